This design comes from an exercise in tuning for small area, a short achievable clock period and few clock cycles per item on the open sky130 flow, not from production work. At most, simulation tests tie the RTL to the original design; equivalence was not proved. The runs stand in the order in which they began. Some may have run side by side, so a run need not build on the results above it, and the first need not be the original design. Not every run is shown, and edits may drop behaviour that the tests do not exercise. Function not checked in runs 2 to 5 and 7 to 10: the RTL went through the layout flow alone.

**flow/weights.mem**
```
00000000111111000000000011111011111110110000000000000000111111100000001011111111000000111111111111111101000000010000000100000000
00000001111111101111111111111111111111100000000011111101000000000000000011111111000000000000000011111101000000011111111000000001
11111110111110011111101111111111111111111111100111110101000000000001001000000101000010000000100011111010000000001111111000000000
11111101111111000000000000000010000000011111110011111100111111011111111111110110111111111111111111111000111111101111101011111010
00000001111111011111111011111100111111101111111000000000000000000000001000000000000000001111111011111101111111100000000000000000
00000000000000101111111100000000000000111111110011111110000000000000000100000010000000000000000000000011111111101111111000000000
00000001000000000000000000000000000000001111110111111101111111100000001011111011111101111111101011111110111111011111100100000000
11111111000000000000011000000100111110010000000000001001111111111111101100000111000011100000001011111101000001010000011100000000
00000001000000001101011010111111110100101110101111100110111111011111110000000100000110000001010100000011111101001111000011101100
00000000111111001111111000000000000000000000000111111110111111110000001011111110111111110000001000000000000000011111111100000001
00000001000000011110100111110111000010000000011011111100000000001111101111111111111110111110000111000110111000111110110100000000
11111100111111100000000100000011000000001111110100000001000001001111111000000100000000001111011111111010111111001111111111111100
11111101111111011111100111111111000000001111110111111001111011111111110100000001000001100000110100001000000001011111110111111100
11111111111101001110110111110010111101011110111111111001000000001111001011101110000101110010100000010010000100001111101100000000
11111101000000000000001100000100000000100000000000000011000000000000000000000100000000001111110011111010000000010000000000000000
11111110111111010000011011111100000000001111110011111111000000001111111100000011111111011101100110111101111000000000000000000010
00000000111010011100110011011011111110010000000000000111000000010000010000001010000011110001010000000110111010101110001011110111
00000110111100111101000110110000110110011011110111111000000010100000100000001011001100000011000000101100000100110000001000000011
00001000000001111100001011001111000000110010000000001001111111111111011011110000111011001100111010101110110010111111001011111111
11111011000001100001000000001101000000010000000000000001000001010000011100001010111110101110101111101010000000000000001111111111
00000010110001011101000000000000000000010000001000000000000010000000111000011000000010100000111000000110111100111101111011011110
00000101111111011110011011011111000001001110101011010100000000001111000011101010000100010001001100001111000000101111010100000001
11111110111111110001001000010101000011011111110011111111000000110000100000001000000010010000100111111000000010010000000000000101
11111111111100110000100011101011111101010000101011111111111111110000000011111010111011111011001010101110101110111111110011111111
11101101111001001101110111110100111111110000100000001111111101000000011000010000000100000000110111110001111001011101101111111111
00011110000101010000110000001111000011111110111000000110000101110000011100001010000101110001101100010101000100111111001011110011
00000001111111101110110011100110000010110001000011111100000000011111110011111001111101001011011111100010111101001111111000000001
11111101000101110011001100101111001000000001100100000110000001110000110100001011111011111101110111101001111111010000101000000110
11100101111001111111111000010000000001010000000100000100000000000000111000010101000011010000110100000101111100011110101011111000
00011000000010101111110000000001111111101110010011001010000000101101011011110111000000110000011100001011000001001111100100000010
00001011000000110001111100110001000110100000111000000101000001011111101011111011000001000000001100000100000101000000011000000110
00000001111110001111111111111000111111110001011111111101111110110000001111111111111010001010111010110110111100010000000011111011
11101101111101011111101011110010111111100000011011110110111011000000101100001010111110101110111100001000000010010000011100010110
00100100000100100000100100010001000011010001010000101010000011000000001000000100000010010000101000001001111110001110100011101111
00000100000000001111100100000000000011001111111011100111111111100000000000000000111111001101010011111010111101100000001011111110
11111110001001110100010100110110001010010000110000000010111101110000100000010100111110110000011000011000000111100000011100000110
11110010000000010000100100001000000001010000010100000110111100110000100000010000000010100000001111111010000000000000100100001110
00100100000001101111101111111110111111111111110000001000111110011101010011110011000001010000101100000011111101111110010111111010
11111000111101000000000000011100000101011111001000001011111111110000001100000010000010000001100100101001001100100000010000000100
00000000000000001110111011110100111100111111101011111000000000010000001011111001110100101101011111100101111111001111111000000001
00010101000101000000010111101101111010001110011111001100111101101111010011101000111001110000000000001001000001010001001000010100
00001111000010100000011000001101000011100000111000010011111101001110100011101101000000000000110100001000000001001111111111111100
00001000000001111111110111110110111110111111000011101011000000000000000011111110111011111111101011111100111100111110100000000001
11111001000000110010111100110010001001010000110011110101111101100000010000010011111001111100011011011011000001010000011100001101
00010010000101110000110100000110000001100000100011111100110111011110101111111000111101001111110000000110000100100000111000011111
11111000111110101111110000000011000000000000100100010111111110111111100000000010000010000000111000000011111010101100010111111101
11101011111001101110100100010010000000000000100011111000111101010000100100000111000100000001011011110001111101001111010100000010
00000001000100101110101011011011110100001101011011111011000000000000000011111010111011011111000111110101111110001111100111111111
00010001000011011111001011100110110111101101010011001000111110101110111111100101111110110000111000000011000100010001010000000001
11111101111111011111110000001000000001110000101011111111111100011111100011111011000000000000011100000011000001001111111111111001
00010001000100111111110011010101111000001111000100000110111111111111100111111010111111000000100111101000111001111101000000000000
11111100111110100000100100000101000000000000000011110110111110110000001100000000111110111110100111111110111111010000010100001010
00010000000011000000000100000110000001001111110111011110111001011110001111110010111101011111111100000101000011100001011000000110
11101000111101000000000000000000000010110001100000011111111110111111110000000110000010010000011000000000111010001100100011111101
11101011111011101111100100000011111111010000001111110011111111001111110000000011000010100000001011110011111000001111010100000010
11111101001001110000001111101001110010101110011000000000111111101111110111110101111110111110010011111000111100001111101111111101
00001000000101010000011011111011111100101110001111111000111101111111011111110011111111110000101000011011000110000000100000000010
11110000000000101111111100000011000010010000100000000001111111101111011111111001000001000000011000001001000011000000001011111010
00011000000111000000010011011110111011110000010000000101000000001111101111111010000011100000011011100000111000101111011000000000
11111011111110100000000111111110111111011111111111111101000000001111111000000011000000011111100011111010111111000000000111111111
00000010000011100000000100010100000010101111110100010001000010101111100011101111111101000000011100010100000101110000100100001011
11111110000000100000001011110111000000000001100100010000000000000000010100000101000100000001100011111000110000011110010000000000
00000000111110111111011111111011111110111111110111111100111111111111011111111100000001010000000011110100111011100000000000000000
00000000000101110000100011111111111001101111110000000000111111000000000011111111111101101101111111110110111001010000000011111011
```
**flow/config.mk**
```make
export PLATFORM = sky130hd
export DESIGN_NAME = Full_Connect
export DESIGN_NICKNAME = Full_Connect
export VERILOG_FILES = /design/flow/design.v
export SDC_FILE = /design/flow/constraint.sdc
export NUM_CORES = 4
export LEC_CHECK = 0
export CAP_MARGIN = 20
export CORE_MARGIN = 2
export CORE_UTILIZATION = 40
export SLEW_MARGIN = 20
export SYNTH_MEMORY_MAX_BITS = 16384
```
**flow/run.sh**
```bash
#!/bin/bash
# synth_recipe.tcl (not shown) runs the flow's synth.tcl, then flattens the netlist and writes it again
# the make line also repeats each setting of config.mk as NAME=value (left out here)
make -C /OpenROAD-flow-scripts/flow DESIGN_CONFIG=/design/flow/config.mk WORK_HOME=/design/flow/orfs CLKGATE_MAP_FILE= SYNTH_SCRIPT=/design/flow/synth_recipe.tcl finish
```
**flow/constraint.sdc**
```tcl
create_clock -name core_clock -period 8.0 [get_ports {aclk}]
set_input_delay 1.6000 -clock core_clock [delete_from_list [all_inputs] [get_ports {aclk}]]
set_output_delay 1.6000 -clock core_clock [all_outputs]
set_load 0.01 [all_outputs]
```
**flow/design.v**
```verilog
module Delay_2(
	input  aclk,
	input  aresetn,
	input  iStart,
	output oStart
);
reg [1:0] Start_Delay;  
always @(posedge aclk or negedge aresetn) begin
    if(!aresetn) begin
        Start_Delay <= 0;
    end
    else begin
        Start_Delay[0] <= iStart;
        Start_Delay[1] <= Start_Delay[0];
    end
end
assign oStart = Start_Delay[1];
endmodule
module Delay_2_Data(
	input  aclk,
	input  aresetn,
	input  [31:0] iStart,
	output [31:0] oStart
);
reg [31:0] Start_Delay [1:0];  
always @(posedge aclk or negedge aresetn) begin
    if(!aresetn) begin
        Start_Delay[0] <= 0;
        Start_Delay[1] <= 0;
    end
    else begin
        Start_Delay[0] <= iStart;
        Start_Delay[1] <= Start_Delay[0];
    end
end
assign oStart = Start_Delay[1];
endmodule
module FSM(
S_AXIS_ACLK,S_AXIS_ARESETN,Din_Valid,Ti1,Ti2,To1,To2,Cal_Valid,Dout_Valid
    );
    input S_AXIS_ACLK;
    input S_AXIS_ARESETN;
    input Din_Valid,Ti1,Ti2;  
    output reg Cal_Valid,Dout_Valid,To1,To2;  
    parameter   S0=2'b00,  
                S1=2'b01,  
                S2=2'b11;  
    reg [2:0] cs;  
    reg [2:0] ns;  
    always @(posedge S_AXIS_ACLK or negedge S_AXIS_ARESETN) begin
        if(!S_AXIS_ARESETN)
            cs <= S0;
        else
            cs <= ns;
    end
    always @(cs or Din_Valid or Ti1 or Ti2) begin
        ns = S0;
        case(cs)
            S0: ns = Din_Valid? S1:S0;
            S1: ns = Ti1? S2:S1;
            S2: ns = Ti2? S0:S2;
       default: ns = S0;
        endcase
     end
     always @(cs) begin
        case(cs)
            S0: begin To1=0;To2=0;Cal_Valid=0;Dout_Valid=0; end
            S1: begin To1=1;To2=0;Cal_Valid=1;Dout_Valid=0; end
            S2: begin To1=0;To2=1;Cal_Valid=0;Dout_Valid=1; end
       default: begin To1=0;To2=0;Cal_Valid=0;Dout_Valid=0; end
        endcase
     end
endmodule
module Timer(
S_AXIS_ACLK,S_AXIS_ARESETN,Ti1,Ti2,To1,To2,Addr
);
    input  S_AXIS_ACLK;
    input  S_AXIS_ARESETN;
    input  Ti1,Ti2;
    output To1,To2;
    output [5:0] Addr;
    reg [7:0]  cnt1;
    reg [7:0]  cnt2;
    always @(posedge S_AXIS_ACLK or negedge S_AXIS_ARESETN) begin
        if(!S_AXIS_ARESETN)
            cnt1 <= 0;
        else begin
            if(Ti1)
                cnt1 <= cnt1 + 1'b1;
            else 
                cnt1 <= 0;
        end
    end
    always @(posedge S_AXIS_ACLK or negedge S_AXIS_ARESETN) begin
        if(!S_AXIS_ARESETN)
            cnt2 <= 0;
        else begin
            if(Ti2)
                cnt2 <= cnt2 + 1'b1;
            else 
                cnt2 <= 0;
        end
    end
    assign To1 = (cnt1 < 8'd63)? 0:1;
    assign To2 = 1;
    assign Addr = cnt1[5:0];
endmodule
module FSM_Timer(
S_AXIS_ACLK,S_AXIS_ARESETN,Din_Valid,Cal_Valid,Dout_Valid,Addr
    );
    input  S_AXIS_ACLK;
    input  S_AXIS_ARESETN;
    input  Din_Valid;
    output Cal_Valid;
    output Dout_Valid;
    output [5:0] Addr;
    wire Ti1,Ti2,To1,To2;
    FSM FSM(
    .S_AXIS_ACLK(S_AXIS_ACLK),
    .S_AXIS_ARESETN(S_AXIS_ARESETN),
    .Din_Valid(Din_Valid),
    .Ti1(Ti1),.Ti2(Ti2),.To1(To1),.To2(To2),
    .Cal_Valid(Cal_Valid),
    .Dout_Valid(Dout_Valid)
    );
    Timer Timer(
    .S_AXIS_ACLK(S_AXIS_ACLK),
    .S_AXIS_ARESETN(S_AXIS_ARESETN),
   .Ti1(To1),.Ti2(To2),.To1(Ti1),.To2(Ti2),
   .Addr(Addr)
   );
endmodule
module Mul_Accumulate(
    input clk,
    input rst_n,
    input Cal_Valid,
    input signed [7:0]  weight,
    input signed [31:0] data,
    output reg signed [31:0] Dout
);
    reg  [31:0] buffer ;
    always @(posedge clk or negedge rst_n) begin
        if(!rst_n) begin
            Dout <= 0;
            buffer <= 0;
        end
        else begin
            if(Cal_Valid)begin
                buffer <= weight * data;
                Dout   <= buffer + Dout;
            end
            else begin
                Dout   <= 0;
                buffer <= 0;
            end
        end
    end
endmodule
module Weight_ROM #(
    parameter N = 16
)(
    input              aclk,
    input              aresetn,
    input  [5:0]       addr,
    output reg [8*N-1:0] dout
);
    reg [8*N-1:0] rom [0:63];
    reg [5:0]     addr_r;
    initial $readmemb("weights.mem", rom);
    always @(posedge aclk or negedge aresetn) begin
        if (!aresetn) begin
            addr_r <= 0;
            dout   <= 0;
        end
        else begin
            addr_r <= addr;
            dout   <= rom[addr_r];
        end
    end
endmodule
module Full_Connect (
    input              aclk,
    input              aresetn,
    input              s_valid,
    input  [31:0]      s_data,
    output             s_ready,
    output             m_valid,
    output [16*32-1:0] m_data
);
    localparam N = 16;
    wire        Cal_Valid, Dout_Valid;
    wire [5:0]  Addr;
    wire [8*N-1:0] weights;
    wire [31:0] data_d2;
    wire        cal_d2;
    reg  [31:0] data_r;
    reg         cal_d3, cal_d4;
    assign s_ready = !Cal_Valid && !Dout_Valid;
    FSM_Timer FSM_Timer (
        .S_AXIS_ACLK(aclk),
        .S_AXIS_ARESETN(aresetn),
        .Din_Valid(s_valid),
        .Cal_Valid(Cal_Valid),
        .Dout_Valid(Dout_Valid),
        .Addr(Addr)
    );
    always @(posedge aclk or negedge aresetn) begin
        if (!aresetn) begin
            data_r <= 0;
            cal_d3 <= 0;
            cal_d4 <= 0;
        end
        else begin
            data_r <= s_data;
            cal_d3 <= cal_d2;
            cal_d4 <= cal_d3;
        end
    end
    Weight_ROM #(.N(N)) Weight_ROM (
        .aclk(aclk),
        .aresetn(aresetn),
        .addr(Addr),
        .dout(weights)
    );
    Delay_2 Delay_Valid (
        .aclk(aclk),
        .aresetn(aresetn),
        .iStart(Cal_Valid),
        .oStart(cal_d2)
    );
    Delay_2_Data Delay_Data (
        .aclk(aclk),
        .aresetn(aresetn),
        .iStart(data_r),
        .oStart(data_d2)
    );
    wire        mac_valid = cal_d2 | cal_d3;
    wire [31:0] mac_data  = cal_d2 ? data_d2 : 32'd0;
    genvar i;
    generate
        for (i = 0; i < N; i = i + 1) begin : neuron
            Mul_Accumulate Mul_Accumulate (
                .clk(aclk),
                .rst_n(aresetn),
                .Cal_Valid(mac_valid),
                .weight(weights[8*i+7:8*i]),
                .data(mac_data),
                .Dout(m_data[32*i+31:32*i])
            );
        end
    endgenerate
    assign m_valid = cal_d4 & !cal_d3;
endmodule
```
==> results_dict.tcl, run 1 <==
set metrics [dict create \
    pin_count 549 \
    drv_slew 0 \
    numCtsBuffers 163 \
    synth-compound-area-share_pct 10.91 \
    required_ns 8.77 \
    gr-usage-met1_pct 37.45 \
    drc 0 \
    hp-class "reg -> reg" \
    syn_area_um2 181800 \
    muxShareOfSynthArea_pct 0.1569 \
    clkSinkCount 1257 \
    busiest_layer "met2" \
    fin_crit_sh_pct 94.76 \
    slew_headroom_pct 12.90 \
    rsz0062_at_grt "false" \
    antenna_found_initial 45 \
    cp_max_fo 53 \
    gp_congestion 1.046 \
    utilization_pct 44.20 \
    grtUsageMet3_pct 4.916 \
    clkLatencyLatePin_ns 0.93 \
    layout_commonest_cell "inv_1" \
    grt_max_degree 252 \
    ant_nets 0 \
    nFillCells 44670 \
    startpoint "Delay_Valid.Start_Delay[1]$_DFF_PN0_" \
    cts_resized 0 \
    port_buffers 548 \
    hold_violations 0 \
    cts_hold_repair.buffers 0 \
    area_delta_synth_final_pct 10.01 \
    status "finished clean" \
    cp_data_arrival_time_ns 8.35 \
    synthCells 20880 \
    synth_xor_area_share_pct 4.562 \
    startpoint_type "flip-flop" \
    grt_pass1_vias 153200 \
    grt.met2_usage_pct 44.93 \
    ctsHtreeMaxLevel 4 \
    synth_top_family_by_area "adder cells" \
    setup_tns_ns 0 \
    drive_gt1_share_pct 4.310 \
    die_x_um 678.2 \
    cap_viol_max_count 0 \
    firstDrtPassIters 6 \
    end_kind "flip-flop" \
    die-area_um2 459900 \
    setup_viol 0 \
    dr_total_vias 149100 \
    synthFlopType "dfrtp_1" \
    drt_wl_total_um 649200 \
    synth-seq-cells 1257 \
    synth_nets 25020 \
    synth_cell_type_count 91 \
    worst_pin_slew_ns 1.293 \
    min-delay-start "Delay_Data.Start_Delay[0][15]$_DFF_PN0_" \
    core.rowCount 247 \
    grt_overflow 0 \
    grt_pass1_wl_um 978300 \
    clkSlewWorstSetupHoldPaths_ns 0.06 \
    min_period_ns 7.580 \
    synth-async-reset-ratio_pct 100.0 \
    ys_warn_count 8 \
    crit_type "reg -> reg" \
    post_cts_buffers 0 \
    cts_tree "built" \
    die_h_um 678.2 \
    routedWlPerCell_um 24.15 \
    fmaxAchievable_mhz 131.9 \
    synthAdderAreaFrac_pct 38.63 \
    first_iter_violations 12500 \
    r2r_start "Delay_Valid.Start_Delay[1]$_DFF_PN0_" \
    final_cell_mix "inv_1, and3_1, fa_1, nor2_1, ha_1" \
    clockBufferDepth 4 \
    synth_edf_count 0 \
    fp.coreArea_um2 452400 \
    place_hpwl_um 482500 \
    viasPerCell 5.546 \
    skew_ns 0.06051 \
    seq_area_frac_synth_pct 17.30 \
    nets 24890 \
    grt_usage_pct 27.98 \
    start_util_pct 40.18 \
    root_buffer "clkbuf_16" \
    yosys.area_share.simple_pct 18.18 \
    avgSynthCellArea_um2 8.706 \
]
## worst paths after layout
| kind | slack [ns] | cells past startpoint | endpoint |
|---|---|---|---|
| setup / recovery | 0.42 | 17 | neuron[1].Mul_Accumulate.buffer[25]$_DFF_PN0_ |
| hold / removal | 0.33 | 0 | Delay_Data.Start_Delay[1][15]$_DFF_PN0_ |
| setup reg to reg | 0.42 | 17 | neuron[1].Mul_Accumulate.buffer[25]$_DFF_PN0_ |
| hold reg to reg | 0.33 | 0 | Delay_Data.Start_Delay[1][15]$_DFF_PN0_ |
| max in group asynchronous | 5.49 | 3 | neuron[1].Mul_Accumulate.Dout[9]$_DFF_PN0_ |
| min in group asynchronous | 0.66 | 1 | Delay_Data.Start_Delay[1][0]$_DFF_PN0_ |
## per-layer routing
layer / up-vias / share of wire, % / wire length [um]
met2: 5368 / 46 / 295500
met3: 1120 / 7.7 / 49730
met4: 16 / 4.7 / 30830
met5: - / 0.016 / 101
met1: 75310 / 42 / 273000
li1: 67270 / - / -
## synth_stat cells (23+ instances only)
cell type	count	area share, %
a311oi_1	31	0.15
a31o_2	26	0.13
fa_1	2522	28
nor2_1	1613	3.3
nand2_1	1232	2.5
and3_1	2557	8.8
o221ai_1	24	0.12
o21bai_1	109	0.45
ha_1	1576	11
o22ai_1	31	0.11
o31ai_1	54	0.22
xor2_1	382	1.8
o311ai_0	26	0.13
a211oi_1	101	0.42
o21a_1	91	0.38
nor4_1	26	0.089
nand4_1	56	0.19
nor3_1	208	0.57
a21o_1	471	1.9
a31oi_1	114	0.39
or3_1	53	0.18
and2_1	170	0.59
a2111oi_0	34	0.16
o211ai_1	78	0.32
nor2b_1	81	0.28
buf_1	54	0.11
inv_1	3661	7.6
a211o_1	23	0.11
or2_2	40	0.14
a221oi_1	25	0.12
mux2i_1	24	0.13
clkbuf_1	1253	2.6
nor3b_1	24	0.099
a21oi_1	1001	2.8
o21ai_0	625	1.7
dfrtp_1	1257	17
nand3_1	207	0.57
xnor2_1	565	2.7
and4_1	23	0.11
nand2b_1	125	0.43
## registers in the layout, summed over array words and instances (netlist names)
signal,flops
Weight_ROM.addr_r,6
data_r,32
Weight_ROM.dout,117
FSM_Timer.Timer.cnt1,8
FSM_Timer.FSM.cs,2
Delay_Valid.Start_Delay,2
neuron.Mul_Accumulate.buffer,512
cal_d4,1
cal_d3,1
Delay_Data.Start_Delay,64
neuron.Mul_Accumulate.Dout,512
## cell type report
cell class,instances,area (um^2),area share [%]
multi-input combinational,14650,131800,65.89
sequential,1257,31580,15.79
inverter,3662,13750,6.877
timing repair buffer,1015,9734,4.867
tap,5976,7477,3.739
clock buffer,213,4487,2.244
clock inverter,79,1136,0.5681
antenna,25,62.56,0.03128
## worst max-delay path, cell delays in order, from the launching register on
cell	delay [ns]
dfrtp_4	1.01
nand2_1	0.80
buf_4	0.42
nor2_1	0.43
fa_1	0.58
fa_1	0.50
fa_1	0.50
inv_1	0.05
fa_1	0.48
inv_1	0.05
ha_1	0.23
a2111oi_0	0.64
o21ai_0	0.32
a21oi_1	0.36
a21oi_1	0.18
a21o_1	0.23
a2111oi_0	0.38
a2111oi_0	0.12
## kinds of logic after synthesis
kind of cell             Yosys count
adder cells (fa/ha/maj)         4099
flip-flops                      1257
multiplexers                      26
XOR/XNOR                         947
AO/OA/AOI/OAI                   3109
AND/OR/NAND/NOR                 6473
buffers and inverters           4971
## stage by stage
stage | cells | area, um^2 | setup WS [ns] | hold WS (ns)
final | 26880 | 200000 | 0.4195 | 0.3256
after global routing | 26860 | 199900 | 0.09344 | 0.3363
after floorplan | 20880 | 181800 | 1.659 | 0.3312
after global placement | 26560 | 194300 | 0.7535 | 0.3323
after CTS | 26860 | 199900 | 0.6189 | 0.3145
after detailed placement | 26560 | 194300 | 0.6522 | 0.3347
Testbench counts, summed over its fixed seeds: cycles 25,368, items 384.
Power of run 1 is left out: the tool's default activity adds up to more than one toggle a clock period on the data nets, which glitch-free logic cannot reach.
==> inputs of run 2 (changes only) <==
==> flow/design.v (replaced) <==
module Mul_Accumulate(
    input             clk,
    input             first,
    input      [11:0] sel,
    input      [31:0] data,
    output reg [31:0] Dout
);
    wire [31:0] d2 = {data[30:0], 1'b0};
    wire [31:0] pp [0:3];
    wire [31:0] negs;
    genvar d;
    generate
        for (d = 0; d < 4; d = d + 1) begin : digit
            wire one = sel[3*d+0];
            wire two = sel[3*d+1];
            wire neg = sel[3*d+2];
            wire [31:0] m = ({32{one}} & data) | ({32{two}} & d2);
            assign pp[d] = (m ^ {32{neg}}) << (2*d);
        end
    endgenerate
    assign negs = {25'd0, sel[11], 1'b0, sel[8], 1'b0, sel[5], 1'b0, sel[2]};
    wire [31:0] acc = first ? 32'd0 : Dout;
    always @(posedge clk)
        Dout <= acc + pp[0] + pp[1] + pp[2] + pp[3] + negs;
endmodule
module Weight_ROM #(
    parameter N = 16
)(
    input  [5:0]        addr,
    output [12*N-1:0]   sel
);
    reg [8*N-1:0] rom [0:63];
    initial $readmemb("weights.mem", rom);
    wire [8*N-1:0] w = rom[addr];
    genvar n, d;
    generate
        for (n = 0; n < N; n = n + 1) begin : neuron
            wire [8:0] wb = {w[8*n+7:8*n], 1'b0};
            for (d = 0; d < 4; d = d + 1) begin : digit
                wire b0 = wb[2*d];
                wire b1 = wb[2*d+1];
                wire b2 = wb[2*d+2];
                assign sel[12*n+3*d+0] = b1 ^ b0;
                assign sel[12*n+3*d+1] = (b2 & ~b1 & ~b0) | (~b2 & b1 & b0);
                assign sel[12*n+3*d+2] = b2 & ~(b1 & b0);
            end
        end
    endgenerate
endmodule
module Full_Connect (
    input              aclk,
    input              aresetn,
    input              s_valid,
    input  [31:0]      s_data,
    output             s_ready,
    output             m_valid,
    output [16*32-1:0] m_data
);
    localparam N = 16;
    reg         busy;        
    reg  [5:0]  cnt;         
    reg         v1, l1;      
    reg         f1;          
    reg         l2;          
    reg  [31:0] x1;
    reg  [12*N-1:0] sel1;
    wire [12*N-1:0] sel;
    wire take = busy | s_valid;
    assign s_ready = !busy;
    always @(posedge aclk or negedge aresetn) begin
        if (!aresetn) begin
            busy <= 1'b0;
            cnt  <= 6'd0;
            v1   <= 1'b0;
            l1   <= 1'b0;
            l2   <= 1'b0;
        end
        else begin
            if (take) begin
                cnt  <= cnt + 6'd1;
                busy <= (cnt != 6'd63);
            end
            v1 <= take;
            l1 <= take & (cnt == 6'd63);
            l2 <= v1 & l1;
        end
    end
    Weight_ROM #(.N(N)) Weight_ROM (
        .addr(cnt),
        .sel(sel)
    );
    always @(posedge aclk) begin
        x1   <= s_data;
        sel1 <= sel;
        f1   <= (cnt == 6'd0);
    end
    genvar i;
    generate
        for (i = 0; i < N; i = i + 1) begin : neuron
            Mul_Accumulate Mul_Accumulate (
                .clk(aclk),
                .first(f1),
                .sel(sel1[12*i+11:12*i]),
                .data(x1),
                .Dout(m_data[32*i+31:32*i])
            );
        end
    endgenerate
    assign m_valid = l2;
endmodule
==> run 2 against run 1 <==
Net effect:
- clock skew down 0.019 ns
- register-to-register slack better by 1.6 ns
- setup slack gained 1.6 ns
- clock-buffer cell count fell by 79
- cell count fell by 32%
- first-iteration DRC count decreased by 22%
- routed wire length is 30% lower
- synthesized area decreased by 33%
- via count fell by 30%
- worst hold slack better by 0.15 ns
- die area down 33%
==> results_dict.tcl, run 2 <==
set metrics [dict create \
    status "finished clean" \
    clockBufferDepth 4 \
    viasPerCell 5.676 \
    synthCells 14400 \
    post_cts_buffers 0 \
    dr_total_vias 103800 \
    syn_area_um2 121500 \
    root_buffer "clkbuf_16" \
    crit_chain "buf_12 -> a22oi_1 -> xnor2_1 -> fa_1 -> fa_1 -> inv_1 -> fa_1 -> inv_1 -> ha_1 -> or3_1 -> a211oi_1 -> nor3_1 -> o21ai_1 -> a31oi_1 -> o41ai_2 -> o311ai_0" \
    synth-seq-cells 735 \
    grt_pass1_vias 102400 \
    synth_nets 16750 \
    cts_resized 0 \
    synth_most_common_cell "inv_1" \
    ctsHtreeMaxLevel 3 \
    ant_nets 0 \
    grt_pass1_wl_um 679600 \
    synth_top_area_share_pct 20.96 \
    synth-async-reset-ratio_pct 1.361 \
    grt_usage_pct 28.90 \
    layout_commonest_cell "inv_1" \
    drt_wl_total_um 454700 \
    drive_gt1_share_pct 5.237 \
    cp_data_arrival_time_ns 6.71 \
    firstDrtPassIters 6 \
    cpPeakStageDelay_ns 0.75 \
    die_x_um 555.1 \
    hp-class "reg -> reg" \
    reg_top3 "neuron.Mul_Accumulate.Dout: 512 flops, sel1: 180 flops, x1: 32 flops" \
    numCtsBuffers 106 \
    cp_common_cell "fa_1" \
    fmaxAchievable_mhz 166.0 \
    synth_edf_count 0 \
    worst_pin_slew_ns 1.228 \
    grt_max_degree 108 \
    start_util_pct 40.16 \
    synth_cell_type_count 96 \
    routedWlPerCell_um 24.86 \
    gp_congestion 1.034 \
    ys_top_cells_by_area "fa_1, xnor2_1, dfxtp_1" \
    skew_ns 0.04162 \
    place_hpwl_um 333100 \
    synth_top_cell_by_area "fa_1" \
    worst_path_max_delay_cell "dfxtp_4" \
    die_h_um 555.1 \
    fp.coreArea_um2 302500 \
    drc 0 \
    first_iter_violations 9782 \
    cts_tree "built" \
    setup_tns_ns 0 \
    ys_warn_count 3 \
    clkLatencyLatePin_ns 0.88 \
    end_kind "flip-flop" \
    clkSinkCount 735 \
    grt_overflow 0 \
    cap_viol_max_count 0 \
    nets 16570 \
    port_buffers 548 \
    die-area_um2 308200 \
    avgSynthCellArea_um2 8.438 \
    slew_headroom_pct 17.99 \
    startpoint_type "flip-flop" \
    antenna_found_initial 22 \
    min_period_ns 6.024 \
    pin_count 549 \
    dp.cells 18090 \
    largest_register_ffs 512 \
    crit_type "reg -> reg" \
    regMostFlops "neuron.Mul_Accumulate.Dout" \
    required_ns 8.68 \
    seq_area_frac_synth_pct 12.15 \
    area_delta_synth_final_pct 10.55 \
    rsz0062_at_grt "false" \
    fin_crit_sh_pct 75.30 \
    drv_slew 0 \
    core.rowCount 202 \
    final_cell_mix "inv_1, xnor2_1, a22oi_1, fa_1, ha_1" \
    cts_hold_repair.buffers 0 \
    synthFlopType "dfxtp_1" \
    setup_viol 0 \
    fin_cells 18290 \
    cp_max_fo 58 \
    synth_common_cells "inv_1, xnor2_1, a22oi_1" \
    clkSlewWorstSetupHoldPaths_ns 0.06 \
    hold_violations 0 \
]
-- run 2: cell types whose count changed after synthesis, sizes merged, moves of 326 or more --
cell / change
a21o: -326
nor2b: +459
clkbuf: -408
a21oi: -504
a22oi: +1544
fa: -1250
nor2: -1127
and3: -2512
dfrtp: -1247
nand2: -554
inv: -1526
ha: -533
dfxtp: +725
xnor2: +1456
-- run 2: final cells by class --
type                            count  area [um^2]
Inverter                         2137         8023
Clock inverter                     60        560.5
Multi-Input combinational cell  10350        94280
Antenna cell                       13        32.53
Sequential cell                   735        14950
Fill cell                       29930       168200
Tap cell                         3978         4977
Timing Repair Buffer              885         8491
Clock buffer                      134         3005
-- run 2: worst max-delay path: cells and delay by family (launching register included) --
family | cells | cell delay (ns)
and+or+nand+nor | 2 | 0.60
xor gates and xnor gates | 1 | 0.21
DFF | 1 | 0.75
buffers and inverters | 3 | 0.48
AOI/OAI and AO/OA | 6 | 1.92
adders and majority gates | 4 | 1.63
-- run 2: path summary, 6_finish.rpt --
check | from | endpoint | slack (ns) | cells after the start
max in group asynchronous | aresetn | cnt[5]$_DFFE_PN0N_ | 6.60 | 1
min | l1$_DFF_PN0_ | l2$_DFF_PN0_ | 0.48 | 1
min in group asynchronous | aresetn | cnt[0]$_DFFE_PN0N_ | 1.05 | 1
max | x1[2]$_DFF_P_ | neuron[2].Mul_Accumulate.Dout[30]$_DFF_P_ | 1.98 | 16
max reg2reg | x1[2]$_DFF_P_ | neuron[2].Mul_Accumulate.Dout[30]$_DFF_P_ | 1.98 | 16
min reg2reg | l1$_DFF_PN0_ | l2$_DFF_PN0_ | 0.48 | 1
-- run 2: per-stage QoR --
step	area, um^2	util [%]	worst slack (ns)	hold WS [ns]
after floorplan	121500	-	2.675	0.4277
after global placement	130700	43.20	2.144	0.4793
after detailed placement	130700	43.20	2.095	0.4817
after CTS	134300	44.38	2.073	0.4929
after global routing	134300	44.39	1.712	0.4994
final	134300	44.40	1.976	0.4782
-- run 2: metal layers --
| layer | up-vias | track usage [%] | wire length [um] |
|---|---|---|---|
| li1 | 47220 | - | - |
| met1 | 51200 | 39.27 | 194000 |
| met2 | 4472 | 44.61 | 199600 |
| met3 | 916 | 4.568 | 35610 |
| met4 | 10 | 13.85 | 25410 |
| met5 | - | 0 | 68 |
-- run 2: cell families (layout without fill, tap and decap cells) --
family	count (synthesis)	count (layout)	synth area share, %
AO/OA/AOI/OAI	3281	3281	18.85
multiplexers	82	82	0.8042
AND/OR/NAND/NOR	2346	2346	9.466
XOR/XNOR	2325	2325	16.76
adder cells (fa/ha/maj)	2315	2315	31.70
buffers and inverters	3315	3216	10.27
other	1	14	0.003086
flip-flops	735	735	12.15
Power of run 2 is left out for the same reason.
==> inputs of run 3 (changes only) <==
--- a/flow/config.mk
+++ b/flow/config.mk
@@ -9,4 +9,5 @@
 export CORE_MARGIN = 2
 export CORE_UTILIZATION = 40
+export SETUP_SLACK_MARGIN = 4.5
 export SLEW_MARGIN = 20
 export SYNTH_MEMORY_MAX_BITS = 16384
==> run 3 against run 2 <==
Net effect:
- register-to-register slack improved by 0.92 ns
- critical path depth up 3
- die area stayed put
- cell count increased by 4.7%
- first-iteration DRC count grew 16%
- clock-buffer cell count grew 21
==> results_dict.tcl, run 3 <==
set metrics [dict create \
    synth_edf_count 0 \
    place_hpwl_um 328500 \
    slew_headroom_pct 14.24 \
    crit_type "reg -> reg" \
    clockBufferDepth 4 \
    drv_slew 0 \
    drive_gt1_share_pct 22.92 \
    antenna_found_initial 28 \
    synth_most_common_cell "inv_1" \
    pin_count 549 \
    die_h_um 555.1 \
    worst_pin_slew_ns 1.286 \
    grt_pass1_wl_um 745700 \
    clkSlewWorstSetupHoldPaths_ns 0.06 \
    clkSinkCount 735 \
    cap_viol_max_count 0 \
    syn_area_um2 121500 \
    final_cell_mix "inv_1, xnor2_1, a22oi_1, fa_1, ha_1" \
    start_util_pct 40.16 \
    cpPeakStageDelay_ns 0.49 \
    drc 0 \
    skew_ns 0.03233 \
    hp-class "reg -> reg" \
    regMostFlops "neuron.Mul_Accumulate.Dout" \
    fmaxAchievable_mhz 196.0 \
    status "finished clean" \
    synth-async-reset-ratio_pct 1.361 \
    startpoint_type "flip-flop" \
    area_delta_synth_final_pct 29.25 \
    die-area_um2 308200 \
    synth_top_area_share_pct 20.96 \
    nets 17430 \
    grt_pass1_vias 109500 \
    largest_register_ffs 512 \
    nFillCells 27510 \
    seq_area_frac_synth_pct 12.15 \
    layout_commonest_cell "inv_1" \
    cp_common_cell "fa_1" \
    worst_path_max_delay_cell "fa_1" \
    cp_max_fo 6 \
    drt_wl_total_um 529100 \
    end_kind "flip-flop" \
    gp_congestion 1.054 \
    synthCells 14400 \
    reg_top3 "neuron.Mul_Accumulate.Dout: 512 flops, sel1: 180 flops, x1: 32 flops" \
    grt_max_degree 166 \
    cp_data_arrival_time_ns 5.93 \
    synthFlopType "dfxtp_1" \
    ant_nets 0 \
    synth-seq-cells 735 \
    crit_chain "buf_12 -> buf_16 -> a22oi_2 -> xnor2_2 -> fa_1 -> fa_1 -> inv_1 -> fa_1 -> inv_2 -> ha_4 -> o211a_1 -> a211oi_2 -> a211oi_2 -> o311a_1 -> nor4_4 -> o31ai_4 -> o41a_1 -> a21boi_2 -> xnor2_1" \
    ys_top_cells_by_area "fa_1, xnor2_1, dfxtp_1" \
    first_iter_violations 11370 \
    setup_tns_ns 0 \
    port_buffers 548 \
    synth_common_cells "inv_1, xnor2_1, a22oi_1" \
    firstDrtPassIters 10 \
    grt_overflow 0 \
    dr_total_vias 111500 \
    numCtsBuffers 108 \
    fin_crit_sh_pct 63.79 \
    synth_nets 16750 \
    synth_cell_type_count 96 \
    root_buffer "clkbuf_16" \
    synth_top_cell_by_area "fa_1" \
    cts_tree "built" \
    min_period_ns 5.103 \
    viasPerCell 5.819 \
    fp.coreArea_um2 302500 \
    ys_warn_count 3 \
    avgSynthCellArea_um2 8.438 \
    hold_violations 0 \
    grt_usage_pct 32.23 \
    rsz0062_at_grt "true" \
    routedWlPerCell_um 27.61 \
    ctsHtreeMaxLevel 3 \
    die_x_um 555.1 \
    required_ns 8.83 \
    setup_viol 0 \
    core.rowCount 202 \
    utilization_pct 51.91 \
    clkLatencyLatePin_ns 0.91 \
]
==> run 3: cell counts after synthesis <==
No cell type changed its count.
==> run 3: worst paths after layout <==
check / startpoint / endpoint / slack [ns] / cells past startpoint
max: x1[1]$_DFF_P_ / neuron[10].Mul_Accumulate.Dout[28]$_DFF_P_ / 2.90 / 19
min: l1$_DFF_PN0_ / l2$_DFF_PN0_ / 0.48 / 1
max reg2reg: x1[1]$_DFF_P_ / neuron[10].Mul_Accumulate.Dout[28]$_DFF_P_ / 2.90 / 19
min reg2reg: l1$_DFF_PN0_ / l2$_DFF_PN0_ / 0.48 / 1
max in group asynchronous: aresetn / cnt[5]$_DFFE_PN0N_ / 6.58 / 1
min in group asynchronous: aresetn / l1$_DFF_PN0_ / 1.04 / 1
==> run 3: final cells by class <==
| cell class | instances | area, um^2 | share of cell area (%) |
|---|---|---|---|
| diodes | 18 | 45.04 | 0.02868 |
| clock buffers | 155 | 3164 | 2.015 |
| clock inverters | 42 | 600.6 | 0.3824 |
| inverters | 2137 | 8035 | 5.117 |
| multi-input cells | 10350 | 105300 | 67.05 |
| flip-flops and latches | 735 | 15330 | 9.761 |
| well taps | 3978 | 4977 | 3.169 |
| repair buffers | 1745 | 19590 | 12.47 |
==> run 3: what timing repair did <==
item | in CTS | in global routing
hold buffers | 0 | 0
buffers inserted | 518 | 265
endpoints found under the setup margin | 858 | 516
cloned | 40 | 20
resized for setup | 1393 | 781
pin swaps | 505 | 613
==> run 3: per-layer routing <==
metal / track usage (%) / part of all wire (%)
met5: 0 / 0.018
met1: 41.88 / 40
met4: 18.35 / 7.3
met3: 6.820 / 9.6
met2: 49.43 / 43
==> run 3: worst max-delay path: cells and delay by family, from the launching register on <==
| kind | cells | cell delay (ns) |
|---|---|---|
| compound gates | 8 | 1.90 |
| fa+ha+maj | 4 | 1.65 |
| buf+inv | 4 | 0.43 |
| simple gates | 1 | 0.41 |
| flops | 1 | 0.38 |
| xor+xnor | 2 | 0.27 |
==> run 3: logic make-up (layout without fill, tap and decap cells) <==
logic type | after synthesis | in the layout | synth area share (%)
buffers and inverters | 3315 | 4079 | 10.27
AND/OR/NAND/NOR | 2346 | 2346 | 9.466
flip-flops | 735 | 735 | 12.15
adder cells (fa/ha/maj) | 2315 | 2315 | 31.70
other | 1 | 19 | 0.003086
multiplexers | 82 | 82 | 0.8042
XOR/XNOR | 2325 | 2325 | 16.76
AO/OA/AOI/OAI | 3281 | 3281 | 18.85
==> run 3: metrics by stage <==
stage / hold WS [ns] / cells / area, um^2 / setup WS (ns)
CTS: 0.4721 / 18860 / 150400 / 2.944
global route: 0.4765 / 19150 / 157000 / 2.726
floorplan: 0.4277 / 14400 / 128400 / 3.242
global placement: 0.4547 / 18100 / 135000 / 2.251
finish: 0.4786 / 19160 / 157000 / 2.897
detailed placement: 0.4508 / 18100 / 135000 / 2.208
Power of run 3 is left out for the same reason.
==> inputs of run 4 (changes only) <==
==> flow/design.v (replaced) <==
module Mul_Accumulate (
    input             clk,
    input             first,       
    input      [31:0] init,        
    input      [11:0] sel,
    input      [31:0] data,
    output reg [31:0] Dout
);
    wire [31:0] p0, p1, p2, p3;
    wire [32:0] dx = {data, 1'b0};
    wire [3:0]  one = {sel[9], sel[6], sel[3], sel[0]};
    wire [3:0]  two = {sel[10], sel[7], sel[4], sel[1]};
    wire [3:0]  neg = {sel[11], sel[8], sel[5], sel[2]};
    genvar j;
    generate
        for (j = 0; j < 32; j = j + 1) begin : pp
            assign p0[j] = ((one[0] & dx[j+1]) | (two[0] & dx[j])) ^ neg[0];
            assign p1[j] = ((one[1] & dx[j+1]) | (two[1] & dx[j])) ^ neg[1];
            assign p2[j] = ((one[2] & dx[j+1]) | (two[2] & dx[j])) ^ neg[2];
            assign p3[j] = ((one[3] & dx[j+1]) | (two[3] & dx[j])) ^ neg[3];
        end
    endgenerate
    wire s1 = p0[6] ^ p1[4];
    wire c2 = p0[6] & p1[4];
    wire s3 = p0[7] ^ p1[5] ^ p2[3];
    wire c4 = (p0[7] & p1[5]) | (p0[7] & p2[3]) | (p1[5] & p2[3]);
    wire s5 = p0[8] ^ p1[6] ^ p2[4];
    wire c6 = (p0[8] & p1[6]) | (p0[8] & p2[4]) | (p1[6] & p2[4]);
    wire s7 = p0[9] ^ p1[7] ^ p2[5];
    wire c8 = (p0[9] & p1[7]) | (p0[9] & p2[5]) | (p1[7] & p2[5]);
    wire s9 = p0[10] ^ p1[8] ^ p2[6];
    wire c10 = (p0[10] & p1[8]) | (p0[10] & p2[6]) | (p1[8] & p2[6]);
    wire s11 = p0[11] ^ p1[9] ^ p2[7];
    wire c12 = (p0[11] & p1[9]) | (p0[11] & p2[7]) | (p1[9] & p2[7]);
    wire s13 = p0[12] ^ p1[10] ^ p2[8];
    wire c14 = (p0[12] & p1[10]) | (p0[12] & p2[8]) | (p1[10] & p2[8]);
    wire s15 = p0[13] ^ p1[11] ^ p2[9];
    wire c16 = (p0[13] & p1[11]) | (p0[13] & p2[9]) | (p1[11] & p2[9]);
    wire s17 = p0[14] ^ p1[12] ^ p2[10];
    wire c18 = (p0[14] & p1[12]) | (p0[14] & p2[10]) | (p1[12] & p2[10]);
    wire s19 = p0[15] ^ p1[13] ^ p2[11];
    wire c20 = (p0[15] & p1[13]) | (p0[15] & p2[11]) | (p1[13] & p2[11]);
    wire s21 = p0[16] ^ p1[14] ^ p2[12];
    wire c22 = (p0[16] & p1[14]) | (p0[16] & p2[12]) | (p1[14] & p2[12]);
    wire s23 = p0[17] ^ p1[15] ^ p2[13];
    wire c24 = (p0[17] & p1[15]) | (p0[17] & p2[13]) | (p1[15] & p2[13]);
    wire s25 = p0[18] ^ p1[16] ^ p2[14];
    wire c26 = (p0[18] & p1[16]) | (p0[18] & p2[14]) | (p1[16] & p2[14]);
    wire s27 = p0[19] ^ p1[17] ^ p2[15];
    wire c28 = (p0[19] & p1[17]) | (p0[19] & p2[15]) | (p1[17] & p2[15]);
    wire s29 = p0[20] ^ p1[18] ^ p2[16];
    wire c30 = (p0[20] & p1[18]) | (p0[20] & p2[16]) | (p1[18] & p2[16]);
    wire s31 = p0[21] ^ p1[19] ^ p2[17];
    wire c32 = (p0[21] & p1[19]) | (p0[21] & p2[17]) | (p1[19] & p2[17]);
    wire s33 = p0[22] ^ p1[20] ^ p2[18];
    wire c34 = (p0[22] & p1[20]) | (p0[22] & p2[18]) | (p1[20] & p2[18]);
    wire s35 = p0[23] ^ p1[21] ^ p2[19];
    wire c36 = (p0[23] & p1[21]) | (p0[23] & p2[19]) | (p1[21] & p2[19]);
    wire s37 = p0[24] ^ p1[22] ^ p2[20];
    wire c38 = (p0[24] & p1[22]) | (p0[24] & p2[20]) | (p1[22] & p2[20]);
    wire s39 = p0[25] ^ p1[23] ^ p2[21];
    wire c40 = (p0[25] & p1[23]) | (p0[25] & p2[21]) | (p1[23] & p2[21]);
    wire s41 = p0[26] ^ p1[24] ^ p2[22];
    wire c42 = (p0[26] & p1[24]) | (p0[26] & p2[22]) | (p1[24] & p2[22]);
    wire s43 = p0[27] ^ p1[25] ^ p2[23];
    wire c44 = (p0[27] & p1[25]) | (p0[27] & p2[23]) | (p1[25] & p2[23]);
    wire s45 = p0[28] ^ p1[26] ^ p2[24];
    wire c46 = (p0[28] & p1[26]) | (p0[28] & p2[24]) | (p1[26] & p2[24]);
    wire s47 = p0[29] ^ p1[27] ^ p2[25];
    wire c48 = (p0[29] & p1[27]) | (p0[29] & p2[25]) | (p1[27] & p2[25]);
    wire s49 = p0[30] ^ p1[28] ^ p2[26];
    wire c50 = (p0[30] & p1[28]) | (p0[30] & p2[26]) | (p1[28] & p2[26]);
    wire s51 = p0[31] ^ p1[29] ^ p2[27];
    wire c52 = (p0[31] & p1[29]) | (p0[31] & p2[27]) | (p1[29] & p2[27]);
    wire s53 = p0[4] ^ p1[2];
    wire c54 = p0[4] & p1[2];
    wire s55 = p0[5] ^ p1[3] ^ p2[1];
    wire c56 = (p0[5] & p1[3]) | (p0[5] & p2[1]) | (p1[3] & p2[1]);
    wire s57 = p2[2] ^ p3[0] ^ s1;
    wire c58 = (p2[2] & p3[0]) | (p2[2] & s1) | (p3[0] & s1);
    wire s59 = p3[1] ^ c2 ^ s3;
    wire c60 = (p3[1] & c2) | (p3[1] & s3) | (c2 & s3);
    wire s61 = p3[2] ^ c4 ^ s5;
    wire c62 = (p3[2] & c4) | (p3[2] & s5) | (c4 & s5);
    wire s63 = p3[3] ^ c6 ^ s7;
    wire c64 = (p3[3] & c6) | (p3[3] & s7) | (c6 & s7);
    wire s65 = p3[4] ^ c8 ^ s9;
    wire c66 = (p3[4] & c8) | (p3[4] & s9) | (c8 & s9);
    wire s67 = p3[5] ^ c10 ^ s11;
    wire c68 = (p3[5] & c10) | (p3[5] & s11) | (c10 & s11);
    wire s69 = p3[6] ^ c12 ^ s13;
    wire c70 = (p3[6] & c12) | (p3[6] & s13) | (c12 & s13);
    wire s71 = p3[7] ^ c14 ^ s15;
    wire c72 = (p3[7] & c14) | (p3[7] & s15) | (c14 & s15);
    wire s73 = p3[8] ^ c16 ^ s17;
    wire c74 = (p3[8] & c16) | (p3[8] & s17) | (c16 & s17);
    wire s75 = p3[9] ^ c18 ^ s19;
    wire c76 = (p3[9] & c18) | (p3[9] & s19) | (c18 & s19);
    wire s77 = p3[10] ^ c20 ^ s21;
    wire c78 = (p3[10] & c20) | (p3[10] & s21) | (c20 & s21);
    wire s79 = p3[11] ^ c22 ^ s23;
    wire c80 = (p3[11] & c22) | (p3[11] & s23) | (c22 & s23);
    wire s81 = p3[12] ^ c24 ^ s25;
    wire c82 = (p3[12] & c24) | (p3[12] & s25) | (c24 & s25);
    wire s83 = p3[13] ^ c26 ^ s27;
    wire c84 = (p3[13] & c26) | (p3[13] & s27) | (c26 & s27);
    wire s85 = p3[14] ^ c28 ^ s29;
    wire c86 = (p3[14] & c28) | (p3[14] & s29) | (c28 & s29);
    wire s87 = p3[15] ^ c30 ^ s31;
    wire c88 = (p3[15] & c30) | (p3[15] & s31) | (c30 & s31);
    wire s89 = p3[16] ^ c32 ^ s33;
    wire c90 = (p3[16] & c32) | (p3[16] & s33) | (c32 & s33);
    wire s91 = p3[17] ^ c34 ^ s35;
    wire c92 = (p3[17] & c34) | (p3[17] & s35) | (c34 & s35);
    wire s93 = p3[18] ^ c36 ^ s37;
    wire c94 = (p3[18] & c36) | (p3[18] & s37) | (c36 & s37);
    wire s95 = p3[19] ^ c38 ^ s39;
    wire c96 = (p3[19] & c38) | (p3[19] & s39) | (c38 & s39);
    wire s97 = p3[20] ^ c40 ^ s41;
    wire c98 = (p3[20] & c40) | (p3[20] & s41) | (c40 & s41);
    wire s99 = p3[21] ^ c42 ^ s43;
    wire c100 = (p3[21] & c42) | (p3[21] & s43) | (c42 & s43);
    wire s101 = p3[22] ^ c44 ^ s45;
    wire c102 = (p3[22] & c44) | (p3[22] & s45) | (c44 & s45);
    wire s103 = p3[23] ^ c46 ^ s47;
    wire c104 = (p3[23] & c46) | (p3[23] & s47) | (c46 & s47);
    wire s105 = p3[24] ^ c48 ^ s49;
    wire c106 = (p3[24] & c48) | (p3[24] & s49) | (c48 & s49);
    wire s107 = p3[25] ^ c50 ^ s51;
    wire c108 = (p3[25] & c50) | (p3[25] & s51) | (c50 & s51);
    reg  [31:0] S, C;
    always @(posedge clk) begin
        S      <= {c106 , c104 , c102 , c100 , c98 , c96 , c94 , c92 , c90 , c88 , c86 , c84 , c82 , c80 , c78 , c76 , c74 , c72 , c70 , c68 , c66 , c64 , c62 , c60 , c58 , c56 , c54 , p2[0] , p0[3] , p0[2] , p0[1] , p0[0]};
        C      <= {s107 , s105 , s103 , s101 , s99 , s97 , s95 , s93 , s91 , s89 , s87 , s85 , s83 , s81 , s79 , s77 , s75 , s73 , s71 , s69 , s67 , s65 , s63 , s61 , s59 , s57 , s55 , s53 , p1[1] , p1[0] , 1'b0 , 1'b0};
        Dout   <= (first ? init : Dout) + S + C;
    end
endmodule
module Weight_ROM #(
    parameter N = 16
)(
    input      [5:0]      addr,
    output reg [12*N-1:0] sel,
    output     [32*N-1:0] init
);
    always @(*) begin
        case (addr)
            6'd0: sel = 192'h00002800002d02d00000000600e00500d005029001001000;
            6'd1: sel = 192'h001006005005006000029000000005000000029001006001;
            6'd2: sel = 192'h00603102d00500503114900004e00907007002e000006000;
            6'd3: sel = 192'h02902800000e00102802802900515600500503000602e02e;
            6'd4: sel = 192'h00102900602800600600000000e000000006029006000000;
            6'd5: sel = 192'h00000e00500000d02800600000100e00000000d006006000;
            6'd6: sel = 192'h00100000000000002902900600e02d15502e006029031000;
            6'd7: sel = 192'h00500001600803100007100502d01504600e029009015000;
            6'd8: sel = 192'h001000a56a05a4e16d1960290280080b004900d148140168;
            6'd9: sel = 192'h00002800600000000100600500e00600500e000001005001;
            6'd10: sel = 192'h00100117115507001602800002d00502d181a1618d169000;
            6'd11: sel = 192'h02800600100d00002900100800600800015502e028005028;
            6'd12: sel = 192'h029029031005000029031145029001016069070009029028;
            6'd13: sel = 192'h00514816914e14914503100014e14605537004e04002d000;
            6'd14: sel = 192'h02900000d00800e00000d00000000800002802e001000000;
            6'd15: sel = 192'h00602901602800002800500000500d029ab1a2918000000e;
            6'd16: sel = 192'h000171a68aad03100001500100806e04504801616e18e155;
            6'd17: sel = 192'h01614da41b40ab1a2903006e07006d34034036804d00e00d;
            6'd18: sel = 192'h070015a0ea4500d380071005156140168a46b46a6d14e005;
            6'd19: sel = 192'h02d01604006900100000100901506e02e16d16e00000d005;
            6'd20: sel = 192'h00ea09a4000000100e0000700460b006e04601614da86a86;
            6'd21: sel = 192'h009029196a8500816ea4800014016e04104d04500e149001;
            6'd22: sel = 192'h00600504e04906902800500d070070071071030071000009;
            6'd23: sel = 192'h00514d07016d14906e00500500002e145b4eb46a2d028005;
            6'd24: sel = 192'h169188aa9148005070045148016040040069141189aad005;
            6'd25: sel = 192'h08604906804504514601605501506e0550ad04904d14e14d;
            6'd26: sel = 192'h00100616819606d040028001028031148b5518e148006001;
            6'd27: sel = 192'h02905534d3453800b101601506906d145aa917102906e016;
            6'd28: sel = 192'h18919500604000900100800004604906906900914116e030;
            6'd29: sel = 192'h0b006e028001006188a6e00ea5615500d01506d00803100e;
            6'd30: sel = 192'h06d00d0853410ae04600900902e02d00800d008048016016;
            6'd31: sel = 192'h00103000503000505502902d00d005170b46b5614100002d;
            6'd32: sel = 192'h16914902e14e00601615616806d06e02e145070071015056;
            6'd33: sel = 192'h38804e07104106904836e06800e00807106e071030170145;
            6'd34: sel = 192'h008000031000068006195006000000028a4802e15600e006;
            6'd35: sel = 192'h00639520935637106800e15507004802d0160b0086015016;
            6'd36: sel = 192'h14e00107107000900901614d07004006e00d02e000071046;
            6'd37: sel = 192'h38801602d006005028070031a4814d00906d00d15518902e;
            6'd38: sel = 192'h0301480000a804914e06d00500d00e0700b137134e008008;
            6'd39: sel = 192'h00000014614814d02e03000100e031a4ea55189028006001;
            6'd40: sel = 192'h049048009169170195a6815614817019500007100904e048;
            6'd41: sel = 192'h04506e01606904604604d148170169000069070008005028;
            6'd42: sel = 192'h07001502915602d14016d00000000614502e02814d170001;
            6'd43: sel = 192'h03100d34534e38906814915600804d195a16aad009015069;
            6'd44: sel = 192'h04e055069016016070028aa916d03014802801604e046085;
            6'd45: sel = 192'h03002e02800d00007105502d03000e07004600d16ea09029;
            6'd46: sel = 192'h16d19617104e00007003014907101504005614114814900e;
            6'd47: sel = 192'h00104e16eaada40a5602d00000002e169141149030031005;
            6'd48: sel = 192'h04106914e196a86a48a7002e14518902d04600d041048001;
            6'd49: sel = 192'h02902902807001506e00514103002d00001500d008005031;
            6'd50: sel = 192'h04104d028a4918014101600503102e028071170195a40000;
            6'd51: sel = 192'h02802e07100900000015602d00d00002d17100602900906e;
            6'd52: sel = 192'h040068001016008029a8618918d14e149005009046056016;
            6'd53: sel = 192'h17014800000006d0b008502d028016071016000170a70029;
            6'd54: sel = 192'h16d14603100d02900d14d02802800d06e00e14d18014900e;
            6'd55: sel = 192'h02939500d171a6e19600000602914902d18803014002d029;
            6'd56: sel = 192'h07004901602d14e18d03015515514d00506e0ad0b007000e;
            6'd57: sel = 192'h14000e00500d07107000100615503100801607106800e02e;
            6'd58: sel = 192'h0b00a8008a8614500800900002d02e04601618018e156000;
            6'd59: sel = 192'h02d02e00100602900502900000600d00103002e028001005;
            6'd60: sel = 192'h00e04600104806e02904106e03014514801504805507106d;
            6'd61: sel = 192'h00600e00e1550000b10400000090090400b0030a01188000;
            6'd62: sel = 192'h00002d15502d02d029028005155028009000148146000000;
            6'd63: sel = 192'h000055070005196028000028000005156a8515618900002d;
            default: sel = 192'h0;
        endcase
    end
    assign init[31:0] = 32'h000000e3;
    assign init[63:32] = 32'h00000288;
    assign init[95:64] = 32'h0000027b;
    assign init[127:96] = 32'h0000032a;
    assign init[159:128] = 32'h000003c1;
    assign init[191:160] = 32'h000001ad;
    assign init[223:192] = 32'h00000152;
    assign init[255:224] = 32'h000001ad;
    assign init[287:256] = 32'h0000015d;
    assign init[319:288] = 32'h00000250;
    assign init[351:320] = 32'h0000020a;
    assign init[383:352] = 32'h0000025d;
    assign init[415:384] = 32'h00000373;
    assign init[447:416] = 32'h000002b0;
    assign init[479:448] = 32'h00000181;
    assign init[511:480] = 32'h00000114;
endmodule
module Full_Connect (
    input              aclk,
    input              aresetn,
    input              s_valid,
    input  [31:0]      s_data,
    output             s_ready,
    output             m_valid,
    output [16*32-1:0] m_data
);
    localparam N = 16;
    reg         busy;        
    reg  [5:0]  cnt;         
    reg         l1, l2, l3;  
    reg         f1, f2;      
    reg  [31:0] x1;
    reg  [12*N-1:0] sel1;
    wire [12*N-1:0] sel;
    wire [32*N-1:0] init;
    wire take = busy | s_valid;
    assign s_ready = !busy;
    always @(posedge aclk or negedge aresetn) begin
        if (!aresetn) begin
            busy <= 1'b0;
            cnt  <= 6'd0;
            l1   <= 1'b0;
            l2   <= 1'b0;
            l3   <= 1'b0;
        end
        else begin
            if (take) begin
                cnt  <= cnt + 6'd1;
                busy <= (cnt != 6'd63);
            end
            l1 <= take & (cnt == 6'd63);
            l2 <= l1;
            l3 <= l2;
        end
    end
    Weight_ROM #(.N(N)) Weight_ROM (
        .addr(cnt),
        .sel(sel),
        .init(init)
    );
    always @(posedge aclk) begin
        x1   <= s_data;
        sel1 <= sel;
        f1   <= (cnt == 6'd0);
        f2   <= f1;
    end
    genvar i;
    generate
        for (i = 0; i < N; i = i + 1) begin : neuron
            Mul_Accumulate Mul_Accumulate (
                .clk(aclk),
                .first(f2),
                .init(init[32*i+31:32*i]),
                .sel(sel1[12*i+11:12*i]),
                .data(x1),
                .Dout(m_data[32*i+31:32*i])
            );
        end
    endgenerate
    assign m_valid = l3;
endmodule
--- a/flow/config.mk
+++ b/flow/config.mk
@@ -9,5 +9,4 @@
 export CORE_MARGIN = 2
 export CORE_UTILIZATION = 40
-export SETUP_SLACK_MARGIN = 4.5
 export SLEW_MARGIN = 20
 export SYNTH_MEMORY_MAX_BITS = 16384
removed: flow/weights.mem
==> run 4 against run 3 <==
Net effect:
- first-iteration DRC count is 18% lower
- register-to-register slack about the same
- routed wire length decreased by 8.5%
- setup slack gained 0.0020 ns
- die area up 7.2%
- design area down 6.5%
- clock-buffer cell count rose by 114
- critical path type unchanged
- largest cell class unchanged
==> results_dict.tcl, run 4 <==
set metrics [dict create \
    hp-class "reg -> reg" \
    port_buffers 548 \
    drt_wl_total_um 484000 \
    crit_type "reg -> reg" \
    fp.coreArea_um2 324300 \
    die_h_um 574.9 \
    firstDrtPassIters 9 \
    area_delta_synth_final_pct 12.58 \
    r2r_cells 16 \
    worst_pin_slew_ns 1.312 \
    root_buffer "clkbuf_16" \
    fin_crit_sh_pct 63.76 \
    cts_resized 0 \
    numCtsBuffers 210 \
    grt_usage_pct 28.69 \
    core.rowCount 209 \
    rsz0062_at_grt "false" \
    required_ns 8.79 \
    drv_slew 0 \
    drive_gt1_share_pct 6.237 \
    ys_top_cells_by_area "dfxtp_1, fa_1, xor2_1" \
    synthFlopType "dfxtp_1" \
    nets 15670 \
    ctsHtreeMaxLevel 4 \
    synth_most_common_cell "dfxtp_1" \
    fmaxAchievable_mhz 196.0 \
    min-delay-start "f1$_DFF_P_" \
    cts_tree "built" \
    synth-async-reset-ratio_pct 0.5828 \
    post_cts_buffers 0 \
    startpoint "f2$_DFF_P_" \
    setup_tns_ns 0 \
    die_x_um 574.9 \
    synth_top_cell_by_area "dfxtp_1" \
    cap_viol_max_count 0 \
    r2r-end "neuron[7].Mul_Accumulate.Dout[29]$_DFF_P_" \
    end_kind "flip-flop" \
    place_hpwl_um 334900 \
    clockBufferDepth 4 \
    synth-seq-cells 1716 \
    cts_hold_repair.buffers 0 \
    reg_top3 "neuron.Mul_Accumulate.Dout: 512 flops, neuron.Mul_Accumulate.S: 512 flops, neuron.Mul_Accumulate.C: 480 flops" \
    grt_max_degree 114 \
    grt_pass1_vias 105000 \
    final_cell_mix "dfxtp_1, a22oi_1, xor2_1, fa_1, inv_1" \
    hold_depth 0 \
    syn_area_um2 130400 \
    layout_commonest_cell "dfxtp_1" \
    startpoint_type "flip-flop" \
    grt_overflow 0 \
    synth_common_cells "dfxtp_1, a22oi_1, xor2_1" \
    reg2reg_slack_ns 2.90 \
    synth_edf_count 0 \
    die-area_um2 330500 \
    start_util_pct 40.20 \
    setup_viol 0 \
    skew_ns 0.08040 \
    pin_count 549 \
    fin_area_um2 146800 \
    hold_violations 0 \
    routedWlPerCell_um 26.44 \
    synth_nets 15790 \
    dr_total_vias 102900 \
    synthCells 13900 \
    gp_congestion 1.040 \
    ant_nets 0 \
    clkSlewWorstSetupHoldPaths_ns 0.06 \
    avgSynthCellArea_um2 9.376 \
    synth_top_area_share_pct 26.20 \
    ys_warn_count 3 \
    seq_area_frac_synth_pct 26.39 \
    clkLatencyLatePin_ns 0.96 \
    drc 0 \
    cp_data_arrival_time_ns 5.89 \
    slew_headroom_pct 11.61 \
    first_iter_violations 9320 \
    place_area_um2 139400 \
    clkSinkCount 1716 \
    r2r_start "f2$_DFF_P_" \
    status "finished clean" \
    cp_max_fo 33 \
    min_period_ns 5.101 \
    hold_path_end "f2$_DFF_P_" \
    antenna_found_initial 37 \
    grt_pass1_wl_um 716400 \
    synth_cell_type_count 98 \
    viasPerCell 5.622 \
]
-- run 4: critical path: stages (launching register included) --
cell and delay [ns]:
dfxtp_4 0.81, buf_4 0.48, or2_2 0.18, ha_1 0.13
ha_1 0.19, inv_1 0.07, fa_1 0.46, nor2b_1 0.17
o2111ai_1 0.15, a31oi_1 0.22, o21ai_0 0.16, a21oi_1 0.34
o21ai_0 0.32, o41ai_1 0.80, a21bo_2 0.26, a21oi_1 0.07
xnor2_1 0.13
-- run 4: cell type report --
class                   count  area, um^2
inverters                1186        4452
repair buffers            843        7812
clock inverters           120        1455
fillers                 31080      177500
diodes                     16       40.04
multi-input cells        9830       87180
well taps                4325        5411
flip-flops and latches   1716       34610
clock buffers             269        5801
-- run 4: cells by family after synthesis --
family	synth area share [%]
compound gates	17.51
xor+xnor	15.16
fa+ha+maj	24.97
buf+inv	6.791
flops	26.39
mux	0.2620
simple gates	8.917
-- run 4: worst max path at each step --
stage	slack, ns	endpoint
after floorplan	3.55	neuron[6].Mul_Accumulate.Dout[31]$_DFF_P_
after global placement	2.93	neuron[13].Mul_Accumulate.Dout[31]$_DFF_P_
after detailed placement	2.92	neuron[13].Mul_Accumulate.Dout[31]$_DFF_P_
after CTS	2.90	neuron[13].Mul_Accumulate.Dout[31]$_DFF_P_
after global routing	2.53	neuron[7].Mul_Accumulate.Dout[29]$_DFF_P_
final	2.90	neuron[7].Mul_Accumulate.Dout[29]$_DFF_P_
-- run 4: per-stage QoR --
| stage | hold WS, ns | worst slack [ns] | utilization, % | cells |
|---|---|---|---|---|
| floorplan | 0.3096 | 3.554 | - | 13900 |
| global placement | 0.3108 | 2.933 | 43.00 | 17900 |
| detailed placement | 0.3118 | 2.918 | 43.00 | 17900 |
| CTS | 0.3246 | 2.900 | 45.24 | 18290 |
| finish | 0.3237 | 2.899 | 45.26 | 18310 |
| global route | 0.3267 | 2.532 | 45.25 | 18290 |
-- run 4: layer usage --
metal	track usage (%)	part of all wire (%)
met2	44.65	45
met3	5.267	7.5
met1	38.41	43
met5	0	0.028
met4	13.70	5.2
Power of run 4 is left out for the same reason.
==> inputs of run 5 (changes only) <==
--- a/flow/config.mk
+++ b/flow/config.mk
@@ -9,4 +9,5 @@
 export CORE_MARGIN = 2
 export CORE_UTILIZATION = 40
+export SETUP_SLACK_MARGIN = 4.8
 export SLEW_MARGIN = 20
 export SYNTH_MEMORY_MAX_BITS = 16384
==> run 5 against run 4 <==
Net effect:
- via count is 3.7% higher
- synthesized cell count stayed put
- clock skew is 0.024 ns lower
- non-clock buffer count is 464 higher
- setup slack better by 1.1 ns
- still clean on timing, DRC and antenna
- fmax is 27% higher
- core utilization is 3.8 points higher
- register-to-register slack better by 1.1 ns
- sequential share of layout area is 1.6 points lower
- highest routed layer unchanged
- design area is 8.3% higher
==> results_dict.tcl, run 5 <==
set metrics [dict create \
    met1_length_um 210800 \
    setup_tns_ns 0 \
    muxShareOfSynthArea_pct 0.2620 \
    synth_cell_type_count 98 \
    synth_edf_count 0 \
    fp.coreArea_um2 324300 \
    cts_hold_repair.buffers 0 \
    nFillCells 29760 \
    yosys.area_share.simple_pct 8.917 \
    worst_path_max_delay_cell "fa_2" \
    whs_ns 0.3309 \
    drive_gt1_share_pct 19.26 \
    ant_nets 0 \
    skew_ns 0.05670 \
    crit_type "reg -> reg" \
    dr_total_vias 106700 \
    synth_xor_area_share_pct 15.16 \
    synth_common_cells "dfxtp_1, a22oi_1, xor2_1" \
    synth_nets 15790 \
    crit_chain "buf_12 -> buf_16 -> or2_4 -> fa_2 -> ha_4 -> a211o_4 -> a2111oi_4 -> o2111ai_2 -> a221o_1 -> nand2_2 -> nor3_4 -> o2111ai_4 -> buf_6 -> nand2b_4 -> a21oi_4 -> xnor2_1" \
    cp_data_arrival_time_ns 4.85 \
    drt_wl_total_um 504000 \
    area_delta_synth_final_pct 21.91 \
    port_buffers 548 \
    regArea_um2 34960 \
    seq_area_frac_synth_pct 26.39 \
    synth_top_cell_by_area "dfxtp_1" \
    synth_top_family_by_area "adder cells" \
    grt_overflow 0 \
    drc 0 \
    clkSlewWorstSetupHoldPaths_ns 0.07 \
    top_layer "met5" \
    numCtsBuffers 209 \
    end_kind "flip-flop" \
    cp_top_family "compound AO/OA/AOI/OAI gates" \
    dr_wl_met3_um 43360 \
    viasPerCell 5.688 \
    ys_top_cells_by_area "dfxtp_1, fa_1, xor2_1" \
    grt_pass1_wl_um 733400 \
    place_hpwl_um 325100 \
    layout_commonest_cell "dfxtp_1" \
    wl_met2_um 222200 \
    syn_area_um2 130400 \
    synth-seq-cells 1716 \
    first_iter_violations 10480 \
    die_h_um 574.9 \
    utilization_pct 49.01 \
    die-area_um2 330500 \
    cp_max_fo 5 \
    reg_top3 "neuron.Mul_Accumulate.Dout: 512 flops, neuron.Mul_Accumulate.S: 512 flops, neuron.Mul_Accumulate.C: 480 flops" \
    cap_viol_max_count 0 \
    drv_slew 0 \
    hp-class "reg -> reg" \
    ctsHtreeMaxLevel 4 \
    reg2reg_slack_ns 3.98 \
    cpPeakStageDelay_ns 0.57 \
    synthFlopType "dfxtp_1" \
    slew_headroom_pct 18.76 \
    start_util_pct 40.20 \
    synth-async-reset-ratio_pct 0.5828 \
    status "finished clean" \
    required_ns 8.83 \
    worst_pin_slew_ns 1.217 \
    fmaxAchievable_mhz 248.6 \
    fin_crit_sh_pct 50.29 \
    die_x_um 574.9 \
    startpoint_type "flip-flop" \
    grt_usage_pct 29.29 \
    clkLatencyLatePin_ns 0.93 \
    clockBufferDepth 4 \
    synth_most_common_cell "dfxtp_1" \
    antenna_found_initial 31 \
    hold_violations 0 \
    nets 16130 \
    multi_input_area_um2 93760 \
    grt_max_degree 84 \
    routedWlPerCell_um 26.85 \
    pin_count 549 \
    cts_tree "built" \
    root_buffer "clkbuf_16" \
    ys_warn_count 3 \
    avgSynthCellArea_um2 9.376 \
    core.rowCount 209 \
    firstDrtPassIters 6 \
    rsz0062_at_grt "true" \
    gp_congestion 1.080 \
    setup_viol 0 \
    synth-compound-area-share_pct 17.51 \
    synth_top_area_share_pct 26.20 \
    final_cell_mix "dfxtp_1, a22oi_1, xor2_1, fa_1, inv_1" \
    synthCells 13900 \
    grt_pass1_vias 107600 \
    clkSinkCount 1716 \
    synthAdderAreaFrac_pct 24.97 \
    worst-path-buf-inv 3 \
    min_period_ns 4.023 \
]
-- run 5: per-layer routing --
layer,vias to the layer above,global-route usage [%]
met4,24,13.64
li1,47160,-
met5,-,0
met1,53450,39.68
met3,1142,6.218
met2,4965,44.54
-- run 5: worst register-to-register path, cell delays in order (launching register included) --
cell	delay [ns]
dfxtp_4	0.40
buf_12	0.15
buf_16	0.14
or2_4	0.24
fa_2	0.57
ha_4	0.22
a211o_4	0.35
a2111oi_4	0.34
o2111ai_2	0.17
a221o_1	0.39
nand2_2	0.14
nor3_4	0.07
o2111ai_4	0.28
buf_6	0.15
nand2b_4	0.06
a21oi_4	0.14
xnor2_1	0.12
-- run 5: stage by stage --
stage / instances / cell area, um^2 / setup slack, ns
global route: 18750 / 158900 / 3.854
detailed placement: 17870 / 140400 / 3.132
CTS: 18560 / 154100 / 3.939
global placement: 17870 / 140400 / 3.147
floorplan: 13900 / 131700 / 4.269
finish: 18770 / 158900 / 3.977
-- run 5: layout make-up --
class / instances / share of cell area, %
Antenna cell: 16 / 0.02519
Clock buffer: 279 / 3.750
Clock inverter: 108 / 0.9054
Inverter: 1186 / 2.818
Multi-Input combinational cell: 9830 / 59.00
Sequential cell: 1716 / 22.00
Tap cell: 4325 / 3.405
Timing Repair Buffer: 1307 / 8.100
-- run 5: cell families (layout without fill, tap and decap cells) --
group / count (synthesis) / in the layout
multiplexers: 21 / 21
other: 0 / 16
buffers and inverters: 2357 / 2880
AND/OR/NAND/NOR: 2381 / 2381
flip-flops: 1716 / 1716
XOR/XNOR: 2256 / 2256
AO/OA/AOI/OAI: 3323 / 3323
adder cells (fa/ha/maj): 1849 / 1849
-- run 5: final timing paths --
kind / start / to / depth (start not counted)
max in group asynchronous: aresetn / cnt[3]$_DFFE_PN0N_ / 1
hold reg to reg: f1$_DFF_P_ / f2$_DFF_P_ / 0
setup reg to reg: f2$_DFF_P_ / neuron[7].Mul_Accumulate.Dout[24]$_DFF_P_ / 16
setup / recovery: f2$_DFF_P_ / neuron[7].Mul_Accumulate.Dout[24]$_DFF_P_ / 16
hold / removal: f1$_DFF_P_ / f2$_DFF_P_ / 0
min in group asynchronous: aresetn / l3$_DFF_PN0_ / 1
-- run 5: repair_timing --
action / in CTS / in global routing
gates resized for setup: 2305 / 673
setup endpoints to repair: 1156 / 507
setup buffers: 276 / 181
pin swaps: 363 / 439
gates cloned: 26 / 9
Power of run 5 is left out for the same reason.
==> inputs of run 6 (changes only) <==
--- a/flow/design.v
+++ b/flow/design.v
@@ -21,117 +21,239 @@
         end
     endgenerate
-    wire s1 = p0[6] ^ p1[4];
-    wire c2 = p0[6] & p1[4];
-    wire s3 = p0[7] ^ p1[5] ^ p2[3];
-    wire c4 = (p0[7] & p1[5]) | (p0[7] & p2[3]) | (p1[5] & p2[3]);
-    wire s5 = p0[8] ^ p1[6] ^ p2[4];
-    wire c6 = (p0[8] & p1[6]) | (p0[8] & p2[4]) | (p1[6] & p2[4]);
-    wire s7 = p0[9] ^ p1[7] ^ p2[5];
-    wire c8 = (p0[9] & p1[7]) | (p0[9] & p2[5]) | (p1[7] & p2[5]);
-    wire s9 = p0[10] ^ p1[8] ^ p2[6];
-    wire c10 = (p0[10] & p1[8]) | (p0[10] & p2[6]) | (p1[8] & p2[6]);
-    wire s11 = p0[11] ^ p1[9] ^ p2[7];
-    wire c12 = (p0[11] & p1[9]) | (p0[11] & p2[7]) | (p1[9] & p2[7]);
-    wire s13 = p0[12] ^ p1[10] ^ p2[8];
-    wire c14 = (p0[12] & p1[10]) | (p0[12] & p2[8]) | (p1[10] & p2[8]);
-    wire s15 = p0[13] ^ p1[11] ^ p2[9];
-    wire c16 = (p0[13] & p1[11]) | (p0[13] & p2[9]) | (p1[11] & p2[9]);
-    wire s17 = p0[14] ^ p1[12] ^ p2[10];
-    wire c18 = (p0[14] & p1[12]) | (p0[14] & p2[10]) | (p1[12] & p2[10]);
-    wire s19 = p0[15] ^ p1[13] ^ p2[11];
-    wire c20 = (p0[15] & p1[13]) | (p0[15] & p2[11]) | (p1[13] & p2[11]);
-    wire s21 = p0[16] ^ p1[14] ^ p2[12];
-    wire c22 = (p0[16] & p1[14]) | (p0[16] & p2[12]) | (p1[14] & p2[12]);
-    wire s23 = p0[17] ^ p1[15] ^ p2[13];
-    wire c24 = (p0[17] & p1[15]) | (p0[17] & p2[13]) | (p1[15] & p2[13]);
-    wire s25 = p0[18] ^ p1[16] ^ p2[14];
-    wire c26 = (p0[18] & p1[16]) | (p0[18] & p2[14]) | (p1[16] & p2[14]);
-    wire s27 = p0[19] ^ p1[17] ^ p2[15];
-    wire c28 = (p0[19] & p1[17]) | (p0[19] & p2[15]) | (p1[17] & p2[15]);
-    wire s29 = p0[20] ^ p1[18] ^ p2[16];
-    wire c30 = (p0[20] & p1[18]) | (p0[20] & p2[16]) | (p1[18] & p2[16]);
-    wire s31 = p0[21] ^ p1[19] ^ p2[17];
-    wire c32 = (p0[21] & p1[19]) | (p0[21] & p2[17]) | (p1[19] & p2[17]);
-    wire s33 = p0[22] ^ p1[20] ^ p2[18];
-    wire c34 = (p0[22] & p1[20]) | (p0[22] & p2[18]) | (p1[20] & p2[18]);
-    wire s35 = p0[23] ^ p1[21] ^ p2[19];
-    wire c36 = (p0[23] & p1[21]) | (p0[23] & p2[19]) | (p1[21] & p2[19]);
-    wire s37 = p0[24] ^ p1[22] ^ p2[20];
-    wire c38 = (p0[24] & p1[22]) | (p0[24] & p2[20]) | (p1[22] & p2[20]);
-    wire s39 = p0[25] ^ p1[23] ^ p2[21];
-    wire c40 = (p0[25] & p1[23]) | (p0[25] & p2[21]) | (p1[23] & p2[21]);
-    wire s41 = p0[26] ^ p1[24] ^ p2[22];
-    wire c42 = (p0[26] & p1[24]) | (p0[26] & p2[22]) | (p1[24] & p2[22]);
-    wire s43 = p0[27] ^ p1[25] ^ p2[23];
-    wire c44 = (p0[27] & p1[25]) | (p0[27] & p2[23]) | (p1[25] & p2[23]);
-    wire s45 = p0[28] ^ p1[26] ^ p2[24];
-    wire c46 = (p0[28] & p1[26]) | (p0[28] & p2[24]) | (p1[26] & p2[24]);
-    wire s47 = p0[29] ^ p1[27] ^ p2[25];
-    wire c48 = (p0[29] & p1[27]) | (p0[29] & p2[25]) | (p1[27] & p2[25]);
-    wire s49 = p0[30] ^ p1[28] ^ p2[26];
-    wire c50 = (p0[30] & p1[28]) | (p0[30] & p2[26]) | (p1[28] & p2[26]);
-    wire s51 = p0[31] ^ p1[29] ^ p2[27];
-    wire c52 = (p0[31] & p1[29]) | (p0[31] & p2[27]) | (p1[29] & p2[27]);
-    wire s53 = p0[4] ^ p1[2];
-    wire c54 = p0[4] & p1[2];
-    wire s55 = p0[5] ^ p1[3] ^ p2[1];
-    wire c56 = (p0[5] & p1[3]) | (p0[5] & p2[1]) | (p1[3] & p2[1]);
-    wire s57 = p2[2] ^ p3[0] ^ s1;
-    wire c58 = (p2[2] & p3[0]) | (p2[2] & s1) | (p3[0] & s1);
-    wire s59 = p3[1] ^ c2 ^ s3;
-    wire c60 = (p3[1] & c2) | (p3[1] & s3) | (c2 & s3);
-    wire s61 = p3[2] ^ c4 ^ s5;
-    wire c62 = (p3[2] & c4) | (p3[2] & s5) | (c4 & s5);
-    wire s63 = p3[3] ^ c6 ^ s7;
-    wire c64 = (p3[3] & c6) | (p3[3] & s7) | (c6 & s7);
-    wire s65 = p3[4] ^ c8 ^ s9;
-    wire c66 = (p3[4] & c8) | (p3[4] & s9) | (c8 & s9);
-    wire s67 = p3[5] ^ c10 ^ s11;
-    wire c68 = (p3[5] & c10) | (p3[5] & s11) | (c10 & s11);
-    wire s69 = p3[6] ^ c12 ^ s13;
-    wire c70 = (p3[6] & c12) | (p3[6] & s13) | (c12 & s13);
-    wire s71 = p3[7] ^ c14 ^ s15;
-    wire c72 = (p3[7] & c14) | (p3[7] & s15) | (c14 & s15);
-    wire s73 = p3[8] ^ c16 ^ s17;
-    wire c74 = (p3[8] & c16) | (p3[8] & s17) | (c16 & s17);
-    wire s75 = p3[9] ^ c18 ^ s19;
-    wire c76 = (p3[9] & c18) | (p3[9] & s19) | (c18 & s19);
-    wire s77 = p3[10] ^ c20 ^ s21;
-    wire c78 = (p3[10] & c20) | (p3[10] & s21) | (c20 & s21);
-    wire s79 = p3[11] ^ c22 ^ s23;
-    wire c80 = (p3[11] & c22) | (p3[11] & s23) | (c22 & s23);
-    wire s81 = p3[12] ^ c24 ^ s25;
-    wire c82 = (p3[12] & c24) | (p3[12] & s25) | (c24 & s25);
-    wire s83 = p3[13] ^ c26 ^ s27;
-    wire c84 = (p3[13] & c26) | (p3[13] & s27) | (c26 & s27);
-    wire s85 = p3[14] ^ c28 ^ s29;
-    wire c86 = (p3[14] & c28) | (p3[14] & s29) | (c28 & s29);
-    wire s87 = p3[15] ^ c30 ^ s31;
-    wire c88 = (p3[15] & c30) | (p3[15] & s31) | (c30 & s31);
-    wire s89 = p3[16] ^ c32 ^ s33;
-    wire c90 = (p3[16] & c32) | (p3[16] & s33) | (c32 & s33);
-    wire s91 = p3[17] ^ c34 ^ s35;
-    wire c92 = (p3[17] & c34) | (p3[17] & s35) | (c34 & s35);
-    wire s93 = p3[18] ^ c36 ^ s37;
-    wire c94 = (p3[18] & c36) | (p3[18] & s37) | (c36 & s37);
-    wire s95 = p3[19] ^ c38 ^ s39;
-    wire c96 = (p3[19] & c38) | (p3[19] & s39) | (c38 & s39);
-    wire s97 = p3[20] ^ c40 ^ s41;
-    wire c98 = (p3[20] & c40) | (p3[20] & s41) | (c40 & s41);
-    wire s99 = p3[21] ^ c42 ^ s43;
-    wire c100 = (p3[21] & c42) | (p3[21] & s43) | (c42 & s43);
-    wire s101 = p3[22] ^ c44 ^ s45;
-    wire c102 = (p3[22] & c44) | (p3[22] & s45) | (c44 & s45);
-    wire s103 = p3[23] ^ c46 ^ s47;
-    wire c104 = (p3[23] & c46) | (p3[23] & s47) | (c46 & s47);
-    wire s105 = p3[24] ^ c48 ^ s49;
-    wire c106 = (p3[24] & c48) | (p3[24] & s49) | (c48 & s49);
-    wire s107 = p3[25] ^ c50 ^ s51;
-    wire c108 = (p3[25] & c50) | (p3[25] & s51) | (c50 & s51);
     reg  [31:0] S, C;
+    wire [31:0] a = first ? init : S;
+    wire [31:0] b = first ? 32'd0 : C;
+    wire s1 = a[4] ^ b[4];
+    wire c2 = a[4] & b[4];
+    wire s3 = a[5] ^ b[5] ^ p0[5];
+    wire c4 = (a[5] & b[5]) | (a[5] & p0[5]) | (b[5] & p0[5]);
+    wire s5 = a[6] ^ b[6] ^ p0[6];
+    wire c6 = (a[6] & b[6]) | (a[6] & p0[6]) | (b[6] & p0[6]);
+    wire s7 = p1[4] ^ p2[2];
+    wire c8 = p1[4] & p2[2];
+    wire s9 = a[7] ^ b[7] ^ p0[7];
+    wire c10 = (a[7] & b[7]) | (a[7] & p0[7]) | (b[7] & p0[7]);
+    wire s11 = p1[5] ^ p2[3] ^ p3[1];
+    wire c12 = (p1[5] & p2[3]) | (p1[5] & p3[1]) | (p2[3] & p3[1]);
+    wire s13 = a[8] ^ b[8] ^ p0[8];
+    wire c14 = (a[8] & b[8]) | (a[8] & p0[8]) | (b[8] & p0[8]);
+    wire s15 = p1[6] ^ p2[4] ^ p3[2];
+    wire c16 = (p1[6] & p2[4]) | (p1[6] & p3[2]) | (p2[4] & p3[2]);
+    wire s17 = a[9] ^ b[9] ^ p0[9];
+    wire c18 = (a[9] & b[9]) | (a[9] & p0[9]) | (b[9] & p0[9]);
+    wire s19 = p1[7] ^ p2[5] ^ p3[3];
+    wire c20 = (p1[7] & p2[5]) | (p1[7] & p3[3]) | (p2[5] & p3[3]);
+    wire s21 = a[10] ^ b[10] ^ p0[10];
+    wire c22 = (a[10] & b[10]) | (a[10] & p0[10]) | (b[10] & p0[10]);
+    wire s23 = p1[8] ^ p2[6] ^ p3[4];
+    wire c24 = (p1[8] & p2[6]) | (p1[8] & p3[4]) | (p2[6] & p3[4]);
+    wire s25 = a[11] ^ b[11] ^ p0[11];
+    wire c26 = (a[11] & b[11]) | (a[11] & p0[11]) | (b[11] & p0[11]);
+    wire s27 = p1[9] ^ p2[7] ^ p3[5];
+    wire c28 = (p1[9] & p2[7]) | (p1[9] & p3[5]) | (p2[7] & p3[5]);
+    wire s29 = a[12] ^ b[12] ^ p0[12];
+    wire c30 = (a[12] & b[12]) | (a[12] & p0[12]) | (b[12] & p0[12]);
+    wire s31 = p1[10] ^ p2[8] ^ p3[6];
+    wire c32 = (p1[10] & p2[8]) | (p1[10] & p3[6]) | (p2[8] & p3[6]);
+    wire s33 = a[13] ^ b[13] ^ p0[13];
+    wire c34 = (a[13] & b[13]) | (a[13] & p0[13]) | (b[13] & p0[13]);
+    wire s35 = p1[11] ^ p2[9] ^ p3[7];
+    wire c36 = (p1[11] & p2[9]) | (p1[11] & p3[7]) | (p2[9] & p3[7]);
+    wire s37 = a[14] ^ b[14] ^ p0[14];
+    wire c38 = (a[14] & b[14]) | (a[14] & p0[14]) | (b[14] & p0[14]);
+    wire s39 = p1[12] ^ p2[10] ^ p3[8];
+    wire c40 = (p1[12] & p2[10]) | (p1[12] & p3[8]) | (p2[10] & p3[8]);
+    wire s41 = a[15] ^ b[15] ^ p0[15];
+    wire c42 = (a[15] & b[15]) | (a[15] & p0[15]) | (b[15] & p0[15]);
+    wire s43 = p1[13] ^ p2[11] ^ p3[9];
+    wire c44 = (p1[13] & p2[11]) | (p1[13] & p3[9]) | (p2[11] & p3[9]);
+    wire s45 = a[16] ^ b[16] ^ p0[16];
+    wire c46 = (a[16] & b[16]) | (a[16] & p0[16]) | (b[16] & p0[16]);
+    wire s47 = p1[14] ^ p2[12] ^ p3[10];
+    wire c48 = (p1[14] & p2[12]) | (p1[14] & p3[10]) | (p2[12] & p3[10]);
+    wire s49 = a[17] ^ b[17] ^ p0[17];
+    wire c50 = (a[17] & b[17]) | (a[17] & p0[17]) | (b[17] & p0[17]);
+    wire s51 = p1[15] ^ p2[13] ^ p3[11];
+    wire c52 = (p1[15] & p2[13]) | (p1[15] & p3[11]) | (p2[13] & p3[11]);
+    wire s53 = a[18] ^ b[18] ^ p0[18];
+    wire c54 = (a[18] & b[18]) | (a[18] & p0[18]) | (b[18] & p0[18]);
+    wire s55 = p1[16] ^ p2[14] ^ p3[12];
+    wire c56 = (p1[16] & p2[14]) | (p1[16] & p3[12]) | (p2[14] & p3[12]);
+    wire s57 = a[19] ^ b[19] ^ p0[19];
+    wire c58 = (a[19] & b[19]) | (a[19] & p0[19]) | (b[19] & p0[19]);
+    wire s59 = p1[17] ^ p2[15] ^ p3[13];
+    wire c60 = (p1[17] & p2[15]) | (p1[17] & p3[13]) | (p2[15] & p3[13]);
+    wire s61 = a[20] ^ b[20] ^ p0[20];
+    wire c62 = (a[20] & b[20]) | (a[20] & p0[20]) | (b[20] & p0[20]);
+    wire s63 = p1[18] ^ p2[16] ^ p3[14];
+    wire c64 = (p1[18] & p2[16]) | (p1[18] & p3[14]) | (p2[16] & p3[14]);
+    wire s65 = a[21] ^ b[21] ^ p0[21];
+    wire c66 = (a[21] & b[21]) | (a[21] & p0[21]) | (b[21] & p0[21]);
+    wire s67 = p1[19] ^ p2[17] ^ p3[15];
+    wire c68 = (p1[19] & p2[17]) | (p1[19] & p3[15]) | (p2[17] & p3[15]);
+    wire s69 = a[22] ^ b[22] ^ p0[22];
+    wire c70 = (a[22] & b[22]) | (a[22] & p0[22]) | (b[22] & p0[22]);
+    wire s71 = p1[20] ^ p2[18] ^ p3[16];
+    wire c72 = (p1[20] & p2[18]) | (p1[20] & p3[16]) | (p2[18] & p3[16]);
+    wire s73 = a[23] ^ b[23] ^ p0[23];
+    wire c74 = (a[23] & b[23]) | (a[23] & p0[23]) | (b[23] & p0[23]);
+    wire s75 = p1[21] ^ p2[19] ^ p3[17];
+    wire c76 = (p1[21] & p2[19]) | (p1[21] & p3[17]) | (p2[19] & p3[17]);
+    wire s77 = a[24] ^ b[24] ^ p0[24];
+    wire c78 = (a[24] & b[24]) | (a[24] & p0[24]) | (b[24] & p0[24]);
+    wire s79 = p1[22] ^ p2[20] ^ p3[18];
+    wire c80 = (p1[22] & p2[20]) | (p1[22] & p3[18]) | (p2[20] & p3[18]);
+    wire s81 = a[25] ^ b[25] ^ p0[25];
+    wire c82 = (a[25] & b[25]) | (a[25] & p0[25]) | (b[25] & p0[25]);
+    wire s83 = p1[23] ^ p2[21] ^ p3[19];
+    wire c84 = (p1[23] & p2[21]) | (p1[23] & p3[19]) | (p2[21] & p3[19]);
+    wire s85 = a[26] ^ b[26] ^ p0[26];
+    wire c86 = (a[26] & b[26]) | (a[26] & p0[26]) | (b[26] & p0[26]);
+    wire s87 = p1[24] ^ p2[22] ^ p3[20];
+    wire c88 = (p1[24] & p2[22]) | (p1[24] & p3[20]) | (p2[22] & p3[20]);
+    wire s89 = a[27] ^ b[27] ^ p0[27];
+    wire c90 = (a[27] & b[27]) | (a[27] & p0[27]) | (b[27] & p0[27]);
+    wire s91 = p1[25] ^ p2[23] ^ p3[21];
+    wire c92 = (p1[25] & p2[23]) | (p1[25] & p3[21]) | (p2[23] & p3[21]);
+    wire s93 = a[28] ^ b[28] ^ p0[28];
+    wire c94 = (a[28] & b[28]) | (a[28] & p0[28]) | (b[28] & p0[28]);
+    wire s95 = p1[26] ^ p2[24] ^ p3[22];
+    wire c96 = (p1[26] & p2[24]) | (p1[26] & p3[22]) | (p2[24] & p3[22]);
+    wire s97 = a[29] ^ b[29] ^ p0[29];
+    wire c98 = (a[29] & b[29]) | (a[29] & p0[29]) | (b[29] & p0[29]);
+    wire s99 = p1[27] ^ p2[25] ^ p3[23];
+    wire c100 = (p1[27] & p2[25]) | (p1[27] & p3[23]) | (p2[25] & p3[23]);
+    wire s101 = a[30] ^ b[30] ^ p0[30];
+    wire c102 = (a[30] & b[30]) | (a[30] & p0[30]) | (b[30] & p0[30]);
+    wire s103 = p1[28] ^ p2[26] ^ p3[24];
+    wire c104 = (p1[28] & p2[26]) | (p1[28] & p3[24]) | (p2[26] & p3[24]);
+    wire s105 = a[31] ^ b[31] ^ p0[31];
+    wire s107 = p1[29] ^ p2[27] ^ p3[25];
+    wire s109 = a[2] ^ b[2];
+    wire c110 = a[2] & b[2];
+    wire s111 = a[3] ^ b[3] ^ p0[3];
+    wire c112 = (a[3] & b[3]) | (a[3] & p0[3]) | (b[3] & p0[3]);
+    wire s113 = p0[4] ^ p1[2] ^ p2[0];
+    wire c114 = (p0[4] & p1[2]) | (p0[4] & p2[0]) | (p1[2] & p2[0]);
+    wire s115 = p1[3] ^ p2[1] ^ c2;
+    wire c116 = (p1[3] & p2[1]) | (p1[3] & c2) | (p2[1] & c2);
+    wire s117 = p3[0] ^ c4 ^ s5;
+    wire c118 = (p3[0] & c4) | (p3[0] & s5) | (c4 & s5);
+    wire s119 = c6 ^ c8 ^ s9;
+    wire c120 = (c6 & c8) | (c6 & s9) | (c8 & s9);
+    wire s121 = c10 ^ c12 ^ s13;
+    wire c122 = (c10 & c12) | (c10 & s13) | (c12 & s13);
+    wire s123 = c14 ^ c16 ^ s17;
+    wire c124 = (c14 & c16) | (c14 & s17) | (c16 & s17);
+    wire s125 = c18 ^ c20 ^ s21;
+    wire c126 = (c18 & c20) | (c18 & s21) | (c20 & s21);
+    wire s127 = c22 ^ c24 ^ s25;
+    wire c128 = (c22 & c24) | (c22 & s25) | (c24 & s25);
+    wire s129 = c26 ^ c28 ^ s29;
+    wire c130 = (c26 & c28) | (c26 & s29) | (c28 & s29);
+    wire s131 = c30 ^ c32 ^ s33;
+    wire c132 = (c30 & c32) | (c30 & s33) | (c32 & s33);
+    wire s133 = c34 ^ c36 ^ s37;
+    wire c134 = (c34 & c36) | (c34 & s37) | (c36 & s37);
+    wire s135 = c38 ^ c40 ^ s41;
+    wire c136 = (c38 & c40) | (c38 & s41) | (c40 & s41);
+    wire s137 = c42 ^ c44 ^ s45;
+    wire c138 = (c42 & c44) | (c42 & s45) | (c44 & s45);
+    wire s139 = c46 ^ c48 ^ s49;
+    wire c140 = (c46 & c48) | (c46 & s49) | (c48 & s49);
+    wire s141 = c50 ^ c52 ^ s53;
+    wire c142 = (c50 & c52) | (c50 & s53) | (c52 & s53);
+    wire s143 = c54 ^ c56 ^ s57;
+    wire c144 = (c54 & c56) | (c54 & s57) | (c56 & s57);
+    wire s145 = c58 ^ c60 ^ s61;
+    wire c146 = (c58 & c60) | (c58 & s61) | (c60 & s61);
+    wire s147 = c62 ^ c64 ^ s65;
+    wire c148 = (c62 & c64) | (c62 & s65) | (c64 & s65);
+    wire s149 = c66 ^ c68 ^ s69;
+    wire c150 = (c66 & c68) | (c66 & s69) | (c68 & s69);
+    wire s151 = c70 ^ c72 ^ s73;
+    wire c152 = (c70 & c72) | (c70 & s73) | (c72 & s73);
+    wire s153 = c74 ^ c76 ^ s77;
+    wire c154 = (c74 & c76) | (c74 & s77) | (c76 & s77);
+    wire s155 = c78 ^ c80 ^ s81;
+    wire c156 = (c78 & c80) | (c78 & s81) | (c80 & s81);
+    wire s157 = c82 ^ c84 ^ s85;
+    wire c158 = (c82 & c84) | (c82 & s85) | (c84 & s85);
+    wire s159 = c86 ^ c88 ^ s89;
+    wire c160 = (c86 & c88) | (c86 & s89) | (c88 & s89);
+    wire s161 = c90 ^ c92 ^ s93;
+    wire c162 = (c90 & c92) | (c90 & s93) | (c92 & s93);
+    wire s163 = c94 ^ c96 ^ s97;
+    wire c164 = (c94 & c96) | (c94 & s97) | (c96 & s97);
+    wire s165 = c98 ^ c100 ^ s101;
+    wire c166 = (c98 & c100) | (c98 & s101) | (c100 & s101);
+    wire s167 = c102 ^ c104 ^ s105;
+    wire s169 = a[0] ^ b[0];
+    wire c170 = a[0] & b[0];
+    wire s171 = a[1] ^ b[1] ^ p0[1];
+    wire c172 = (a[1] & b[1]) | (a[1] & p0[1]) | (b[1] & p0[1]);
+    wire s173 = p0[2] ^ p1[0] ^ s109;
+    wire c174 = (p0[2] & p1[0]) | (p0[2] & s109) | (p1[0] & s109);
+    wire s175 = p1[1] ^ c110 ^ s111;
+    wire c176 = (p1[1] & c110) | (p1[1] & s111) | (c110 & s111);
+    wire s177 = s1 ^ c112 ^ s113;
+    wire c178 = (s1 & c112) | (s1 & s113) | (c112 & s113);
+    wire s179 = s3 ^ c114 ^ s115;
+    wire c180 = (s3 & c114) | (s3 & s115) | (c114 & s115);
+    wire s181 = s7 ^ c116 ^ s117;
+    wire c182 = (s7 & c116) | (s7 & s117) | (c116 & s117);
+    wire s183 = s11 ^ c118 ^ s119;
+    wire c184 = (s11 & c118) | (s11 & s119) | (c118 & s119);
+    wire s185 = s15 ^ c120 ^ s121;
+    wire c186 = (s15 & c120) | (s15 & s121) | (c120 & s121);
+    wire s187 = s19 ^ c122 ^ s123;
+    wire c188 = (s19 & c122) | (s19 & s123) | (c122 & s123);
+    wire s189 = s23 ^ c124 ^ s125;
+    wire c190 = (s23 & c124) | (s23 & s125) | (c124 & s125);
+    wire s191 = s27 ^ c126 ^ s127;
+    wire c192 = (s27 & c126) | (s27 & s127) | (c126 & s127);
+    wire s193 = s31 ^ c128 ^ s129;
+    wire c194 = (s31 & c128) | (s31 & s129) | (c128 & s129);
+    wire s195 = s35 ^ c130 ^ s131;
+    wire c196 = (s35 & c130) | (s35 & s131) | (c130 & s131);
+    wire s197 = s39 ^ c132 ^ s133;
+    wire c198 = (s39 & c132) | (s39 & s133) | (c132 & s133);
+    wire s199 = s43 ^ c134 ^ s135;
+    wire c200 = (s43 & c134) | (s43 & s135) | (c134 & s135);
+    wire s201 = s47 ^ c136 ^ s137;
+    wire c202 = (s47 & c136) | (s47 & s137) | (c136 & s137);
+    wire s203 = s51 ^ c138 ^ s139;
+    wire c204 = (s51 & c138) | (s51 & s139) | (c138 & s139);
+    wire s205 = s55 ^ c140 ^ s141;
+    wire c206 = (s55 & c140) | (s55 & s141) | (c140 & s141);
+    wire s207 = s59 ^ c142 ^ s143;
+    wire c208 = (s59 & c142) | (s59 & s143) | (c142 & s143);
+    wire s209 = s63 ^ c144 ^ s145;
+    wire c210 = (s63 & c144) | (s63 & s145) | (c144 & s145);
+    wire s211 = s67 ^ c146 ^ s147;
+    wire c212 = (s67 & c146) | (s67 & s147) | (c146 & s147);
+    wire s213 = s71 ^ c148 ^ s149;
+    wire c214 = (s71 & c148) | (s71 & s149) | (c148 & s149);
+    wire s215 = s75 ^ c150 ^ s151;
+    wire c216 = (s75 & c150) | (s75 & s151) | (c150 & s151);
+    wire s217 = s79 ^ c152 ^ s153;
+    wire c218 = (s79 & c152) | (s79 & s153) | (c152 & s153);
+    wire s219 = s83 ^ c154 ^ s155;
+    wire c220 = (s83 & c154) | (s83 & s155) | (c154 & s155);
+    wire s221 = s87 ^ c156 ^ s157;
+    wire c222 = (s87 & c156) | (s87 & s157) | (c156 & s157);
+    wire s223 = s91 ^ c158 ^ s159;
+    wire c224 = (s91 & c158) | (s91 & s159) | (c158 & s159);
+    wire s225 = s95 ^ c160 ^ s161;
+    wire c226 = (s95 & c160) | (s95 & s161) | (c160 & s161);
+    wire s227 = s99 ^ c162 ^ s163;
+    wire c228 = (s99 & c162) | (s99 & s163) | (c162 & s163);
+    wire s229 = s103 ^ c164 ^ s165;
+    wire c230 = (s103 & c164) | (s103 & s165) | (c164 & s165);
+    wire s231 = s107 ^ c166 ^ s167;
     always @(posedge clk) begin
-        S      <= {c106 , c104 , c102 , c100 , c98 , c96 , c94 , c92 , c90 , c88 , c86 , c84 , c82 , c80 , c78 , c76 , c74 , c72 , c70 , c68 , c66 , c64 , c62 , c60 , c58 , c56 , c54 , p2[0] , p0[3] , p0[2] , p0[1] , p0[0]};
-        C      <= {s107 , s105 , s103 , s101 , s99 , s97 , s95 , s93 , s91 , s89 , s87 , s85 , s83 , s81 , s79 , s77 , s75 , s73 , s71 , s69 , s67 , s65 , s63 , s61 , s59 , s57 , s55 , s53 , p1[1] , p1[0] , 1'b0 , 1'b0};
-        Dout   <= (first ? init : Dout) + S + C;
+        S    <= {c230, c228, c226, c224, c222, c220, c218, c216, c214, c212, c210, c208, c206, c204, c202, c200, c198, c196, c194, c192, c190, c188, c186, c184, c182, c180, c178, c176, c174, c172, c170, p0[0]};
+        C    <= {s231, s229, s227, s225, s223, s221, s219, s217, s215, s213, s211, s209, s207, s205, s203, s201, s199, s197, s195, s193, s191, s189, s187, s185, s183, s181, s179, s177, s175, s173, s171, s169};
+        Dout <= S + C;
     end
 endmodule
@@ -242,5 +364,5 @@
     reg  [5:0]  cnt;         
     reg         l1, l2, l3;  
-    reg         f1, f2;      
+    reg         f1;          
     reg  [31:0] x1;
     reg  [12*N-1:0] sel1;
@@ -276,5 +398,4 @@
         sel1 <= sel;
         f1   <= (cnt == 6'd0);
-        f2   <= f1;
     end
     genvar i;
@@ -283,5 +404,5 @@
             Mul_Accumulate Mul_Accumulate (
                 .clk(aclk),
-                .first(f2),
+                .first(f1),
                 .init(init[32*i+31:32*i]),
                 .sel(sel1[12*i+11:12*i]),
--- a/flow/config.mk
+++ b/flow/config.mk
@@ -9,5 +9,5 @@
 export CORE_MARGIN = 2
 export CORE_UTILIZATION = 40
-export SETUP_SLACK_MARGIN = 4.8
+export SETUP_SLACK_MARGIN = 5.0
 export SLEW_MARGIN = 20
 export SYNTH_MEMORY_MAX_BITS = 16384
==> run 6 against run 5 <==
Net effect:
- still clean on timing, DRC and antenna
- design area is 9.3% higher
- synthesized cell count rose by 11%
- fmax up 23%
- critical path depth fell by 14
- clock skew up 0.037 ns
- global-route usage increased by 1.3 points
- clock-buffer cell count grew 4
- routed wire length rose by 22%
- largest cell class unchanged
==> results_dict.tcl, run 6 <==
set metrics [dict create \
    status "finished clean" \
    die_h_um 607.3 \
    synthAdderAreaFrac_pct 28.88 \
    hold_depth 0 \
    grt_pass1_vias 119900 \
    synth_top_area_share_pct 23.89 \
    cts_hold_repair.buffers 0 \
    reg_top3 "neuron.Mul_Accumulate.C: 512 flops, neuron.Mul_Accumulate.Dout: 512 flops, neuron.Mul_Accumulate.S: 512 flops" \
    avgSynthCellArea_um2 9.466 \
    min_period_ns 3.277 \
    dp.cells 19770 \
    cts_tree "built" \
    clkSinkCount 1747 \
    seq_area_frac_synth_pct 24.06 \
    synth_top_cell_by_area "dfxtp_1" \
    synthFlopType "dfxtp_1" \
    cap_viol_max_count 0 \
    min-delay-start "l2$_DFF_PN0_" \
    synth-seq-cells 1747 \
    grt_max_degree 139 \
    place_hpwl_um 354600 \
    first_iter_violations 12970 \
    start_util_pct 40.19 \
    area_delta_synth_final_pct 19.35 \
    muxShareOfSynthArea_pct 0.2449 \
    root_buffer "clkbuf_16" \
    cp_data_arrival_time_ns 1.68 \
    synth_nets 17740 \
    yosys.area_share.simple_pct 9.909 \
    skew_ns 0.09397 \
    hold_path_end "l3$_DFF_PN0_" \
    final_cell_mix "fa_1, xnor2_1, inv_1, a22oi_1, dfxtp_1" \
    layout_commonest_cell "fa_1" \
    drive_gt1_share_pct 16.73 \
    grt_usage_pct 30.58 \
    die-area_um2 368800 \
    dr_total_vias 119700 \
    grt_overflow 0 \
    ctsHtreeMaxLevel 4 \
    slew_headroom_pct 20.99 \
    cp_max_fo 2 \
    end_kind "primary output" \
    drv_slew 0 \
    synthCells 15380 \
    port_buffers 548 \
    clkLatencyLatePin_ns 0.99 \
    required_ns 6.40 \
    synth_top_family_by_area "adder cells" \
    synth_common_cells "dfxtp_1, fa_1, xnor2_1" \
    synth_cell_type_count 90 \
    drt_wl_total_um 613500 \
    r2r_start "cnt[2]$_DFFE_PN0N_" \
    synth_edf_count 0 \
    crit_type "reg -> out" \
    ant_nets 0 \
    fp.coreArea_um2 362200 \
    hp-class "reg -> reg" \
    core.rowCount 221 \
    die_x_um 607.3 \
    firstDrtPassIters 9 \
    fmaxAchievable_mhz 305.2 \
    syn_area_um2 145600 \
    gp_congestion 1.067 \
    ys_warn_count 3 \
    clkSlewWorstSetupHoldPaths_ns 0.06 \
    synth_xor_area_share_pct 13.67 \
    nets 17960 \
    hold_violations 0 \
    fin_crit_sh_pct 40.96 \
    setup_viol 0 \
    startpoint_type "flip-flop" \
    reg2reg_slack_ns 4.86 \
    drc 0 \
    clockBufferDepth 4 \
    synth_most_common_cell "dfxtp_1" \
    pin_count 549 \
    worst_pin_slew_ns 1.185 \
    ys_top_cells_by_area "dfxtp_1, fa_1, xnor2_1" \
    routedWlPerCell_um 29.77 \
    rsz0062_at_grt "true" \
    grt_pass1_wl_um 840800 \
    antenna_found_initial 52 \
    synth-compound-area-share_pct 16.13 \
    synth-async-reset-ratio_pct 0.5724 \
    r2r_cells 8 \
    setup_tns_ns 0 \
    fin_cells 20610 \
    numCtsBuffers 223 \
    viasPerCell 5.810 \
    r2r-end "sel1[100]$_DFF_P_" \
]
==> run 6: worst max-delay path, stage by stage (launching register included) <==
cell and delay, ns:
dfrtp_1 0.41, inv_2 0.15, buf_6 0.13
==> run 6: cells by family (layout without fill, tap and decap cells) <==
kind of cell,Yosys count,count (layout)
simple gates,2798,2798
other cells,0,29
buf+inv,2755,3160
xor+xnor,2271,2271
fa+ha+maj,2329,2329
flops,1747,1747
compound gates,3454,3454
mux,25,25
==> run 6: area by class of cell <==
| cell class | count | area [um^2] |
|---|---|---|
| Fill cell | 33780 | 188500 |
| Tap cell | 4794 | 5998 |
| Clock inverter | 133 | 1803 |
| Inverter | 1521 | 5715 |
| Sequential cell | 1747 | 35740 |
| Multi-Input combinational cell | 10880 | 103700 |
| Antenna cell | 29 | 72.57 |
| Timing Repair Buffer | 1223 | 14600 |
| Clock buffer | 283 | 6087 |
==> run 6: worst max-delay path by stage <==
stage	startpoint	end	slack [ns]	depth (start not counted)
CTS	busy$_DFFE_PN0N_	s_ready	4.67	2
detailed placement	f1$_DFF_P_	neuron[3].Mul_Accumulate.C[6]$_DFF_P_	3.68	8
global placement	f1$_DFF_P_	neuron[3].Mul_Accumulate.C[6]$_DFF_P_	3.69	8
floorplan	x1[26]$_DFF_P_	neuron[13].Mul_Accumulate.C[27]$_DFF_P_	4.99	9
global route	busy$_DFFE_PN0N_	s_ready	4.68	2
finish	busy$_DFFE_PN0N_	s_ready	4.72	2
==> run 6: layer usage <==
layer / share of wire [%] / wire length (um) / global-route usage, %
met1: 39 / 240900 / 40.40
met4: 7.0 / 43240 / 16.25
met2: 44 / 267100 / 47.06
met3: 10 / 62140 / 6.238
met5: 0.024 / 148 / 0
==> run 6: per-stage QoR <==
| step | instance area, um^2 | hold WS [ns] | setup slack (ns) | util, % |
|---|---|---|---|---|
| finish | 173800 | 0.3529 | 4.723 | 47.97 |
| global route | 173700 | 0.3582 | 4.677 | 47.95 |
| CTS | 167700 | 0.3537 | 4.671 | 46.29 |
| detailed placement | 155000 | 0.3410 | 3.684 | 42.79 |
| global placement | 155000 | 0.3395 | 3.689 | 42.78 |
| floorplan | 145600 | 0.3312 | 4.993 | - |
==> run 6: repair_timing <==
| action | CTS | global route |
|---|---|---|
| cloned | 40 | 62 |
| resized for setup | 2952 | 769 |
| pin swaps | 81 | 271 |
| endpoints found under the setup margin | 1707 | 1049 |
| buffers inserted | 186 | 107 |
Testbench counts for the RTL of run 6, summed over its fixed seeds: cycles 24,600, items 384.
Power of run 6 is left out for the same reason.
==> run 7: too many edits to list; what changed since run 6 <==
flow/design.v: 415 -> 4273 lines; modules unchanged: 0
  Mul_Accumulate: edited, 259 -> 31 lines
  Mul_Accumulate_0: new, 216 lines
  Mul_Accumulate_1: new, 268 lines, not shown
  Mul_Accumulate_2: new, 268 lines, not shown
  Mul_Accumulate_3: new, 268 lines, not shown
  Mul_Accumulate_4: new, 268 lines, not shown
  Mul_Accumulate_5: new, 262 lines, not shown
  Mul_Accumulate_6: new, 216 lines
  Mul_Accumulate_7: new, 268 lines, not shown
  Mul_Accumulate_8: new, 216 lines, not shown
  Mul_Accumulate_9: new, 268 lines, not shown
  Mul_Accumulate_10: new, 268 lines, shown in part
  Mul_Accumulate_11: new, 268 lines, not shown
  Mul_Accumulate_12: new, 268 lines, not shown
  Mul_Accumulate_13: new, 268 lines, not shown
  Mul_Accumulate_14: new, 268 lines, not shown
  Mul_Accumulate_15: new, 216 lines, not shown
  Weight_ROM: edited, 93 -> 93 lines
  Full_Connect: edited, 63 -> 75 lines
==> module Mul_Accumulate as of run 7 <==
module Mul_Accumulate #(
    parameter IDX = 0
)(
    input         clk,
    input         first,       
    input  [31:0] init,        
    input  [11:0] sel,
    input  [31:0] data,
    output [31:0] Dout
);
    generate
        case (IDX)
            0: Mul_Accumulate_0 u (.clk(clk), .first(first), .init(init), .sel(sel), .data(data), .Dout(Dout));
            1: Mul_Accumulate_1 u (.clk(clk), .first(first), .init(init), .sel(sel), .data(data), .Dout(Dout));
            2: Mul_Accumulate_2 u (.clk(clk), .first(first), .init(init), .sel(sel), .data(data), .Dout(Dout));
            3: Mul_Accumulate_3 u (.clk(clk), .first(first), .init(init), .sel(sel), .data(data), .Dout(Dout));
            4: Mul_Accumulate_4 u (.clk(clk), .first(first), .init(init), .sel(sel), .data(data), .Dout(Dout));
            5: Mul_Accumulate_5 u (.clk(clk), .first(first), .init(init), .sel(sel), .data(data), .Dout(Dout));
            6: Mul_Accumulate_6 u (.clk(clk), .first(first), .init(init), .sel(sel), .data(data), .Dout(Dout));
            7: Mul_Accumulate_7 u (.clk(clk), .first(first), .init(init), .sel(sel), .data(data), .Dout(Dout));
            8: Mul_Accumulate_8 u (.clk(clk), .first(first), .init(init), .sel(sel), .data(data), .Dout(Dout));
            9: Mul_Accumulate_9 u (.clk(clk), .first(first), .init(init), .sel(sel), .data(data), .Dout(Dout));
            10: Mul_Accumulate_10 u (.clk(clk), .first(first), .init(init), .sel(sel), .data(data), .Dout(Dout));
            11: Mul_Accumulate_11 u (.clk(clk), .first(first), .init(init), .sel(sel), .data(data), .Dout(Dout));
            12: Mul_Accumulate_12 u (.clk(clk), .first(first), .init(init), .sel(sel), .data(data), .Dout(Dout));
            13: Mul_Accumulate_13 u (.clk(clk), .first(first), .init(init), .sel(sel), .data(data), .Dout(Dout));
            14: Mul_Accumulate_14 u (.clk(clk), .first(first), .init(init), .sel(sel), .data(data), .Dout(Dout));
            15: Mul_Accumulate_15 u (.clk(clk), .first(first), .init(init), .sel(sel), .data(data), .Dout(Dout));
        endcase
    endgenerate
endmodule
==> module Mul_Accumulate_0 as of run 7 <==
module Mul_Accumulate_0 (
    input             clk,
    input             first,
    input      [31:0] init,
    input      [11:0] sel,
    input      [31:0] data,
    output reg [31:0] Dout
);
    wire [32:0] dx = {data, 1'b0};
    wire [31:0] p0;
    genvar j0;
    generate
        for (j0 = 0; j0 < 32; j0 = j0 + 1) begin : row0
            assign p0[j0] = ((sel[0] & dx[j0+1]) | (sel[1] & dx[j0])) ^ sel[2];
        end
    endgenerate
    wire [29:0] p1;
    genvar j1;
    generate
        for (j1 = 0; j1 < 30; j1 = j1 + 1) begin : row1
            assign p1[j1] = ((sel[3] & dx[j1+1]) | (sel[4] & dx[j1])) ^ sel[5];
        end
    endgenerate
    wire [27:0] p2;
    genvar j2;
    generate
        for (j2 = 0; j2 < 28; j2 = j2 + 1) begin : row2
            assign p2[j2] = ((sel[6] & dx[j2+1]) | (sel[7] & dx[j2])) ^ sel[8];
        end
    endgenerate
    reg  [31:0] S, C;
    wire [31:0] a = first ? init : S;
    wire [31:0] b = first ? 32'd0 : C;
    wire s1 = a[4] ^ b[4];
    wire c2 = a[4] & b[4];
    wire s3 = a[5] ^ b[5] ^ p0[5];
    wire c4 = (a[5] & b[5]) | (a[5] & p0[5]) | (b[5] & p0[5]);
    wire s5 = a[6] ^ b[6] ^ p0[6];
    wire c6 = (a[6] & b[6]) | (a[6] & p0[6]) | (b[6] & p0[6]);
    wire s7 = a[7] ^ b[7] ^ p0[7];
    wire c8 = (a[7] & b[7]) | (a[7] & p0[7]) | (b[7] & p0[7]);
    wire s9 = a[8] ^ b[8] ^ p0[8];
    wire c10 = (a[8] & b[8]) | (a[8] & p0[8]) | (b[8] & p0[8]);
    wire s11 = a[9] ^ b[9] ^ p0[9];
    wire c12 = (a[9] & b[9]) | (a[9] & p0[9]) | (b[9] & p0[9]);
    wire s13 = a[10] ^ b[10] ^ p0[10];
    wire c14 = (a[10] & b[10]) | (a[10] & p0[10]) | (b[10] & p0[10]);
    wire s15 = a[11] ^ b[11] ^ p0[11];
    wire c16 = (a[11] & b[11]) | (a[11] & p0[11]) | (b[11] & p0[11]);
    wire s17 = a[12] ^ b[12] ^ p0[12];
    wire c18 = (a[12] & b[12]) | (a[12] & p0[12]) | (b[12] & p0[12]);
    wire s19 = a[13] ^ b[13] ^ p0[13];
    wire c20 = (a[13] & b[13]) | (a[13] & p0[13]) | (b[13] & p0[13]);
    wire s21 = a[14] ^ b[14] ^ p0[14];
    wire c22 = (a[14] & b[14]) | (a[14] & p0[14]) | (b[14] & p0[14]);
    wire s23 = a[15] ^ b[15] ^ p0[15];
    wire c24 = (a[15] & b[15]) | (a[15] & p0[15]) | (b[15] & p0[15]);
    wire s25 = a[16] ^ b[16] ^ p0[16];
    wire c26 = (a[16] & b[16]) | (a[16] & p0[16]) | (b[16] & p0[16]);
    wire s27 = a[17] ^ b[17] ^ p0[17];
    wire c28 = (a[17] & b[17]) | (a[17] & p0[17]) | (b[17] & p0[17]);
    wire s29 = a[18] ^ b[18] ^ p0[18];
    wire c30 = (a[18] & b[18]) | (a[18] & p0[18]) | (b[18] & p0[18]);
    wire s31 = a[19] ^ b[19] ^ p0[19];
    wire c32 = (a[19] & b[19]) | (a[19] & p0[19]) | (b[19] & p0[19]);
    wire s33 = a[20] ^ b[20] ^ p0[20];
    wire c34 = (a[20] & b[20]) | (a[20] & p0[20]) | (b[20] & p0[20]);
    wire s35 = a[21] ^ b[21] ^ p0[21];
    wire c36 = (a[21] & b[21]) | (a[21] & p0[21]) | (b[21] & p0[21]);
    wire s37 = a[22] ^ b[22] ^ p0[22];
    wire c38 = (a[22] & b[22]) | (a[22] & p0[22]) | (b[22] & p0[22]);
    wire s39 = a[23] ^ b[23] ^ p0[23];
    wire c40 = (a[23] & b[23]) | (a[23] & p0[23]) | (b[23] & p0[23]);
    wire s41 = a[24] ^ b[24] ^ p0[24];
    wire c42 = (a[24] & b[24]) | (a[24] & p0[24]) | (b[24] & p0[24]);
    wire s43 = a[25] ^ b[25] ^ p0[25];
    wire c44 = (a[25] & b[25]) | (a[25] & p0[25]) | (b[25] & p0[25]);
    wire s45 = a[26] ^ b[26] ^ p0[26];
    wire c46 = (a[26] & b[26]) | (a[26] & p0[26]) | (b[26] & p0[26]);
    wire s47 = a[27] ^ b[27] ^ p0[27];
    wire c48 = (a[27] & b[27]) | (a[27] & p0[27]) | (b[27] & p0[27]);
    wire s49 = a[28] ^ b[28] ^ p0[28];
    wire c50 = (a[28] & b[28]) | (a[28] & p0[28]) | (b[28] & p0[28]);
    wire s51 = a[29] ^ b[29] ^ p0[29];
    wire c52 = (a[29] & b[29]) | (a[29] & p0[29]) | (b[29] & p0[29]);
    wire s53 = a[30] ^ b[30] ^ p0[30];
    wire c54 = (a[30] & b[30]) | (a[30] & p0[30]) | (b[30] & p0[30]);
    wire s55 = a[31] ^ b[31] ^ p0[31];
    wire s57 = a[2] ^ b[2];
    wire c58 = a[2] & b[2];
    wire s59 = a[3] ^ b[3] ^ p0[3];
    wire c60 = (a[3] & b[3]) | (a[3] & p0[3]) | (b[3] & p0[3]);
    wire s61 = p0[4] ^ p1[2] ^ p2[0];
    wire c62 = (p0[4] & p1[2]) | (p0[4] & p2[0]) | (p1[2] & p2[0]);
    wire s63 = p1[3] ^ p2[1] ^ c2;
    wire c64 = (p1[3] & p2[1]) | (p1[3] & c2) | (p2[1] & c2);
    wire s65 = p1[4] ^ p2[2] ^ c4;
    wire c66 = (p1[4] & p2[2]) | (p1[4] & c4) | (p2[2] & c4);
    wire s67 = p1[5] ^ p2[3] ^ c6;
    wire c68 = (p1[5] & p2[3]) | (p1[5] & c6) | (p2[3] & c6);
    wire s69 = p1[6] ^ p2[4] ^ c8;
    wire c70 = (p1[6] & p2[4]) | (p1[6] & c8) | (p2[4] & c8);
    wire s71 = p1[7] ^ p2[5] ^ c10;
    wire c72 = (p1[7] & p2[5]) | (p1[7] & c10) | (p2[5] & c10);
    wire s73 = p1[8] ^ p2[6] ^ c12;
    wire c74 = (p1[8] & p2[6]) | (p1[8] & c12) | (p2[6] & c12);
    wire s75 = p1[9] ^ p2[7] ^ c14;
    wire c76 = (p1[9] & p2[7]) | (p1[9] & c14) | (p2[7] & c14);
    wire s77 = p1[10] ^ p2[8] ^ c16;
    wire c78 = (p1[10] & p2[8]) | (p1[10] & c16) | (p2[8] & c16);
    wire s79 = p1[11] ^ p2[9] ^ c18;
    wire c80 = (p1[11] & p2[9]) | (p1[11] & c18) | (p2[9] & c18);
    wire s81 = p1[12] ^ p2[10] ^ c20;
    wire c82 = (p1[12] & p2[10]) | (p1[12] & c20) | (p2[10] & c20);
    wire s83 = p1[13] ^ p2[11] ^ c22;
    wire c84 = (p1[13] & p2[11]) | (p1[13] & c22) | (p2[11] & c22);
    wire s85 = p1[14] ^ p2[12] ^ c24;
    wire c86 = (p1[14] & p2[12]) | (p1[14] & c24) | (p2[12] & c24);
    wire s87 = p1[15] ^ p2[13] ^ c26;
    wire c88 = (p1[15] & p2[13]) | (p1[15] & c26) | (p2[13] & c26);
    wire s89 = p1[16] ^ p2[14] ^ c28;
    wire c90 = (p1[16] & p2[14]) | (p1[16] & c28) | (p2[14] & c28);
    wire s91 = p1[17] ^ p2[15] ^ c30;
    wire c92 = (p1[17] & p2[15]) | (p1[17] & c30) | (p2[15] & c30);
    wire s93 = p1[18] ^ p2[16] ^ c32;
    wire c94 = (p1[18] & p2[16]) | (p1[18] & c32) | (p2[16] & c32);
    wire s95 = p1[19] ^ p2[17] ^ c34;
    wire c96 = (p1[19] & p2[17]) | (p1[19] & c34) | (p2[17] & c34);
    wire s97 = p1[20] ^ p2[18] ^ c36;
    wire c98 = (p1[20] & p2[18]) | (p1[20] & c36) | (p2[18] & c36);
    wire s99 = p1[21] ^ p2[19] ^ c38;
    wire c100 = (p1[21] & p2[19]) | (p1[21] & c38) | (p2[19] & c38);
    wire s101 = p1[22] ^ p2[20] ^ c40;
    wire c102 = (p1[22] & p2[20]) | (p1[22] & c40) | (p2[20] & c40);
    wire s103 = p1[23] ^ p2[21] ^ c42;
    wire c104 = (p1[23] & p2[21]) | (p1[23] & c42) | (p2[21] & c42);
    wire s105 = p1[24] ^ p2[22] ^ c44;
    wire c106 = (p1[24] & p2[22]) | (p1[24] & c44) | (p2[22] & c44);
    wire s107 = p1[25] ^ p2[23] ^ c46;
    wire c108 = (p1[25] & p2[23]) | (p1[25] & c46) | (p2[23] & c46);
    wire s109 = p1[26] ^ p2[24] ^ c48;
    wire c110 = (p1[26] & p2[24]) | (p1[26] & c48) | (p2[24] & c48);
    wire s111 = p1[27] ^ p2[25] ^ c50;
    wire c112 = (p1[27] & p2[25]) | (p1[27] & c50) | (p2[25] & c50);
    wire s113 = p1[28] ^ p2[26] ^ c52;
    wire c114 = (p1[28] & p2[26]) | (p1[28] & c52) | (p2[26] & c52);
    wire s115 = p1[29] ^ p2[27] ^ c54;
    wire s117 = a[0] ^ b[0];
    wire c118 = a[0] & b[0];
    wire s119 = a[1] ^ b[1] ^ p0[1];
    wire c120 = (a[1] & b[1]) | (a[1] & p0[1]) | (b[1] & p0[1]);
    wire s121 = p0[2] ^ p1[0] ^ s57;
    wire c122 = (p0[2] & p1[0]) | (p0[2] & s57) | (p1[0] & s57);
    wire s123 = p1[1] ^ c58 ^ s59;
    wire c124 = (p1[1] & c58) | (p1[1] & s59) | (c58 & s59);
    wire s125 = s1 ^ c60 ^ s61;
    wire c126 = (s1 & c60) | (s1 & s61) | (c60 & s61);
    wire s127 = s3 ^ c62 ^ s63;
    wire c128 = (s3 & c62) | (s3 & s63) | (c62 & s63);
    wire s129 = s5 ^ c64 ^ s65;
    wire c130 = (s5 & c64) | (s5 & s65) | (c64 & s65);
    wire s131 = s7 ^ c66 ^ s67;
    wire c132 = (s7 & c66) | (s7 & s67) | (c66 & s67);
    wire s133 = s9 ^ c68 ^ s69;
    wire c134 = (s9 & c68) | (s9 & s69) | (c68 & s69);
    wire s135 = s11 ^ c70 ^ s71;
    wire c136 = (s11 & c70) | (s11 & s71) | (c70 & s71);
    wire s137 = s13 ^ c72 ^ s73;
    wire c138 = (s13 & c72) | (s13 & s73) | (c72 & s73);
    wire s139 = s15 ^ c74 ^ s75;
    wire c140 = (s15 & c74) | (s15 & s75) | (c74 & s75);
    wire s141 = s17 ^ c76 ^ s77;
    wire c142 = (s17 & c76) | (s17 & s77) | (c76 & s77);
    wire s143 = s19 ^ c78 ^ s79;
    wire c144 = (s19 & c78) | (s19 & s79) | (c78 & s79);
    wire s145 = s21 ^ c80 ^ s81;
    wire c146 = (s21 & c80) | (s21 & s81) | (c80 & s81);
    wire s147 = s23 ^ c82 ^ s83;
    wire c148 = (s23 & c82) | (s23 & s83) | (c82 & s83);
    wire s149 = s25 ^ c84 ^ s85;
    wire c150 = (s25 & c84) | (s25 & s85) | (c84 & s85);
    wire s151 = s27 ^ c86 ^ s87;
    wire c152 = (s27 & c86) | (s27 & s87) | (c86 & s87);
    wire s153 = s29 ^ c88 ^ s89;
    wire c154 = (s29 & c88) | (s29 & s89) | (c88 & s89);
    wire s155 = s31 ^ c90 ^ s91;
    wire c156 = (s31 & c90) | (s31 & s91) | (c90 & s91);
    wire s157 = s33 ^ c92 ^ s93;
    wire c158 = (s33 & c92) | (s33 & s93) | (c92 & s93);
    wire s159 = s35 ^ c94 ^ s95;
    wire c160 = (s35 & c94) | (s35 & s95) | (c94 & s95);
    wire s161 = s37 ^ c96 ^ s97;
    wire c162 = (s37 & c96) | (s37 & s97) | (c96 & s97);
    wire s163 = s39 ^ c98 ^ s99;
    wire c164 = (s39 & c98) | (s39 & s99) | (c98 & s99);
    wire s165 = s41 ^ c100 ^ s101;
    wire c166 = (s41 & c100) | (s41 & s101) | (c100 & s101);
    wire s167 = s43 ^ c102 ^ s103;
    wire c168 = (s43 & c102) | (s43 & s103) | (c102 & s103);
    wire s169 = s45 ^ c104 ^ s105;
    wire c170 = (s45 & c104) | (s45 & s105) | (c104 & s105);
    wire s171 = s47 ^ c106 ^ s107;
    wire c172 = (s47 & c106) | (s47 & s107) | (c106 & s107);
    wire s173 = s49 ^ c108 ^ s109;
    wire c174 = (s49 & c108) | (s49 & s109) | (c108 & s109);
    wire s175 = s51 ^ c110 ^ s111;
    wire c176 = (s51 & c110) | (s51 & s111) | (c110 & s111);
    wire s177 = s53 ^ c112 ^ s113;
    wire c178 = (s53 & c112) | (s53 & s113) | (c112 & s113);
    wire s179 = s55 ^ c114 ^ s115;
    always @(posedge clk) begin
        S    <= {c178, c176, c174, c172, c170, c168, c166, c164, c162, c160, c158, c156, c154, c152, c150, c148, c146, c144, c142, c140, c138, c136, c134, c132, c130, c128, c126, c124, c122, c120, c118, p0[0]};
        C    <= {s179, s177, s175, s173, s171, s169, s167, s165, s163, s161, s159, s157, s155, s153, s151, s149, s147, s145, s143, s141, s139, s137, s135, s133, s131, s129, s127, s125, s123, s121, s119, s117};
        Dout <= S + C;
    end
endmodule
==> module Mul_Accumulate_6 as of run 7 <==
module Mul_Accumulate_6 (
    input             clk,
    input             first,
    input      [31:0] init,
    input      [11:0] sel,
    input      [31:0] data,
    output reg [31:0] Dout
);
    wire [32:0] dx = {data, 1'b0};
    wire [31:0] p0;
    genvar j0;
    generate
        for (j0 = 0; j0 < 32; j0 = j0 + 1) begin : row0
            assign p0[j0] = ((sel[0] & dx[j0+1]) | (sel[1] & dx[j0])) ^ sel[2];
        end
    endgenerate
    wire [29:0] p1;
    genvar j1;
    generate
        for (j1 = 0; j1 < 30; j1 = j1 + 1) begin : row1
            assign p1[j1] = ((sel[3] & dx[j1+1]) | (sel[4] & dx[j1])) ^ sel[5];
        end
    endgenerate
    wire [27:0] p2;
    genvar j2;
    generate
        for (j2 = 0; j2 < 28; j2 = j2 + 1) begin : row2
            assign p2[j2] = ((sel[6] & dx[j2+1]) | (sel[7] & dx[j2])) ^ sel[8];
        end
    endgenerate
    reg  [31:0] S, C;
    wire [31:0] a = first ? init : S;
    wire [31:0] b = first ? 32'd0 : C;
    wire s1 = a[4] ^ b[4];
    wire c2 = a[4] & b[4];
    wire s3 = a[5] ^ b[5] ^ p0[5];
    wire c4 = (a[5] & b[5]) | (a[5] & p0[5]) | (b[5] & p0[5]);
    wire s5 = a[6] ^ b[6] ^ p0[6];
    wire c6 = (a[6] & b[6]) | (a[6] & p0[6]) | (b[6] & p0[6]);
    wire s7 = a[7] ^ b[7] ^ p0[7];
    wire c8 = (a[7] & b[7]) | (a[7] & p0[7]) | (b[7] & p0[7]);
    wire s9 = a[8] ^ b[8] ^ p0[8];
    wire c10 = (a[8] & b[8]) | (a[8] & p0[8]) | (b[8] & p0[8]);
    wire s11 = a[9] ^ b[9] ^ p0[9];
    wire c12 = (a[9] & b[9]) | (a[9] & p0[9]) | (b[9] & p0[9]);
    wire s13 = a[10] ^ b[10] ^ p0[10];
    wire c14 = (a[10] & b[10]) | (a[10] & p0[10]) | (b[10] & p0[10]);
    wire s15 = a[11] ^ b[11] ^ p0[11];
    wire c16 = (a[11] & b[11]) | (a[11] & p0[11]) | (b[11] & p0[11]);
    wire s17 = a[12] ^ b[12] ^ p0[12];
    wire c18 = (a[12] & b[12]) | (a[12] & p0[12]) | (b[12] & p0[12]);
    wire s19 = a[13] ^ b[13] ^ p0[13];
    wire c20 = (a[13] & b[13]) | (a[13] & p0[13]) | (b[13] & p0[13]);
    wire s21 = a[14] ^ b[14] ^ p0[14];
    wire c22 = (a[14] & b[14]) | (a[14] & p0[14]) | (b[14] & p0[14]);
    wire s23 = a[15] ^ b[15] ^ p0[15];
    wire c24 = (a[15] & b[15]) | (a[15] & p0[15]) | (b[15] & p0[15]);
    wire s25 = a[16] ^ b[16] ^ p0[16];
    wire c26 = (a[16] & b[16]) | (a[16] & p0[16]) | (b[16] & p0[16]);
    wire s27 = a[17] ^ b[17] ^ p0[17];
    wire c28 = (a[17] & b[17]) | (a[17] & p0[17]) | (b[17] & p0[17]);
    wire s29 = a[18] ^ b[18] ^ p0[18];
    wire c30 = (a[18] & b[18]) | (a[18] & p0[18]) | (b[18] & p0[18]);
    wire s31 = a[19] ^ b[19] ^ p0[19];
    wire c32 = (a[19] & b[19]) | (a[19] & p0[19]) | (b[19] & p0[19]);
    wire s33 = a[20] ^ b[20] ^ p0[20];
    wire c34 = (a[20] & b[20]) | (a[20] & p0[20]) | (b[20] & p0[20]);
    wire s35 = a[21] ^ b[21] ^ p0[21];
    wire c36 = (a[21] & b[21]) | (a[21] & p0[21]) | (b[21] & p0[21]);
    wire s37 = a[22] ^ b[22] ^ p0[22];
    wire c38 = (a[22] & b[22]) | (a[22] & p0[22]) | (b[22] & p0[22]);
    wire s39 = a[23] ^ b[23] ^ p0[23];
    wire c40 = (a[23] & b[23]) | (a[23] & p0[23]) | (b[23] & p0[23]);
    wire s41 = a[24] ^ b[24] ^ p0[24];
    wire c42 = (a[24] & b[24]) | (a[24] & p0[24]) | (b[24] & p0[24]);
    wire s43 = a[25] ^ b[25] ^ p0[25];
    wire c44 = (a[25] & b[25]) | (a[25] & p0[25]) | (b[25] & p0[25]);
    wire s45 = a[26] ^ b[26] ^ p0[26];
    wire c46 = (a[26] & b[26]) | (a[26] & p0[26]) | (b[26] & p0[26]);
    wire s47 = a[27] ^ b[27] ^ p0[27];
    wire c48 = (a[27] & b[27]) | (a[27] & p0[27]) | (b[27] & p0[27]);
    wire s49 = a[28] ^ b[28] ^ p0[28];
    wire c50 = (a[28] & b[28]) | (a[28] & p0[28]) | (b[28] & p0[28]);
    wire s51 = a[29] ^ b[29] ^ p0[29];
    wire c52 = (a[29] & b[29]) | (a[29] & p0[29]) | (b[29] & p0[29]);
    wire s53 = a[30] ^ b[30] ^ p0[30];
    wire c54 = (a[30] & b[30]) | (a[30] & p0[30]) | (b[30] & p0[30]);
    wire s55 = a[31] ^ b[31] ^ p0[31];
    wire s57 = a[2] ^ b[2];
    wire c58 = a[2] & b[2];
    wire s59 = a[3] ^ b[3] ^ p0[3];
    wire c60 = (a[3] & b[3]) | (a[3] & p0[3]) | (b[3] & p0[3]);
    wire s61 = p0[4] ^ p1[2] ^ p2[0];
    wire c62 = (p0[4] & p1[2]) | (p0[4] & p2[0]) | (p1[2] & p2[0]);
    wire s63 = p1[3] ^ p2[1] ^ c2;
    wire c64 = (p1[3] & p2[1]) | (p1[3] & c2) | (p2[1] & c2);
    wire s65 = p1[4] ^ p2[2] ^ c4;
    wire c66 = (p1[4] & p2[2]) | (p1[4] & c4) | (p2[2] & c4);
    wire s67 = p1[5] ^ p2[3] ^ c6;
    wire c68 = (p1[5] & p2[3]) | (p1[5] & c6) | (p2[3] & c6);
    wire s69 = p1[6] ^ p2[4] ^ c8;
    wire c70 = (p1[6] & p2[4]) | (p1[6] & c8) | (p2[4] & c8);
    wire s71 = p1[7] ^ p2[5] ^ c10;
    wire c72 = (p1[7] & p2[5]) | (p1[7] & c10) | (p2[5] & c10);
    wire s73 = p1[8] ^ p2[6] ^ c12;
    wire c74 = (p1[8] & p2[6]) | (p1[8] & c12) | (p2[6] & c12);
    wire s75 = p1[9] ^ p2[7] ^ c14;
    wire c76 = (p1[9] & p2[7]) | (p1[9] & c14) | (p2[7] & c14);
    wire s77 = p1[10] ^ p2[8] ^ c16;
    wire c78 = (p1[10] & p2[8]) | (p1[10] & c16) | (p2[8] & c16);
    wire s79 = p1[11] ^ p2[9] ^ c18;
    wire c80 = (p1[11] & p2[9]) | (p1[11] & c18) | (p2[9] & c18);
    wire s81 = p1[12] ^ p2[10] ^ c20;
    wire c82 = (p1[12] & p2[10]) | (p1[12] & c20) | (p2[10] & c20);
    wire s83 = p1[13] ^ p2[11] ^ c22;
    wire c84 = (p1[13] & p2[11]) | (p1[13] & c22) | (p2[11] & c22);
    wire s85 = p1[14] ^ p2[12] ^ c24;
    wire c86 = (p1[14] & p2[12]) | (p1[14] & c24) | (p2[12] & c24);
    wire s87 = p1[15] ^ p2[13] ^ c26;
    wire c88 = (p1[15] & p2[13]) | (p1[15] & c26) | (p2[13] & c26);
    wire s89 = p1[16] ^ p2[14] ^ c28;
    wire c90 = (p1[16] & p2[14]) | (p1[16] & c28) | (p2[14] & c28);
    wire s91 = p1[17] ^ p2[15] ^ c30;
    wire c92 = (p1[17] & p2[15]) | (p1[17] & c30) | (p2[15] & c30);
    wire s93 = p1[18] ^ p2[16] ^ c32;
    wire c94 = (p1[18] & p2[16]) | (p1[18] & c32) | (p2[16] & c32);
    wire s95 = p1[19] ^ p2[17] ^ c34;
    wire c96 = (p1[19] & p2[17]) | (p1[19] & c34) | (p2[17] & c34);
    wire s97 = p1[20] ^ p2[18] ^ c36;
    wire c98 = (p1[20] & p2[18]) | (p1[20] & c36) | (p2[18] & c36);
    wire s99 = p1[21] ^ p2[19] ^ c38;
    wire c100 = (p1[21] & p2[19]) | (p1[21] & c38) | (p2[19] & c38);
    wire s101 = p1[22] ^ p2[20] ^ c40;
    wire c102 = (p1[22] & p2[20]) | (p1[22] & c40) | (p2[20] & c40);
    wire s103 = p1[23] ^ p2[21] ^ c42;
    wire c104 = (p1[23] & p2[21]) | (p1[23] & c42) | (p2[21] & c42);
    wire s105 = p1[24] ^ p2[22] ^ c44;
    wire c106 = (p1[24] & p2[22]) | (p1[24] & c44) | (p2[22] & c44);
    wire s107 = p1[25] ^ p2[23] ^ c46;
    wire c108 = (p1[25] & p2[23]) | (p1[25] & c46) | (p2[23] & c46);
    wire s109 = p1[26] ^ p2[24] ^ c48;
    wire c110 = (p1[26] & p2[24]) | (p1[26] & c48) | (p2[24] & c48);
    wire s111 = p1[27] ^ p2[25] ^ c50;
    wire c112 = (p1[27] & p2[25]) | (p1[27] & c50) | (p2[25] & c50);
    wire s113 = p1[28] ^ p2[26] ^ c52;
    wire c114 = (p1[28] & p2[26]) | (p1[28] & c52) | (p2[26] & c52);
    wire s115 = p1[29] ^ p2[27] ^ c54;
    wire s117 = a[0] ^ b[0];
    wire c118 = a[0] & b[0];
    wire s119 = a[1] ^ b[1] ^ p0[1];
    wire c120 = (a[1] & b[1]) | (a[1] & p0[1]) | (b[1] & p0[1]);
    wire s121 = p0[2] ^ p1[0] ^ s57;
    wire c122 = (p0[2] & p1[0]) | (p0[2] & s57) | (p1[0] & s57);
    wire s123 = p1[1] ^ c58 ^ s59;
    wire c124 = (p1[1] & c58) | (p1[1] & s59) | (c58 & s59);
    wire s125 = s1 ^ c60 ^ s61;
    wire c126 = (s1 & c60) | (s1 & s61) | (c60 & s61);
    wire s127 = s3 ^ c62 ^ s63;
    wire c128 = (s3 & c62) | (s3 & s63) | (c62 & s63);
    wire s129 = s5 ^ c64 ^ s65;
    wire c130 = (s5 & c64) | (s5 & s65) | (c64 & s65);
    wire s131 = s7 ^ c66 ^ s67;
    wire c132 = (s7 & c66) | (s7 & s67) | (c66 & s67);
    wire s133 = s9 ^ c68 ^ s69;
    wire c134 = (s9 & c68) | (s9 & s69) | (c68 & s69);
    wire s135 = s11 ^ c70 ^ s71;
    wire c136 = (s11 & c70) | (s11 & s71) | (c70 & s71);
    wire s137 = s13 ^ c72 ^ s73;
    wire c138 = (s13 & c72) | (s13 & s73) | (c72 & s73);
    wire s139 = s15 ^ c74 ^ s75;
    wire c140 = (s15 & c74) | (s15 & s75) | (c74 & s75);
    wire s141 = s17 ^ c76 ^ s77;
    wire c142 = (s17 & c76) | (s17 & s77) | (c76 & s77);
    wire s143 = s19 ^ c78 ^ s79;
    wire c144 = (s19 & c78) | (s19 & s79) | (c78 & s79);
    wire s145 = s21 ^ c80 ^ s81;
    wire c146 = (s21 & c80) | (s21 & s81) | (c80 & s81);
    wire s147 = s23 ^ c82 ^ s83;
    wire c148 = (s23 & c82) | (s23 & s83) | (c82 & s83);
    wire s149 = s25 ^ c84 ^ s85;
    wire c150 = (s25 & c84) | (s25 & s85) | (c84 & s85);
    wire s151 = s27 ^ c86 ^ s87;
    wire c152 = (s27 & c86) | (s27 & s87) | (c86 & s87);
    wire s153 = s29 ^ c88 ^ s89;
    wire c154 = (s29 & c88) | (s29 & s89) | (c88 & s89);
    wire s155 = s31 ^ c90 ^ s91;
    wire c156 = (s31 & c90) | (s31 & s91) | (c90 & s91);
    wire s157 = s33 ^ c92 ^ s93;
    wire c158 = (s33 & c92) | (s33 & s93) | (c92 & s93);
    wire s159 = s35 ^ c94 ^ s95;
    wire c160 = (s35 & c94) | (s35 & s95) | (c94 & s95);
    wire s161 = s37 ^ c96 ^ s97;
    wire c162 = (s37 & c96) | (s37 & s97) | (c96 & s97);
    wire s163 = s39 ^ c98 ^ s99;
    wire c164 = (s39 & c98) | (s39 & s99) | (c98 & s99);
    wire s165 = s41 ^ c100 ^ s101;
    wire c166 = (s41 & c100) | (s41 & s101) | (c100 & s101);
    wire s167 = s43 ^ c102 ^ s103;
    wire c168 = (s43 & c102) | (s43 & s103) | (c102 & s103);
    wire s169 = s45 ^ c104 ^ s105;
    wire c170 = (s45 & c104) | (s45 & s105) | (c104 & s105);
    wire s171 = s47 ^ c106 ^ s107;
    wire c172 = (s47 & c106) | (s47 & s107) | (c106 & s107);
    wire s173 = s49 ^ c108 ^ s109;
    wire c174 = (s49 & c108) | (s49 & s109) | (c108 & s109);
    wire s175 = s51 ^ c110 ^ s111;
    wire c176 = (s51 & c110) | (s51 & s111) | (c110 & s111);
    wire s177 = s53 ^ c112 ^ s113;
    wire c178 = (s53 & c112) | (s53 & s113) | (c112 & s113);
    wire s179 = s55 ^ c114 ^ s115;
    always @(posedge clk) begin
        S    <= {c178, c176, c174, c172, c170, c168, c166, c164, c162, c160, c158, c156, c154, c152, c150, c148, c146, c144, c142, c140, c138, c136, c134, c132, c130, c128, c126, c124, c122, c120, c118, p0[0]};
        C    <= {s179, s177, s175, s173, s171, s169, s167, s165, s163, s161, s159, s157, s155, s153, s151, s149, s147, s145, s143, s141, s139, s137, s135, s133, s131, s129, s127, s125, s123, s121, s119, s117};
        Dout <= S + C;
    end
endmodule
==> module Mul_Accumulate_10 as of run 7, first 51 of 268 lines <==
module Mul_Accumulate_10 (
    input             clk,
    input             first,
    input      [31:0] init,
    input      [11:0] sel,
    input      [31:0] data,
    output reg [31:0] Dout
);
    wire [32:0] dx = {data, 1'b0};
    wire [31:0] p0;
    genvar j0;
    generate
        for (j0 = 0; j0 < 32; j0 = j0 + 1) begin : row0
            assign p0[j0] = ((sel[0] & dx[j0+1]) | (sel[1] & dx[j0])) ^ sel[2];
        end
    endgenerate
    wire [29:0] p1;
    genvar j1;
    generate
        for (j1 = 0; j1 < 30; j1 = j1 + 1) begin : row1
            assign p1[j1] = ((sel[3] & dx[j1+1]) | (sel[4] & dx[j1])) ^ sel[5];
        end
    endgenerate
    wire [27:0] p2;
    genvar j2;
    generate
        for (j2 = 0; j2 < 28; j2 = j2 + 1) begin : row2
            assign p2[j2] = ((sel[6] & dx[j2+1]) | (sel[7] & dx[j2])) ^ sel[8];
        end
    endgenerate
    wire [25:0] p3 = ({26{sel[9]}} & data[25:0]) ^ {26{sel[11]}};
    reg  [31:0] S, C;
    wire [31:0] a = first ? init : S;
    wire [31:0] b = first ? 32'd0 : C;
    wire s1 = a[4] ^ b[4];
    wire c2 = a[4] & b[4];
    wire s3 = a[5] ^ b[5] ^ p0[5];
    wire c4 = (a[5] & b[5]) | (a[5] & p0[5]) | (b[5] & p0[5]);
    wire s5 = a[6] ^ b[6] ^ p0[6];
    wire c6 = (a[6] & b[6]) | (a[6] & p0[6]) | (b[6] & p0[6]);
    wire s7 = p1[4] ^ p2[2];
    wire c8 = p1[4] & p2[2];
    wire s9 = a[7] ^ b[7] ^ p0[7];
    wire c10 = (a[7] & b[7]) | (a[7] & p0[7]) | (b[7] & p0[7]);
    wire s11 = p1[5] ^ p2[3] ^ p3[1];
    wire c12 = (p1[5] & p2[3]) | (p1[5] & p3[1]) | (p2[3] & p3[1]);
    wire s13 = a[8] ^ b[8] ^ p0[8];
    wire c14 = (a[8] & b[8]) | (a[8] & p0[8]) | (b[8] & p0[8]);
    wire s15 = p1[6] ^ p2[4] ^ p3[2];
    wire c16 = (p1[6] & p2[4]) | (p1[6] & p3[2]) | (p2[4] & p3[2]);
    wire s17 = a[9] ^ b[9] ^ p0[9];
==> module Weight_ROM as of run 7 <==
module Weight_ROM #(
    parameter N = 16
)(
    input      [5:0]      addr,
    output reg [12*N-1:0] sel,
    output     [32*N-1:0] init
);
    always @(*) begin
        case (addr)
            6'd0: sel = 192'h00002800002d02d00000000600200500d005029001001000;
            6'd1: sel = 192'h001006005005006000029000000005000000029001006001;
            6'd2: sel = 192'h00603102d005005031149000042009010010032000006000;
            6'd3: sel = 192'h029028000002001028028029005036005005030006032032;
            6'd4: sel = 192'h001029006028006006000000002000000006029006000000;
            6'd5: sel = 192'h00000200500000d02800600000100200000000d006006000;
            6'd6: sel = 192'h00100000000000002902900600202d035032006029031000;
            6'd7: sel = 192'h00500000a00803100001100502d015046002029009015000;
            6'd8: sel = 192'h0010001b6a05a4216d18a02902800805004900d148140168;
            6'd9: sel = 192'h000028006000000001006005002006005002000001005001;
            6'd10: sel = 192'h00100119103501000a02800002d00502d181a0a18d169000;
            6'd11: sel = 192'h02800600100d000029001008006008000035032028005028;
            6'd12: sel = 192'h02902903100500002903114502900100a069010009029028;
            6'd13: sel = 192'h00514816914214914503100014214605509004204002d000;
            6'd14: sel = 192'h02900000d00800200000d000000008000028032001000000;
            6'd15: sel = 192'h00602900a02800002800500000500d0291b1a29180000002;
            6'd16: sel = 192'h000191a681ad03100001500100801204504800a192182035;
            6'd17: sel = 192'h00a14da41b401b1a2903001201006d34034036804d00200d;
            6'd18: sel = 192'h010015a02a4500d080011005036140168a46b46a6d142005;
            6'd19: sel = 192'h02d00a04006900100000100901501203216d19200000d005;
            6'd20: sel = 192'h002a09a4000000100200001004605001204600a14d186186;
            6'd21: sel = 192'h00902918a185008192a4800014019204104d045002149001;
            6'd22: sel = 192'h00600504204906902800500d010010011011030011000009;
            6'd23: sel = 192'h00514d01016d149012005005000032145b42b46a2d028005;
            6'd24: sel = 192'h1691881a914800501004514800a0400400691411891ad005;
            6'd25: sel = 192'h08604906804504514600a0550150120550ad04904d14214d;
            6'd26: sel = 192'h00100616818a06d040028001028031148a35182148006001;
            6'd27: sel = 192'h02905534d34508005100a01506906d1451a919102901200a;
            6'd28: sel = 192'h189195006040009001008000046049069069009141192030;
            6'd29: sel = 192'h050012028001006188a120021b603500d01506d008031002;
            6'd30: sel = 192'h06d00d08534105204600900903202d00800d00804800a00a;
            6'd31: sel = 192'h00103000503000505502902d00d005170b46a3614100002d;
            6'd32: sel = 192'h16914903214200600a03616806d01203214501001101504a;
            6'd33: sel = 192'h088042011041069048092068002008011012011030190145;
            6'd34: sel = 192'h008000031000068006195006000000028a48032036002006;
            6'd35: sel = 192'h00609520923609106800203501004802d00a05008601500a;
            6'd36: sel = 192'h14200101101000900900a14d01004001200d032000011046;
            6'd37: sel = 192'h08800a02d006005028010031a4814d00906d00d035189032;
            6'd38: sel = 192'h0301480000a804914206d00500d002010051091342008008;
            6'd39: sel = 192'h00000014614814d032030001002031a421b5189028006001;
            6'd40: sel = 192'h049048009169190195a68036148190175000011009042048;
            6'd41: sel = 192'h04501200a06904604604d148190169000069010008005028;
            6'd42: sel = 192'h01001502903602d14016d00000000614503202814d190001;
            6'd43: sel = 192'h03100d34534208906814903600804d175a0a1ad009015069;
            6'd44: sel = 192'h04205506900a00a0100281a916d03014802800a042046085;
            6'd45: sel = 192'h03003202800d00001105502d03000201004600d192a09029;
            6'd46: sel = 192'h16d18a19104200001003014901101504004a141148149002;
            6'd47: sel = 192'h0010421921ada401b602d000000032169141149030031005;
            6'd48: sel = 192'h04106914218a186a48a1003214518902d04600d041048001;
            6'd49: sel = 192'h02902902801001501200514103002d00001500d008005031;
            6'd50: sel = 192'h04104d028a4918014100a005031032028011190195a40000;
            6'd51: sel = 192'h02803201100900000003602d00d00002d191006029009012;
            6'd52: sel = 192'h04006800100a00802918618918d14214900500904604a00a;
            6'd53: sel = 192'h19014800000006d05008502d02800a01100a000190a10029;
            6'd54: sel = 192'h16d14603100d02900d14d02802800d01200214d180149002;
            6'd55: sel = 192'h02909500d191a1218a00000602914902d18803014002d029;
            6'd56: sel = 192'h01004900a02d14218d03003503514d0050120ad050010002;
            6'd57: sel = 192'h14000200500d01101000100603503100800a011068002032;
            6'd58: sel = 192'h0500a800818614500800900002d03204600a180182036000;
            6'd59: sel = 192'h02d03200100602900502900000600d001030032028001005;
            6'd60: sel = 192'h00204600104801202904101203014514801504805501106d;
            6'd61: sel = 192'h006002002035000051040000009009040050030a01188000;
            6'd62: sel = 192'h00002d03502d02d029028005035028009000148146000000;
            6'd63: sel = 192'h00005501000518a02800002800000503618503618900002d;
            default: sel = 192'h0;
        endcase
    end
    assign init[31:0] = 32'h00000095;
    assign init[63:32] = 32'h000001f0;
    assign init[95:64] = 32'h00000245;
    assign init[127:96] = 32'h00000299;
    assign init[159:128] = 32'h000002ab;
    assign init[191:160] = 32'h0000016e;
    assign init[223:192] = 32'h0000010c;
    assign init[255:224] = 32'h0000012f;
    assign init[287:256] = 32'h000000ed;
    assign init[319:288] = 32'h000001d8;
    assign init[351:320] = 32'h00000199;
    assign init[383:352] = 32'h000001a9;
    assign init[415:384] = 32'h0000026e;
    assign init[447:416] = 32'h0000021d;
    assign init[479:448] = 32'h00000148;
    assign init[511:480] = 32'h000000d7;
endmodule
==> module Full_Connect as of run 7 <==
module Full_Connect (
    input              aclk,
    input              aresetn,
    input              s_valid,
    input  [31:0]      s_data,
    output             s_ready,
    output             m_valid,
    output [16*32-1:0] m_data
);
    localparam N = 16;
    reg         busy;        
    reg  [5:0]  cnt;         
    reg  [5:0]  cntn;        
    reg         ready;       
    reg         l1, l2, l3;  
    reg         f1;          
    reg  [31:0] x1, x1n;     
    reg  [12*N-1:0] sel1;
    wire [12*N-1:0] sel, seln;
    wire [32*N-1:0] init;
    wire take = busy | s_valid;
    assign s_ready = ready;
    always @(posedge aclk or negedge aresetn) begin
        if (!aresetn) begin
            busy  <= 1'b0;
            ready <= 1'b1;
            cnt   <= 6'd0;
            cntn  <= 6'h3f;
            l1   <= 1'b0;
            l2   <= 1'b0;
            l3   <= 1'b0;
        end
        else begin
            if (take) begin
                cnt   <= cnt + 6'd1;
                cntn  <= ~(cnt + 6'd1);
                busy  <= (cnt != 6'd63);
                ready <= (cnt == 6'd63);
            end
            l1 <= take & (cnt == 6'd63);
            l2 <= l1;
            l3 <= l2;
        end
    end
    Weight_ROM #(.N(N)) Weight_ROM (
        .addr(cnt),
        .sel(sel),
        .init(init)
    );
    Weight_ROM #(.N(N)) Weight_ROM_n (
        .addr(~cntn),
        .sel(seln),
        .init()
    );
    always @(posedge aclk) begin
        x1   <= s_data;
        x1n  <= ~s_data;
        sel1 <= {seln[12*N-1:6*N], sel[6*N-1:0]};
        f1   <= (cnt == 6'd0);
    end
    genvar i;
    generate
        for (i = 0; i < N; i = i + 1) begin : neuron
            Mul_Accumulate #(.IDX(i)) Mul_Accumulate (
                .clk(aclk),
                .first(f1),
                .init(init[32*i+31:32*i]),
                .sel(sel1[12*i+11:12*i]),
                .data(i < N/2 ? x1 : ~x1n),
                .Dout(m_data[32*i+31:32*i])
            );
        end
    endgenerate
    assign m_valid = l3;
endmodule
--- a/flow/config.mk
+++ b/flow/config.mk
@@ -9,5 +9,5 @@
 export CORE_MARGIN = 2
 export CORE_UTILIZATION = 40
-export SETUP_SLACK_MARGIN = 5.0
+export SETUP_SLACK_MARGIN = 4.8
 export SLEW_MARGIN = 20
 export SYNTH_MEMORY_MAX_BITS = 16384
==> run 7 against run 6 <==
Net effect:
- still clean on timing, DRC and antenna
- first-iteration DRC count shrank 28%
- setup slack better by 0.0027 ns
- critical path depth did not move
- via count fell by 6.8%
- sequential cell count up 32
- core utilization is 2.3 points lower
- non-clock buffer count decreased by 357
- cell count decreased by 2.6%
- largest cell class unchanged
- highest routed layer unchanged
==> results_dict.tcl, run 7 <==
set metrics [dict create \
    synth_cell_type_count 99 \
    worst_pin_slew_ns 1.223 \
    clkSlewWorstSetupHoldPaths_ns 0.06 \
    fmaxAchievable_mhz 305.4 \
    fp.coreArea_um2 356200 \
    startpoint_type "flip-flop" \
    antenna_found_initial 31 \
    synthFlopType "dfxtp_1" \
    cpPeakStageDelay_ns 0.54 \
    cp_top_family "flip-flops" \
    drive_gt1_share_pct 9.394 \
    seq_area_frac_synth_pct 24.93 \
    ys_warn_count 18 \
    first_iter_violations 9329 \
    routedWlPerCell_um 24.63 \
    reg_top3 "neuron.Mul_Accumulate.genblk1.u.C: 512 flops, neuron.Mul_Accumulate.genblk1.u.Dout: 512 flops, neuron.Mul_Accumulate.genblk1.u.S: 512 flops" \
    rsz0062_at_grt "true" \
    grt_max_degree 203 \
    cp_data_arrival_time_ns 1.67 \
    drv_slew 0 \
    grt_pass1_vias 114600 \
    cts_tree "built" \
    layout_commonest_cell "fa_1" \
    synth_most_common_cell "dfxtp_1" \
    pin_count 549 \
    ant_nets 0 \
    ys_top_cells_by_area "dfxtp_1, fa_1, xnor2_1" \
    clkSinkCount 1779 \
    hold_violations 0 \
    final_cell_mix "fa_1, dfxtp_1, inv_1, xnor2_1, nand2b_1" \
    hp-class "reg -> reg" \
    dr_total_vias 111600 \
    viasPerCell 5.559 \
    ctsHtreeMaxLevel 4 \
    die-area_um2 362800 \
    numCtsBuffers 225 \
    fin_cells 20070 \
    start_util_pct 40.20 \
    fin_crit_sh_pct 40.93 \
    required_ns 6.40 \
    synth_common_cells "dfxtp_1, fa_1, inv_1" \
    drt_wl_total_um 494200 \
    die_h_um 602.4 \
    cap_viol_max_count 0 \
    root_buffer "clkbuf_16" \
    skew_ns 0.08738 \
    avgSynthCellArea_um2 9.424 \
    drc 0 \
    crit_chain "buf_12 -> buf_6" \
    end_kind "primary output" \
    grt_overflow 0 \
    crit_type "reg -> out" \
    nets 17390 \
    worst-path-buf-inv 2 \
    setup_tns_ns 0 \
    grt_pass1_wl_um 745600 \
    synth_nets 17470 \
    dp.cells 19530 \
    synth-async-reset-ratio_pct 0.9556 \
    port_buffers 548 \
    synth-seq-cells 1779 \
    area_delta_synth_final_pct 13.59 \
    synth_top_area_share_pct 24.63 \
    clkLatencyLatePin_ns 0.97 \
    synth_top_cell_by_area "dfxtp_1" \
    gp_congestion 1.013 \
    core.rowCount 219 \
    place_hpwl_um 341500 \
    cp_max_fo 2 \
    slew_headroom_pct 18.19 \
    worst_path_max_delay_cell "dfstp_2" \
    synth_edf_count 0 \
    status "finished clean" \
    setup_viol 0 \
    clockBufferDepth 4 \
    min_period_ns 3.274 \
    grt_usage_pct 26.74 \
    syn_area_um2 143200 \
    synthCells 15200 \
    firstDrtPassIters 7 \
    die_x_um 602.4 \
]
-- run 7: changes by cell type in the layout (fill, tap and decap cells not counted), moves of 133 or more --
cell,previous run,this run
o22ai_1,24,727
a22oi_1,1327,692
buf_6,349,50
dlygate4sd2_1,0,245
dfxtp_1,1309,1551
xnor2_1,1539,1303
dfxtp_2,360,148
xor2_1,650,853
buf_2,215,42
nand2b_1,795,949
clkdlybuf4s15_1,0,133
-- run 7: kinds of logic after synthesis --
logic type	count (synthesis)	share of synthesized area, %
simple gates	2893	10.64
fa+ha+maj	2238	28.19
mux	16	0.1739
xor+xnor	2169	13.26
flops	1779	24.93
buf+inv	2718	7.151
compound gates	3384	15.64
-- run 7: worst register-to-register path, stage by stage, from the launching register on --
cell	delay [ns]
dfrtp_1	0.33
buf_4	0.35
clkinvlp_4	0.26
ha_1	0.25
buf_4	0.25
nor2_1	0.68
nor2_1	0.26
a21oi_1	0.50
a21oi_1	0.15
-- run 7: through the flow --
stage               area, um^2  hold slack [ns]  utilization [%]  worst slack [ns]
global route            162700           0.4195            45.66             4.653
global placement        152000           0.3891            42.66             3.765
floorplan               143200           0.3312                -             4.882
finish                  162700           0.3955            45.67             4.726
CTS                     161200           0.4141            45.24             4.651
detailed placement      152000           0.3821            42.68             3.801
-- run 7: final cells by class --
type / instances / area [um^2]
Multi-Input combinational cell: 10700 / 98600
Inverter: 1537 / 5822
Timing Repair inverter: 7 / 50.05
Sequential cell: 1779 / 36160
Clock inverter: 117 / 1762
Clock buffer: 301 / 6406
Tap cell: 4751 / 5944
Antenna cell: 9 / 22.52
Fill cell: 34300 / 193500
Timing Repair Buffer: 866 / 7905
-- run 7: worst paths after layout --
path	startpoint	endpoint	slack [ns]	cells past startpoint
worst max-delay path	ready$_DFFE_PN1N_	s_ready	4.73	2
worst min-delay path	l2$_DFF_PN0_	l3$_DFF_PN0_	0.40	0
worst max register to register	cnt[0]$_DFFE_PN0N_	sel1[6]$_DFF_P_	4.76	8
worst min register to register	l2$_DFF_PN0_	l3$_DFF_PN0_	0.40	0
max in group asynchronous	aresetn	ready$_DFFE_PN1N_	6.57	2
min in group asynchronous	aresetn	cnt[1]$_DFFE_PN0N_	1.05	2
-- run 7: repair_timing --
action / in CTS / in global routing
endpoints found under the setup margin: 1185 / 531
setup buffers: 47 / 55
pin swaps: 43 / 84
hold buffers: 0 / 0
gates resized for setup: 1292 / 233
cloned: 5 / 3
-- run 7: routing by layer --
| metal | global-route usage [%] | up-vias | wire [um] |
|---|---|---|---|
| met1 | 35.44 | 56080 | 206700 |
| met3 | 4.565 | 940 | 35990 |
| met5 | 0 | - | 151 |
| li1 | - | 50050 | - |
| met2 | 43.13 | 4460 | 228300 |
| met4 | 11.06 | 18 | 23080 |
Power of run 7 is left out for the same reason.
==> inputs of run 8 (changes only) <==
--- a/flow/config.mk
+++ b/flow/config.mk
@@ -8,5 +8,5 @@
 export CAP_MARGIN = 20
 export CORE_MARGIN = 2
-export CORE_UTILIZATION = 40
+export CORE_UTILIZATION = 55
 export SETUP_SLACK_MARGIN = 4.8
 export SLEW_MARGIN = 20
==> run 8 against run 7 <==
Net effect:
- worst hold slack lost 0.043 ns
- first-iteration DRC count grew 14%
- clock skew shrank 0.047 ns
- register-to-register slack lost 0.02 ns
- clock-buffer cell count shrank 11
- routed wire length grew 0.28%
- critical path depth grew 11
- design area shrank 1.3%
- sequential share of layout area grew 0.30 points
- die area shrank 27%
- global-route usage grew 9.8 points
- via count grew 2.8%
==> results_dict.tcl, run 8 <==
set metrics [dict create \
    ys_warn_count 18 \
    antenna_found_initial 31 \
    nets 17370 \
    clkSinkCount 1779 \
    layout_commonest_cell "fa_1" \
    reg_top3 "neuron.Mul_Accumulate.genblk1.u.C: 512 flops, neuron.Mul_Accumulate.genblk1.u.Dout: 512 flops, neuron.Mul_Accumulate.genblk1.u.S: 512 flops" \
    drv_slew 0 \
    whs_ns 0.3524 \
    fin_crit_sh_pct 40.78 \
    synth_edf_count 0 \
    crit_chain "ha_4 -> a21o_1 -> a221oi_2 -> o31ai_4 -> a311oi_4 -> buf_6 -> nor4_4 -> o41a_1 -> buf_4 -> a211o_1 -> a31o_1 -> a21oi_2 -> xnor2_1" \
    synthCells 15200 \
    yosys.area_share.simple_pct 10.64 \
    synth_top_area_share_pct 24.63 \
    place_hpwl_um 331700 \
    cap_viol_max_count 0 \
    grt_pass1_wl_um 743900 \
    synth_xor_area_share_pct 13.26 \
    synth_top_cell_by_area "dfxtp_1" \
    required_ns 8.84 \
    drt_wl_total_um 495700 \
    ant_nets 0 \
    hold_violations 0 \
    final_cell_mix "fa_1, dfxtp_1, inv_1, xnor2_1, nand2b_1" \
    synth_cell_type_count 99 \
    die_x_um 514.3 \
    avgSynthCellArea_um2 9.424 \
    drive_gt1_share_pct 8.833 \
    area_delta_synth_final_pct 12.11 \
    gp_congestion 1.022 \
    cp_data_arrival_time_ns 4.10 \
    firstDrtPassIters 7 \
    cp_max_fo 5 \
    clkLatencyLatePin_ns 0.93 \
    synth_common_cells "dfxtp_1, fa_1, inv_1" \
    cts_hold_repair.buffers 0 \
    ctsHtreeMaxLevel 4 \
    skew_ns 0.04052 \
    clkSlewWorstSetupHoldPaths_ns 0.06 \
    dr_total_vias 114700 \
    status "finished clean" \
    die-area_um2 264500 \
    synth-compound-area-share_pct 15.64 \
    grt_usage_pct 36.55 \
    synth-async-reset-ratio_pct 0.9556 \
    syn_area_um2 143200 \
    first_iter_violations 10600 \
    grt_pass1_vias 120700 \
    synth_top_family_by_area "adder cells" \
    core.rowCount 187 \
    end_kind "flip-flop" \
    min_period_ns 3.262 \
    hp-class "reg -> reg" \
    ys_top_cells_by_area "dfxtp_1, fa_1, xnor2_1" \
    routedWlPerCell_um 26.53 \
    muxShareOfSynthArea_pct 0.1739 \
    grt_max_degree 234 \
    pin_count 549 \
    drc 0 \
    crit_type "reg -> reg" \
    setup_viol 0 \
    cts_tree "built" \
    setup_tns_ns 0 \
    die_h_um 514.3 \
    startpoint_type "flip-flop" \
    seq_area_frac_synth_pct 24.93 \
    worst_path_max_delay_cell "o41a_1" \
    fmaxAchievable_mhz 306.5 \
    synth_nets 17470 \
    grt_overflow 0 \
    clockBufferDepth 4 \
    cpPeakStageDelay_ns 0.48 \
    start_util_pct 55.24 \
    viasPerCell 6.140 \
    port_buffers 548 \
    synthAdderAreaFrac_pct 28.19 \
    root_buffer "clkbuf_16" \
    synth-seq-cells 1779 \
    worst_pin_slew_ns 1.207 \
    synth_most_common_cell "dfxtp_1" \
    numCtsBuffers 212 \
    nFillCells 21820 \
    synthFlopType "dfxtp_1" \
    rsz0062_at_grt "true" \
    fp.coreArea_um2 259200 \
    slew_headroom_pct 19.45 \
]
run 8: cell counts after synthesis:
No cell type changed its count.
run 8: area by class of cell:
class                      instances  area (um^2)  share of cell area (%)
timing repair inverter            10        75.07                 0.04676
multi-input combinational      10700        98810                   61.54
clock buffer                     290         6106                   3.803
sequential                      1779        36180                   22.53
inverter                        1537         5846                   3.641
timing repair buffer             856         7961                   4.958
clock inverter                   100         1309                  0.8151
tap                             3402         4257                   2.651
antenna                           11        27.53                 0.01714
run 8: metal layers:
metal | share of wire, % | up-vias | global-route usage (%)
met2 | 46 | 5504 | 58.97
met5 | 0.034 | - | 0
met4 | 7.1 | 26 | 21.78
met3 | 8.2 | 1465 | 6.848
li1 | - | 49990 | -
met1 | 38 | 57740 | 45.66
run 8: path summary, 6_finish.rpt:
kind | from | endpoint | slack (ns) | cells after the start
worst max-delay path | neuron[8].Mul_Accumulate.genblk1.u.S[5]$_DFF_P_ | neuron[8].Mul_Accumulate.genblk1.u.Dout[29]$_DFF_P_ | 4.74 | 13
worst min-delay path | l2$_DFF_PN0_ | l3$_DFF_PN0_ | 0.35 | 0
worst max register to register | neuron[8].Mul_Accumulate.genblk1.u.S[5]$_DFF_P_ | neuron[8].Mul_Accumulate.genblk1.u.Dout[29]$_DFF_P_ | 4.74 | 13
worst min register to register | l2$_DFF_PN0_ | l3$_DFF_PN0_ | 0.35 | 0
max in group asynchronous | aresetn | cnt[3]$_DFFE_PN0N_ | 6.85 | 1
min in group asynchronous | aresetn | l2$_DFF_PN0_ | 0.68 | 1
run 8: per-stage QoR:
stage          instances  cell area, um^2  util, %  setup slack [ns]
2_1_floorplan      15200           143200        -             4.882
3_3_place_gp       18150           150100    57.91             3.899
3_5_place_dp       18160           150200    57.93             3.840
4_1_cts            18610           158800    61.26             4.718
5_1_grt            18680           160600    61.93             4.699
6_report           18690           160600    61.94             4.738
run 8: kinds of logic (layout without fill, tap and decap cells):
family	after synthesis	in the layout
adder cells (fa/ha/maj)	2238	2238
AND/OR/NAND/NOR	2893	2893
flip-flops	1779	1779
other	0	11
AO/OA/AOI/OAI	3384	3384
XOR/XNOR	2169	2169
multiplexers	16	16
buffers and inverters	2718	2793
run 8: critical path, delay by kind of cell, from the launching register on:
family,cells,cell delay (ns)
adder cells (fa/ha/maj),1,0.26
buffers and inverters,2,0.35
flip-flops,1,0.34
AND/OR/NAND/NOR,1,0.05
AO/OA/AOI/OAI,8,2.06
XOR/XNOR,1,0.12
run 8: repair_timing:
item | CTS | global route
buffers inserted | 56 | 57
pin swaps | 59 | 120
cloned | 11 | 2
resized for setup | 1046 | 254
endpoints found under the setup margin | 1241 | 614
Power of run 8 is left out for the same reason.
==> inputs of run 9 (changes only) <==
--- a/flow/config.mk
+++ b/flow/config.mk
@@ -8,6 +8,6 @@
 export CAP_MARGIN = 20
 export CORE_MARGIN = 2
-export CORE_UTILIZATION = 55
-export SETUP_SLACK_MARGIN = 4.8
+export CORE_UTILIZATION = 40
+export SETUP_SLACK_MARGIN = 4.5
 export SLEW_MARGIN = 20
 export SYNTH_MEMORY_MAX_BITS = 16384
==> run 9 against run 8 <==
Net effect:
- still clean on timing, DRC and antenna
- register-to-register slack worse by 0.29 ns
- sequential share of layout area is 0.16 points lower
- clock skew is 0.050 ns higher
- design area is 0.21% higher
- die area is 37% higher
- synthesized area stayed put
- synthesized cell count stayed put
- routed wire length is 1.8% lower
- first-iteration DRC count is 4.8% lower
- via count is 2.9% lower
- cell count is 7.1% higher
- core utilization is 17 points lower
==> results_dict.tcl, run 9 <==
set metrics [dict create \
    fin_crit_sh_pct 44.36 \
    fmaxAchievable_mhz 281.8 \
    drive_gt1_share_pct 6.678 \
    synth_top_area_share_pct 24.63 \
    nFillCells 34270 \
    hold_violations 0 \
    first_iter_violations 10090 \
    grt_pass1_vias 114200 \
    end_kind "flip-flop" \
    synth-seq-cells 1779 \
    numCtsBuffers 224 \
    skew_ns 0.09036 \
    synthCells 15200 \
    required_ns 8.82 \
    cap_viol_max_count 0 \
    nets 17300 \
    clkSlewWorstSetupHoldPaths_ns 0.06 \
    ant_nets 0 \
    status "finished clean" \
    grt_max_degree 218 \
    die_h_um 602.4 \
    grt_pass1_wl_um 735200 \
    synth_cell_type_count 99 \
    ctsHtreeMaxLevel 4 \
    synth-async-reset-ratio_pct 0.9556 \
    pin_count 549 \
    slew_headroom_pct 10.95 \
    dp.cells 19530 \
    setup_ws_ns 4.451 \
    fin_cells 20020 \
    drt_wl_total_um 486900 \
    hp-class "reg -> reg" \
    routedWlPerCell_um 24.32 \
    grt_overflow 0 \
    ys_top_cells_by_area "dfxtp_1, fa_1, xnor2_1" \
    crit_type "reg -> reg" \
    firstDrtPassIters 8 \
    viasPerCell 5.566 \
    start_util_pct 40.20 \
    cp_data_arrival_time_ns 4.37 \
    min_period_ns 3.549 \
    setup_tns_ns 0 \
    setup_viol 0 \
    reg_top3 "neuron.Mul_Accumulate.genblk1.u.C: 512 flops, neuron.Mul_Accumulate.genblk1.u.Dout: 512 flops, neuron.Mul_Accumulate.genblk1.u.S: 512 flops" \
    place_hpwl_um 336900 \
    gp_congestion 1.038 \
    reg2reg_slack_ns 4.45 \
    cts_tree "built" \
    dp_slack_ns 3.739 \
    worst_pin_slew_ns 1.336 \
    area_delta_synth_final_pct 12.35 \
    fp.coreArea_um2 356200 \
    antenna_found_initial 45 \
    clkSinkCount 1779 \
    cp_max_fo 217 \
    ys_warn_count 18 \
    synth_most_common_cell "dfxtp_1" \
    avgSynthCellArea_um2 9.424 \
    drc 0 \
    synth_nets 17470 \
    grt_usage_pct 26.34 \
    core.rowCount 219 \
    whs_ns 0.3562 \
    startpoint_type "flip-flop" \
    final_cell_mix "fa_1, dfxtp_1, inv_1, xnor2_1, nand2b_1" \
    synth_top_cell_by_area "dfxtp_1" \
    root_buffer "clkbuf_16" \
    die_x_um 602.4 \
    clkLatencyLatePin_ns 0.95 \
    seq_area_frac_synth_pct 24.93 \
    rsz0062_at_grt "true" \
    drv_slew 0 \
    cts_hold_repair.buffers 0 \
    die-area_um2 362800 \
    synthFlopType "dfxtp_1" \
    port_buffers 548 \
    layout_commonest_cell "fa_1" \
    syn_area_um2 143200 \
    clockBufferDepth 4 \
    dr_total_vias 111400 \
    synth_edf_count 0 \
    synth_common_cells "dfxtp_1, fa_1, inv_1" \
]
## run 9: cell types whose count changed in the layout (fill, tap and decap cells not counted), moves of 42 or more
cell / delta
clkdlybuf4s50_1: +405
dlygate4sd2_1: -281
clkdlybuf4s15_2: -57
dfxtp_1: +54
clkdlybuf4s15_1: -49
dfxtp_4: -47
diode_2: +42
## run 9: critical path: stages (launching register included)
cell and delay [ns]:
dfxtp_4 0.41, buf_12 0.18, buf_12 0.17, or2_2 0.63, fa_1 0.53, inv_1 0.05
fa_1 0.48, inv_1 0.05, fa_1 0.44
## run 9: path summary, 6_finish.rpt
path                         startpoint  cells after the start                                                to
hold reg to reg            l2$_DFF_PN0_                      0                                      l3$_DFF_PN0_
min in group asynchronous       aresetn                      2                                      l3$_DFF_PN0_
setup / recovery             f1$_DFF_P_                      8  neuron[14].Mul_Accumulate.genblk1.u.C[6]$_DFF_P_
hold / removal             l2$_DFF_PN0_                      0                                      l3$_DFF_PN0_
max in group asynchronous       aresetn                      2                               cntn[1]$_DFFE_PN1N_
setup reg to reg             f1$_DFF_P_                      8  neuron[14].Mul_Accumulate.genblk1.u.C[6]$_DFF_P_
## run 9: what timing repair did
action | in CTS | in global routing
pin swaps | 8 | 25
buffers inserted | 7 | 11
gates cloned | 1 | 0
gates resized for setup | 221 | 83
endpoints found under the setup margin | 472 | 169
## run 9: through the flow
| stage | util, % | instance area (um^2) |
|---|---|---|
| floorplan | - | 143200 |
| global placement | 42.67 | 152000 |
| detailed placement | 42.69 | 152100 |
| CTS | 44.95 | 160100 |
| global route | 45.15 | 160800 |
| finish | 45.17 | 160900 |
## run 9: kinds of logic after synthesis
group,Yosys count,share of synthesized area [%]
DFF,1779,24.93
adders and majority gates,2238,28.19
buffers and inverters,2718,7.151
xor gates and xnor gates,2169,13.26
muxes,16,0.1739
and+or+nand+nor,2893,10.64
AOI/OAI and AO/OA,3384,15.64
## run 9: cell type report
cell class	count	area, um^2	area share (%)
clock inverter	99	1365	0.8484
timing repair buffer	788	7440	4.624
inverter	1537	5782	3.593
antenna	53	132.6	0.08243
clock buffer	311	6449	4.008
multi-input combinational	10700	97790	60.78
sequential	1779	36000	22.37
tap	4751	5944	3.695
## run 9: layer usage
metal	vias up	wire length, um	share of wire, %	GRT usage [%]
met5	-	136	0.028	0
met4	22	27020	5.6	13.17
met3	1045	35160	7.2	4.384
met2	4637	221500	45	41.96
met1	55770	203100	42	34.58
li1	49940	-	-	-
Power of run 9 is left out for the same reason.
==> inputs of run 10 (changes only) <==
--- a/flow/design.v
+++ b/flow/design.v
@@ -4107,77 +4107,200 @@
     parameter N = 16
 )(
-    input      [5:0]      addr,
-    output reg [12*N-1:0] sel,
-    output     [32*N-1:0] init
+    input  [63:0]     addr,
+    output [12*N-1:0] sel,
+    output [32*N-1:0] init
 );
-    always @(*) begin
-        case (addr)
-            6'd0: sel = 192'h00002800002d02d00000000600200500d005029001001000;
-            6'd1: sel = 192'h001006005005006000029000000005000000029001006001;
-            6'd2: sel = 192'h00603102d005005031149000042009010010032000006000;
-            6'd3: sel = 192'h029028000002001028028029005036005005030006032032;
-            6'd4: sel = 192'h001029006028006006000000002000000006029006000000;
-            6'd5: sel = 192'h00000200500000d02800600000100200000000d006006000;
-            6'd6: sel = 192'h00100000000000002902900600202d035032006029031000;
-            6'd7: sel = 192'h00500000a00803100001100502d015046002029009015000;
-            6'd8: sel = 192'h0010001b6a05a4216d18a02902800805004900d148140168;
-            6'd9: sel = 192'h000028006000000001006005002006005002000001005001;
-            6'd10: sel = 192'h00100119103501000a02800002d00502d181a0a18d169000;
-            6'd11: sel = 192'h02800600100d000029001008006008000035032028005028;
-            6'd12: sel = 192'h02902903100500002903114502900100a069010009029028;
-            6'd13: sel = 192'h00514816914214914503100014214605509004204002d000;
-            6'd14: sel = 192'h02900000d00800200000d000000008000028032001000000;
-            6'd15: sel = 192'h00602900a02800002800500000500d0291b1a29180000002;
-            6'd16: sel = 192'h000191a681ad03100001500100801204504800a192182035;
-            6'd17: sel = 192'h00a14da41b401b1a2903001201006d34034036804d00200d;
-            6'd18: sel = 192'h010015a02a4500d080011005036140168a46b46a6d142005;
-            6'd19: sel = 192'h02d00a04006900100000100901501203216d19200000d005;
-            6'd20: sel = 192'h002a09a4000000100200001004605001204600a14d186186;
-            6'd21: sel = 192'h00902918a185008192a4800014019204104d045002149001;
-            6'd22: sel = 192'h00600504204906902800500d010010011011030011000009;
-            6'd23: sel = 192'h00514d01016d149012005005000032145b42b46a2d028005;
-            6'd24: sel = 192'h1691881a914800501004514800a0400400691411891ad005;
-            6'd25: sel = 192'h08604906804504514600a0550150120550ad04904d14214d;
-            6'd26: sel = 192'h00100616818a06d040028001028031148a35182148006001;
-            6'd27: sel = 192'h02905534d34508005100a01506906d1451a919102901200a;
-            6'd28: sel = 192'h189195006040009001008000046049069069009141192030;
-            6'd29: sel = 192'h050012028001006188a120021b603500d01506d008031002;
-            6'd30: sel = 192'h06d00d08534105204600900903202d00800d00804800a00a;
-            6'd31: sel = 192'h00103000503000505502902d00d005170b46a3614100002d;
-            6'd32: sel = 192'h16914903214200600a03616806d01203214501001101504a;
-            6'd33: sel = 192'h088042011041069048092068002008011012011030190145;
-            6'd34: sel = 192'h008000031000068006195006000000028a48032036002006;
-            6'd35: sel = 192'h00609520923609106800203501004802d00a05008601500a;
-            6'd36: sel = 192'h14200101101000900900a14d01004001200d032000011046;
-            6'd37: sel = 192'h08800a02d006005028010031a4814d00906d00d035189032;
-            6'd38: sel = 192'h0301480000a804914206d00500d002010051091342008008;
-            6'd39: sel = 192'h00000014614814d032030001002031a421b5189028006001;
-            6'd40: sel = 192'h049048009169190195a68036148190175000011009042048;
-            6'd41: sel = 192'h04501200a06904604604d148190169000069010008005028;
-            6'd42: sel = 192'h01001502903602d14016d00000000614503202814d190001;
-            6'd43: sel = 192'h03100d34534208906814903600804d175a0a1ad009015069;
-            6'd44: sel = 192'h04205506900a00a0100281a916d03014802800a042046085;
-            6'd45: sel = 192'h03003202800d00001105502d03000201004600d192a09029;
-            6'd46: sel = 192'h16d18a19104200001003014901101504004a141148149002;
-            6'd47: sel = 192'h0010421921ada401b602d000000032169141149030031005;
-            6'd48: sel = 192'h04106914218a186a48a1003214518902d04600d041048001;
-            6'd49: sel = 192'h02902902801001501200514103002d00001500d008005031;
-            6'd50: sel = 192'h04104d028a4918014100a005031032028011190195a40000;
-            6'd51: sel = 192'h02803201100900000003602d00d00002d191006029009012;
-            6'd52: sel = 192'h04006800100a00802918618918d14214900500904604a00a;
-            6'd53: sel = 192'h19014800000006d05008502d02800a01100a000190a10029;
-            6'd54: sel = 192'h16d14603100d02900d14d02802800d01200214d180149002;
-            6'd55: sel = 192'h02909500d191a1218a00000602914902d18803014002d029;
-            6'd56: sel = 192'h01004900a02d14218d03003503514d0050120ad050010002;
-            6'd57: sel = 192'h14000200500d01101000100603503100800a011068002032;
-            6'd58: sel = 192'h0500a800818614500800900002d03204600a180182036000;
-            6'd59: sel = 192'h02d03200100602900502900000600d001030032028001005;
-            6'd60: sel = 192'h00204600104801202904101203014514801504805501106d;
-            6'd61: sel = 192'h006002002035000051040000009009040050030a01188000;
-            6'd62: sel = 192'h00002d03502d02d029028005035028009000148146000000;
-            6'd63: sel = 192'h00005501000518a02800002800000503618503618900002d;
-            default: sel = 192'h0;
-        endcase
-    end
+    assign sel[0] = |(addr & 64'h98a3bc8287ef0202);
+    assign sel[1] = |(addr & 64'h0358403d68108008);
+    assign sel[2] = |(addr & 64'h98009016839f0000);
+    assign sel[3] = |(addr & 64'h90b02b49ca421900);
+    assign sel[4] = |(addr & 64'h020a002010010008);
+    assign sel[5] = |(addr & 64'h92a22a2090011908);
+    assign sel[6] = |(addr & 64'h1000091302000100);
+    assign sel[7] = |(addr & 64'h0000100000100000);
+    assign sel[8] = |(addr & 64'h0000000202100100);
+    assign sel[9] = |(addr & 64'h0000000000000000);
+    assign sel[10] = |(addr & 64'h0000000000000000);
+    assign sel[11] = |(addr & 64'h0000000000000000);
+    assign sel[12] = |(addr & 64'h18caea3921283ec1);
+    assign sel[13] = |(addr & 64'h061011845e17002e);
+    assign sel[14] = |(addr & 64'h04821a8905182aa6);
+    assign sel[15] = |(addr & 64'h20d9606041a83400);
+    assign sel[16] = |(addr & 64'h15208c1b380000c8);
+    assign sel[17] = |(addr & 64'h0480800021803448);
+    assign sel[18] = |(addr & 64'h0055510002240500);
+    assign sel[19] = |(addr & 64'h2000042211110000);
+    assign sel[20] = |(addr & 64'h2040442213350500);
+    assign sel[21] = |(addr & 64'h0024200000000000);
+    assign sel[22] = |(addr & 64'h0000000000000000);
+    assign sel[23] = |(addr & 64'h0024200000000000);
+    assign sel[24] = |(addr & 64'hb00d0d219bd656c3);
+    assign sel[25] = |(addr & 64'h4410304c00210038);
+    assign sel[26] = |(addr & 64'h5014042c02960438);
+    assign sel[27] = |(addr & 64'h8a0a4f806f961dc0);
+    assign sel[28] = |(addr & 64'h1124a02700410000);
+    assign sel[29] = |(addr & 64'h0a0880a608840840);
+    assign sel[30] = |(addr & 64'h53915440d6162100);
+    assign sel[31] = |(addr & 64'h8464200801018400);
+    assign sel[32] = |(addr & 64'hc4e4644095118500);
+    assign sel[33] = |(addr & 64'h2000004000840000);
+    assign sel[34] = |(addr & 64'h0000000000000000);
+    assign sel[35] = |(addr & 64'h2000000000840000);
+    assign sel[36] = |(addr & 64'h0353e9e23b2081b3);
+    assign sel[37] = |(addr & 64'h88081014849d6c44);
+    assign sel[38] = |(addr & 64'h814b2820a0a40160);
+    assign sel[39] = |(addr & 64'h5153bca0721385b3);
+    assign sel[40] = |(addr & 64'haa84035f8848580c);
+    assign sel[41] = |(addr & 64'ha9800c14a042c89f);
+    assign sel[42] = |(addr & 64'h5040c00823a62000);
+    assign sel[43] = |(addr & 64'h050408c00c080000);
+    assign sel[44] = |(addr & 64'h4444c8800d8e0000);
+    assign sel[45] = |(addr & 64'h0000000080868400);
+    assign sel[46] = |(addr & 64'h0000000000000000);
+    assign sel[47] = |(addr & 64'h0000000080848400);
+    assign sel[48] = |(addr & 64'h901e82f17f689d09);
+    assign sel[49] = |(addr & 64'h07616c0a809402d0);
+    assign sel[50] = |(addr & 64'h901320b1e63c0819);
+    assign sel[51] = |(addr & 64'h06a05a3c5b295100);
+    assign sel[52] = |(addr & 64'h390e04c22440a844);
+    assign sel[53] = |(addr & 64'h080016a01f08d840);
+    assign sel[54] = |(addr & 64'h2001e26591bf1100);
+    assign sel[55] = |(addr & 64'h808800800a00a400);
+    assign sel[56] = |(addr & 64'h80888081888a8400);
+    assign sel[57] = |(addr & 64'h0000080484860000);
+    assign sel[58] = |(addr & 64'h0000000000000000);
+    assign sel[59] = |(addr & 64'h0000080484840000);
+    assign sel[60] = |(addr & 64'h49b98d2a3ae1a649);
+    assign sel[61] = |(addr & 64'h8440009100181080);
+    assign sel[62] = |(addr & 64'h85890d082a8126c9);
+    assign sel[63] = |(addr & 64'h529d902c74049401);
+    assign sel[64] = |(addr & 64'h8060295382582144);
+    assign sel[65] = |(addr & 64'h808d890d900c8440);
+    assign sel[66] = |(addr & 64'h3410dd809fa72180);
+    assign sel[67] = |(addr & 64'h0000000000000000);
+    assign sel[68] = |(addr & 64'h10109d008c860000);
+    assign sel[69] = |(addr & 64'h0000008000020000);
+    assign sel[70] = |(addr & 64'h0000000000000000);
+    assign sel[71] = |(addr & 64'h0000008000000000);
+    assign sel[72] = |(addr & 64'hbbc34aa0fc0294c7);
+    assign sel[73] = |(addr & 64'h0434a44102a92228);
+    assign sel[74] = |(addr & 64'h99424c20e802a6cb);
+    assign sel[75] = |(addr & 64'h69e30a2a5802c944);
+    assign sel[76] = |(addr & 64'h0604d18126f90088);
+    assign sel[77] = |(addr & 64'h460692806c820048);
+    assign sel[78] = |(addr & 64'h11900a3819162000);
+    assign sel[79] = |(addr & 64'h0001010000200000);
+    assign sel[80] = |(addr & 64'h1191032000242000);
+    assign sel[81] = |(addr & 64'h0000000000000000);
+    assign sel[82] = |(addr & 64'h0000000000000000);
+    assign sel[83] = |(addr & 64'h0000000000000000);
+    assign sel[84] = |(addr & 64'h679d50418a0894a8);
+    assign sel[85] = |(addr & 64'h0800008271142a55);
+    assign sel[86] = |(addr & 64'h4f191041b21c8c88);
+    assign sel[87] = |(addr & 64'h24f819618d011580);
+    assign sel[88] = |(addr & 64'h53066218624e0000);
+    assign sel[89] = |(addr & 64'h57e630016c041580);
+    assign sel[90] = |(addr & 64'h0001112118302004);
+    assign sel[91] = |(addr & 64'h0010020020000000);
+    assign sel[92] = |(addr & 64'h0011130020202000);
+    assign sel[93] = |(addr & 64'h0000002000000000);
+    assign sel[94] = |(addr & 64'h0000000000000000);
+    assign sel[95] = |(addr & 64'h0000002000000000);
+    assign sel[96] = |(addr & 64'h413e70f8cecd1388);
+    assign sel[97] = |(addr & 64'h1281090420020041);
+    assign sel[98] = |(addr & 64'h43ac295c8ac412c1);
+    assign sel[99] = |(addr & 64'h80787213c1480908);
+    assign sel[100] = |(addr & 64'h110109280a120000);
+    assign sel[101] = |(addr & 64'h8169392b80000108);
+    assign sel[102] = |(addr & 64'h0002421303001000);
+    assign sel[103] = |(addr & 64'h0010100000000000);
+    assign sel[104] = |(addr & 64'h0012521101001000);
+    assign sel[105] = |(addr & 64'h0000000000000000);
+    assign sel[106] = |(addr & 64'h0000000000000000);
+    assign sel[107] = |(addr & 64'h0000000000000000);
+    assign sel[108] = |(addr & 64'h1e62ae44c1cdf8c6);
+    assign sel[109] = |(addr & 64'h001c001b2a000320);
+    assign sel[110] = |(addr & 64'h007aa64501c1c220);
+    assign sel[111] = |(addr & 64'h4c449f50de20454e);
+    assign sel[112] = |(addr & 64'h010960a720073080);
+    assign sel[113] = |(addr & 64'h4908d5c18402344a);
+    assign sel[114] = |(addr & 64'h30402f4001200004);
+    assign sel[115] = |(addr & 64'h0030000600000100);
+    assign sel[116] = |(addr & 64'h00500c0400000104);
+    assign sel[117] = |(addr & 64'h0001010020200000);
+    assign sel[118] = |(addr & 64'h0000000000000000);
+    assign sel[119] = |(addr & 64'h0001010020200000);
+    assign sel[120] = |(addr & 64'h7954211098023b44);
+    assign sel[121] = |(addr & 64'h008282c542b00410);
+    assign sel[122] = |(addr & 64'h09408304c2002110);
+    assign sel[123] = |(addr & 64'hd5d1083b20429d68);
+    assign sel[124] = |(addr & 64'h2222f18089a00004);
+    assign sel[125] = |(addr & 64'hd01088a80042996c);
+    assign sel[126] = |(addr & 64'h20250e4ace002100);
+    assign sel[127] = |(addr & 64'h0180810020240000);
+    assign sel[128] = |(addr & 64'h0184854022202100);
+    assign sel[129] = |(addr & 64'h0001000000020000);
+    assign sel[130] = |(addr & 64'h0000000000000000);
+    assign sel[131] = |(addr & 64'h0001000000020000);
+    assign sel[132] = |(addr & 64'h4e620cfa97df20ad);
+    assign sel[133] = |(addr & 64'h9181120160004112);
+    assign sel[134] = |(addr & 64'h442306a1a7040037);
+    assign sel[135] = |(addr & 64'hc8701cd614e42021);
+    assign sel[136] = |(addr & 64'h1282010840030480);
+    assign sel[137] = |(addr & 64'h4860040604430081);
+    assign sel[138] = |(addr & 64'h052082c646c02100);
+    assign sel[139] = |(addr & 64'h8005090808020000);
+    assign sel[140] = |(addr & 64'h8505018000822000);
+    assign sel[141] = |(addr & 64'h0080800000000100);
+    assign sel[142] = |(addr & 64'h0000000000000000);
+    assign sel[143] = |(addr & 64'h0080800000000100);
+    assign sel[144] = |(addr & 64'he3cca3026aed1d07);
+    assign sel[145] = |(addr & 64'h0c115c2904002008);
+    assign sel[146] = |(addr & 64'hef40a4280aa51d07);
+    assign sel[147] = |(addr & 64'h535db3c005c9c891);
+    assign sel[148] = |(addr & 64'h2082041880000400);
+    assign sel[149] = |(addr & 64'h6100874880898411);
+    assign sel[150] = |(addr & 64'h10044b835bce2000);
+    assign sel[151] = |(addr & 64'h0481804004210000);
+    assign sel[152] = |(addr & 64'h048189814da32000);
+    assign sel[153] = |(addr & 64'h0004080848060100);
+    assign sel[154] = |(addr & 64'h0000000000000000);
+    assign sel[155] = |(addr & 64'h0004000000060100);
+    assign sel[156] = |(addr & 64'h5ad85d3ec9027c26);
+    assign sel[157] = |(addr & 64'h2101828110648390);
+    assign sel[158] = |(addr & 64'h428008a0d8004336);
+    assign sel[159] = |(addr & 64'h058637282f21e084);
+    assign sel[160] = |(addr & 64'hc048c01700801500);
+    assign sel[161] = |(addr & 64'h4046342527013104);
+    assign sel[162] = |(addr & 64'h000118800e5b2000);
+    assign sel[163] = |(addr & 64'h0000c00041200500);
+    assign sel[164] = |(addr & 64'h0001c8800d202500);
+    assign sel[165] = |(addr & 64'h0000080808170000);
+    assign sel[166] = |(addr & 64'h0000000000000000);
+    assign sel[167] = |(addr & 64'h0000000000170000);
+    assign sel[168] = |(addr & 64'hc1871c195af79414);
+    assign sel[169] = |(addr & 64'h3a48e22224080822);
+    assign sel[170] = |(addr & 64'hd0c41c085cc60802);
+    assign sel[171] = |(addr & 64'h4537496143bab219);
+    assign sel[172] = |(addr & 64'h88883608b8050004);
+    assign sel[173] = |(addr & 64'h4c1b20008020921d);
+    assign sel[174] = |(addr & 64'h917591430a822000);
+    assign sel[175] = |(addr & 64'h0480400811010000);
+    assign sel[176] = |(addr & 64'h0060404111832000);
+    assign sel[177] = |(addr & 64'h0000000000100000);
+    assign sel[178] = |(addr & 64'h0000000000000000);
+    assign sel[179] = |(addr & 64'h0000000000100000);
+    assign sel[180] = |(addr & 64'h08c7cb01dda875da);
+    assign sel[181] = |(addr & 64'h3000101802528004);
+    assign sel[182] = |(addr & 64'h2840420842c8a084);
+    assign sel[183] = |(addr & 64'h08ca4127592a5808);
+    assign sel[184] = |(addr & 64'h05202c4020040000);
+    assign sel[185] = |(addr & 64'h08ca684149085808);
+    assign sel[186] = |(addr & 64'h0655531161000000);
+    assign sel[187] = |(addr & 64'h0020002212000000);
+    assign sel[188] = |(addr & 64'h0260401111000000);
+    assign sel[189] = |(addr & 64'h0000000000000000);
+    assign sel[190] = |(addr & 64'h0000000000000000);
+    assign sel[191] = |(addr & 64'h0000000000000000);
     assign init[31:0] = 32'h00000095;
     assign init[63:32] = 32'h000001f0;
@@ -4208,6 +4331,5 @@
     localparam N = 16;
     reg         busy;        
-    reg  [5:0]  cnt;         
-    reg  [5:0]  cntn;        
+    reg  [63:0] pos;         
     reg         ready;       
     reg         l1, l2, l3;  
@@ -4215,5 +4337,5 @@
     reg  [31:0] x1, x1n;     
     reg  [12*N-1:0] sel1;
-    wire [12*N-1:0] sel, seln;
+    wire [12*N-1:0] sel;
     wire [32*N-1:0] init;
     wire take = busy | s_valid;
@@ -4223,6 +4345,5 @@
             busy  <= 1'b0;
             ready <= 1'b1;
-            cnt   <= 6'd0;
-            cntn  <= 6'h3f;
+            pos   <= 64'd1;
             l1   <= 1'b0;
             l2   <= 1'b0;
@@ -4231,10 +4352,9 @@
         else begin
             if (take) begin
-                cnt   <= cnt + 6'd1;
-                cntn  <= ~(cnt + 6'd1);
-                busy  <= (cnt != 6'd63);
-                ready <= (cnt == 6'd63);
+                pos   <= {pos[62:0], pos[63]};
+                busy  <= !pos[63];
+                ready <= pos[63];
             end
-            l1 <= take & (cnt == 6'd63);
+            l1 <= take & pos[63];
             l2 <= l1;
             l3 <= l2;
@@ -4242,18 +4362,13 @@
     end
     Weight_ROM #(.N(N)) Weight_ROM (
-        .addr(cnt),
+        .addr(pos),
         .sel(sel),
         .init(init)
     );
-    Weight_ROM #(.N(N)) Weight_ROM_n (
-        .addr(~cntn),
-        .sel(seln),
-        .init()
-    );
     always @(posedge aclk) begin
         x1   <= s_data;
         x1n  <= ~s_data;
-        sel1 <= {seln[12*N-1:6*N], sel[6*N-1:0]};
-        f1   <= (cnt == 6'd0);
+        sel1 <= sel;
+        f1   <= pos[0];
     end
     genvar i;
--- a/flow/config.mk
+++ b/flow/config.mk
@@ -9,5 +9,5 @@
 export CORE_MARGIN = 2
 export CORE_UTILIZATION = 40
-export SETUP_SLACK_MARGIN = 4.5
+export SETUP_SLACK_MARGIN = 4.8
 export SLEW_MARGIN = 20
 export SYNTH_MEMORY_MAX_BITS = 16384
==> run 10 against run 9 <==
Net effect:
- core utilization is 0.39 points higher
- cell count is 3.8% lower
- non-clock buffer count is 63 higher
- design area is 1.2% lower
- routed wire length is 1.6% lower
- first-iteration DRC count is 8.2% lower
- clock skew is 0.026 ns higher
- synthesized area is 2.2% lower
- via count is 4.5% lower
- register-to-register slack better by 0.17 ns
- sequential share of layout area is 1.2 points higher
==> results_dict.tcl, run 10 <==
set metrics [dict create \
    die_x_um 595.7 \
    cp_max_fo 12 \
    first_iter_violations 9270 \
    drive_gt1_share_pct 9.747 \
    regArea_um2 37400 \
    grt_overflow 0 \
    synth_top_area_share_pct 25.19 \
    cap_viol_max_count 0 \
    ys_top_cells_by_area "dfxtp_1, fa_1, xnor2_1" \
    multi_input_area_um2 94380 \
    required_ns 8.62 \
    crit_chain "buf_4 -> nor2_1 -> nand2_1 -> nor4_1 -> nand4_1" \
    hold_violations 0 \
    seq_area_frac_synth_pct 26.41 \
    layout_commonest_cell "fa_1" \
    synth_edf_count 0 \
    clockBufferDepth 4 \
    avgSynthCellArea_um2 9.687 \
    area_delta_synth_final_pct 13.51 \
    die_h_um 595.7 \
    fp.coreArea_um2 348900 \
    nFillCells 33100 \
    place_hpwl_um 329200 \
    synth-seq-cells 1830 \
    gp_congestion 1.092 \
    min_period_ns 3.379 \
    status "finished clean" \
    fmaxAchievable_mhz 295.9 \
    synth_common_cells "dfxtp_1, fa_1, inv_1" \
    worst_path_max_delay_cell "dfrtp_1" \
    setup_viol 0 \
    worst_pin_slew_ns 1.267 \
    rsz0062_at_grt "true" \
    antenna_found_initial 49 \
    clkSlewWorstSetupHoldPaths_ns 0.06 \
    synthCells 14450 \
    drc 0 \
    cpPeakStageDelay_ns 0.77 \
    startpoint_type "flip-flop" \
    crit_type "reg -> reg" \
    utilization_pct 45.56 \
    syn_area_um2 140000 \
    synthFlopType "dfxtp_1" \
    final_cell_mix "fa_1, dfxtp_1, inv_1, xnor2_1, nand2b_1" \
    cts_tree "built" \
    grt_max_degree 158 \
    cp_data_arrival_time_ns 4.00 \
    ys_warn_count 17 \
    dr_total_vias 106400 \
    synth_nets 16690 \
    numCtsBuffers 224 \
    clkLatencyLatePin_ns 1.00 \
    slew_headroom_pct 15.23 \
    r2r_cells 5 \
    core.rowCount 217 \
    drv_slew 0 \
    viasPerCell 5.526 \
    fin_crit_sh_pct 42.24 \
    grt_pass1_vias 108300 \
    start_util_pct 40.13 \
    ant_nets 0 \
    place_area_um2 149100 \
    fin_area_um2 158900 \
    synth_top_cell_by_area "dfxtp_1" \
    end_kind "flip-flop" \
    nets 16690 \
    hold_depth 0 \
    routedWlPerCell_um 24.88 \
    drt_wl_total_um 479000 \
    port_buffers 548 \
    setup_tns_ns 0 \
    grt_pass1_wl_um 717300 \
    whs_ns 0.3498 \
    grt_usage_pct 26.57 \
    cts_hold_repair.buffers 0 \
    skew_ns 0.1160 \
    root_buffer "clkbuf_16" \
    pin_count 549 \
    hp-class "reg -> reg" \
    die-area_um2 354800 \
    ctsHtreeMaxLevel 4 \
    reg_top3 "neuron.Mul_Accumulate.genblk1.u.C: 512 flops, neuron.Mul_Accumulate.genblk1.u.Dout: 512 flops, neuron.Mul_Accumulate.genblk1.u.S: 512 flops" \
    clkSinkCount 1830 \
    synth_cell_type_count 89 \
    firstDrtPassIters 7 \
    synth_most_common_cell "dfxtp_1" \
    synth-async-reset-ratio_pct 3.716 \
]
## run 10: layer usage
| metal | share of wire [%] | vias up | GRT usage, % |
|---|---|---|---|
| li1 | - | 47380 | - |
| met1 | 43 | 53520 | 36.78 |
| met2 | 43 | 4547 | 39.98 |
| met3 | 8.7 | 951 | 5.872 |
| met4 | 4.9 | 18 | 11.02 |
| met5 | 0.025 | - | 0 |
## run 10: path summary, 6_finish.rpt
kind / from / endpoint / slack [ns]
worst max-delay path: pos[25]$_DFFE_PN0N_ / neuron[12].Mul_Accumulate.genblk1.u.sel[2]$_DFF_P_ / 4.62
worst min-delay path: l2$_DFF_PN0_ / l3$_DFF_PN0_ / 0.35
worst max register to register: pos[25]$_DFFE_PN0N_ / neuron[12].Mul_Accumulate.genblk1.u.sel[2]$_DFF_P_ / 4.62
worst min register to register: l2$_DFF_PN0_ / l3$_DFF_PN0_ / 0.35
max in group asynchronous: aresetn / pos[23]$_DFFE_PN0N_ / 6.44
min in group asynchronous: aresetn / l3$_DFF_PN0_ / 0.80
## run 10: worst max-delay path: cells and delay by family, from the launching register on
kind	cells	cell delay, ns
buffers and inverters	1	0.41
flip-flops	1	0.77
AND/OR/NAND/NOR	4	1.88
## run 10: per-stage QoR
stage / setup WS (ns) / instances
6_report: 4.621 / 19260
4_1_cts: 4.527 / 19180
5_1_grt: 4.602 / 19230
3_5_place_dp: 3.686 / 18730
2_1_floorplan: 4.787 / 14450
3_3_place_gp: 3.740 / 18720
## run 10: kinds of logic (layout without fill, tap and decap cells)
kind of cell / Yosys count / in the layout / share of synthesized area, %
AND/OR/NAND/NOR: 2957 / 2957 / 11.57
buffers and inverters: 2625 / 2801 / 7.037
AO/OA/AOI/OAI: 2619 / 2619 / 12.46
adder cells (fa/ha/maj): 2204 / 2204 / 28.53
XOR/XNOR: 2155 / 2155 / 13.48
flip-flops: 1830 / 1830 / 26.41
multiplexers: 64 / 64 / 0.5138
other: 0 / 26 / 0
## run 10: final cells by class
class	instances	share of cell area, %
multi-input combinational	9999	59.38
tap	4599	3.620
clock inverter	114	0.9895
antenna	26	0.04094
timing repair inverter	9	0.04251
sequential	1830	23.53
inverter	1531	3.657
clock buffer	296	3.963
timing repair buffer	851	4.771
## run 10: what timing repair did
action                     in CTS  in global routing
cloned                          5                  6
setup endpoints to repair    1356                407
resized for setup            1238                214
buffers inserted               38                 40
pin swaps                      47                 92
hold endpoints to repair        0                  0
Power of run 10 is not shown: the default activity estimate is doubtful for this run.
==> run 11: too many edits to list; what changed since run 10 <==
flow/design.v: 4388 -> 4397 lines; modules unchanged: 2
  Mul_Accumulate_0: edited, 216 -> 216 lines
  Mul_Accumulate_1: edited, 268 -> 268 lines, not shown
  Mul_Accumulate_2: edited, 268 -> 268 lines, not shown
  Mul_Accumulate_3: edited, 268 -> 268 lines, not shown
  Mul_Accumulate_4: edited, 268 -> 268 lines, not shown
  Mul_Accumulate_5: edited, 262 -> 262 lines, not shown
  Mul_Accumulate_6: edited, 216 -> 216 lines
  Mul_Accumulate_7: edited, 268 -> 268 lines, not shown
  Mul_Accumulate_8: edited, 216 -> 216 lines, not shown
  Mul_Accumulate_9: edited, 268 -> 268 lines, not shown
  Mul_Accumulate_10: edited, 268 -> 268 lines, shown in part
  Mul_Accumulate_11: edited, 268 -> 268 lines, not shown
  Mul_Accumulate_12: edited, 268 -> 268 lines, not shown
  Mul_Accumulate_13: edited, 268 -> 268 lines, not shown
  Mul_Accumulate_14: edited, 268 -> 268 lines, not shown
  Mul_Accumulate_15: edited, 216 -> 216 lines, not shown
  Full_Connect: edited, 67 -> 76 lines
==> module Mul_Accumulate_0 as of run 11 <==
module Mul_Accumulate_0 (
    input             clk,
    input             first,
    input      [31:0] init,
    input      [11:0] sel,
    input      [31:0] data,
    output reg [31:0] Dout
);
    wire [32:0] dx = {data, 1'b0};
    wire [31:0] p0;
    genvar j0;
    generate
        for (j0 = 0; j0 < 32; j0 = j0 + 1) begin : row0
            assign p0[j0] = ((sel[0] & dx[j0+1]) | (sel[1] & dx[j0])) ^ sel[2];
        end
    endgenerate
    wire [29:0] p1;
    genvar j1;
    generate
        for (j1 = 0; j1 < 30; j1 = j1 + 1) begin : row1
            assign p1[j1] = ((sel[3] & dx[j1+1]) | (sel[4] & dx[j1])) ^ sel[5];
        end
    endgenerate
    wire [27:0] p2;
    genvar j2;
    generate
        for (j2 = 0; j2 < 28; j2 = j2 + 1) begin : row2
            assign p2[j2] = ((sel[6] & dx[j2+1]) | (sel[7] & dx[j2])) ^ sel[8];
        end
    endgenerate
    reg  [31:0] S, C;
    wire [31:0] a = first ? init : S;
    wire [31:0] b = first ? 32'd0 : C;
    wire s1 = p0[4] ^ p1[2];
    wire c2 = p0[4] & p1[2];
    wire s3 = p0[5] ^ p1[3] ^ p2[1];
    wire c4 = (p0[5] & p1[3]) | (p0[5] & p2[1]) | (p1[3] & p2[1]);
    wire s5 = p0[6] ^ p1[4] ^ p2[2];
    wire c6 = (p0[6] & p1[4]) | (p0[6] & p2[2]) | (p1[4] & p2[2]);
    wire s7 = p0[7] ^ p1[5] ^ p2[3];
    wire c8 = (p0[7] & p1[5]) | (p0[7] & p2[3]) | (p1[5] & p2[3]);
    wire s9 = p0[8] ^ p1[6] ^ p2[4];
    wire c10 = (p0[8] & p1[6]) | (p0[8] & p2[4]) | (p1[6] & p2[4]);
    wire s11 = p0[9] ^ p1[7] ^ p2[5];
    wire c12 = (p0[9] & p1[7]) | (p0[9] & p2[5]) | (p1[7] & p2[5]);
    wire s13 = p0[10] ^ p1[8] ^ p2[6];
    wire c14 = (p0[10] & p1[8]) | (p0[10] & p2[6]) | (p1[8] & p2[6]);
    wire s15 = p0[11] ^ p1[9] ^ p2[7];
    wire c16 = (p0[11] & p1[9]) | (p0[11] & p2[7]) | (p1[9] & p2[7]);
    wire s17 = p0[12] ^ p1[10] ^ p2[8];
    wire c18 = (p0[12] & p1[10]) | (p0[12] & p2[8]) | (p1[10] & p2[8]);
    wire s19 = p0[13] ^ p1[11] ^ p2[9];
    wire c20 = (p0[13] & p1[11]) | (p0[13] & p2[9]) | (p1[11] & p2[9]);
    wire s21 = p0[14] ^ p1[12] ^ p2[10];
    wire c22 = (p0[14] & p1[12]) | (p0[14] & p2[10]) | (p1[12] & p2[10]);
    wire s23 = p0[15] ^ p1[13] ^ p2[11];
    wire c24 = (p0[15] & p1[13]) | (p0[15] & p2[11]) | (p1[13] & p2[11]);
    wire s25 = p0[16] ^ p1[14] ^ p2[12];
    wire c26 = (p0[16] & p1[14]) | (p0[16] & p2[12]) | (p1[14] & p2[12]);
    wire s27 = p0[17] ^ p1[15] ^ p2[13];
    wire c28 = (p0[17] & p1[15]) | (p0[17] & p2[13]) | (p1[15] & p2[13]);
    wire s29 = p0[18] ^ p1[16] ^ p2[14];
    wire c30 = (p0[18] & p1[16]) | (p0[18] & p2[14]) | (p1[16] & p2[14]);
    wire s31 = p0[19] ^ p1[17] ^ p2[15];
    wire c32 = (p0[19] & p1[17]) | (p0[19] & p2[15]) | (p1[17] & p2[15]);
    wire s33 = p0[20] ^ p1[18] ^ p2[16];
    wire c34 = (p0[20] & p1[18]) | (p0[20] & p2[16]) | (p1[18] & p2[16]);
    wire s35 = p0[21] ^ p1[19] ^ p2[17];
    wire c36 = (p0[21] & p1[19]) | (p0[21] & p2[17]) | (p1[19] & p2[17]);
    wire s37 = p0[22] ^ p1[20] ^ p2[18];
    wire c38 = (p0[22] & p1[20]) | (p0[22] & p2[18]) | (p1[20] & p2[18]);
    wire s39 = p0[23] ^ p1[21] ^ p2[19];
    wire c40 = (p0[23] & p1[21]) | (p0[23] & p2[19]) | (p1[21] & p2[19]);
    wire s41 = p0[24] ^ p1[22] ^ p2[20];
    wire c42 = (p0[24] & p1[22]) | (p0[24] & p2[20]) | (p1[22] & p2[20]);
    wire s43 = p0[25] ^ p1[23] ^ p2[21];
    wire c44 = (p0[25] & p1[23]) | (p0[25] & p2[21]) | (p1[23] & p2[21]);
    wire s45 = p0[26] ^ p1[24] ^ p2[22];
    wire c46 = (p0[26] & p1[24]) | (p0[26] & p2[22]) | (p1[24] & p2[22]);
    wire s47 = p0[27] ^ p1[25] ^ p2[23];
    wire c48 = (p0[27] & p1[25]) | (p0[27] & p2[23]) | (p1[25] & p2[23]);
    wire s49 = p0[28] ^ p1[26] ^ p2[24];
    wire c50 = (p0[28] & p1[26]) | (p0[28] & p2[24]) | (p1[26] & p2[24]);
    wire s51 = p0[29] ^ p1[27] ^ p2[25];
    wire c52 = (p0[29] & p1[27]) | (p0[29] & p2[25]) | (p1[27] & p2[25]);
    wire s53 = p0[30] ^ p1[28] ^ p2[26];
    wire c54 = (p0[30] & p1[28]) | (p0[30] & p2[26]) | (p1[28] & p2[26]);
    wire s55 = p0[31] ^ p1[29] ^ p2[27];
    wire s57 = p0[2] ^ p1[0];
    wire c58 = p0[2] & p1[0];
    wire s59 = p0[3] ^ p1[1] ^ a[3];
    wire c60 = (p0[3] & p1[1]) | (p0[3] & a[3]) | (p1[1] & a[3]);
    wire s61 = p2[0] ^ a[4] ^ b[4];
    wire c62 = (p2[0] & a[4]) | (p2[0] & b[4]) | (a[4] & b[4]);
    wire s63 = a[5] ^ b[5] ^ c2;
    wire c64 = (a[5] & b[5]) | (a[5] & c2) | (b[5] & c2);
    wire s65 = a[6] ^ b[6] ^ c4;
    wire c66 = (a[6] & b[6]) | (a[6] & c4) | (b[6] & c4);
    wire s67 = a[7] ^ b[7] ^ c6;
    wire c68 = (a[7] & b[7]) | (a[7] & c6) | (b[7] & c6);
    wire s69 = a[8] ^ b[8] ^ c8;
    wire c70 = (a[8] & b[8]) | (a[8] & c8) | (b[8] & c8);
    wire s71 = a[9] ^ b[9] ^ c10;
    wire c72 = (a[9] & b[9]) | (a[9] & c10) | (b[9] & c10);
    wire s73 = a[10] ^ b[10] ^ c12;
    wire c74 = (a[10] & b[10]) | (a[10] & c12) | (b[10] & c12);
    wire s75 = a[11] ^ b[11] ^ c14;
    wire c76 = (a[11] & b[11]) | (a[11] & c14) | (b[11] & c14);
    wire s77 = a[12] ^ b[12] ^ c16;
    wire c78 = (a[12] & b[12]) | (a[12] & c16) | (b[12] & c16);
    wire s79 = a[13] ^ b[13] ^ c18;
    wire c80 = (a[13] & b[13]) | (a[13] & c18) | (b[13] & c18);
    wire s81 = a[14] ^ b[14] ^ c20;
    wire c82 = (a[14] & b[14]) | (a[14] & c20) | (b[14] & c20);
    wire s83 = a[15] ^ b[15] ^ c22;
    wire c84 = (a[15] & b[15]) | (a[15] & c22) | (b[15] & c22);
    wire s85 = a[16] ^ b[16] ^ c24;
    wire c86 = (a[16] & b[16]) | (a[16] & c24) | (b[16] & c24);
    wire s87 = a[17] ^ b[17] ^ c26;
    wire c88 = (a[17] & b[17]) | (a[17] & c26) | (b[17] & c26);
    wire s89 = a[18] ^ b[18] ^ c28;
    wire c90 = (a[18] & b[18]) | (a[18] & c28) | (b[18] & c28);
    wire s91 = a[19] ^ b[19] ^ c30;
    wire c92 = (a[19] & b[19]) | (a[19] & c30) | (b[19] & c30);
    wire s93 = a[20] ^ b[20] ^ c32;
    wire c94 = (a[20] & b[20]) | (a[20] & c32) | (b[20] & c32);
    wire s95 = a[21] ^ b[21] ^ c34;
    wire c96 = (a[21] & b[21]) | (a[21] & c34) | (b[21] & c34);
    wire s97 = a[22] ^ b[22] ^ c36;
    wire c98 = (a[22] & b[22]) | (a[22] & c36) | (b[22] & c36);
    wire s99 = a[23] ^ b[23] ^ c38;
    wire c100 = (a[23] & b[23]) | (a[23] & c38) | (b[23] & c38);
    wire s101 = a[24] ^ b[24] ^ c40;
    wire c102 = (a[24] & b[24]) | (a[24] & c40) | (b[24] & c40);
    wire s103 = a[25] ^ b[25] ^ c42;
    wire c104 = (a[25] & b[25]) | (a[25] & c42) | (b[25] & c42);
    wire s105 = a[26] ^ b[26] ^ c44;
    wire c106 = (a[26] & b[26]) | (a[26] & c44) | (b[26] & c44);
    wire s107 = a[27] ^ b[27] ^ c46;
    wire c108 = (a[27] & b[27]) | (a[27] & c46) | (b[27] & c46);
    wire s109 = a[28] ^ b[28] ^ c48;
    wire c110 = (a[28] & b[28]) | (a[28] & c48) | (b[28] & c48);
    wire s111 = a[29] ^ b[29] ^ c50;
    wire c112 = (a[29] & b[29]) | (a[29] & c50) | (b[29] & c50);
    wire s113 = a[30] ^ b[30] ^ c52;
    wire c114 = (a[30] & b[30]) | (a[30] & c52) | (b[30] & c52);
    wire s115 = a[31] ^ b[31] ^ c54;
    wire s117 = p0[0] ^ a[0];
    wire c118 = p0[0] & a[0];
    wire s119 = p0[1] ^ a[1] ^ b[1];
    wire c120 = (p0[1] & a[1]) | (p0[1] & b[1]) | (a[1] & b[1]);
    wire s121 = a[2] ^ b[2] ^ s57;
    wire c122 = (a[2] & b[2]) | (a[2] & s57) | (b[2] & s57);
    wire s123 = b[3] ^ c58 ^ s59;
    wire c124 = (b[3] & c58) | (b[3] & s59) | (c58 & s59);
    wire s125 = s1 ^ c60 ^ s61;
    wire c126 = (s1 & c60) | (s1 & s61) | (c60 & s61);
    wire s127 = s3 ^ c62 ^ s63;
    wire c128 = (s3 & c62) | (s3 & s63) | (c62 & s63);
    wire s129 = s5 ^ c64 ^ s65;
    wire c130 = (s5 & c64) | (s5 & s65) | (c64 & s65);
    wire s131 = s7 ^ c66 ^ s67;
    wire c132 = (s7 & c66) | (s7 & s67) | (c66 & s67);
    wire s133 = s9 ^ c68 ^ s69;
    wire c134 = (s9 & c68) | (s9 & s69) | (c68 & s69);
    wire s135 = s11 ^ c70 ^ s71;
    wire c136 = (s11 & c70) | (s11 & s71) | (c70 & s71);
    wire s137 = s13 ^ c72 ^ s73;
    wire c138 = (s13 & c72) | (s13 & s73) | (c72 & s73);
    wire s139 = s15 ^ c74 ^ s75;
    wire c140 = (s15 & c74) | (s15 & s75) | (c74 & s75);
    wire s141 = s17 ^ c76 ^ s77;
    wire c142 = (s17 & c76) | (s17 & s77) | (c76 & s77);
    wire s143 = s19 ^ c78 ^ s79;
    wire c144 = (s19 & c78) | (s19 & s79) | (c78 & s79);
    wire s145 = s21 ^ c80 ^ s81;
    wire c146 = (s21 & c80) | (s21 & s81) | (c80 & s81);
    wire s147 = s23 ^ c82 ^ s83;
    wire c148 = (s23 & c82) | (s23 & s83) | (c82 & s83);
    wire s149 = s25 ^ c84 ^ s85;
    wire c150 = (s25 & c84) | (s25 & s85) | (c84 & s85);
    wire s151 = s27 ^ c86 ^ s87;
    wire c152 = (s27 & c86) | (s27 & s87) | (c86 & s87);
    wire s153 = s29 ^ c88 ^ s89;
    wire c154 = (s29 & c88) | (s29 & s89) | (c88 & s89);
    wire s155 = s31 ^ c90 ^ s91;
    wire c156 = (s31 & c90) | (s31 & s91) | (c90 & s91);
    wire s157 = s33 ^ c92 ^ s93;
    wire c158 = (s33 & c92) | (s33 & s93) | (c92 & s93);
    wire s159 = s35 ^ c94 ^ s95;
    wire c160 = (s35 & c94) | (s35 & s95) | (c94 & s95);
    wire s161 = s37 ^ c96 ^ s97;
    wire c162 = (s37 & c96) | (s37 & s97) | (c96 & s97);
    wire s163 = s39 ^ c98 ^ s99;
    wire c164 = (s39 & c98) | (s39 & s99) | (c98 & s99);
    wire s165 = s41 ^ c100 ^ s101;
    wire c166 = (s41 & c100) | (s41 & s101) | (c100 & s101);
    wire s167 = s43 ^ c102 ^ s103;
    wire c168 = (s43 & c102) | (s43 & s103) | (c102 & s103);
    wire s169 = s45 ^ c104 ^ s105;
    wire c170 = (s45 & c104) | (s45 & s105) | (c104 & s105);
    wire s171 = s47 ^ c106 ^ s107;
    wire c172 = (s47 & c106) | (s47 & s107) | (c106 & s107);
    wire s173 = s49 ^ c108 ^ s109;
    wire c174 = (s49 & c108) | (s49 & s109) | (c108 & s109);
    wire s175 = s51 ^ c110 ^ s111;
    wire c176 = (s51 & c110) | (s51 & s111) | (c110 & s111);
    wire s177 = s53 ^ c112 ^ s113;
    wire c178 = (s53 & c112) | (s53 & s113) | (c112 & s113);
    wire s179 = s55 ^ c114 ^ s115;
    always @(posedge clk) begin
        S    <= {c178, c176, c174, c172, c170, c168, c166, c164, c162, c160, c158, c156, c154, c152, c150, c148, c146, c144, c142, c140, c138, c136, c134, c132, c130, c128, c126, c124, c122, c120, c118, b[0]};
        C    <= {s179, s177, s175, s173, s171, s169, s167, s165, s163, s161, s159, s157, s155, s153, s151, s149, s147, s145, s143, s141, s139, s137, s135, s133, s131, s129, s127, s125, s123, s121, s119, s117};
        Dout <= S + C;
    end
endmodule
==> module Mul_Accumulate_6 as of run 11 <==
module Mul_Accumulate_6 (
    input             clk,
    input             first,
    input      [31:0] init,
    input      [11:0] sel,
    input      [31:0] data,
    output reg [31:0] Dout
);
    wire [32:0] dx = {data, 1'b0};
    wire [31:0] p0;
    genvar j0;
    generate
        for (j0 = 0; j0 < 32; j0 = j0 + 1) begin : row0
            assign p0[j0] = ((sel[0] & dx[j0+1]) | (sel[1] & dx[j0])) ^ sel[2];
        end
    endgenerate
    wire [29:0] p1;
    genvar j1;
    generate
        for (j1 = 0; j1 < 30; j1 = j1 + 1) begin : row1
            assign p1[j1] = ((sel[3] & dx[j1+1]) | (sel[4] & dx[j1])) ^ sel[5];
        end
    endgenerate
    wire [27:0] p2;
    genvar j2;
    generate
        for (j2 = 0; j2 < 28; j2 = j2 + 1) begin : row2
            assign p2[j2] = ((sel[6] & dx[j2+1]) | (sel[7] & dx[j2])) ^ sel[8];
        end
    endgenerate
    reg  [31:0] S, C;
    wire [31:0] a = first ? init : S;
    wire [31:0] b = first ? 32'd0 : C;
    wire s1 = p0[4] ^ p1[2];
    wire c2 = p0[4] & p1[2];
    wire s3 = p0[5] ^ p1[3] ^ p2[1];
    wire c4 = (p0[5] & p1[3]) | (p0[5] & p2[1]) | (p1[3] & p2[1]);
    wire s5 = p0[6] ^ p1[4] ^ p2[2];
    wire c6 = (p0[6] & p1[4]) | (p0[6] & p2[2]) | (p1[4] & p2[2]);
    wire s7 = p0[7] ^ p1[5] ^ p2[3];
    wire c8 = (p0[7] & p1[5]) | (p0[7] & p2[3]) | (p1[5] & p2[3]);
    wire s9 = p0[8] ^ p1[6] ^ p2[4];
    wire c10 = (p0[8] & p1[6]) | (p0[8] & p2[4]) | (p1[6] & p2[4]);
    wire s11 = p0[9] ^ p1[7] ^ p2[5];
    wire c12 = (p0[9] & p1[7]) | (p0[9] & p2[5]) | (p1[7] & p2[5]);
    wire s13 = p0[10] ^ p1[8] ^ p2[6];
    wire c14 = (p0[10] & p1[8]) | (p0[10] & p2[6]) | (p1[8] & p2[6]);
    wire s15 = p0[11] ^ p1[9] ^ p2[7];
    wire c16 = (p0[11] & p1[9]) | (p0[11] & p2[7]) | (p1[9] & p2[7]);
    wire s17 = p0[12] ^ p1[10] ^ p2[8];
    wire c18 = (p0[12] & p1[10]) | (p0[12] & p2[8]) | (p1[10] & p2[8]);
    wire s19 = p0[13] ^ p1[11] ^ p2[9];
    wire c20 = (p0[13] & p1[11]) | (p0[13] & p2[9]) | (p1[11] & p2[9]);
    wire s21 = p0[14] ^ p1[12] ^ p2[10];
    wire c22 = (p0[14] & p1[12]) | (p0[14] & p2[10]) | (p1[12] & p2[10]);
    wire s23 = p0[15] ^ p1[13] ^ p2[11];
    wire c24 = (p0[15] & p1[13]) | (p0[15] & p2[11]) | (p1[13] & p2[11]);
    wire s25 = p0[16] ^ p1[14] ^ p2[12];
    wire c26 = (p0[16] & p1[14]) | (p0[16] & p2[12]) | (p1[14] & p2[12]);
    wire s27 = p0[17] ^ p1[15] ^ p2[13];
    wire c28 = (p0[17] & p1[15]) | (p0[17] & p2[13]) | (p1[15] & p2[13]);
    wire s29 = p0[18] ^ p1[16] ^ p2[14];
    wire c30 = (p0[18] & p1[16]) | (p0[18] & p2[14]) | (p1[16] & p2[14]);
    wire s31 = p0[19] ^ p1[17] ^ p2[15];
    wire c32 = (p0[19] & p1[17]) | (p0[19] & p2[15]) | (p1[17] & p2[15]);
    wire s33 = p0[20] ^ p1[18] ^ p2[16];
    wire c34 = (p0[20] & p1[18]) | (p0[20] & p2[16]) | (p1[18] & p2[16]);
    wire s35 = p0[21] ^ p1[19] ^ p2[17];
    wire c36 = (p0[21] & p1[19]) | (p0[21] & p2[17]) | (p1[19] & p2[17]);
    wire s37 = p0[22] ^ p1[20] ^ p2[18];
    wire c38 = (p0[22] & p1[20]) | (p0[22] & p2[18]) | (p1[20] & p2[18]);
    wire s39 = p0[23] ^ p1[21] ^ p2[19];
    wire c40 = (p0[23] & p1[21]) | (p0[23] & p2[19]) | (p1[21] & p2[19]);
    wire s41 = p0[24] ^ p1[22] ^ p2[20];
    wire c42 = (p0[24] & p1[22]) | (p0[24] & p2[20]) | (p1[22] & p2[20]);
    wire s43 = p0[25] ^ p1[23] ^ p2[21];
    wire c44 = (p0[25] & p1[23]) | (p0[25] & p2[21]) | (p1[23] & p2[21]);
    wire s45 = p0[26] ^ p1[24] ^ p2[22];
    wire c46 = (p0[26] & p1[24]) | (p0[26] & p2[22]) | (p1[24] & p2[22]);
    wire s47 = p0[27] ^ p1[25] ^ p2[23];
    wire c48 = (p0[27] & p1[25]) | (p0[27] & p2[23]) | (p1[25] & p2[23]);
    wire s49 = p0[28] ^ p1[26] ^ p2[24];
    wire c50 = (p0[28] & p1[26]) | (p0[28] & p2[24]) | (p1[26] & p2[24]);
    wire s51 = p0[29] ^ p1[27] ^ p2[25];
    wire c52 = (p0[29] & p1[27]) | (p0[29] & p2[25]) | (p1[27] & p2[25]);
    wire s53 = p0[30] ^ p1[28] ^ p2[26];
    wire c54 = (p0[30] & p1[28]) | (p0[30] & p2[26]) | (p1[28] & p2[26]);
    wire s55 = p0[31] ^ p1[29] ^ p2[27];
    wire s57 = p0[2] ^ p1[0];
    wire c58 = p0[2] & p1[0];
    wire s59 = p0[3] ^ p1[1] ^ a[3];
    wire c60 = (p0[3] & p1[1]) | (p0[3] & a[3]) | (p1[1] & a[3]);
    wire s61 = p2[0] ^ a[4] ^ b[4];
    wire c62 = (p2[0] & a[4]) | (p2[0] & b[4]) | (a[4] & b[4]);
    wire s63 = a[5] ^ b[5] ^ c2;
    wire c64 = (a[5] & b[5]) | (a[5] & c2) | (b[5] & c2);
    wire s65 = a[6] ^ b[6] ^ c4;
    wire c66 = (a[6] & b[6]) | (a[6] & c4) | (b[6] & c4);
    wire s67 = a[7] ^ b[7] ^ c6;
    wire c68 = (a[7] & b[7]) | (a[7] & c6) | (b[7] & c6);
    wire s69 = a[8] ^ b[8] ^ c8;
    wire c70 = (a[8] & b[8]) | (a[8] & c8) | (b[8] & c8);
    wire s71 = a[9] ^ b[9] ^ c10;
    wire c72 = (a[9] & b[9]) | (a[9] & c10) | (b[9] & c10);
    wire s73 = a[10] ^ b[10] ^ c12;
    wire c74 = (a[10] & b[10]) | (a[10] & c12) | (b[10] & c12);
    wire s75 = a[11] ^ b[11] ^ c14;
    wire c76 = (a[11] & b[11]) | (a[11] & c14) | (b[11] & c14);
    wire s77 = a[12] ^ b[12] ^ c16;
    wire c78 = (a[12] & b[12]) | (a[12] & c16) | (b[12] & c16);
    wire s79 = a[13] ^ b[13] ^ c18;
    wire c80 = (a[13] & b[13]) | (a[13] & c18) | (b[13] & c18);
    wire s81 = a[14] ^ b[14] ^ c20;
    wire c82 = (a[14] & b[14]) | (a[14] & c20) | (b[14] & c20);
    wire s83 = a[15] ^ b[15] ^ c22;
    wire c84 = (a[15] & b[15]) | (a[15] & c22) | (b[15] & c22);
    wire s85 = a[16] ^ b[16] ^ c24;
    wire c86 = (a[16] & b[16]) | (a[16] & c24) | (b[16] & c24);
    wire s87 = a[17] ^ b[17] ^ c26;
    wire c88 = (a[17] & b[17]) | (a[17] & c26) | (b[17] & c26);
    wire s89 = a[18] ^ b[18] ^ c28;
    wire c90 = (a[18] & b[18]) | (a[18] & c28) | (b[18] & c28);
    wire s91 = a[19] ^ b[19] ^ c30;
    wire c92 = (a[19] & b[19]) | (a[19] & c30) | (b[19] & c30);
    wire s93 = a[20] ^ b[20] ^ c32;
    wire c94 = (a[20] & b[20]) | (a[20] & c32) | (b[20] & c32);
    wire s95 = a[21] ^ b[21] ^ c34;
    wire c96 = (a[21] & b[21]) | (a[21] & c34) | (b[21] & c34);
    wire s97 = a[22] ^ b[22] ^ c36;
    wire c98 = (a[22] & b[22]) | (a[22] & c36) | (b[22] & c36);
    wire s99 = a[23] ^ b[23] ^ c38;
    wire c100 = (a[23] & b[23]) | (a[23] & c38) | (b[23] & c38);
    wire s101 = a[24] ^ b[24] ^ c40;
    wire c102 = (a[24] & b[24]) | (a[24] & c40) | (b[24] & c40);
    wire s103 = a[25] ^ b[25] ^ c42;
    wire c104 = (a[25] & b[25]) | (a[25] & c42) | (b[25] & c42);
    wire s105 = a[26] ^ b[26] ^ c44;
    wire c106 = (a[26] & b[26]) | (a[26] & c44) | (b[26] & c44);
    wire s107 = a[27] ^ b[27] ^ c46;
    wire c108 = (a[27] & b[27]) | (a[27] & c46) | (b[27] & c46);
    wire s109 = a[28] ^ b[28] ^ c48;
    wire c110 = (a[28] & b[28]) | (a[28] & c48) | (b[28] & c48);
    wire s111 = a[29] ^ b[29] ^ c50;
    wire c112 = (a[29] & b[29]) | (a[29] & c50) | (b[29] & c50);
    wire s113 = a[30] ^ b[30] ^ c52;
    wire c114 = (a[30] & b[30]) | (a[30] & c52) | (b[30] & c52);
    wire s115 = a[31] ^ b[31] ^ c54;
    wire s117 = p0[0] ^ a[0];
    wire c118 = p0[0] & a[0];
    wire s119 = p0[1] ^ a[1] ^ b[1];
    wire c120 = (p0[1] & a[1]) | (p0[1] & b[1]) | (a[1] & b[1]);
    wire s121 = a[2] ^ b[2] ^ s57;
    wire c122 = (a[2] & b[2]) | (a[2] & s57) | (b[2] & s57);
    wire s123 = b[3] ^ c58 ^ s59;
    wire c124 = (b[3] & c58) | (b[3] & s59) | (c58 & s59);
    wire s125 = s1 ^ c60 ^ s61;
    wire c126 = (s1 & c60) | (s1 & s61) | (c60 & s61);
    wire s127 = s3 ^ c62 ^ s63;
    wire c128 = (s3 & c62) | (s3 & s63) | (c62 & s63);
    wire s129 = s5 ^ c64 ^ s65;
    wire c130 = (s5 & c64) | (s5 & s65) | (c64 & s65);
    wire s131 = s7 ^ c66 ^ s67;
    wire c132 = (s7 & c66) | (s7 & s67) | (c66 & s67);
    wire s133 = s9 ^ c68 ^ s69;
    wire c134 = (s9 & c68) | (s9 & s69) | (c68 & s69);
    wire s135 = s11 ^ c70 ^ s71;
    wire c136 = (s11 & c70) | (s11 & s71) | (c70 & s71);
    wire s137 = s13 ^ c72 ^ s73;
    wire c138 = (s13 & c72) | (s13 & s73) | (c72 & s73);
    wire s139 = s15 ^ c74 ^ s75;
    wire c140 = (s15 & c74) | (s15 & s75) | (c74 & s75);
    wire s141 = s17 ^ c76 ^ s77;
    wire c142 = (s17 & c76) | (s17 & s77) | (c76 & s77);
    wire s143 = s19 ^ c78 ^ s79;
    wire c144 = (s19 & c78) | (s19 & s79) | (c78 & s79);
    wire s145 = s21 ^ c80 ^ s81;
    wire c146 = (s21 & c80) | (s21 & s81) | (c80 & s81);
    wire s147 = s23 ^ c82 ^ s83;
    wire c148 = (s23 & c82) | (s23 & s83) | (c82 & s83);
    wire s149 = s25 ^ c84 ^ s85;
    wire c150 = (s25 & c84) | (s25 & s85) | (c84 & s85);
    wire s151 = s27 ^ c86 ^ s87;
    wire c152 = (s27 & c86) | (s27 & s87) | (c86 & s87);
    wire s153 = s29 ^ c88 ^ s89;
    wire c154 = (s29 & c88) | (s29 & s89) | (c88 & s89);
    wire s155 = s31 ^ c90 ^ s91;
    wire c156 = (s31 & c90) | (s31 & s91) | (c90 & s91);
    wire s157 = s33 ^ c92 ^ s93;
    wire c158 = (s33 & c92) | (s33 & s93) | (c92 & s93);
    wire s159 = s35 ^ c94 ^ s95;
    wire c160 = (s35 & c94) | (s35 & s95) | (c94 & s95);
    wire s161 = s37 ^ c96 ^ s97;
    wire c162 = (s37 & c96) | (s37 & s97) | (c96 & s97);
    wire s163 = s39 ^ c98 ^ s99;
    wire c164 = (s39 & c98) | (s39 & s99) | (c98 & s99);
    wire s165 = s41 ^ c100 ^ s101;
    wire c166 = (s41 & c100) | (s41 & s101) | (c100 & s101);
    wire s167 = s43 ^ c102 ^ s103;
    wire c168 = (s43 & c102) | (s43 & s103) | (c102 & s103);
    wire s169 = s45 ^ c104 ^ s105;
    wire c170 = (s45 & c104) | (s45 & s105) | (c104 & s105);
    wire s171 = s47 ^ c106 ^ s107;
    wire c172 = (s47 & c106) | (s47 & s107) | (c106 & s107);
    wire s173 = s49 ^ c108 ^ s109;
    wire c174 = (s49 & c108) | (s49 & s109) | (c108 & s109);
    wire s175 = s51 ^ c110 ^ s111;
    wire c176 = (s51 & c110) | (s51 & s111) | (c110 & s111);
    wire s177 = s53 ^ c112 ^ s113;
    wire c178 = (s53 & c112) | (s53 & s113) | (c112 & s113);
    wire s179 = s55 ^ c114 ^ s115;
    always @(posedge clk) begin
        S    <= {c178, c176, c174, c172, c170, c168, c166, c164, c162, c160, c158, c156, c154, c152, c150, c148, c146, c144, c142, c140, c138, c136, c134, c132, c130, c128, c126, c124, c122, c120, c118, b[0]};
        C    <= {s179, s177, s175, s173, s171, s169, s167, s165, s163, s161, s159, s157, s155, s153, s151, s149, s147, s145, s143, s141, s139, s137, s135, s133, s131, s129, s127, s125, s123, s121, s119, s117};
        Dout <= S + C;
    end
endmodule
==> module Mul_Accumulate_10 as of run 11, first 50 of 268 lines <==
module Mul_Accumulate_10 (
    input             clk,
    input             first,
    input      [31:0] init,
    input      [11:0] sel,
    input      [31:0] data,
    output reg [31:0] Dout
);
    wire [32:0] dx = {data, 1'b0};
    wire [31:0] p0;
    genvar j0;
    generate
        for (j0 = 0; j0 < 32; j0 = j0 + 1) begin : row0
            assign p0[j0] = ((sel[0] & dx[j0+1]) | (sel[1] & dx[j0])) ^ sel[2];
        end
    endgenerate
    wire [29:0] p1;
    genvar j1;
    generate
        for (j1 = 0; j1 < 30; j1 = j1 + 1) begin : row1
            assign p1[j1] = ((sel[3] & dx[j1+1]) | (sel[4] & dx[j1])) ^ sel[5];
        end
    endgenerate
    wire [27:0] p2;
    genvar j2;
    generate
        for (j2 = 0; j2 < 28; j2 = j2 + 1) begin : row2
            assign p2[j2] = ((sel[6] & dx[j2+1]) | (sel[7] & dx[j2])) ^ sel[8];
        end
    endgenerate
    wire [25:0] p3 = ({26{sel[9]}} & data[25:0]) ^ {26{sel[11]}};
    reg  [31:0] S, C;
    wire [31:0] a = first ? init : S;
    wire [31:0] b = first ? 32'd0 : C;
    wire s1 = p0[4] ^ p1[2];
    wire c2 = p0[4] & p1[2];
    wire s3 = p0[5] ^ p1[3] ^ p2[1];
    wire c4 = (p0[5] & p1[3]) | (p0[5] & p2[1]) | (p1[3] & p2[1]);
    wire s5 = p0[6] ^ p1[4] ^ p2[2];
    wire c6 = (p0[6] & p1[4]) | (p0[6] & p2[2]) | (p1[4] & p2[2]);
    wire s7 = p3[0] ^ a[6];
    wire c8 = p3[0] & a[6];
    wire s9 = p0[7] ^ p1[5] ^ p2[3];
    wire c10 = (p0[7] & p1[5]) | (p0[7] & p2[3]) | (p1[5] & p2[3]);
    wire s11 = p3[1] ^ a[7] ^ b[7];
    wire c12 = (p3[1] & a[7]) | (p3[1] & b[7]) | (a[7] & b[7]);
    wire s13 = p0[8] ^ p1[6] ^ p2[4];
    wire c14 = (p0[8] & p1[6]) | (p0[8] & p2[4]) | (p1[6] & p2[4]);
    wire s15 = p3[2] ^ a[8] ^ b[8];
    wire c16 = (p3[2] & a[8]) | (p3[2] & b[8]) | (a[8] & b[8]);
==> module Full_Connect, changes in run 11 <==
@@ -11,10 +11,11 @@
     reg         busy;        
     reg  [63:0] pos;         
+    reg  [63:0] posn;        
     reg         ready;       
     reg         l1, l2, l3;  
-    reg         f1;          
+    reg         f1, f1n;     
     reg  [31:0] x1, x1n;     
     reg  [12*N-1:0] sel1;
-    wire [12*N-1:0] sel;
+    wire [12*N-1:0] sel, seln;
     wire [32*N-1:0] init;
     wire take = busy | s_valid;
@@ -25,4 +26,5 @@
             ready <= 1'b1;
             pos   <= 64'd1;
+            posn  <= ~64'd1;
             l1   <= 1'b0;
             l2   <= 1'b0;
@@ -32,4 +34,5 @@
             if (take) begin
                 pos   <= {pos[62:0], pos[63]};
+                posn  <= {posn[62:0], posn[63]};
                 busy  <= !pos[63];
                 ready <= pos[63];
@@ -45,9 +48,15 @@
         .init(init)
     );
+    Weight_ROM #(.N(N)) Weight_ROM_n (
+        .addr(~posn),
+        .sel(seln),
+        .init()
+    );
     always @(posedge aclk) begin
         x1   <= s_data;
         x1n  <= ~s_data;
-        sel1 <= sel;
+        sel1 <= {seln[12*N-1:6*N], sel[6*N-1:0]};
         f1   <= pos[0];
+        f1n  <= !pos[0];
     end
     genvar i;
@@ -56,5 +65,5 @@
             Mul_Accumulate #(.IDX(i)) Mul_Accumulate (
                 .clk(aclk),
-                .first(f1),
+                .first(i < N/2 ? f1 : !f1n),
                 .init(init[32*i+31:32*i]),
                 .sel(sel1[12*i+11:12*i]),
==> run 11 against run 10 <==
Net effect:
- clock-buffer cell count shrank 3
- highest routed layer unchanged
- still clean
- critical path depth shrank 4
- core utilization is 0.30 points lower
==> results_dict.tcl, run 11 <==
set metrics [dict create \
    grt_pass1_vias 110000 \
    startpoint "pos[0]$_DFFE_PN1N_" \
    ant_nets 0 \
    synthCells 14800 \
    slew_headroom_pct 19.49 \
    clockBufferDepth 4 \
    r2r_start "neuron[14].Mul_Accumulate.genblk1.u.sel[3]$_DFF_P_" \
    min-delay-start "l1$_DFF_PN0_" \
    area_delta_synth_final_pct 12.61 \
    worst_pin_slew_ns 1.199 \
    clkSlewWorstSetupHoldPaths_ns 0.06 \
    ys_top_cells_by_area "dfxtp_1, fa_1, xnor2_1" \
    crit_cells 1 \
    required_ns 6.40 \
    skew_ns 0.08200 \
    port_buffers 548 \
    start_util_pct 40.19 \
    drt_wl_total_um 461200 \
    synth_top_cell_by_area "dfxtp_1" \
    grt_overflow 0 \
    fp.coreArea_um2 355700 \
    end_kind "primary output" \
    synth_cell_type_count 105 \
    crit_chain "buf_8" \
    grt_usage_pct 24.95 \
    r2r_cells 7 \
    syn_area_um2 142900 \
    layout_commonest_cell "fa_1" \
    seq_area_frac_synth_pct 27.06 \
    synth_common_cells "dfxtp_1, fa_1, inv_1" \
    fin_crit_sh_pct 41.74 \
    firstDrtPassIters 17 \
    synth_nets 17040 \
    crit_type "reg -> out" \
    synthFlopType "dfxtp_1" \
    rsz0062_at_grt "true" \
    first_iter_violations 8893 \
    ys_warn_count 17 \
    synth-async-reset-ratio_pct 6.966 \
    reg_top3 "neuron.Mul_Accumulate.genblk1.u.C: 512 flops, neuron.Mul_Accumulate.genblk1.u.Dout: 512 flops, neuron.Mul_Accumulate.genblk1.u.S: 512 flops" \
    grt_max_degree 212 \
    synth_edf_count 0 \
    die-area_um2 362200 \
    pin_count 549 \
    cts_hold_repair.buffers 0 \
    root_buffer "clkbuf_16" \
    ctsHtreeMaxLevel 4 \
    hold_depth 0 \
    cts_tree "built" \
    cpPeakStageDelay_ns 0.65 \
    synth_top_area_share_pct 24.69 \
    worst_path_max_delay_cell "dfstp_4" \
    routedWlPerCell_um 23.51 \
    worst-path-buf-inv 1 \
    die_h_um 601.8 \
    setup_viol 0 \
    avgSynthCellArea_um2 9.660 \
    cp_top_family "flip-flops" \
    synth_most_common_cell "dfxtp_1" \
    min_period_ns 3.339 \
    synth-seq-cells 1895 \
    clkSinkCount 1895 \
    drc 0 \
    status "finished clean" \
    cp_max_fo 2 \
    antenna_found_initial 19 \
    drv_slew 0 \
    final_cell_mix "fa_1, dfxtp_1, inv_1, xnor2_1, nand2_1" \
    setup_tns_ns 0 \
    hp-class "reg -> reg" \
    die_x_um 601.8 \
    cp_data_arrival_time_ns 1.74 \
    gp_congestion 1.012 \
    clkLatencyLatePin_ns 0.95 \
    grt_pass1_wl_um 698000 \
    startpoint_type "flip-flop" \
    fmaxAchievable_mhz 299.5 \
    place_hpwl_um 317300 \
    dr_total_vias 107400 \
    viasPerCell 5.473 \
    drive_gt1_share_pct 9.477 \
    hold_violations 0 \
    cap_viol_max_count 0 \
    core.rowCount 219 \
    nets 16890 \
    numCtsBuffers 229 \
]
run 11: cell types whose count changed after synthesis, sizes merged, moves of 63 or more:
cell / previous run / this run
xor2: 874 / 944
clkbuf: 880 / 978
dfstp: 1 / 64
nand2: 405 / 958
nand2b: 924 / 544
nor2: 445 / 338
a21o: 188 / 279
xnor2: 1281 / 1203
run 11: stage by stage:
step | worst slack (ns) | hold slack (ns) | instance area, um^2 | cells | util (%)
2_1_floorplan | 4.882 | 0.3312 | 142900 | 14800 | -
3_5_place_dp | 3.529 | 0.3378 | 151400 | 19100 | 42.56
5_1_grt | 4.618 | 0.3675 | 160900 | 19610 | 45.25
4_1_cts | 4.563 | 0.3583 | 159800 | 19550 | 44.94
6_report | 4.661 | 0.3553 | 161000 | 19620 | 45.26
3_3_place_gp | 3.517 | 0.3458 | 151400 | 19100 | 42.56
run 11: metal layers:
layer,up-vias,track usage [%],wire length [um]
li1,48540,-,-
met1,53920,31.96,188700
met2,3916,40.34,212500
met3,969,3.702,29760
met4,8,14.05,30170
met5,-,0,54
run 11: what timing repair did:
item	CTS	global route
endpoints found under the hold margin	0	0
gates cloned	4	12
pin swaps	24	56
buffers inserted	18	38
endpoints found under the setup margin	1237	477
resized for setup	1259	163
run 11: cell type report:
type	instances	area, um^2
fillers	34150	194700
repair buffers	763	6868
flip-flops and latches	1895	39160
inverters	1494	5724
multi-input cells	10260	94960
clock buffers	293	6399
well taps	4751	5944
repair inverters	13	97.59
diodes	18	45.04
clock inverters	133	1768
run 11: cells by family (layout without fill, tap and decap cells):
kind of cell / count (synthesis) / count (layout) / synth area share, %
buffers and inverters: 2646 / 2696 / 6.962
and+or+nand+nor: 2995 / 2995 / 10.72
xor gates and xnor gates: 2148 / 2148 / 13.17
muxes: 130 / 130 / 1.017
other: 0 / 18 / 0
AOI/OAI and AO/OA: 2779 / 2779 / 13.13
adders and majority gates: 2204 / 2204 / 27.95
DFF: 1895 / 1895 / 27.06
run 11: worst paths after layout:
| check | end | slack, ns |
|---|---|---|
| setup / recovery | s_ready | 4.66 |
| hold reg to reg | l2$_DFF_PN0_ | 0.36 |
| hold / removal | l2$_DFF_PN0_ | 0.36 |
| min in group asynchronous | l3$_DFF_PN0_ | 0.68 |
| setup reg to reg | neuron[14].Mul_Accumulate.genblk1.u.C[20]$_DFF_P_ | 4.83 |
| max in group asynchronous | posn[0]$_DFFE_PN0N_ | 5.94 |
Testbench counts for the RTL of run 11, summed over its fixed seeds: cycles 24,600, items 384.
Power of run 11 is not shown: the default activity estimate is doubtful for this run.
==> inputs of run 12 (changes only) <==
--- a/flow/design.v
+++ b/flow/design.v
@@ -4332,5 +4332,4 @@
     reg         busy;        
     reg  [63:0] pos;         
-    reg  [63:0] posn;        
     reg         ready;       
     reg         l1, l2, l3;  
@@ -4338,5 +4337,5 @@
     reg  [31:0] x1, x1n;     
     reg  [12*N-1:0] sel1;
-    wire [12*N-1:0] sel, seln;
+    wire [12*N-1:0] sel;
     wire [32*N-1:0] init;
     wire take = busy | s_valid;
@@ -4347,5 +4346,4 @@
             ready <= 1'b1;
             pos   <= 64'd1;
-            posn  <= ~64'd1;
             l1   <= 1'b0;
             l2   <= 1'b0;
@@ -4355,5 +4353,4 @@
             if (take) begin
                 pos   <= {pos[62:0], pos[63]};
-                posn  <= {posn[62:0], posn[63]};
                 busy  <= !pos[63];
                 ready <= pos[63];
@@ -4369,13 +4366,8 @@
         .init(init)
     );
-    Weight_ROM #(.N(N)) Weight_ROM_n (
-        .addr(~posn),
-        .sel(seln),
-        .init()
-    );
     always @(posedge aclk) begin
         x1   <= s_data;
         x1n  <= ~s_data;
-        sel1 <= {seln[12*N-1:6*N], sel[6*N-1:0]};
+        sel1 <= sel;
         f1   <= pos[0];
         f1n  <= !pos[0];
==> run 12 against run 11 <==
Net effect:
- still clean
- routed wire length increased by 3.8%
- clock skew increased by 0.031 ns
- first-iteration DRC count increased by 14%
- design area decreased by 1.5%
- worst hold slack got worse by 0.0058 ns
- global-route usage increased by 1.1 points
- non-clock buffer count increased by 42
- critical path depth increased by 5
- sequential cell count decreased by 64
- setup slack got worse by 0.052 ns
==> results_dict.tcl, run 12 <==
set metrics [dict create \
    status "finished clean" \
    startpoint_type "flip-flop" \
    setup_tns_ns 0 \
    synth_top_cell_by_area "dfxtp_1" \
    place_hpwl_um 323300 \
    reg2reg_slack_ns 4.61 \
    synthFlopType "dfxtp_1" \
    rsz0062_at_grt "true" \
    hold_violations 0 \
    grt_overflow 0 \
    nets 16720 \
    crit_chain "buf_4 -> nor2_1 -> nand2_1 -> nor3_1 -> nand4_1 -> or4_1" \
    cts_hold_repair.buffers 0 \
    setup_viol 0 \
    area_delta_synth_final_pct 13.52 \
    clockBufferDepth 4 \
    die_x_um 594.8 \
    port_buffers 548 \
    cp_data_arrival_time_ns 4.12 \
    min_period_ns 3.391 \
    die-area_um2 353800 \
    synth_cell_type_count 92 \
    cts_tree "built" \
    pin_count 549 \
    cp_max_fo 10 \
    avgSynthCellArea_um2 9.583 \
    start_util_pct 40.27 \
    cpPeakStageDelay_ns 1.02 \
    ant_nets 0 \
    slew_headroom_pct 10.00 \
    syn_area_um2 139600 \
    end_kind "flip-flop" \
    synth-seq-cells 1831 \
    crit_type "reg -> reg" \
    gp_congestion 1.049 \
    grt_pass1_wl_um 708400 \
    fp.coreArea_um2 346700 \
    worst-path-buf-inv 1 \
    synth_top_area_share_pct 25.28 \
    grt_usage_pct 26.05 \
    synth_nets 16810 \
    synthCells 14570 \
    final_cell_mix "fa_1, dfxtp_1, inv_1, xnor2_1, xor2_1" \
    dp_slack_ns 3.914 \
    root_buffer "clkbuf_16" \
    numCtsBuffers 223 \
    fin_crit_sh_pct 42.39 \
    die_h_um 594.8 \
    whs_ns 0.3495 \
    fmaxAchievable_mhz 294.9 \
    first_iter_violations 10160 \
    clkLatencyLatePin_ns 0.98 \
    drv_slew 0 \
    synth-async-reset-ratio_pct 3.714 \
    dr_total_vias 107200 \
    grt_max_degree 178 \
    clkSinkCount 1831 \
    antenna_found_initial 46 \
    routedWlPerCell_um 24.85 \
    cap_viol_max_count 0 \
    worst_pin_slew_ns 1.340 \
    synth_common_cells "dfxtp_1, fa_1, inv_1" \
    cp_top_family "simple AND/OR/NAND/NOR gates" \
    reg_top3 "neuron.Mul_Accumulate.genblk1.u.C: 512 flops, neuron.Mul_Accumulate.genblk1.u.Dout: 512 flops, neuron.Mul_Accumulate.genblk1.u.S: 512 flops" \
    core.rowCount 216 \
    synth_most_common_cell "dfxtp_1" \
    drive_gt1_share_pct 8.489 \
    hp-class "reg -> reg" \
    ctsHtreeMaxLevel 4 \
    setup_ws_ns 4.609 \
    drc 0 \
    grt_pass1_vias 109900 \
    seq_area_frac_synth_pct 26.50 \
    viasPerCell 5.565 \
    worst_path_max_delay_cell "nor3_1" \
    ys_warn_count 17 \
    layout_commonest_cell "fa_1" \
    synth_edf_count 0 \
    clkSlewWorstSetupHoldPaths_ns 0.06 \
    drt_wl_total_um 478600 \
    ys_top_cells_by_area "dfxtp_1, fa_1, xnor2_1" \
    firstDrtPassIters 7 \
    required_ns 8.73 \
    skew_ns 0.1134 \
]
-- run 12: cell count changes after synthesis, sizes merged, moves of 33 or more --
cell   before  now
nor2      338  423
dfstp      64    1
mux2      122   62
nand3     194  136
nor3      134  173
nand4     162  128
nor4      109  142
-- run 12: worst paths after layout --
check,from,endpoint,cells after the start
max,pos[6]$_DFFE_PN0N_,neuron[6].Mul_Accumulate.genblk1.u.sel[0]$_DFF_P_,6
min,l2$_DFF_PN0_,l3$_DFF_PN0_,0
max reg2reg,pos[6]$_DFFE_PN0N_,neuron[6].Mul_Accumulate.genblk1.u.sel[0]$_DFF_P_,6
min reg2reg,l2$_DFF_PN0_,l3$_DFF_PN0_,0
max in group asynchronous,aresetn,l3$_DFF_PN0_,2
min in group asynchronous,aresetn,pos[36]$_DFFE_PN0N_,2
-- run 12: metrics by stage --
stage | instances | area (um^2) | util [%]
after floorplan | 14570 | 139600 | -
after global placement | 18740 | 148200 | 42.75
after detailed placement | 18740 | 148200 | 42.75
after CTS | 19190 | 156900 | 45.25
after global routing | 19250 | 158500 | 45.70
final | 19260 | 158500 | 45.71
-- run 12: kinds of logic after synthesis --
group | Yosys count | synth area share (%)
flops | 1831 | 26.50
fa+ha+maj | 2204 | 28.61
compound gates | 2706 | 13.01
xor+xnor | 2152 | 13.50
simple gates | 2966 | 10.73
mux | 70 | 0.5574
buf+inv | 2641 | 7.101
-- run 12: what timing repair did --
item / in CTS / in global routing
gates cloned: 8 / 10
endpoints found under the setup margin: 1088 / 564
resized for setup: 999 / 195
pin swaps: 32 / 55
buffers inserted: 24 / 41
-- run 12: metal layers --
layer | routed length, um | GRT usage [%] | vias to the layer above
li1 | - | - | 47680
met1 | 203300 | 35.25 | 53670
met5 | 124 | 0 | -
met2 | 207400 | 39.60 | 4684
met4 | 25890 | 11.94 | 20
met3 | 41910 | 5.825 | 1130
-- run 12: cell type report --
type	count	area (um^2)
Tap cell	4578	5728
Antenna cell	19	47.55
Timing Repair Buffer	805	7642
Clock buffer	280	6222
Fill cell	33070	188200
Sequential cell	1831	37350
Clock inverter	135	1891
Inverter	1501	5749
Timing Repair inverter	16	120.1
Multi-Input combinational cell	10100	93750
Testbench counts for the RTL of run 12, summed over its fixed seeds: cycles 24,600, items 384.
Power of run 12 is not shown: the default activity estimate is doubtful for this run.
==> inputs of run 13 (changes only) <==
--- a/flow/design.v
+++ b/flow/design.v
@@ -4332,18 +4332,20 @@
     reg         busy;        
     reg  [63:0] pos;         
-    reg         ready;       
+    reg  [63:0] posn;        
+    reg         nready;      
     reg         l1, l2, l3;  
     reg         f1, f1n;     
     reg  [31:0] x1, x1n;     
     reg  [12*N-1:0] sel1;
-    wire [12*N-1:0] sel;
+    wire [12*N-1:0] sel, seln;
     wire [32*N-1:0] init;
     wire take = busy | s_valid;
-    assign s_ready = ready;
+    assign s_ready = !nready;
     always @(posedge aclk or negedge aresetn) begin
         if (!aresetn) begin
             busy  <= 1'b0;
-            ready <= 1'b1;
+            nready <= 1'b0;
             pos   <= 64'd1;
+            posn  <= ~64'd1;
             l1   <= 1'b0;
             l2   <= 1'b0;
@@ -4353,6 +4355,7 @@
             if (take) begin
                 pos   <= {pos[62:0], pos[63]};
+                posn  <= {posn[62:0], posn[63]};
                 busy  <= !pos[63];
-                ready <= pos[63];
+                nready <= !(pos[63] | pos[62]);
             end
             l1 <= take & pos[63];
@@ -4366,8 +4369,13 @@
         .init(init)
     );
+    Weight_ROM #(.N(N)) Weight_ROM_n (
+        .addr(~posn),
+        .sel(seln),
+        .init()
+    );
     always @(posedge aclk) begin
         x1   <= s_data;
         x1n  <= ~s_data;
-        sel1 <= sel;
+        sel1 <= {seln[12*N-1:6*N], sel[6*N-1:0]};
         f1   <= pos[0];
         f1n  <= !pos[0];
==> run 13 against run 12 <==
Net effect:
- non-clock buffer count increased by 13
- highest routed layer unchanged
- synthesized area is 0.87% higher
- largest cell class unchanged
- global-route usage fell by 0.42 points
==> results_dict.tcl, run 13 <==
set metrics [dict create \
    wl_met2_um 201700 \
    synth_edf_count 0 \
    status "finished clean" \
    dr_wl_met3_um 39180 \
    core.rowCount 217 \
    first_iter_violations 8797 \
    reg_top3 "neuron.Mul_Accumulate.genblk1.u.C: 512 flops, neuron.Mul_Accumulate.genblk1.u.Dout: 512 flops, neuron.Mul_Accumulate.genblk1.u.S: 512 flops" \
    hold_path_end "l3$_DFF_PN0_" \
    pin_count 549 \
    grt_pass1_wl_um 699100 \
    setup_tns_ns 0 \
    worst-path-buf-inv 0 \
    cp_data_arrival_time_ns 4.00 \
    grt_overflow 0 \
    drc 0 \
    layout_commonest_cell "fa_1" \
    slew_headroom_pct 23.42 \
    fmaxAchievable_mhz 311.2 \
    hold_violations 0 \
    r2r_start "neuron[9].Mul_Accumulate.genblk1.u.S[3]$_DFF_P_" \
    ctsHtreeMaxLevel 4 \
    fin_crit_sh_pct 40.17 \
    cpPeakStageDelay_ns 0.45 \
    synthFlopType "dfxtp_1" \
    hold_depth 0 \
    cp_max_fo 3 \
    die-area_um2 356900 \
    ant_nets 0 \
    synthCells 14480 \
    antenna_found_initial 50 \
    final_cell_mix "fa_1, dfxtp_1, inv_1, xnor2_1, xor2_1" \
    r2r-end "neuron[9].Mul_Accumulate.genblk1.u.Dout[28]$_DFF_P_" \
    die_h_um 597.4 \
    cp_top_family "compound AO/OA/AOI/OAI gates" \
    crit_chain "ha_1 -> a2111oi_4 -> o21a_1 -> o21ai_2 -> o21ba_4 -> a41oi_4 -> a211oi_4 -> o41ai_4 -> nand2b_1 -> a21o_1 -> a221oi_2 -> xnor2_1" \
    dr_total_vias 105800 \
    synth_top_cell_by_area "dfxtp_1" \
    seq_area_frac_synth_pct 27.48 \
    synth_top_area_share_pct 25.06 \
    synth_nets 16720 \
    end_kind "flip-flop" \
    nets 16650 \
    grt_pass1_vias 107800 \
    cts_tree "built" \
    r2r_cells 12 \
    cap_viol_max_count 0 \
    syn_area_um2 140900 \
    setup_viol 0 \
    rsz0062_at_grt "true" \
    synth_common_cells "dfxtp_1, fa_1, inv_1" \
    viasPerCell 5.500 \
    cts_hold_repair.buffers 0 \
    routedWlPerCell_um 24.51 \
    clkSinkCount 1896 \
    clockBufferDepth 4 \
    root_buffer "clkbuf_16" \
    worst_pin_slew_ns 1.149 \
    reg2reg_slack_ns 4.79 \
    hp-class "reg -> reg" \
    met1_length_um 209500 \
    required_ns 8.79 \
    min-delay-start "l2$_DFF_PN0_" \
    worst_path_max_delay_cell "o41ai_4" \
    avgSynthCellArea_um2 9.730 \
    start_util_pct 40.25 \
    nFillCells 33080 \
    port_buffers 548 \
    area_delta_synth_final_pct 13.52 \
    drt_wl_total_um 471300 \
    synth-async-reset-ratio_pct 7.015 \
    crit_type "reg -> reg" \
    synth_cell_type_count 87 \
    synth_most_common_cell "dfxtp_1" \
    drv_slew 0 \
    clkSlewWorstSetupHoldPaths_ns 0.06 \
    top_layer "met5" \
    ys_warn_count 17 \
    startpoint_type "flip-flop" \
    ys_top_cells_by_area "dfxtp_1, fa_1, xnor2_1" \
    numCtsBuffers 229 \
    drive_gt1_share_pct 10.88 \
    die_x_um 597.4 \
    fp.coreArea_um2 350000 \
    grt_max_degree 222 \
    min_period_ns 3.214 \
    place_hpwl_um 318500 \
    clkLatencyLatePin_ns 0.97 \
    synth-seq-cells 1896 \
    skew_ns 0.08148 \
    gp_congestion 0.9816 \
    grt_usage_pct 25.63 \
    firstDrtPassIters 6 \
]
run 13: layout make-up:
class / instances / area, um^2 / area share, %
multi-input cells: 9959 / 93540 / 58.50
flip-flops and latches: 1896 / 39280 / 24.56
repair buffers: 818 / 7283 / 4.555
clock buffers: 314 / 6534 / 4.086
well taps: 4599 / 5754 / 3.599
inverters: 1495 / 5731 / 3.584
clock inverters: 115 / 1613 / 1.009
repair inverters: 15 / 112.6 / 0.07043
diodes: 19 / 47.55 / 0.02974
run 13: worst max-delay path by stage:
stage	cells past startpoint	to	slack [ns]	start
floorplan	13	neuron[15].Mul_Accumulate.genblk1.u.Dout[30]$_DFF_P_	4.84	neuron[15].Mul_Accumulate.genblk1.u.S[0]$_SDFF_PN0_
global placement	13	neuron[4].Mul_Accumulate.genblk1.u.Dout[28]$_DFF_P_	3.80	neuron[4].Mul_Accumulate.genblk1.u.S[0]$_SDFF_PP0_
detailed placement	13	neuron[4].Mul_Accumulate.genblk1.u.Dout[28]$_DFF_P_	3.79	neuron[4].Mul_Accumulate.genblk1.u.S[0]$_SDFF_PP0_
CTS	13	neuron[4].Mul_Accumulate.genblk1.u.Dout[28]$_DFF_P_	4.67	neuron[4].Mul_Accumulate.genblk1.u.S[0]$_SDFF_PP0_
global route	12	neuron[9].Mul_Accumulate.genblk1.u.Dout[28]$_DFF_P_	4.65	neuron[9].Mul_Accumulate.genblk1.u.S[3]$_DFF_P_
finish	12	neuron[9].Mul_Accumulate.genblk1.u.Dout[28]$_DFF_P_	4.79	neuron[9].Mul_Accumulate.genblk1.u.S[3]$_DFF_P_
run 13: through the flow:
stage	cell area, um^2	instances	util (%)	setup slack [ns]	hold WS, ns
final	159900	19230	45.69	4.786	0.3571
after global routing	159900	19220	45.68	4.646	0.3737
after CTS	158100	19120	45.18	4.668	0.3643
after detailed placement	149300	18660	42.65	3.788	0.3512
after global placement	149300	18660	42.65	3.798	0.3456
after floorplan	140900	14480	-	4.837	0.3312
run 13: cells by family (layout without fill, tap and decap cells):
group                      after synthesis  after routing  share of synthesized area [%]
and+or+nand+nor                       2832           2832                          10.27
other                                    0             19                              0
DFF                                   1896           1896                          27.48
buffers and inverters                 2621           2757                          6.985
xor gates and xnor gates              2172           2172                          13.51
adders and majority gates             2204           2204                          28.36
AOI/OAI and AO/OA                     2628           2628                          12.42
muxes                                  123            123                         0.9825
run 13: metal layers:
layer / global-route usage (%) / vias to the layer above
met2: 38.05 / 4193
met3: 5.181 / 874
met1: 36.57 / 53340
li1: - / 47340
met4: 9.638 / 18
met5: 0 / -
run 13: worst register-to-register path, cell delays in order, from the launching register on:
cell,delay (ns)
dfxtp_1,0.32
ha_1,0.26
a2111oi_4,0.40
o21a_1,0.22
o21ai_2,0.09
o21ba_4,0.22
a41oi_4,0.30
a211oi_4,0.13
o41ai_4,0.45
nand2b_1,0.10
a21o_1,0.20
a221oi_2,0.25
xnor2_1,0.10
run 13: timing repair:
item,4_1_cts,5_1_grt
resized for setup,1546,203
gates cloned,3,14
endpoints found under the hold margin,0,0
endpoints found under the setup margin,1097,499
pin swaps,36,117
buffers inserted,33,74
Testbench counts for the RTL of run 13, summed over its fixed seeds: cycles 24,600, items 384.
Power of run 13 is not shown: the default activity estimate is doubtful for this run.
==> inputs of run 14 (changes only) <==
--- a/flow/config.mk
+++ b/flow/config.mk
@@ -9,5 +9,5 @@
 export CORE_MARGIN = 2
 export CORE_UTILIZATION = 40
-export SETUP_SLACK_MARGIN = 4.8
+export SETUP_SLACK_MARGIN = 5.0
 export SLEW_MARGIN = 20
 export SYNTH_MEMORY_MAX_BITS = 16384
==> run 14 against run 13 <==
Net effect:
- design area grew 2.4%
- global-route usage increased by 0.093 points
- die area is the same
- routed wire length fell by 0.50%
- sequential share of layout area is 0.34 points lower
==> results_dict.tcl, run 14 <==
set metrics [dict create \
    routedWlPerCell_um 24.19 \
    syn_area_um2 140900 \
    synth-async-reset-ratio_pct 7.015 \
    dr_total_vias 106600 \
    synthCells 14480 \
    startpoint_type "flip-flop" \
    ctsHtreeMaxLevel 4 \
    required_ns 6.40 \
    synth-seq-cells 1896 \
    synthFlopType "dfxtp_1" \
    grt_overflow 0 \
    pin_count 549 \
    cp_max_fo 2 \
    gp_congestion 0.9869 \
    synth_most_common_cell "dfxtp_1" \
    cap_viol_max_count 0 \
    nets 16800 \
    synth_cell_type_count 87 \
    viasPerCell 5.502 \
    grt_pass1_wl_um 704000 \
    min_period_ns 3.205 \
    place_hpwl_um 312900 \
    drive_gt1_share_pct 16.83 \
    cts_hold_repair.buffers 0 \
    fin_area_um2 163700 \
    port_buffers 548 \
    cp_data_arrival_time_ns 1.60 \
    grt_usage_pct 25.72 \
    drt_wl_total_um 468900 \
    setup_viol 0 \
    synth_nets 16720 \
    ys_top_cells_by_area "dfxtp_1, fa_1, xnor2_1" \
    core.rowCount 217 \
    fin_crit_sh_pct 40.06 \
    clkLatencyLatePin_ns 0.98 \
    utilization_pct 46.76 \
    whs_ns 0.3523 \
    die_h_um 597.4 \
    avgSynthCellArea_um2 9.730 \
    ant_nets 0 \
    skew_ns 0.07999 \
    layout_commonest_cell "fa_1" \
    grt_pass1_vias 109900 \
    synth_top_area_share_pct 25.06 \
    seq_area_frac_synth_pct 27.48 \
    setup_tns_ns 0 \
    fmaxAchievable_mhz 312.0 \
    worst_pin_slew_ns 1.113 \
    clkSinkCount 1896 \
    area_delta_synth_final_pct 16.19 \
    drv_slew 0 \
    synth_top_cell_by_area "dfxtp_1" \
    root_buffer "clkbuf_16" \
    ys_warn_count 17 \
    cts_tree "built" \
    final_cell_mix "fa_1, inv_1, dfxtp_1, xnor2_1, xor2_1" \
    hold_violations 0 \
    crit_type "reg -> out" \
    die_x_um 597.4 \
    fp.coreArea_um2 350000 \
    start_util_pct 40.25 \
    grt_max_degree 126 \
    die-area_um2 356900 \
    first_iter_violations 8425 \
    clkSlewWorstSetupHoldPaths_ns 0.06 \
    firstDrtPassIters 6 \
    status "finished clean" \
    nFillCells 32750 \
    clockBufferDepth 4 \
    synth_common_cells "dfxtp_1, fa_1, inv_1" \
    drc 0 \
    place_area_um2 149400 \
    hp-class "reg -> reg" \
    end_kind "primary output" \
    numCtsBuffers 229 \
    reg_top3 "neuron.Mul_Accumulate.genblk1.u.C: 512 flops, neuron.Mul_Accumulate.genblk1.u.Dout: 512 flops, neuron.Mul_Accumulate.genblk1.u.S: 512 flops" \
    slew_headroom_pct 25.78 \
    rsz0062_at_grt "true" \
    antenna_found_initial 37 \
    synth_edf_count 0 \
]
[run 14: final cells by class]
cell class / instances / area (um^2) / area share [%]
multi-input cells: 9959 / 94660 / 57.84
flip-flops and latches: 1896 / 39640 / 24.22
repair buffers: 959 / 9264 / 5.661
clock buffers: 295 / 6481 / 3.960
well taps: 4599 / 5754 / 3.516
inverters: 1495 / 5715 / 3.492
clock inverters: 136 / 1916 / 1.171
repair inverters: 23 / 172.7 / 0.1055
diodes: 20 / 50.05 / 0.03058
[run 14: worst max-delay path: stages, from the launching register on]
cell and delay [ns]:
dfrtp_2 0.49, inv_2 0.08, buf_6 0.09
[run 14: per-layer routing]
metal | global-route usage (%) | wire length, um
met3 | 5.083 | 37780
met2 | 39.59 | 207500
met4 | 10.09 | 20750
met1 | 35.44 | 202700
met5 | 0 | 132
[run 14: worst paths after layout]
path | to | slack [ns] | start | depth (start not counted)
max | s_ready | 4.80 | nready$_DFFE_PN0N_ | 2
min | l3$_DFF_PN0_ | 0.35 | l2$_DFF_PN0_ | 0
max reg2reg | neuron[7].Mul_Accumulate.genblk1.u.Dout[30]$_DFF_P_ | 4.92 | neuron[7].Mul_Accumulate.genblk1.u.C[0]$_DFF_P_ | 13
min reg2reg | l3$_DFF_PN0_ | 0.35 | l2$_DFF_PN0_ | 0
max in group asynchronous | pos[44]$_DFFE_PN0N_ | 5.83 | aresetn | 2
min in group asynchronous | posn[0]$_DFFE_PN0N_ | 0.73 | aresetn | 1
[run 14: kinds of logic after synthesis]
kind of cell             count (synthesis)  share of synthesized area [%]
adder cells (fa/ha/maj)               2204                          28.36
buffers and inverters                 2621                          6.985
multiplexers                           123                         0.9825
AND/OR/NAND/NOR                       2832                          10.27
flip-flops                            1896                          27.48
AO/OA/AOI/OAI                         2628                          12.42
XOR/XNOR                              2172                          13.51
[run 14: metrics by stage]
stage | worst slack, ns | std cells
after floorplan | 4.944 | 14480
after global placement | 4.205 | 18670
after detailed placement | 4.195 | 18670
after CTS | 4.729 | 19250
after global routing | 4.723 | 19370
final | 4.795 | 19380
[run 14: timing repair]
| action | CTS | global route |
|---|---|---|
| setup buffers | 128 | 103 |
| cloned | 22 | 7 |
| setup endpoints to repair | 1424 | 1097 |
| pin swaps | 155 | 227 |
| resized for setup | 3166 | 492 |
Power of run 14 is not shown: the default activity estimate is doubtful for this run.
==> inputs of run 15 (changes only) <==
--- a/flow/design.v
+++ b/flow/design.v
@@ -4336,5 +4336,5 @@
     reg         l1, l2, l3;  
     reg         f1, f1n;     
-    reg  [31:0] x1, x1n;     
+    reg  [31:0] x1;          
     reg  [12*N-1:0] sel1;
     wire [12*N-1:0] sel, seln;
@@ -4376,5 +4376,4 @@
     always @(posedge aclk) begin
         x1   <= s_data;
-        x1n  <= ~s_data;
         sel1 <= {seln[12*N-1:6*N], sel[6*N-1:0]};
         f1   <= pos[0];
@@ -4389,5 +4388,5 @@
                 .init(init[32*i+31:32*i]),
                 .sel(sel1[12*i+11:12*i]),
-                .data(i < N/2 ? x1 : ~x1n),
+                .data(x1),
                 .Dout(m_data[32*i+31:32*i])
             );
==> run 15 against run 14 <==
Net effect:
- still clean
- synthesized area rose by 0.59%
- core utilization barely moved
- clock skew fell by 0.013 ns
- critical path depth rose by 2
- first-iteration DRC count rose by 16%
- synthesized cell count rose by 0.44%
- cell count rose by 1.0%
- sequential cell count fell by 32
- clock-buffer cell count rose by 3
- global-route usage rose by 1.1 points
==> results_dict.tcl, run 15 <==
set metrics [dict create \
    start_util_pct 40.17 \
    fin_area_um2 165000 \
    slew_headroom_pct 23.37 \
    synth_common_cells "dfxtp_1, fa_1, inv_1" \
    met1_length_um 200800 \
    clkSinkCount 1864 \
    min_period_ns 3.166 \
    viasPerCell 5.524 \
    pin_count 549 \
    synthCells 14540 \
    synth_nets 16780 \
    drt_wl_total_um 499200 \
    place_area_um2 150500 \
    nets 16880 \
    drc 0 \
    end_kind "flip-flop" \
    fin_cells 19580 \
    crit_type "reg -> reg" \
    setup_tns_ns 0 \
    core.rowCount 218 \
    crit_chain "nor2_1 -> nand2_1 -> nor4_1 -> nand4_1" \
    firstDrtPassIters 6 \
    synth_top_area_share_pct 24.46 \
    ys_warn_count 17 \
    synthFlopType "dfxtp_1" \
    dr_total_vias 108100 \
    setup_viol 0 \
    clkLatencyLatePin_ns 0.97 \
    grt_usage_pct 26.86 \
    startpoint_type "flip-flop" \
    synth_top_cell_by_area "dfxtp_1" \
    worst_path_max_delay_cell "nor4_1" \
    fin_crit_sh_pct 39.57 \
    worst_pin_slew_ns 1.139 \
    die-area_um2 359000 \
    drive_gt1_share_pct 16.44 \
    hold_violations 0 \
    antenna_found_initial 26 \
    fp.coreArea_um2 352700 \
    ant_nets 0 \
    reg_top3 "neuron.Mul_Accumulate.genblk1.u.C: 512 flops, neuron.Mul_Accumulate.genblk1.u.Dout: 512 flops, neuron.Mul_Accumulate.genblk1.u.S: 512 flops" \
    wl_met2_um 229000 \
    synth-async-reset-ratio_pct 7.135 \
    grt_max_degree 152 \
    cp_top_family "simple AND/OR/NAND/NOR gates" \
    dr_wl_met3_um 37250 \
    ctsHtreeMaxLevel 4 \
    cts_tree "built" \
    seq_area_frac_synth_pct 26.86 \
    numCtsBuffers 234 \
    area_delta_synth_final_pct 16.45 \
    worst-path-buf-inv 0 \
    grt_overflow 0 \
    place_hpwl_um 309600 \
    required_ns 8.70 \
    skew_ns 0.06736 \
    fmaxAchievable_mhz 315.9 \
    synth_cell_type_count 86 \
    root_buffer "clkbuf_16" \
    synth_most_common_cell "dfxtp_1" \
    status "finished clean" \
    layout_commonest_cell "fa_1" \
    cpPeakStageDelay_ns 0.89 \
    die_h_um 599.1 \
    cp_data_arrival_time_ns 3.87 \
    cp_max_fo 13 \
    first_iter_violations 9732 \
    cap_viol_max_count 0 \
    top_layer "met5" \
    whs_ns 0.3624 \
    final_cell_mix "fa_1, inv_1, a22oi_1, dfxtp_1, xor2_1" \
    rsz0062_at_grt "true" \
    syn_area_um2 141700 \
    drv_slew 0 \
    clkSlewWorstSetupHoldPaths_ns 0.06 \
    synth-seq-cells 1864 \
    gp_congestion 1.016 \
    grt_pass1_vias 111500 \
    port_buffers 548 \
    routedWlPerCell_um 25.50 \
    die_x_um 599.1 \
    clockBufferDepth 4 \
    hp-class "reg -> reg" \
    nFillCells 33020 \
    avgSynthCellArea_um2 9.745 \
    dp.cells 18860 \
    grt_pass1_wl_um 729700 \
    synth_edf_count 0 \
    ys_top_cells_by_area "dfxtp_1, fa_1, xor2_1" \
]
## run 15: repair_timing
action / 4_1_cts / 5_1_grt
hold buffers: 0 / 0
buffers inserted: 174 / 70
resized for setup: 2975 / 553
pin swaps: 139 / 197
gates cloned: 8 / 17
endpoints found under the setup margin: 1552 / 947
endpoints found under the hold margin: 0 / 0
## run 15: final timing paths
| kind | start | end | slack, ns | cells past startpoint |
|---|---|---|---|---|
| min reg2reg | l2$_DFF_PN0_ | l3$_DFF_PN0_ | 0.36 | 0 |
| max reg2reg | pos[39]$_DFFE_PN0N_ | neuron[6].Mul_Accumulate.genblk1.u.sel[5]$_DFF_P_ | 4.83 | 4 |
| max | pos[39]$_DFFE_PN0N_ | neuron[6].Mul_Accumulate.genblk1.u.sel[5]$_DFF_P_ | 4.83 | 4 |
| min in group asynchronous | aresetn | pos[26]$_DFFE_PN0N_ | 0.64 | 1 |
| max in group asynchronous | aresetn | posn[0]$_DFFE_PN0N_ | 6.02 | 2 |
| min | l2$_DFF_PN0_ | l3$_DFF_PN0_ | 0.36 | 0 |
## run 15: logic make-up (layout without fill, tap and decap cells)
family | after synthesis | in the layout | synth area share (%)
multiplexers | 123 | 123 | 0.9750
flip-flops | 1864 | 1864 | 26.86
XOR/XNOR | 2148 | 2148 | 13.28
adder cells (fa/ha/maj) | 2204 | 2204 | 28.20
AND/OR/NAND/NOR | 2975 | 2975 | 10.69
other | 0 | 10 | 0
buffers and inverters | 2571 | 2868 | 6.815
AO/OA/AOI/OAI | 2654 | 2654 | 13.18
## run 15: metal layers
metal  vias up  global-route usage, %
li1      48090                      -
met1     54420                  34.97
met2      4482                  43.27
met3      1155                  4.115
met4         4                  13.76
met5         -                      0
## run 15: final cells by class
cell class                      count  area, um^2  area share [%]
Sequential cell                  1864       38850           23.55
Clock inverter                    137        1549          0.9389
Multi-Input combinational cell  10100       96410           58.44
Tap cell                         4730        5918           3.587
Antenna cell                       10       25.02         0.01517
Clock buffer                      298        6515           3.949
Inverter                         1422        5338           3.235
Timing Repair Buffer             1011       10370           6.286
## run 15: stage by stage
stage / util (%) / setup slack, ns
after floorplan: - / 5.003
after global placement: 42.66 / 3.750
after detailed placement: 42.66 / 3.729
after CTS: 45.83 / 4.715
after global routing: 46.77 / 4.698
final: 46.78 / 4.834
Testbench counts for the RTL of run 15, summed over its fixed seeds: cycles 24,600, items 384.
Power of run 15 is not shown: the default activity estimate is doubtful for this run.

==> static timing again, ports no longer ideal <==
How much do the figures lean on ideal ports? The routed layouts below were timed once more, with nothing changed but the port constraints.
Step 1 sets driving cells, clkbuf_16 on the clock port and buf_2 on the other inputs (assumed; they add their load-dependent delay and slew).
Step 2 times the ports against the registers' clock, not the clock port: input delays grow and output delays shrink by t, the midpoint of the rising clock arrivals with the driver on.
Three values: no drivers, after step 1, after step 2; two values: the first two.
run | t (ns) | setup WS [ns] | hold WS [ns] | latest minus earliest clock arrival (ns) | worst data-port slew with drivers (ns)
run 1 | 1.034 | 0.420 / 0.420 / 0.420 | 0.326 / 0.326 / 0.326 | 0.061 / 0.062 | 0.08
run 2 | 0.966 | 1.976 / 1.976 / 1.976 | 0.478 / 0.478 / 0.478 | 0.045 / 0.045 | 0.16
run 3 | 0.980 | 2.897 / 2.897 / 2.897 | 0.479 / 0.479 / 0.479 | 0.037 / 0.037 | 0.16
run 4 | 1.023 | 2.899 / 2.899 / 2.899 | 0.324 / 0.324 / 0.324 | 0.087 / 0.088 | 0.08
run 5 | 1.010 | 3.977 / 3.977 / 3.977 | 0.331 / 0.331 / 0.331 | 0.066 / 0.066 | 0.07
run 6 | 1.067 | 4.723 / 4.601 / 4.649 | 0.353 / 0.353 / 0.353 | 0.105 / 0.105 | 0.14
run 7 | 1.028 | 4.726 / 4.617 / 4.760 | 0.395 / 0.395 / 0.395 | 0.097 / 0.097 | 0.31
run 8 | 1.004 | 4.738 / 4.672 / 4.618 | 0.352 / 0.352 / 0.352 | 0.045 / 0.044 | 0.07
run 9 | 1.006 | 4.451 / 4.451 / 4.451 | 0.356 / 0.356 / 0.356 | 0.113 / 0.113 | 0.20
run 10 | 1.063 | 4.621 / 4.611 / 4.340 | 0.350 / 0.350 / 0.350 | 0.118 / 0.118 | 0.21
run 11 | 1.024 | 4.661 / 4.550 / 3.882 | 0.355 / 0.355 / 0.355 | 0.094 / 0.093 | 0.13
run 12 | 1.034 | 4.609 / 4.609 / 4.325 | 0.349 / 0.349 / 0.349 | 0.114 / 0.114 | 0.15
run 13 | 1.048 | 4.786 / 4.692 / 4.172 | 0.357 / 0.357 / 0.357 | 0.090 / 0.090 | 0.15
run 14 | 1.050 | 4.795 / 4.680 / 4.169 | 0.352 / 0.352 / 0.352 | 0.085 / 0.085 | 0.15
run 15 | 1.043 | 4.834 / 4.755 / 4.185 | 0.362 / 0.362 / 0.362 | 0.075 / 0.075 | 0.16
After both steps setup and hold are still met in every run listed. For run 11, which loses most, drivers alone change the setup slack by -0.111 ns; drivers and shift together by -0.779 ns.
